Background: an optimization exercise with open tools, aiming at small area. Do not read the settings as production practice.
RTL that was checked went through simulation tests only; none was proved equivalent to the original.
Order is by start time. A run may have started before the one above it ended, and the first run may already hold edits.
The series may have gaps, and a smaller design here may also do less where the tests do not look.
For run 9, only the layout was checked, not whether the RTL still works.
In runs 10 to 29 the design's own scripts or RTL, not TritonCTS, make the clock network.
The clock input has no modelled driver; a real chip could not lean on it and would need a root buffer or a full tree.
No activity file was given, so power comes from the tool's default toggle rates.

`flow/config.mk`:
```
export PLATFORM = sky130hd
export DESIGN_NAME = UART_FIFO_Top
export DESIGN_NICKNAME = UART_FIFO_Top
export VERILOG_FILES = /design/flow/design.v
export SDC_FILE = /design/flow/constraint.sdc
export NUM_CORES = 4
export LEC_CHECK = 0
export CAP_MARGIN = 20
export CORE_MARGIN = 2
export CORE_UTILIZATION = 40
export SLEW_MARGIN = 20
```
`flow/constraint.sdc`:
```
create_clock -name core_clock -period 5.0 [get_ports {clk}]
set_input_delay 1.0000 -clock core_clock [delete_from_list [all_inputs] [get_ports {clk}]]
set_output_delay 1.0000 -clock core_clock [all_outputs]
set_load 0.01 [all_outputs]
```
`flow/design.v`:
```
`timescale 1ns / 1ps
module UART_FIFO_Top #(
    parameter DATA_WIDTH = 8,    
    parameter FIFO_DEPTH = 16,   
    parameter ADDR_WIDTH = 4     
)(
    input clk,
    input rst,
    input en,               
    input push_in,          
    input pop_in,           
    input [DATA_WIDTH-1:0] din,        
    input [3:0] threshold,  
    output [DATA_WIDTH-1:0] dout,      
    output empty,           
    output full,            
    output overrun,         
    output underrun,        
    output thr_trigger      
);
reg [DATA_WIDTH-1:0] mem [0:FIFO_DEPTH-1];      
reg [ADDR_WIDTH:0] waddr;     
reg empty_t;     
reg full_t;      
reg underrun_t;
reg overrun_t;
reg thr_t;
logic push;  
logic pop;   
always @(posedge clk, posedge rst) begin
    if (rst) begin
        empty_t <= 1'b1;     
    end else begin
        case ({push, pop})  
            2'b01: empty_t <= ((waddr == 1) |~(en));    
            2'b10: empty_t <= 1'b0;  
            default: ;
        endcase
    end
end
always @(posedge clk, posedge rst) begin
    if (rst) begin
        full_t <= 1'b0;  
    end else begin
        case ({push, pop})  
            2'b10: full_t <= ((waddr == FIFO_DEPTH-1) |~(en));  
            2'b01: full_t <= 1'b0;
            default: ;
        endcase
    end    
end
assign push = push_in & ~full_t;     
assign pop = pop_in & ~empty_t;      
assign dout = mem[0];
always @(posedge clk, posedge rst) begin
    if (rst) begin
        waddr <= {(ADDR_WIDTH+1){1'b0}};
    end else begin
        case ({push, pop})
            2'b10: begin
                if (full_t == 1'b0)        
                    waddr <= waddr + 1;                 
                else
                    waddr <= waddr;
            end
            2'b01: begin
                if (waddr != 0 && empty_t == 1'b0)
                    waddr <= waddr - 1;
                else
                    waddr <= waddr;
            end
            default: ;
        endcase
    end
end
always @(posedge clk, posedge rst) begin
    if (rst) begin
        for (int i = 0; i < FIFO_DEPTH; i++)
            mem[i] <= {DATA_WIDTH{1'b0}};
    end else begin
        case ({push, pop})
            2'b00: ;
            2'b01: begin    
                for (int i = 0; i < FIFO_DEPTH-1; i++) begin
                    mem[i] <= mem[i+1];
                end
                mem[FIFO_DEPTH-1] <= {DATA_WIDTH{1'b0}};
            end
            2'b10: begin
                mem[waddr] <= din;
            end
            2'b11: begin
                for (int i = 0; i < FIFO_DEPTH-1; i++) begin
                    mem[i] <= mem[i+1];
                end
                mem[FIFO_DEPTH-1] <= {DATA_WIDTH{1'b0}};
                mem[waddr - 1] <= din;
            end
        endcase
    end
end
always @(posedge clk, posedge rst) begin
    if (rst)
        underrun_t <= 1'b0;
    else if (pop_in == 1'b1 && empty_t == 1'b1)
        underrun_t <= 1'b1;
    else
        underrun_t <= 1'b0;
end
always @(posedge clk, posedge rst) begin
    if (rst)
        overrun_t <= 1'b0;
    else if (push_in == 1'b1 && full_t == 1'b1)
        overrun_t <= 1'b1;
    else
        overrun_t <= 1'b0;
end
always @(posedge clk, posedge rst) begin
    if (rst) begin
        thr_t <= 1'b0;
    end else if (push ^ pop) begin   
        thr_t <= (waddr >= threshold) ? 1'b1 : 1'b0;     
    end            
end
assign empty = empty_t;
assign full = full_t;
assign overrun = overrun_t;
assign underrun = underrun_t;
assign thr_trigger = thr_t;
endmodule
```
`flow/run.sh`:
```
#!/bin/bash
# synth_recipe.tcl (not shown) runs the flow's synth.tcl, then flattens the netlist and writes it again
# the make line also repeats each setting of config.mk as NAME=value (left out here)
make -C /OpenROAD-flow-scripts/flow DESIGN_CONFIG=/design/flow/config.mk WORK_HOME=/design/flow/orfs CLKGATE_MAP_FILE= SYNTH_SCRIPT=/design/flow/synth_recipe.tcl finish
```
==> impl_metrics.tcl, run 1 <==
set metrics [dict create \
    cts_hold_buf 0 \
    cap_violations 0 \
    pwr-share-clk 0.198 \
    cts_made_buffers 17 \
    yosysUniqueCellTypes 43 \
    peakVddDrop_mv 0.300 \
    routed-via-count 7436 \
    synthesis.area_sq_um 7940 \
    fmax_mhz 257 \
    period_minus_slack_ns 3.89 \
    slowest_delay_ns 0.64 \
    finalHoldWorstSlack_ns 0.545 \
    core_sq_um 19500 \
    dp.cells 1236 \
    antenna_found_initial 0 \
    p_switching_mw 2.91 \
    grt_pass1_wl_mm 39.6 \
    final_hold_viol_count 0 \
    synth_top_area_frac 0.432 \
    overflow 0 \
    yosysMostFrequentCell "nor2_1" \
    yosysWarnings 2 \
    place_area_sq_um 8540 \
    setup_ws_ns 1.11 \
    io_pins 30 \
    p_leak_nw 3.79 \
    required_ns 5.26 \
    ant_nets 0 \
    pre_cts_ws_ns 0.658 \
    finalSetupTns_ns 0 \
    rows 51 \
    cp-end-kind "register" \
    syn_inst 980 \
    postCtsSetupRepairBufs 0 \
    start_kind "primary input" \
    crit_chain "clkdlybuf4s50_1 > nand2b_1 > ha_1 > nor2_1 > a21o_1 > a21boi_1 > a221oi_1" \
    clk_pin_slew_ns 0.06 \
    cp_slowest_cell "a21boi_1" \
    power_frac_comb 0.500 \
    drtIter0Drc 580 \
    p_sw_frac 0.453 \
    syn_area_per_cell_sq_um 8.11 \
    clock_latency_ns 0.43 \
    rsz0062_at_grt "no" \
    cts_sinks 138 \
    cts.path.max_buffers 2 \
    io_buffers 29 \
    fin_crit_sh 0.778 \
    area_delta_synth_final_pct 14.7 \
    utilization 0.468 \
    cts_resized 0 \
    grt_usage 0.238 \
    crit_type "primary input to register" \
    synthTopCellsByArea "dfrtp_1, nor2_1, a221oi_1, a21oi_1, o21ai_0" \
    wire_per_inst_um 19.2 \
    slew_headroom 0.339 \
    synth_common_cells "nor2_1, dfrtp_1, a221oi_1" \
    num_antenna_cells 0 \
    drc 0 \
    synth-seq-cells 138 \
    cts.htree.levels 4 \
    worst_pin_slew_ns 0.991 \
    async_flop_share 1.00 \
    gp_congestion 0.854 \
    hold_class "register to register" \
    wl_mm 24.3 \
    arrival_ns 4.15 \
    routed_via_density 5.87 \
    cts_root_buf "clkbuf_16" \
    start_util 0.408 \
    slew_violations 0 \
    status "no timing/DRC/antenna violations" \
    layout.cell_area.non_filler_sq_um 9110 \
    hold_path_depth 2 \
    r2r_cells 6 \
    drive_gt1_frac 0.0828 \
    ys.flop_type "dfrtp_1" \
    cellPowerDensity_nw_per_um2 704 \
    synth_area_leader_cell "dfrtp_1" \
    dieArea_sq_um 21000 \
    finalNonFillerCells 1267 \
    die_y_um 145 \
    nNetsFinal 1021 \
    power_mw 6.42 \
    die_w_um 145 \
    p_seq_frac 0.303 \
    skew_ns 0.0127 \
    ys_seq_area_frac 0.435 \
    setup-violations-final 0 \
    p_int_mw 3.51 \
    dp_hpwl_mm 15.6 \
    grt_pass1_vias 7125 \
    synth_edf_count 0 \
    cp_max_fo 18 \
    dr.pass1.iters 5 \
    cts_tree "yes" \
    syn-num-nets 1011 \
    grt_max_degree 99 \
]
==> sequential cells by signal, indices dropped and copies added (netlist names) <==
name / count
waddr: 5
underrun_t: 1
overrun_t: 1
thr_t: 1
full_t: 1
empty_t: 1
mem: 128
==> metal layers <==
layer,GRT usage,up-vias,wire length [um]
met5,0,-,0
met4,0.0693,0,459
met3,0.0591,39,1640
met2,0.372,214,11100
met1,0.327,3648,11100
li1,-,3535,-
==> kinds of logic after synthesis <==
kind of cell | Yosys count | share of synthesized area
DFF | 138 | 0.435
AOI/OAI and AO/OA | 327 | 0.281
xor gates and xnor gates | 4 | 0.00441
buffers and inverters | 88 | 0.0443
adders and majority gates | 14 | 0.0221
muxes | 3 | 0.00409
and+or+nand+nor | 406 | 0.209
==> path summary, 6_finish.rpt <==
kind / startpoint / to / slack (ns)
worst max register to register: full_t / mem[4][7] / 1.62
worst min-delay path: thr_t / thr_t / 0.54
worst max-delay path: push_in / mem[4][7] / 1.11
worst min register to register: thr_t / thr_t / 0.54
max in group asynchronous: rst / mem[4][5] / 2.95
min in group asynchronous: rst / mem[1][7] / 1.17
==> layout by cell type (no fill, tap or decap), types with 3 or more instances in the layout <==
cell	n
dfrtp_1	137
a22o_1	8
o21ai_0	53
nor2b_1	12
clkinv_2	5
or3b_1	4
nor2_1	310
inv_1	14
ha_1	14
a31oi_1	4
a221oi_1	120
nand2_1	48
a21oi_2	6
clkbuf_16	17
buf_4	34
nand2b_1	3
a21oi_1	110
clkdlybuf4s50_1	29
a21o_1	5
and2_1	11
xor2_1	3
or3_1	8
o21a_1	8
==> layout make-up <==
class | count | area (sq um)
Timing Repair Buffer | 63 | 546
Clock inverter | 11 | 121
Clock buffer | 20 | 457
Sequential cell | 138 | 3450
Tap cell | 265 | 332
Fill cell | 1919 | 10300
Inverter | 16 | 66.3
Multi-Input combinational cell | 754 | 4140
==> power groups by stage <==
stage                     Combinational [mW]  Sequential (mW)  Clock, mW
after global placement                  3.12             1.95          0
after global routing                    3.62             2.00       1.33
after detailed placement                3.17             1.95          0
after floorplan                         2.35             1.82          0
after CTS                               3.19             1.94       1.28
final                                   3.21             1.94       1.27
==> worst max-delay path, delay by kind of cell <==
| kind | cells | cell delay, ns |
|---|---|---|
| and+or+nand+nor | 2 | 0.90 |
| adders and majority gates | 1 | 0.47 |
| AOI/OAI and AO/OA | 3 | 1.30 |
| buffers and inverters | 1 | 0.47 |
==> run 2: changes to the inputs <==
==> flow/design.v (replaced) <==
`timescale 1ns / 1ps
module UART_FIFO_Top #(
    parameter DATA_WIDTH = 8,
    parameter FIFO_DEPTH = 16,
    parameter ADDR_WIDTH = 4
)(
    input clk,
    input rst,
    input en,
    input push_in,
    input pop_in,
    input [DATA_WIDTH-1:0] din,
    input [3:0] threshold,
    output [DATA_WIDTH-1:0] dout,
    output empty,
    output full,
    output overrun,
    output underrun,
    output thr_trigger
);
reg [DATA_WIDTH-1:0] mem [0:FIFO_DEPTH-1];    
reg [ADDR_WIDTH-1:0] rp;                      
reg empty_t, full_t, overrun_t, underrun_t, thr_t;
wire push = push_in & ~full_t;
wire pop  = pop_in & ~empty_t;
always @(posedge clk) begin
    if (push) begin
        mem[0] <= din;
        for (int i = 1; i < FIFO_DEPTH; i++)
            mem[i] <= mem[i-1];
    end
end
reg [DATA_WIDTH-1:0] rd;
always @* begin
    rd = 0;
    for (int i = 0; i < FIFO_DEPTH; i++)
        rd = rd | (mem[i] & {DATA_WIDTH{rp == i}});
end
assign dout = rd;
wire thr_ge = (&rp) ? (pop | (threshold == 0)) : ({1'b0, rp} + 5'd1 >= {1'b0, threshold});
always @(posedge clk, posedge rst) begin
    if (rst) begin
        rp <= {ADDR_WIDTH{1'b1}};
        empty_t <= 1'b1;
        full_t <= 1'b0;
        overrun_t <= 1'b0;
        underrun_t <= 1'b0;
        thr_t <= 1'b0;
    end else begin
        overrun_t <= push_in & full_t;
        underrun_t <= pop_in & empty_t;
        if (push & ~pop) begin
            rp <= rp + 1'b1;
            empty_t <= 1'b0;
            full_t <= (rp == FIFO_DEPTH-2) | ~en;
        end else if (pop & ~push) begin
            rp <= rp - 1'b1;
            full_t <= 1'b0;
            empty_t <= (rp == 0) | ~en;
        end
        if (push ^ pop)
            thr_t <= thr_ge;
    end
end
assign empty = empty_t;
assign full = full_t;
assign overrun = overrun_t;
assign underrun = underrun_t;
assign thr_trigger = thr_t;
endmodule
==> run 2 against run 1 <==
Compared with the run above: final cell count decreased by 56%; critical endpoint is now dout[1]; largest cell class is now registers; critical path depth unchanged; first-iteration DRC count shrank 44%; count of clock-buffer cells in the layout is the same; register-to-register slack gained 1.3 ns; via count fell by 58%; utilization is 1.8 points higher; die area down 31%; global-route usage decreased by 8.3 points.
==> impl_metrics.tcl, run 2 <==
set metrics [dict create \
    status "no timing/DRC/antenna violations" \
    cts_sinks 137 \
    cts_hold_buf 0 \
    start_util 0.411 \
    clk_pin_slew_ns 0.05 \
    setup_ws_ns 0.811 \
    syn_inst 340 \
    yosysMostFrequentCell "edfxtp_1" \
    drc 0 \
    syn_area_per_cell_sq_um 16.0 \
    rsz0062_at_grt "no" \
    routed_via_density 5.51 \
    cp_slowest_cell "ha_1" \
    crit_type "register to output pin" \
    hold_class "register to register" \
    dieArea_sq_um 14600 \
    wl_mm 10.4 \
    rows 42 \
    power_mw 4.33 \
    top_regs "mem: 128 flops, rp: 4 flops" \
    finalSetupTns_ns 0 \
    grt_pass1_vias 3069 \
    cellPowerDensity_nw_per_um2 672 \
    synth_edf_count 128 \
    num_antenna_cells 0 \
    core_sq_um 13200 \
    required_ns 4.00 \
    cts_root_buf "clkbuf_16" \
    slew_violations 0 \
    crit_chain "ha_1 > buf_4 > a22oi_1 > a22oi_1 > a22oi_1 > o211ai_1 > clkdlybuf4s50_1" \
    io_pins 30 \
    final_hold_viol_count 0 \
    slowest_delay_ns 0.61 \
    grt_pass1_wl_mm 16.9 \
    area_delta_synth_final_pct 18.4 \
    synth_area_leader_cell "edfxtp_1" \
    cts.path.max_buffers 2 \
    crit_path_frequent_cell "a22oi_1" \
    path_buf_inv 2 \
    worst_pin_slew_ns 0.898 \
    critPathTopFamily "buffers and inverters" \
    arrival_ns 3.19 \
    drtIter0Drc 323 \
    ys_seq_area_frac 0.748 \
    finalHoldWorstSlack_ns 0.444 \
    period_minus_slack_ns 4.19 \
    die_w_um 121 \
    io_buffers 29 \
    async_flop_share 0.0657 \
    gp_congestion 0.816 \
    cp_max_fo 16 \
    synthesis.area_sq_um 5450 \
    clock_latency_ns 0.41 \
    cap_violations 0 \
    cts_tree "yes" \
    cts_made_buffers 17 \
    wire_per_inst_um 18.6 \
    utilization 0.487 \
    grt_usage 0.155 \
    synth_common_cells "edfxtp_1, a22oi_1, nand2_1" \
    fin_crit_sh 0.838 \
    start_kind "register" \
    cts_resized 0 \
    ant_nets 0 \
    nNetsFinal 399 \
    antenna_found_initial 0 \
    p_leak_nw 2.21 \
    layout_common_cells "edfxtp_1, a22oi_1, clkdlybuf4s50_1" \
    overflow 0 \
    slew_headroom 0.401 \
    synth_top_area_frac 0.706 \
    largest_reg_flops 128 \
    routed-via-count 3087 \
    top_register "mem" \
    skew_ns 0.00437 \
    ys.flop_type "edfxtp_1" \
    drive_gt1_frac 0.107 \
    synthTopCellsByArea "edfxtp_1, a22oi_1, dfstp_2, ha_1, dfrtp_1" \
    postCtsSetupRepairBufs 0 \
    dp_hpwl_mm 6.06 \
    yosysUniqueCellTypes 42 \
    peakVddDrop_mv 0.276 \
    die_y_um 121 \
    cts.htree.levels 4 \
    cp-end-kind "output pin" \
    final_common_cell "edfxtp_1" \
    yosysWarnings 2 \
    syn-num-nets 367 \
    setup-violations-final 0 \
    grt_max_degree 108 \
    pre_cts_ws_ns 1.26 \
    dr.pass1.iters 5 \
    fmax_mhz 239 \
    synth-seq-cells 137 \
]
==> run 2: changes by cell type after synthesis, moves of 9 or more <==
cell,previous run,this run
inv_1,16,7
nor2b_1,12,1
nor2_1,310,4
a22oi_1,1,33
clkbuf_1,55,3
dfrtp_1,137,4
o21ai_0,53,14
nand3_1,1,15
a21oi_1,110,12
a221oi_1,120,7
nand2_1,48,20
edfxtp_1,0,128
==> run 2: cell type report <==
| class | count | area [sq um] |
|---|---|---|
| fillers | 1112 | 6800 |
| clock inverters | 11 | 106 |
| inverters | 7 | 26.3 |
| flip-flops and latches | 137 | 4080 |
| repair buffers | 36 | 355 |
| multi-input cells | 173 | 1230 |
| clock buffers | 20 | 437 |
| well taps | 176 | 220 |
==> run 2: path summary, 6_finish.rpt <==
check | startpoint | endpoint | slack [ns] | cells after the start
worst max-delay path | rp[1] | dout[1] | 0.81 | 7
worst min-delay path | mem[7][6] | mem[8][6] | 0.44 | 0
worst max register to register | rp[2] | thr_t | 2.90 | 3
worst min register to register | mem[7][6] | mem[8][6] | 0.44 | 0
max in group asynchronous | rst | empty_t | 3.84 | 2
min in group asynchronous | rst | underrun_t | 0.86 | 2
==> run 2: power by group <==
part           switching [mW]  total [mW]  internal (mW)
clock network           0.436        1.16          0.720
logic                   0.737        1.30          0.560
registers               0.216        1.88           1.66
==> run 2: layer usage <==
| metal | track usage | up-vias | routed length (um) |
|---|---|---|---|
| met5 | 0 | - | 0 |
| met4 | 0.0538 | 0 | 148 |
| met3 | 0.0557 | 15 | 520 |
| met2 | 0.222 | 92 | 4760 |
| met1 | 0.218 | 1550 | 5010 |
| li1 | - | 1430 | - |
==> run 2: cell families (layout without fill, tap and decap cells) <==
group | count (synthesis) | after routing | synth area share
compound gates | 99 | 99 | 0.132
xor+xnor | 6 | 6 | 0.00965
fa+ha+maj | 10 | 10 | 0.0230
buf+inv | 30 | 74 | 0.0278
flops | 137 | 137 | 0.748
mux | 7 | 7 | 0.0131
simple gates | 51 | 51 | 0.0457
==> run 2: stage by stage <==
step,cells,area [sq um]
floorplan,340,5450
global placement,529,5900
detailed placement,529,5900
CTS,560,6450
global route,560,6450
finish,560,6450
==> run 3: changes to the inputs <==
==> flow/design.v (replaced) <==
`timescale 1ns / 1ps
module UART_FIFO_Top #(
    parameter DATA_WIDTH = 8,
    parameter FIFO_DEPTH = 16,
    parameter ADDR_WIDTH = 4
)(
    input clk,
    input rst,
    input en,
    input push_in,
    input pop_in,
    input [DATA_WIDTH-1:0] din,
    input [3:0] threshold,
    output [DATA_WIDTH-1:0] dout,
    output empty,
    output full,
    output overrun,
    output underrun,
    output thr_trigger
);
reg [DATA_WIDTH-1:0] mem [0:FIFO_DEPTH-1];    
reg [ADDR_WIDTH-1:0] cnt;                     
reg empty_t, full_t, overrun_t, underrun_t, thr_t;
wire push = push_in & ~full_t;
wire pop  = pop_in & ~empty_t;
wire inc  = push & ~pop;
wire dec  = pop & ~push;
always @(posedge clk) begin
    if (push) begin
        mem[0] <= din;
        for (int i = 1; i < FIFO_DEPTH; i++)
            mem[i] <= mem[i-1];
    end
end
wire [FIFO_DEPTH-1:0] hit;
genvar g;
generate
    for (g = 0; g < FIFO_DEPTH; g = g + 1) begin : g_hit
        assign hit[g] = (cnt[3:2] == g / 4) & (cnt[1:0] == g % 4);
    end
endgenerate
wire [FIFO_DEPTH-1:0] sel = {hit[0], hit[FIFO_DEPTH-1:1]};
generate
    for (g = 0; g < DATA_WIDTH; g = g + 1) begin : g_rd
        wire [FIFO_DEPTH-1:0] col;
        for (genvar k = 0; k < FIFO_DEPTH; k = k + 1) begin : g_col
            assign col[k] = mem[k][g];
        end
        fifo_mux16 u_mux (.s(sel), .d(col), .y(dout[g]));
    end
endgenerate
wire [ADDR_WIDTH-1:0] tgl;
assign tgl[0] = inc | dec;
generate
    for (g = 1; g < ADDR_WIDTH; g = g + 1) begin : g_tgl
        assign tgl[g] = (inc & (&cnt[g-1:0])) | (dec & ~(|cnt[g-1:0]));
    end
endgenerate
wire [ADDR_WIDTH:0] cge;
assign cge[0] = 1'b1;
generate
    for (g = 0; g < ADDR_WIDTH; g = g + 1) begin : g_cge
        assign cge[g+1] = (cnt[g] & ~threshold[g]) | ((cnt[g] | ~threshold[g]) & cge[g]);
    end
endgenerate
wire thr_ge = cge[ADDR_WIDTH] | (hit[0] & full_t);
always @(posedge clk, posedge rst) begin
    if (rst) begin
        cnt <= {ADDR_WIDTH{1'b0}};
        empty_t <= 1'b1;
        full_t <= 1'b0;
        overrun_t <= 1'b0;
        underrun_t <= 1'b0;
        thr_t <= 1'b0;
    end else begin
        cnt <= cnt ^ tgl;
        overrun_t <= push_in & full_t;
        underrun_t <= pop_in & empty_t;
        if (inc) begin
            empty_t <= 1'b0;
            full_t <= hit[FIFO_DEPTH-1] | ~en;
        end else if (dec) begin
            full_t <= 1'b0;
            empty_t <= hit[1] | ~en;
        end
        if (inc | dec)
            thr_t <= thr_ge;
    end
end
assign empty = empty_t;
assign full = full_t;
assign overrun = overrun_t;
assign underrun = underrun_t;
assign thr_trigger = thr_t;
endmodule
module fifo_mux16 (
    input  [15:0] s,
    input  [15:0] d,
    output y
);
wire [5:0] t;
fifo_aoi222 u0 (.a0(s[0]),  .b0(d[0]),  .a1(s[1]),  .b1(d[1]),  .a2(s[2]),  .b2(d[2]),  .y(t[0]));
fifo_aoi222 u1 (.a0(s[3]),  .b0(d[3]),  .a1(s[4]),  .b1(d[4]),  .a2(s[5]),  .b2(d[5]),  .y(t[1]));
fifo_aoi222 u2 (.a0(s[6]),  .b0(d[6]),  .a1(s[7]),  .b1(d[7]),  .a2(s[8]),  .b2(d[8]),  .y(t[2]));
fifo_aoi222 u3 (.a0(s[9]),  .b0(d[9]),  .a1(s[10]), .b1(d[10]), .a2(s[11]), .b2(d[11]), .y(t[3]));
fifo_aoi222 u4 (.a0(s[12]), .b0(d[12]), .a1(s[13]), .b1(d[13]), .a2(s[14]), .b2(d[14]), .y(t[4]));
assign t[5] = ~(s[15] & d[15]);
assign y = ~&t;
endmodule
module fifo_aoi222 (
    input a0, b0, a1, b1, a2, b2,
    output y
);
assign y = ~((a0 & b0) | (a1 & b1) | (a2 & b2));
endmodule
--- a/flow/config.mk
+++ b/flow/config.mk
@@ -9,3 +9,4 @@
 export CORE_MARGIN = 2
 export CORE_UTILIZATION = 40
 export SLEW_MARGIN = 20
+export SYNTH_HIERARCHICAL = 1
==> run 3 against run 2 <==
Compared with the run above: fmax increased by 3.9%; critical path type unchanged; largest cell class unchanged; area after synthesis shrank 8.3%; global-route usage barely moved; highest routed layer unchanged; clock power shrank 11%; final cell count shrank 12%; die area is 8.1% lower; sequential cell count unchanged; total power is 13% lower; count of clock-buffer cells in the layout is the same.
==> impl_metrics.tcl, run 3 <==
set metrics [dict create \
    syn_inst 265 \
    p_leak_nw 1.99 \
    die_y_um 116 \
    start_kind "register" \
    critPathTopFamily "simple AND/OR/NAND/NOR gates" \
    synth_edf_count 128 \
    dieArea_sq_um 13400 \
    ys.flop_type "edfxtp_1" \
    slowest_delay_ns 0.68 \
    num_antenna_cells 0 \
    layout_common_cells "edfxtp_1, a222oi_1, clkdlybuf4s50_1" \
    yosysWarnings 8 \
    io_buffers 29 \
    grt_max_degree 65 \
    final_hold_viol_count 0 \
    wire_per_inst_um 19.7 \
    antenna_found_initial 0 \
    synth-seq-cells 137 \
    required_ns 4.00 \
    overflow 0 \
    final_common_cell "edfxtp_1" \
    cts_tree "yes" \
    grt_usage 0.155 \
    hold_class "register to register" \
    period_minus_slack_ns 4.03 \
    gp_congestion 0.770 \
    routed-via-count 2741 \
    clk_pin_slew_ns 0.05 \
    cellPowerDensity_nw_per_um2 632 \
    area_delta_synth_final_pct 19.9 \
    cts_sinks 137 \
    cts_made_buffers 17 \
    cp-end-kind "output pin" \
    drc 0 \
    skew_ns 0.0150 \
    arrival_ns 3.03 \
    cp_slowest_cell "nor2_1" \
    fmax_mhz 248 \
    drtIter0Drc 419 \
    cap_violations 0 \
    dr.pass1.iters 7 \
    slew_headroom 0.429 \
    cts_root_buf "clkbuf_16" \
    drive_gt1_frac 0.102 \
    peakVddDrop_mv 0.257 \
    finalSetupTns_ns 0 \
    grt_pass1_wl_mm 14.6 \
    setup-violations-final 0 \
    core_sq_um 12100 \
    crit_chain "nand2b_1 > nor2_1 > a222oi_1 > and3_1 > nand4_1 > clkdlybuf4s50_1" \
    io_pins 30 \
    synth_common_cells "edfxtp_1, a222oi_1, nand2_1" \
    routed_via_density 5.56 \
    postCtsSetupRepairBufs 0 \
    cts_resized 0 \
    largest_reg_flops 128 \
    rsz0062_at_grt "no" \
    dp_hpwl_mm 5.98 \
    synthTopCellsByArea "edfxtp_1, a222oi_1, dfrtp_1, nand2_1, and3_1" \
    cts_hold_buf 0 \
    crit_type "register to output pin" \
    async_flop_share 0.0657 \
    worst_pin_slew_ns 0.853 \
    synth_area_leader_cell "edfxtp_1" \
    grt_pass1_vias 2562 \
    slew_violations 0 \
    cts.htree.levels 4 \
    status "no timing/DRC/antenna violations" \
    power_mw 3.78 \
    fin_crit_sh 0.807 \
    wl_mm 9.71 \
    top_register "mem" \
    yosysMostFrequentCell "edfxtp_1" \
    synth_top_area_frac 0.770 \
    ys_seq_area_frac 0.815 \
    cp_max_fo 12 \
    rows 40 \
    nNetsFinal 335 \
    syn-num-nets 284 \
    cts.path.max_buffers 2 \
    path_buf_inv 1 \
    die_w_um 116 \
    synthesis.area_sq_um 4990 \
    syn_area_per_cell_sq_um 18.8 \
    clock_latency_ns 0.42 \
    yosysUniqueCellTypes 30 \
    ant_nets 0 \
    start_util 0.412 \
    top_regs "mem: 128 flops, cnt: 4 flops" \
]
[run 3: changes by cell type in the layout (fill, tap and decap cells not counted), sizes merged, moves of 7 or more]
cell and delta:
a21oi -12, a222oi +34, a22oi -33, and3 +8, ha -8, nand3 -14
nand4 +7, o21ai -12
[run 3: area by class of cell]
class | instances | area [sq um]
clock buffer | 20 | 437
sequential | 137 | 4070
inverter | 5 | 21.3
clock inverter | 8 | 35.0
multi-input combinational | 119 | 867
tap | 168 | 210
timing repair buffer | 36 | 343
fill | 1052 | 6130
[run 3: cell families (layout without fill, tap and decap cells)]
family | Yosys count | count (layout) | share of synthesized area
flops | 137 | 137 | 0.815
simple gates | 64 | 64 | 0.0689
compound gates | 48 | 48 | 0.0907
buf+inv | 9 | 69 | 0.0108
xor+xnor | 4 | 4 | 0.00702
fa+ha+maj | 2 | 2 | 0.00501
mux | 1 | 1 | 0.00201
[run 3: per-stage QoR]
stage          setup slack [ns]  hold slack, ns  utilization  std cells  instance area, sq um
5_1_grt                   0.789           0.452        0.494        493                  5980
3_3_place_gp               1.37           0.430        0.455        465                  5510
2_1_floorplan              1.68           0.425            -        265                  4990
3_5_place_dp               1.36           0.434        0.455        465                  5510
6_report                  0.967           0.444        0.494        493                  5980
4_1_cts                   0.921           0.447        0.494        493                  5980
[run 3: power by group]
group | switching [mW] | internal (mW)
clock network | 0.419 | 0.609
registers | 0.192 | 1.65
logic | 0.497 | 0.417
[run 3: worst paths after layout]
check | startpoint | depth (start not counted) | to | slack, ns
max in group asynchronous | rst | 2 | empty_t | 3.84
min | mem[10][3] | 0 | mem[11][3] | 0.44
min in group asynchronous | rst | 2 | underrun_t | 0.86
min reg2reg | mem[10][3] | 0 | mem[11][3] | 0.44
max reg2reg | full_t | 3 | mem[12][5] | 2.84
max | cnt[2] | 6 | dout[1] | 0.97
[run 3: Yosys stat by module (local to each module, per instance)]
module         flip-flops and latches  times used  cells  area (sq um)
UART_FIFO_Top                     137           1    201          4460
fifo_mux16                          0           8      3          16.3
fifo_aoi222                         0          40      1          10.0
[run 3: metal layers]
layer / track usage / share of wire / up-vias
li1: - / - / 1245
met1: 0.226 / 0.46 / 1357
met2: 0.205 / 0.44 / 129
met3: 0.0586 / 0.092 / 10
met4: 0.0738 / 0.015 / 0
met5: 0 / 0 / -
==> run 4: changes to the inputs <==
--- a/flow/config.mk
+++ b/flow/config.mk
@@ -8,5 +8,6 @@
 export CAP_MARGIN = 20
 export CORE_MARGIN = 2
 export CORE_UTILIZATION = 40
+export CTS_BUF_LIST = sky130_fd_sc_hd__clkbuf_4
 export SLEW_MARGIN = 20
 export SYNTH_HIERARCHICAL = 1
==> run 4 against run 3 <==
Compared with the run above: highest routed layer unchanged; count of clock-buffer cells in the layout did not move; critical path depth did not move; fmax is 2.6% lower; clock skew is 0.0064 ns lower; largest power group unchanged; non-clock buffer count unchanged; design area shrank 4.7%; largest cell class unchanged.
==> impl_metrics.tcl, run 4 <==
set metrics [dict create \
    core_sq_um 12100 \
    ys.flop_type "edfxtp_1" \
    arrival_ns 3.14 \
    finalHoldWorstSlack_ns 0.459 \
    required_ns 4.00 \
    top_regs "mem: 128 flops, cnt: 4 flops" \
    critPathLaunch "cnt[2]" \
    wire_per_inst_um 19.3 \
    peakVddDrop_mv 0.176 \
    cts_resized 0 \
    overflow 0 \
    cp_max_fo 12 \
    cts_tree "yes" \
    cp_slowest_cell "nor2_1" \
    drc 0 \
    p_seq_frac 0.559 \
    syn-num-nets 284 \
    cts_made_buffers 17 \
    die_w_um 116 \
    synthesis.area_sq_um 4990 \
    synth_area_leader_cell "edfxtp_1" \
    gp_congestion 0.770 \
    cts_hold_buf 0 \
    start_util 0.412 \
    p_sw_frac 0.314 \
    yosysMostFrequentCell "edfxtp_1" \
    die_y_um 116 \
    cap_violations 0 \
    p_switching_mw 1.03 \
    antenna_found_initial 1 \
    yosysUniqueCellTypes 30 \
    routed_via_density 5.45 \
    clock_latency_ns 0.51 \
    async_flop_share 0.0657 \
    setup-violations-final 0 \
    yosysWarnings 8 \
    dp_hpwl_mm 5.98 \
    slew_violations 0 \
    area_delta_synth_final_pct 14.2 \
    finalSetupTns_ns 0 \
    cts.path.max_buffers 2 \
    routed-via-count 2693 \
    drtIter0Drc 469 \
    dieArea_sq_um 13400 \
    nNetsFinal 335 \
    period_minus_slack_ns 4.14 \
    slew_headroom 0.433 \
    io_pins 30 \
    cts_sinks 137 \
    final_hold_viol_count 0 \
    top_register "mem" \
    drive_gt1_frac 0.111 \
    syn_area_per_cell_sq_um 18.8 \
    worst_pin_slew_ns 0.847 \
    start_kind "register" \
    grt_pass1_wl_mm 14.5 \
    synth_edf_count 128 \
    fmax_mhz 241 \
    io_buffers 29 \
    synth_common_cells "edfxtp_1, a222oi_1, nand2_1" \
    grt_usage 0.155 \
    largest_reg_flops 128 \
    hold_class "register to register" \
    layout_common_cells "edfxtp_1, a222oi_1, clkdlybuf4s50_1" \
    synth-seq-cells 137 \
    synthTopCellsByArea "edfxtp_1, a222oi_1, dfrtp_1, nand2_1, and3_1" \
    crit_type "register to output pin" \
    grt_max_degree 65 \
    cp-end-kind "output pin" \
    cts_root_buf "clkbuf_4" \
    pwr-share-clk 0.165 \
    hold_start "mem[2][2]" \
    p_int_mw 2.25 \
    rsz0062_at_grt "no" \
    syn_inst 265 \
    timing.rr.start "full_t" \
    skew_ns 0.00862 \
    final_common_cell "edfxtp_1" \
    synth_top_area_frac 0.770 \
    cellPowerDensity_nw_per_um2 576 \
    wl_mm 9.55 \
    rows 40 \
    dr.pass1.iters 6 \
    grt_pass1_vias 2559 \
    fin_crit_sh 0.828 \
    postCtsSetupRepairBufs 0 \
    power_frac_comb 0.276 \
    clk_pin_slew_ns 0.10 \
    ant_nets 0 \
    slowest_delay_ns 0.67 \
    p_leak_nw 1.87 \
    status "no timing/DRC/antenna violations" \
    crit_chain "nand2b_1 > nor2_1 > a222oi_1 > and3_1 > nand4_1 > clkdlybuf4s50_1" \
    ys_seq_area_frac 0.815 \
    cts.htree.levels 4 \
]
[run 4: cell types whose count changed in the layout (fill, tap and decap cells not counted)]
cell	previous run	this run
diode_2	0	1
clkbuf_4	0	20
clkbuf_1	3	0
clkbuf_16	17	0
[run 4: critical path: cells and delay by family, from the launching register on]
kind,cells,cell delay [ns]
and+or+nand+nor,4,1.27
DFF,1,0.55
buffers and inverters,1,0.54
AOI/OAI and AO/OA,1,0.27
[run 4: metrics by stage]
stage          std cells  utilization  power, mW  cell area, sq um  setup slack [ns]
2_1_floorplan        265            -       2.34              4990              1.68
3_3_place_gp         465        0.455       2.76              5510              1.37
3_5_place_dp         465        0.455       2.78              5510              1.36
4_1_cts              493        0.470       3.32              5700             0.766
5_1_grt              494        0.471       3.47              5700             0.615
6_report             494        0.471       3.29              5700             0.858
[run 4: routing by layer]
layer  GRT usage  vias up  part of all wire
met5           0        -                 0
met4      0.0762        0             0.015
met2       0.204      138              0.43
li1            -     1241                 -
met1       0.223     1304              0.45
met3      0.0617       10              0.10
[run 4: power by group through the flow]
stage,sequential (mW),combinational [mW],clock [mW]
6_report,1.84,0.908,0.542
5_1_grt,1.87,0.988,0.613
4_1_cts,1.84,0.921,0.566
3_5_place_dp,1.86,0.920,0
3_3_place_gp,1.84,0.914,0
2_1_floorplan,1.77,0.568,0
[run 4: final cells by class]
cell class,instances,area (sq um)
timing repair buffer,36,343
fill,1089,6410
tap,168,210
antenna,1,2.50
multi-input combinational,119,867
clock inverter,8,35.0
clock buffer,20,150
sequential,137,4070
inverter,5,21.3
[run 4: worst paths after layout]
check	endpoint	slack, ns	depth (start not counted)
max	dout[1]	0.86	6
min	mem[3][2]	0.46	0
max reg2reg	mem[3][5]	2.85	3
min reg2reg	mem[3][2]	0.46	0
max in group asynchronous	empty_t	3.95	2
min in group asynchronous	cnt[0]	0.74	2
[run 4: cells by family after synthesis]
| kind of cell | after synthesis | share of synthesized area |
|---|---|---|
| AO/OA/AOI/OAI | 48 | 0.0907 |
| XOR/XNOR | 4 | 0.00702 |
| adder cells (fa/ha/maj) | 2 | 0.00501 |
| buffers and inverters | 9 | 0.0108 |
| flip-flops | 137 | 0.815 |
| multiplexers | 1 | 0.00201 |
| AND/OR/NAND/NOR | 64 | 0.0689 |
[run 4: per-module statistics from Yosys (local to each module, per instance)]
module	cell area (sq um)	flip-flops and latches	cells	times used
fifo_mux16	16.3	0	3	8
fifo_aoi222	10.0	0	1	40
UART_FIFO_Top	4460	137	201	1
==> run 5: changes to the inputs <==
--- a/flow/config.mk
+++ b/flow/config.mk
@@ -9,5 +9,7 @@
 export CORE_MARGIN = 2
 export CORE_UTILIZATION = 40
 export CTS_BUF_LIST = sky130_fd_sc_hd__clkbuf_4
+export CTS_CLUSTER_DIAMETER = 100
+export CTS_CLUSTER_SIZE = 20
 export SLEW_MARGIN = 20
 export SYNTH_HIERARCHICAL = 1
==> run 5 against run 4 <==
Compared with the run above: clock skew unchanged; fmax unchanged; clock power about the same; sequential cell count unchanged; hold slack unchanged; highest routed layer unchanged.
==> impl_metrics.tcl, run 5 <==
set metrics [dict create \
    cts.path.max_buffers 2 \
    area_delta_synth_final_pct 14.2 \
    slew_headroom 0.433 \
    grt_pass1_wl_mm 14.5 \
    grt_pass1_vias 2559 \
    top_regs "mem: 128 flops, cnt: 4 flops" \
    syn-num-nets 284 \
    fmax_mhz 241 \
    synth_common_cells "edfxtp_1, a222oi_1, nand2_1" \
    grt_max_degree 65 \
    die_y_um 116 \
    drtIter0Drc 469 \
    synthesis.area_sq_um 4990 \
    crit_type "register to output pin" \
    met3_usage 0.0617 \
    cap_violations 0 \
    clk_pin_slew_ns 0.10 \
    cp-end-kind "output pin" \
    dr.pass1.iters 6 \
    overflow 0 \
    syn_inst 265 \
    drive_gt1_frac 0.111 \
    syn_area_per_cell_sq_um 18.8 \
    peakVddDrop_mv 0.176 \
    synth_top_area_frac 0.770 \
    skew_ns 0.00862 \
    antenna_found_initial 1 \
    r2r_cells 3 \
    worst_pin_slew_ns 0.847 \
    postCtsSetupRepairBufs 0 \
    cts.htree.levels 4 \
    synth-seq-cells 137 \
    r2r_slack_ns 2.85 \
    synth_area_leader_cell "edfxtp_1" \
    final_common_cell "edfxtp_1" \
    routed-via-count 2693 \
    dieArea_sq_um 13400 \
    synth_edf_count 128 \
    async_flop_share 0.0657 \
    cts_hold_buf 0 \
    nNetsFinal 335 \
    p_leak_nw 1.87 \
    slew_violations 0 \
    r2r-end "mem[3][5]" \
    start_util 0.412 \
    ant_nets 0 \
    layout_common_cells "edfxtp_1, a222oi_1, clkdlybuf4s50_1" \
    yosysWarnings 8 \
    dp_hpwl_mm 5.98 \
    grt_util_met1 0.223 \
    largest_reg_flops 128 \
    ys.flop_type "edfxtp_1" \
    cts_resized 0 \
    core_sq_um 12100 \
    timing.rr.start "full_t" \
    critPathLaunch "cnt[2]" \
    wl_mm 9.55 \
    gp_congestion 0.770 \
    routed_via_density 5.45 \
    start_kind "register" \
    cp_max_fo 12 \
    clock_latency_ns 0.51 \
    io_buffers 29 \
    cts_tree "yes" \
    grt_util_met2 0.204 \
    grt_usage 0.155 \
    cts_sinks 137 \
    period_minus_slack_ns 4.14 \
    hold_class "register to register" \
    rows 40 \
    status "no timing/DRC/antenna violations" \
    ys_seq_area_frac 0.815 \
    final_hold_viol_count 0 \
    finalSetupTns_ns 0 \
    required_ns 4.00 \
    fin_crit_sh 0.828 \
    io_pins 30 \
    yosysMostFrequentCell "edfxtp_1" \
    arrival_ns 3.14 \
    die_w_um 116 \
    drc 0 \
    wire_per_inst_um 19.3 \
    cellPowerDensity_nw_per_um2 576 \
    endpoint "dout[1]" \
    setup-violations-final 0 \
    cts_made_buffers 17 \
    cts_root_buf "clkbuf_4" \
    grt.busiest_layer "met1" \
    yosysUniqueCellTypes 30 \
    top_register "mem" \
    power_mw 3.29 \
    rsz0062_at_grt "no" \
    synthTopCellsByArea "edfxtp_1, a222oi_1, dfrtp_1, nand2_1, and3_1" \
    finalHoldWorstSlack_ns 0.459 \
]
-- run 5: cell counts after synthesis --
Identical to the previous run, type by type.
-- run 5: layout make-up --
cell class	instances	area [sq um]
sequential	137	4070
timing repair buffer	36	343
clock buffer	20	150
tap	168	210
antenna	1	2.50
inverter	5	21.3
multi-input combinational	119	867
fill	1089	6410
clock inverter	8	35.0
-- run 5: report_power, final --
part | total (mW) | internal (mW) | switching, mW | leakage [nW]
Sequential | 1.84 | 1.64 | 0.192 | 1.35
Clock | 0.542 | 0.192 | 0.350 | 0.114
Combinational | 0.908 | 0.417 | 0.491 | 0.413
Total | 3.29 | 2.25 | 1.03 | 1.87
-- run 5: kinds of logic (layout without fill, tap and decap cells) --
group                    after synthesis  count (layout)  share of synthesized area
adder cells (fa/ha/maj)                2               2                    0.00501
AND/OR/NAND/NOR                       64              64                     0.0689
flip-flops                           137             137                      0.815
XOR/XNOR                               4               4                    0.00702
AO/OA/AOI/OAI                         48              48                     0.0907
multiplexers                           1               1                    0.00201
buffers and inverters                  9              69                     0.0108
other                                  0               1                          0
-- run 5: worst min path at each step --
stage	startpoint	end	slack, ns	cells past startpoint
after global placement	mem[11][4]	mem[12][4]	0.43	0
after CTS	mem[11][2]	mem[12][2]	0.46	0
after global routing	mem[12][4]	mem[13][4]	0.47	0
after detailed placement	mem[1][6]	mem[2][6]	0.43	0
after floorplan	mem[9][0]	mem[10][0]	0.43	0
final	mem[2][2]	mem[3][2]	0.46	0
-- run 5: metal layers --
layer | vias up | wire, um
li1 | 1241 | -
met1 | 1304 | 4330
met2 | 138 | 4120
met3 | 10 | 956
met4 | 0 | 146
met5 | - | 0
-- run 5: worst max-delay path, cell delays in order (launching register included) --
cell and delay (ns):
dfrtp_1 0.55, nand2b_1 0.27, nor2_1 0.67, a222oi_1 0.27, and3_1 0.23, nand4_1 0.10, clkdlybuf4s50_1 0.54
-- run 5: per-module statistics from Yosys, one instance, submodules excluded --
module         area (sq um)  flops+latches
fifo_aoi222            10.0              0
UART_FIFO_Top          4460            137
fifo_mux16             16.3              0
-- run 5: per-stage QoR --
stage | setup WS (ns) | area, sq um | util | std cells
2_1_floorplan | 1.68 | 4990 | - | 265
3_3_place_gp | 1.37 | 5510 | 0.455 | 465
3_5_place_dp | 1.36 | 5510 | 0.455 | 465
4_1_cts | 0.766 | 5700 | 0.470 | 493
5_1_grt | 0.615 | 5700 | 0.471 | 494
6_report | 0.858 | 5700 | 0.471 | 494
==> run 6: changes to the inputs <==
--- a/flow/config.mk
+++ b/flow/config.mk
@@ -8,8 +8,8 @@
 export CAP_MARGIN = 20
 export CORE_MARGIN = 2
 export CORE_UTILIZATION = 40
-export CTS_BUF_LIST = sky130_fd_sc_hd__clkbuf_4
+export CTS_BUF_LIST = sky130_fd_sc_hd__clkbuf_8
 export CTS_CLUSTER_DIAMETER = 100
-export CTS_CLUSTER_SIZE = 20
+export CTS_CLUSTER_SIZE = 30
 export SLEW_MARGIN = 20
 export SYNTH_HIERARCHICAL = 1
==> run 6 against run 5 <==
Compared with the run above: sequential share of layout area fell by 1.1 points; utilization rose by 0.76 points; routed wire length rose by 0.57%; hold slack worse by 0.0069 ns; count of clock-buffer cells in the layout is 3 lower; highest routed layer unchanged; still clean; sequential power hardly changed; design area up 1.6%; synthesized cell count is the same; critical endpoint unchanged; total power up 4.5%; non-clock buffer count unchanged; largest cell class unchanged; clock skew fell by 0.0032 ns.
==> impl_metrics.tcl, run 6 <==
set metrics [dict create \
    status "no timing/DRC/antenna violations" \
    wl_mm 9.61 \
    top_regs "mem: 128 flops, cnt: 4 flops" \
    syn_area_per_cell_sq_um 18.8 \
    cts.htree.levels 4 \
    start_util 0.412 \
    syn_inst 265 \
    cts.path.max_buffers 2 \
    start_kind "register" \
    arrival_ns 3.05 \
    cellPowerDensity_nw_per_um2 593 \
    synth_area_leader_cell "edfxtp_1" \
    crit_type "register to output pin" \
    cap_violations 0 \
    area_delta_synth_final_pct 16.0 \
    antenna_found_initial 0 \
    multi_input_area_sq_um 867 \
    skew_ns 0.00542 \
    worst_pin_slew_ns 0.854 \
    largest_reg_flops 128 \
    cp-end-kind "output pin" \
    p_leak_nw 1.92 \
    layout_common_cells "edfxtp_1, a222oi_1, clkdlybuf4s50_1" \
    cts_hold_buf 0 \
    core_sq_um 12100 \
    synthTopCellsByArea "edfxtp_1, a222oi_1, dfrtp_1, nand2_1, and3_1" \
    final_common_cell "edfxtp_1" \
    syn-num-nets 284 \
    dr.pass1.iters 6 \
    final_hold_viol_count 0 \
    async_flop_share 0.0657 \
    layout.cell_area.non_filler_sq_um 5790 \
    peakVddDrop_mv 0.200 \
    cts_root_buf "clkbuf_8" \
    cts_made_buffers 17 \
    fmax_mhz 247 \
    dp_hpwl_mm 5.98 \
    wire_per_inst_um 19.5 \
    grt_pass1_wl_mm 14.6 \
    dieArea_sq_um 13400 \
    required_ns 4.00 \
    rsz0062_at_grt "no" \
    drc 0 \
    cts_tree "yes" \
    fillers 1086 \
    synth_common_cells "edfxtp_1, a222oi_1, nand2_1" \
    routed_via_density 5.46 \
    ys_seq_area_frac 0.815 \
    cp_max_fo 12 \
    num_antenna_cells 0 \
    synthesis.area_sq_um 4990 \
    yosysWarnings 8 \
    finalSetupTns_ns 0 \
    die_w_um 116 \
    cts_resized 0 \
    io_pins 30 \
    grt_pass1_vias 2592 \
    synth_edf_count 128 \
    drtIter0Drc 440 \
    period_minus_slack_ns 4.05 \
    grt_usage 0.155 \
    seqCellArea_sq_um 4070 \
    ys.flop_type "edfxtp_1" \
    yosysMostFrequentCell "edfxtp_1" \
    cts_sinks 137 \
    io_buffers 29 \
    ant_nets 0 \
    grt_max_degree 65 \
    top_register "mem" \
    yosysUniqueCellTypes 30 \
    clock_latency_ns 0.42 \
    place_area_sq_um 5510 \
    nNetsFinal 335 \
    rows 40 \
    hold_class "register to register" \
    clk_pin_slew_ns 0.06 \
    synth_top_area_frac 0.770 \
    drive_gt1_frac 0.102 \
    synth-seq-cells 137 \
    postCtsSetupRepairBufs 0 \
    overflow 0 \
    setup-violations-final 0 \
    slew_violations 0 \
    gp_congestion 0.770 \
    fin_crit_sh 0.810 \
    routed-via-count 2692 \
    die_y_um 116 \
    slew_headroom 0.429 \
]
-- run 6: cell counts after synthesis --
Identical to the previous run, type by type.
-- run 6: critical path: stages, from the launching register on --
cell             delay (ns)
dfrtp_1                0.53
nand2b_1               0.27
nor2_1                 0.67
a222oi_1               0.28
and3_1                 0.24
nand4_1                0.10
clkdlybuf4s50_1        0.54
-- run 6: logic make-up after synthesis --
kind of cell	count (synthesis)	synth area share
flip-flops	137	0.815
multiplexers	1	0.00201
AND/OR/NAND/NOR	64	0.0689
buffers and inverters	9	0.0108
XOR/XNOR	4	0.00702
AO/OA/AOI/OAI	48	0.0907
adder cells (fa/ha/maj)	2	0.00501
-- run 6: area by class of cell --
class,count,area share
clock buffers,17,0.0404
clock inverters,11,0.00799
inverters,5,0.00367
multi-input cells,119,0.150
flip-flops and latches,137,0.703
well taps,168,0.0363
repair buffers,36,0.0592
-- run 6: power breakdown --
part           switching, mW  leakage, nW  total (mW)  internal [mW]
Combinational          0.494        0.413       0.911          0.417
Sequential             0.192         1.35        1.84           1.65
Clock                  0.370        0.160       0.684          0.314
Total                   1.06         1.92        3.43           2.38
-- run 6: final timing paths --
| path | startpoint | to | slack, ns | cells after the start |
|---|---|---|---|---|
| max | cnt[2] | dout[1] | 0.95 | 6 |
| min | mem[1][5] | mem[2][5] | 0.45 | 0 |
| max reg2reg | full_t | mem[3][5] | 2.87 | 3 |
| min reg2reg | mem[1][5] | mem[2][5] | 0.45 | 0 |
| max in group asynchronous | rst | empty_t | 3.86 | 2 |
| min in group asynchronous | rst | cnt[0] | 0.84 | 2 |
-- run 6: through the flow --
| stage | hold slack [ns] | total power [mW] | worst slack, ns | utilization | instances |
|---|---|---|---|---|---|
| floorplan | 0.425 | 2.34 | 1.68 | - | 265 |
| global placement | 0.430 | 2.76 | 1.37 | 0.455 | 465 |
| detailed placement | 0.434 | 2.78 | 1.36 | 0.455 | 465 |
| CTS | 0.450 | 3.47 | 0.892 | 0.478 | 493 |
| global route | 0.456 | 3.62 | 0.748 | 0.478 | 493 |
| finish | 0.452 | 3.43 | 0.949 | 0.478 | 493 |
-- run 6: routing by layer --
layer / up-vias / GRT usage / wire length (um)
met4: 0 / 0.0667 / 123
met3: 9 / 0.0643 / 904
met5: - / 0 / 0
met1: 1330 / 0.221 / 4320
li1: 1236 / - / -
met2: 117 / 0.207 / 4260
-- run 6: per-module statistics from Yosys (local to each module, per instance) --
module         cells inside  flip-flops and latches  cell area [sq um]  copies in the design
UART_FIFO_Top           201                     137               4460                     1
fifo_mux16                3                       0               16.3                     8
fifo_aoi222               1                       0               10.0                    40
==> run 7: changes to the inputs <==
--- a/flow/design.v
+++ b/flow/design.v
@@ -33,12 +33,8 @@
     end
 end
 wire [FIFO_DEPTH-1:0] hit;
+fifo_dec4 u_dec (.a(cnt), .y(hit));
 genvar g;
-generate
-    for (g = 0; g < FIFO_DEPTH; g = g + 1) begin : g_hit
-        assign hit[g] = (cnt[3:2] == g / 4) & (cnt[1:0] == g % 4);
-    end
-endgenerate
 wire [FIFO_DEPTH-1:0] sel = {hit[0], hit[FIFO_DEPTH-1:1]};
 generate
     for (g = 0; g < DATA_WIDTH; g = g + 1) begin : g_rd
@@ -113,3 +109,37 @@
 );
 assign y = ~((a0 & b0) | (a1 & b1) | (a2 & b2));
 endmodule
+module fifo_dec4 (
+    input  [3:0] a,
+    output [15:0] y
+);
+wire [3:0] a_n;
+wire [3:0] lo_n, hi_n;
+fifo_inv   i0 (.a(a[0]), .y(a_n[0]));
+fifo_inv   i1 (.a(a[1]), .y(a_n[1]));
+fifo_inv   i2 (.a(a[2]), .y(a_n[2]));
+fifo_inv   i3 (.a(a[3]), .y(a_n[3]));
+fifo_nand2 l0 (.a(a_n[1]), .b(a_n[0]), .y(lo_n[0]));
+fifo_nand2 l1 (.a(a_n[1]), .b(a[0]),   .y(lo_n[1]));
+fifo_nand2 l2 (.a(a[1]),   .b(a_n[0]), .y(lo_n[2]));
+fifo_nand2 l3 (.a(a[1]),   .b(a[0]),   .y(lo_n[3]));
+fifo_nand2 h0 (.a(a_n[3]), .b(a_n[2]), .y(hi_n[0]));
+fifo_nand2 h1 (.a(a_n[3]), .b(a[2]),   .y(hi_n[1]));
+fifo_nand2 h2 (.a(a[3]),   .b(a_n[2]), .y(hi_n[2]));
+fifo_nand2 h3 (.a(a[3]),   .b(a[2]),   .y(hi_n[3]));
+genvar i;
+generate
+    for (i = 0; i < 16; i = i + 1) begin : g_y
+        fifo_nor2 u (.a(hi_n[i / 4]), .b(lo_n[i % 4]), .y(y[i]));
+    end
+endgenerate
+endmodule
+module fifo_inv (input a, output y);
+assign y = ~a;
+endmodule
+module fifo_nand2 (input a, input b, output y);
+assign y = ~(a & b);
+endmodule
+module fifo_nor2 (input a, input b, output y);
+assign y = ~(a | b);
+endmodule
--- a/flow/config.mk
+++ b/flow/config.mk
@@ -7,9 +7,7 @@
 export LEC_CHECK = 0
 export CAP_MARGIN = 20
 export CORE_MARGIN = 2
-export CORE_UTILIZATION = 40
-export CTS_BUF_LIST = sky130_fd_sc_hd__clkbuf_8
-export CTS_CLUSTER_DIAMETER = 100
-export CTS_CLUSTER_SIZE = 30
+export CORE_UTILIZATION = 70
+export CTS_BUF_LIST = sky130_fd_sc_hd__clkbuf_4
 export SLEW_MARGIN = 20
 export SYNTH_HIERARCHICAL = 1
==> run 7 against run 6 <==
Compared with the run above: still clean on timing, DRC and antenna; clock skew rose by 0.0097 ns; first-iteration DRC count rose by 29%; die area fell by 42%; final cell count down 14%; register-to-register slack improved by 0.08 ns; critical endpoint unchanged.
==> impl_metrics.tcl, run 7 <==
set metrics [dict create \
    status "no timing/DRC/antenna violations" \
    hold_start "mem[4][6]" \
    postCtsSetupRepairBufs 0 \
    required_ns 4.00 \
    start_kind "register" \
    async_flop_share 0.0657 \
    hold_path_depth 0 \
    syn_inst 266 \
    fmax_mhz 249 \
    dp_hpwl_mm 6.11 \
    grt_pass1_vias 2657 \
    die_w_um 88.1 \
    synth_compound_area_frac 0.0941 \
    syn-num-nets 285 \
    arrival_ns 3.02 \
    setup_ws_ns 0.979 \
    p_int_mw 2.36 \
    r2r-end "mem[4][4]" \
    area_delta_synth_final_pct 14.1 \
    synth_area_leader_cell "edfxtp_1" \
    cts_made_buffers 17 \
    wl_mm 9.62 \
    cp_max_fo 9 \
    synth_top_area_frac 0.777 \
    synth_common_cells "edfxtp_1, a222oi_1, nand2_1" \
    clock_latency_ns 0.52 \
    synthAdderAreaFrac 0.00734 \
    layout_common_cells "edfxtp_1, a222oi_1, clkdlybuf4s50_1" \
    routed-via-count 2863 \
    hold_class "register to register" \
    synth-seq-cells 137 \
    synthSimpleGateAreaFrac 0.0610 \
    grt_max_degree 48 \
    pre_cts_ws_ns 1.56 \
    synthesis.area_sq_um 4950 \
    cellPowerDensity_nw_per_um2 606 \
    top_register "mem" \
    drc 0 \
    io_pins 30 \
    worst_pin_slew_ns 0.906 \
    wire_per_inst_um 22.7 \
    r2r_cells 3 \
    cts_sinks 137 \
    fin_crit_sh 0.804 \
    synthMuxAreaShare 0 \
    gp_congestion 0.812 \
    r2r_slack_ns 2.95 \
    cts_resized 0 \
    rows 30 \
    finalSetupTns_ns 0 \
    p_leak_nw 1.90 \
    start_util 0.724 \
    holdPathEnd "mem[5][6]" \
    synth-xor-area-share 0.00708 \
    slew_headroom 0.394 \
    drtIter0Drc 566 \
    cts.htree.levels 4 \
    ant_nets 0 \
    setup-violations-final 0 \
    peakVddDrop_mv 0.376 \
    cts_tree "yes" \
    final_hold_viol_count 0 \
    largest_reg_flops 128 \
    ys_seq_area_frac 0.823 \
    p_seq_frac 0.534 \
    antenna_found_initial 0 \
    period_minus_slack_ns 4.02 \
    p_switching_mw 1.07 \
    yosysWarnings 8 \
    nNetsFinal 335 \
    drive_gt1_frac 0.113 \
    synth_top_family_by_area "compound AO/OA/AOI/OAI gates" \
    overflow 0 \
    cp-end-kind "output pin" \
    skew_ns 0.0151 \
    pwr-share-clk 0.201 \
    cts_root_buf "clkbuf_4" \
    synth_edf_count 128 \
    cts.path.max_buffers 2 \
    top_regs "mem: 128 flops, cnt: 4 flops" \
    ys.flop_type "edfxtp_1" \
    synthTopCellsByArea "edfxtp_1, a222oi_1, dfrtp_1, nand2_1, nor2_1" \
    p_sw_frac 0.312 \
    final_common_cell "edfxtp_1" \
    slew_violations 0 \
    yosysUniqueCellTypes 24 \
    grt_usage 0.265 \
    yosysMostFrequentCell "edfxtp_1" \
    io_buffers 29 \
    clk_pin_slew_ns 0.12 \
    dieArea_sq_um 7750 \
    num_antenna_cells 0 \
    syn_area_per_cell_sq_um 18.6 \
    timing.rr.start "full_t" \
    die_y_um 88.1 \
    crit_type "register to output pin" \
    routed_via_density 6.75 \
    core_sq_um 6830 \
    dr.pass1.iters 6 \
    cap_violations 0 \
    cts_hold_buf 0 \
    power_frac_comb 0.265 \
    rsz0062_at_grt "no" \
    grt_pass1_wl_mm 14.4 \
]
run 7: cell types whose count changed in the layout (fill, tap and decap cells not counted), moves of 4 or more:
cell	change
nor2_1	+6
clkbuf_4	+19
o21ai_0	+4
clkbuf_8	-17
nor3_1	-4
clkinv_1	-4
buf_4	-5
run 7: cell type report:
class                   instances  area (sq um)
clock buffers                  19           143
clock inverters                12           129
fillers                       364          1190
inverters                      10          40.0
multi-input cells             119           838
flip-flops and latches        137          4070
well taps                      96           120
repair buffers                 31           305
run 7: cell families (layout without fill, tap and decap cells):
| family | count (synthesis) | after routing |
|---|---|---|
| DFF | 137 | 137 |
| and+or+nand+nor | 63 | 63 |
| AOI/OAI and AO/OA | 49 | 49 |
| buffers and inverters | 10 | 72 |
| xor gates and xnor gates | 4 | 4 |
| adders and majority gates | 3 | 3 |
run 7: worst max-delay path by stage:
| stage | start | endpoint | depth (start not counted) |
|---|---|---|---|
| after floorplan | push_in | cnt[3] | 5 |
| after global placement | cnt[1] | dout[6] | 7 |
| after detailed placement | cnt[1] | dout[1] | 7 |
| after CTS | cnt[1] | dout[6] | 7 |
| after global routing | cnt[1] | dout[6] | 7 |
| final | cnt[1] | dout[1] | 7 |
run 7: worst max-delay path, stage by stage, from the launching register on:
cell	delay [ns]
dfrtp_1	0.49
inv_1	0.11
nand2_1	0.11
nor2_1	0.66
a222oi_1	0.28
and3_1	0.19
nand4_1	0.12
clkdlybuf4s50_1	0.56
run 7: Yosys stat by module (local to each module, per instance), excerpt:
| module | flip-flops and latches | cells inside | times used | cell area [sq um] |
|---|---|---|---|---|
| fifo_nand2 | 0 | 1 | 8 | 3.75 |
| fifo_nor2 | 0 | 1 | 16 | 3.75 |
| UART_FIFO_Top | 137 | 174 | 1 | 4310 |
| fifo_inv | 0 | 1 | 4 | 3.75 |
| fifo_mux16 | 0 | 3 | 8 | 16.3 |
| fifo_aoi222 | 0 | 1 | 40 | 10.0 |
run 7: per-stage QoR:
stage          power, mW   util  cell area, sq um  hold slack (ns)  std cells
6_report            3.42  0.826              5650            0.453        424
5_1_grt             3.56  0.826              5650            0.468        424
4_1_cts             3.42  0.826              5650            0.456        424
3_5_place_dp        2.74  0.787              5370            0.434        393
3_3_place_gp        2.71  0.787              5370            0.429        393
2_1_floorplan       2.31      -              4950            0.425        266
run 7: routing by layer:
metal  GRT usage  part of all wire  wire, um
met5           0                 0         0
met3      0.0650              0.11      1100
met1       0.385              0.39      3710
met2       0.394              0.47      4560
met4       0.113             0.026       250
run 7: power groups by stage:
stage / combinational, mW / clock, mW / sequential [mW]
global route: 0.972 / 0.732 / 1.86
detailed placement: 0.895 / 0 / 1.85
finish: 0.907 / 0.686 / 1.83
global placement: 0.881 / 0 / 1.83
floorplan: 0.506 / 0 / 1.81
CTS: 0.901 / 0.694 / 1.83
==> run 8: changes to the inputs <==
==> flow/flow/run.sh (new file) <==
#!/bin/bash
# The standard ORFS layout (standard.sh), with two changes:
#  - the smallest buffer (buf_1) on each input and output port instead of
#    buffer_ports' default choice;
#  - clock tree: clkbuf_4 leaves under a clkbuf_8 root, no dummy loads.
set -euo pipefail
bash standard.sh \
  "BUFFER_PORTS_ARGS=-buffer_cell sky130_fd_sc_hd__buf_1" \
  "CTS_ARGS=-sink_clustering_enable -repair_clock_nets -buf_list sky130_fd_sc_hd__clkbuf_4 -root_buf sky130_fd_sc_hd__clkbuf_8 -dont_use_dummy_load" \
  finish > standard.log 2>&1
==> flow/standard.sh (new file) <==
#!/bin/bash
# synth_recipe.tcl (not shown) runs the flow's synth.tcl, then flattens the netlist and writes it again
# the make line also repeats each setting of config.mk as NAME=value (left out here)
make -C /OpenROAD-flow-scripts/flow DESIGN_CONFIG=/design/flow/config.mk WORK_HOME=/design/flow/orfs CLKGATE_MAP_FILE= SYNTH_SCRIPT=/design/flow/synth_recipe.tcl "${@:-finish}"
--- a/flow/config.mk
+++ b/flow/config.mk
@@ -7,7 +7,7 @@
 export LEC_CHECK = 0
 export CAP_MARGIN = 20
 export CORE_MARGIN = 2
-export CORE_UTILIZATION = 70
+export CORE_UTILIZATION = 40
 export CTS_BUF_LIST = sky130_fd_sc_hd__clkbuf_4
 export SLEW_MARGIN = 20
 export SYNTH_HIERARCHICAL = 1
removed: flow/run.sh
==> run 8 against run 7 <==
Compared with the run above: still clean on timing, DRC and antenna; non-clock buffer count stayed put; worst setup slack better by 0.37 ns; routed wire length is 6.3% higher; area after synthesis stayed put; synthesized cell count stayed put; design area is 4.1% lower; hold slack worse by 0.014 ns; sequential cell count stayed put; clock skew is 0.0026 ns higher; clock power is 28% lower; die area is 71% higher; critical path depth stayed put; critical path type unchanged; critical endpoint is now dout[2]; largest power group unchanged.
==> impl_metrics.tcl, run 8 <==
set metrics [dict create \
    dieArea_sq_um 13300 \
    start_util 0.410 \
    routed_via_density 5.77 \
    cp_max_fo 9 \
    syn_area_per_cell_sq_um 18.6 \
    hold_start "mem[5][3]" \
    timing.rr.start "full_t" \
    status "no timing/DRC/antenna violations" \
    crit_chain "inv_1 > nand2_1 > nor2_1 > a222oi_1 > and3_1 > nand4_1 > buf_1" \
    layout.cell_area.non_filler_sq_um 5420 \
    routed-via-count 2782 \
    nNetsFinal 335 \
    syn_inst 266 \
    cts_sinks 137 \
    cts_tree "yes" \
    synth_area_leader_cell "edfxtp_1" \
    ant_nets 0 \
    clk_pin_slew_ns 0.10 \
    layout_common_cells "edfxtp_1, a222oi_1, buf_1" \
    cts_root_buf "clkbuf_8" \
    synth-seq-cells 137 \
    cellPowerDensity_nw_per_um2 573 \
    yosysWarnings 8 \
    cts.path.max_buffers 2 \
    async_flop_share 0.0657 \
    die_y_um 115 \
    antenna_found_initial 0 \
    synthesis.area_sq_um 4950 \
    cp_slowest_cell "nor2_1" \
    p_leak_nw 1.76 \
    top_regs "mem: 128 flops, cnt: 4 flops" \
    synth_edf_count 128 \
    utilization 0.449 \
    largest_reg_flops 128 \
    rows 40 \
    ys.flop_type "edfxtp_1" \
    die_w_um 115 \
    grt_usage 0.165 \
    slew_violations 0 \
    place_area_sq_um 5280 \
    critPathTopFamily "simple AND/OR/NAND/NOR gates" \
    io_buffers 29 \
    yosysMostFrequentCell "edfxtp_1" \
    cts.htree.levels 4 \
    path_buf_inv 2 \
    required_ns 4.00 \
    grt_pass1_vias 2714 \
    gp_congestion 0.748 \
    wl_mm 10.2 \
    io_pins 30 \
    cap_violations 0 \
    grt_pass1_wl_mm 15.6 \
    overflow 0 \
    cp-end-kind "output pin" \
    rsz0062_at_grt "no" \
    hold_class "register to register" \
    arrival_ns 2.65 \
    setup-violations-final 0 \
    final_hold_viol_count 0 \
    top_register "mem" \
    synthTopCellsByArea "edfxtp_1, a222oi_1, dfrtp_1, nand2_1, nor2_1" \
    peakVddDrop_mv 0.190 \
    dp.cells 465 \
    drive_gt1_frac 0.0732 \
    core_sq_um 12100 \
    finalSetupTns_ns 0 \
    period_minus_slack_ns 3.65 \
    area_delta_synth_final_pct 9.51 \
    wire_per_inst_um 21.2 \
    ys_seq_area_frac 0.823 \
    worst_pin_slew_ns 1.01 \
    syn-num-nets 285 \
    critPathLaunch "cnt[1]" \
    drc 0 \
    synth_top_area_frac 0.777 \
    fin_crit_sh 0.729 \
    crit_type "register to output pin" \
    cts_hold_buf 0 \
    cts_made_buffers 17 \
    dp_hpwl_mm 6.24 \
    fmax_mhz 274 \
    dr.pass1.iters 6 \
    postCtsSetupRepairBufs 0 \
    synth_common_cells "edfxtp_1, a222oi_1, nand2_1" \
    finalNonFillerCells 482 \
    start_kind "register" \
    drtIter0Drc 425 \
    yosysUniqueCellTypes 24 \
    slowest_delay_ns 0.69 \
    skew_ns 0.0177 \
    num_antenna_cells 0 \
    grt_max_degree 62 \
    final_common_cell "edfxtp_1" \
    slew_headroom 0.327 \
    clock_latency_ns 0.42 \
    cts_resized 0 \
]
==> run 8: cell type report <==
type / count / area [sq um]
timing repair buffer: 31 / 124
inverter: 10 / 40.0
tap: 168 / 210
fill: 1057 / 6650
clock buffer: 17 / 134
sequential: 137 / 4070
multi-input combinational: 119 / 838
==> run 8: cell families after synthesis <==
logic type | count (synthesis) | share of synthesized area
adders and majority gates | 3 | 0.00734
xor gates and xnor gates | 4 | 0.00708
buffers and inverters | 10 | 0.00759
and+or+nand+nor | 63 | 0.0610
AOI/OAI and AO/OA | 49 | 0.0941
DFF | 137 | 0.823
==> run 8: worst paths after layout <==
check                             to  slack [ns]  cells past startpoint
max in group asynchronous    empty_t        4.19                      2
hold / removal             mem[6][3]        0.44                      0
setup reg to reg           mem[0][7]        2.86                      3
min in group asynchronous  overrun_t        0.51                      2
setup / recovery             dout[2]        1.35                      7
hold reg to reg            mem[6][3]        0.44                      0
==> run 8: where the power goes <==
group          switching (mW)  internal [mW]
clock                   0.329          0.167
combinational           0.522          0.265
sequential              0.172           1.65
total                    1.02           2.08
==> run 8: per-module statistics from Yosys, one instance, submodules excluded, excerpt <==
| module | cells inside | times used | area, sq um |
|---|---|---|---|
| fifo_nand2 | 1 | 8 | 3.75 |
| fifo_aoi222 | 1 | 40 | 10.0 |
| fifo_inv | 1 | 4 | 3.75 |
| UART_FIFO_Top | 174 | 1 | 4310 |
| fifo_nor2 | 1 | 16 | 3.75 |
| fifo_mux16 | 3 | 8 | 16.3 |
==> run 8: metrics by stage <==
step | worst slack [ns] | hold WS (ns) | total power, mW
2_1_floorplan | 0.475 | 0.425 | 2.31
3_3_place_gp | 1.74 | 0.427 | 2.62
3_5_place_dp | 1.79 | 0.435 | 2.63
4_1_cts | 1.33 | 0.440 | 3.12
5_1_grt | 1.15 | 0.456 | 3.27
6_report | 1.35 | 0.439 | 3.10
==> run 8: routing by layer <==
metal  vias up  part of all wire  global-route usage
met3        10             0.097              0.0575
met1      1382              0.44               0.232
li1       1220                 -                   -
met4         0            0.0099              0.0618
met2       170              0.46               0.240
met5         -                 0                   0
==> run 9: changes to the inputs <==
--- a/flow/design.v
+++ b/flow/design.v
@@ -25,16 +25,24 @@
 wire pop  = pop_in & ~empty_t;
 wire inc  = push & ~pop;
 wire dec  = pop & ~push;
-always @(posedge clk) begin
-    if (push) begin
-        mem[0] <= din;
-        for (int i = 1; i < FIFO_DEPTH; i++)
-            mem[i] <= mem[i-1];
+wire [DATA_WIDTH-1:0] push_l;
+wire push_in_n;
+fifo_inv u_push_n (.a(push_in), .y(push_in_n));
+genvar g;
+generate
+    for (g = 0; g < DATA_WIDTH; g = g + 1) begin : g_lane
+        fifo_nor2 u_push (.a(push_in_n), .b(full_t), .y(push_l[g]));
+        always @(posedge clk) begin
+            if (push_l[g]) begin
+                mem[0][g] <= din[g];
+                for (int i = 1; i < FIFO_DEPTH; i++)
+                    mem[i][g] <= mem[i-1][g];
+            end
+        end
     end
-end
+endgenerate
 wire [FIFO_DEPTH-1:0] hit;
 fifo_dec4 u_dec (.a(cnt), .y(hit));
-genvar g;
 wire [FIFO_DEPTH-1:0] sel = {hit[0], hit[FIFO_DEPTH-1:1]};
 generate
     for (g = 0; g < DATA_WIDTH; g = g + 1) begin : g_rd
==> run 9 against run 8 <==
Compared with the run above: total power is 0.27% higher; sequential cell count did not move; combinational power up 0.8%; first-iteration DRC count rose by 4.2%.
==> impl_metrics.tcl, run 9 <==
set metrics [dict create \
    status "no timing/DRC/antenna violations" \
    power_frac_comb 0.255 \
    synth_area_leader_cell "edfxtp_1" \
    crit_cells 7 \
    routed_via_density 5.80 \
    final_common_cell "edfxtp_1" \
    syn-num-nets 292 \
    wire_per_inst_um 21.8 \
    crit_type "register to output pin" \
    syn_area_per_cell_sq_um 18.3 \
    ys.flop_type "edfxtp_1" \
    arrival_ns 2.63 \
    cellPowerDensity_nw_per_um2 569 \
    critPathLaunch "cnt[1]" \
    synth_common_cells "edfxtp_1, a222oi_1, nor2_1" \
    synth-seq-cells 137 \
    synthesis.area_sq_um 4980 \
    cp_slowest_cell "nor2_1" \
    clk_pin_slew_ns 0.09 \
    final_hold_viol_count 0 \
    r2r_cells 5 \
    place_area_sq_um 5330 \
    synth_top_area_frac 0.771 \
    pwr-share-clk 0.157 \
    finalSetupTns_ns 0 \
    path_buf_inv 2 \
    p_leak_nw 1.79 \
    dp_hpwl_mm 6.27 \
    slowest_delay_ns 0.81 \
    peakVddDrop_mv 0.258 \
    critPathTopFamily "simple AND/OR/NAND/NOR gates" \
    skew_ns 0.0220 \
    start_kind "register" \
    rows 40 \
    rsz0062_at_grt "no" \
    cts.htree.levels 4 \
    yosysWarnings 8 \
    cap_violations 0 \
    synthTopCellsByArea "edfxtp_1, a222oi_1, dfrtp_1, nor2_1, nand2_1" \
    wl_mm 10.6 \
    layout_common_cells "edfxtp_1, a222oi_1, buf_1" \
    io_buffers 29 \
    cts_sinks 137 \
    cts_resized 0 \
    postCtsSetupRepairBufs 0 \
    dieArea_sq_um 13400 \
    yosysMostFrequentCell "edfxtp_1" \
    cts.path.max_buffers 2 \
    crit_chain "inv_1 > nand2_1 > nor2_1 > a222oi_1 > and3_1 > nand4_1 > buf_1" \
    largest_reg_flops 128 \
    gp_congestion 0.775 \
    grt_pass1_wl_mm 15.7 \
    setup-violations-final 0 \
    die_y_um 116 \
    r2r_slack_ns 3.04 \
    ys_seq_area_frac 0.817 \
    routed-via-count 2834 \
    utilization 0.453 \
    p_switching_mw 1.02 \
    dr.pass1.iters 5 \
    nNetsFinal 342 \
    syn_inst 273 \
    p_int_mw 2.09 \
    cts_hold_buf 0 \
    fin_crit_sh 0.727 \
    timing.rr.start "cnt[1]" \
    slew_violations 0 \
    top_regs "mem: 128 flops, cnt: 4 flops" \
    clock_latency_ns 0.41 \
    grt_max_degree 17 \
    top_register "mem" \
    fmax_mhz 275 \
    start_util 0.413 \
    required_ns 4.00 \
    num_antenna_cells 0 \
    synth_edf_count 128 \
    drive_gt1_frac 0.0903 \
    grt_usage 0.166 \
    antenna_found_initial 0 \
    overflow 0 \
    setup_ws_ns 1.37 \
    drc 0 \
    endpoint "dout[4]" \
    r2r-end "empty_t" \
    hold_class "register to register" \
    die_w_um 116 \
    io_pins 30 \
    cp_max_fo 9 \
    drtIter0Drc 443 \
    p_sw_frac 0.328 \
    finalHoldWorstSlack_ns 0.445 \
    yosysUniqueCellTypes 24 \
    core_sq_um 12100 \
    ant_nets 0 \
    cts_made_buffers 17 \
    hold_path_depth 0 \
    cts_root_buf "clkbuf_8" \
    period_minus_slack_ns 3.63 \
    cts_tree "yes" \
    cp-end-kind "output pin" \
    area_delta_synth_final_pct 9.69 \
    pre_cts_ws_ns 1.83 \
    worst_pin_slew_ns 1.14 \
    p_seq_frac 0.588 \
    grt_pass1_vias 2753 \
    async_flop_share 0.0657 \
    slew_headroom 0.238 \
    layout.cell_area.non_filler_sq_um 5470 \
]
run 9: cell count changes in the layout (fill, tap and decap cells not counted), sizes merged, moves of 2 or more:
cell    previous run  this run
xnor2              2         4
mux2i              0         2
nand2b             5         3
xor2               2         0
nand2             20        18
nor2              16        25
run 9: logic make-up (layout without fill, tap and decap cells):
kind of cell,Yosys count,after routing,synth area share
compound gates,47,47,0.0907
fa+ha+maj,3,3,0.00728
xor+xnor,4,4,0.00703
mux,2,2,0.00402
simple gates,69,69,0.0658
buf+inv,11,59,0.00829
flops,137,137,0.817
run 9: worst min-delay path by stage:
stage / to / slack [ns] / from
finish: mem[7][0] / 0.44 / mem[6][0]
global route: mem[5][5] / 0.45 / mem[4][5]
CTS: mem[7][0] / 0.45 / mem[6][0]
detailed placement: mem[4][5] / 0.43 / mem[3][5]
global placement: mem[13][5] / 0.43 / mem[12][5]
floorplan: mem[10][0] / 0.43 / mem[9][0]
run 9: area by class of cell:
class                   instances  area (sq um)
fillers                      1060          6600
clock buffers                  17           134
repair buffers                 31           124
inverters                      11          41.3
well taps                     168           210
multi-input cells             125           886
flip-flops and latches        137          4070
run 9: Yosys stat by module, one instance, submodules excluded, excerpt:
module,times used,cell area [sq um],flip-flops and latches,cells
fifo_mux16,8,16.3,0,3
fifo_nand2,8,3.75,0,1
fifo_inv,5,3.75,0,1
UART_FIFO_Top,1,4310,137,172
fifo_nor2,24,3.75,0,1
fifo_aoi222,40,10.0,0,1
run 9: stage by stage:
stage / std cells / power [mW]
after detailed placement: 472 / 2.64
after global routing: 489 / 3.28
after floorplan: 273 / 2.30
after CTS: 489 / 3.13
final: 489 / 3.11
after global placement: 472 / 2.62
run 9: power by group through the flow:
stage / Clock [mW] / Sequential (mW) / Combinational [mW]
4_1_cts: 0.506 / 1.83 / 0.798
5_1_grt: 0.554 / 1.86 / 0.866
3_3_place_gp: 0 / 1.84 / 0.782
3_5_place_dp: 0 / 1.85 / 0.797
2_1_floorplan: 0 / 1.79 / 0.512
6_report: 0.488 / 1.83 / 0.794
run 9: routing by layer:
metal / vias up / global-route usage / part of all wire / routed length, um
li1: 1242 / - / - / -
met1: 1457 / 0.237 / 0.44 / 4660
met2: 127 / 0.244 / 0.47 / 4960
met3: 8 / 0.0513 / 0.088 / 933
met4: 0 / 0.0554 / 0.0080 / 85
met5: - / 0 / 0 / 0
run 9: worst register-to-register path, delay by kind of cell (launching register included):
family / cells / cell delay, ns
DFF: 1 / 0.46
AOI/OAI and AO/OA: 2 / 0.39
buffers and inverters: 1 / 0.10
and+or+nand+nor: 2 / 0.92
==> run 10: changes to the inputs <==
--- a/flow/design.v
+++ b/flow/design.v
@@ -25,24 +25,16 @@
 wire pop  = pop_in & ~empty_t;
 wire inc  = push & ~pop;
 wire dec  = pop & ~push;
-wire [DATA_WIDTH-1:0] push_l;
-wire push_in_n;
-fifo_inv u_push_n (.a(push_in), .y(push_in_n));
-genvar g;
-generate
-    for (g = 0; g < DATA_WIDTH; g = g + 1) begin : g_lane
-        fifo_nor2 u_push (.a(push_in_n), .b(full_t), .y(push_l[g]));
-        always @(posedge clk) begin
-            if (push_l[g]) begin
-                mem[0][g] <= din[g];
-                for (int i = 1; i < FIFO_DEPTH; i++)
-                    mem[i][g] <= mem[i-1][g];
-            end
-        end
+always @(posedge clk) begin
+    if (push) begin
+        mem[0] <= din;
+        for (int i = 1; i < FIFO_DEPTH; i++)
+            mem[i] <= mem[i-1];
     end
-endgenerate
+end
 wire [FIFO_DEPTH-1:0] hit;
 fifo_dec4 u_dec (.a(cnt), .y(hit));
+genvar g;
 wire [FIFO_DEPTH-1:0] sel = {hit[0], hit[FIFO_DEPTH-1:1]};
 generate
     for (g = 0; g < DATA_WIDTH; g = g + 1) begin : g_rd
==> flow/flow/run.sh (replaced) <==
#!/bin/bash
# The standard ORFS layout (standard.sh), with two changes:
#  - the smallest buffer (buf_1) on each input and output port instead of
#    buffer_ports' default choice;
#  - the clock tree is built by flow/cts_hook.tcl (a root clkbuf_8 feeding
#    CTS_NLEAF clkbuf_4 leaves over k-means clusters of the flip-flops)
#    instead of TritonCTS; the rest of ORFS's CTS step runs unchanged.
set -euo pipefail
export CTS_NLEAF=13
bash standard.sh \
  "BUFFER_PORTS_ARGS=-buffer_cell sky130_fd_sc_hd__buf_1" \
  "PRE_CTS_TCL=$(pwd)/flow/cts_hook.tcl" \
  finish > standard.log 2>&1
==> flow/flow/cts_hook.tcl (new file) <==
# Clock tree built here in place of TritonCTS: the flip-flops are split into
# CTS_NLEAF clusters of about equal size by k-means on their placed
# positions, each driven by one leaf buffer at its centre; a single root
# buffer, at the centre of the leaves and the only cell the clock port feeds,
# drives the leaves. ORFS's cts.tcl then legalizes and repairs timing as usual.
rename clock_tree_synthesis my_orig_clock_tree_synthesis
proc clock_tree_synthesis {args} {
  set nleaf [expr {[info exists ::env(CTS_NLEAF)] ? $::env(CTS_NLEAF) : 12}]
  set leaf_master_name [expr {[info exists ::env(CTS_LEAF_BUF)] ? $::env(CTS_LEAF_BUF) : "sky130_fd_sc_hd__clkbuf_4"}]
  set root_master_name [expr {[info exists ::env(CTS_ROOT_BUF)] ? $::env(CTS_ROOT_BUF) : "sky130_fd_sc_hd__clkbuf_8"}]
  set db [ord::get_db]
  set block [ord::get_db_block]
  set leaf_master [$db findMaster $leaf_master_name]
  set root_master [$db findMaster $root_master_name]
  set clk_net [$block findNet clk]
  # sinks: every instance pin on the clock net
  set sinks {}
  foreach it [$clk_net getITerms] {
    set inst [$it getInst]
    set bb [$inst getBBox]
    set x [expr {([$bb xMin] + [$bb xMax]) / 2.0}]
    set y [expr {([$bb yMin] + [$bb yMax]) / 2.0}]
    lappend sinks [list $it $x $y]
  }
  set n [llength $sinks]
  puts "custom CTS: $n sinks, $nleaf leaves"
  # k-means with a size cap: seed centres along a sorted order, then iterate
  set sorted [lsort -real -index 1 $sinks]
  set cx {}; set cy {}
  for {set k 0} {$k < $nleaf} {incr k} {
    set s [lindex $sorted [expr {int(($k + 0.5) * $n / $nleaf)}]]
    lappend cx [lindex $s 1]; lappend cy [lindex $s 2]
  }
  set cap [expr {int(ceil(double($n) / $nleaf))}]
  for {set iter 0} {$iter < 30} {incr iter} {
    # capacitated assignment: greedily by distance over all sink-centre pairs
    set pairs {}
    for {set i 0} {$i < $n} {incr i} {
      set s [lindex $sinks $i]
      for {set k 0} {$k < $nleaf} {incr k} {
        set d [expr {abs([lindex $s 1] - [lindex $cx $k]) + abs([lindex $s 2] - [lindex $cy $k])}]
        lappend pairs [list $d $i $k]
      }
    }
    set pairs [lsort -real -index 0 $pairs]
    set assign [lrepeat $n -1]
    set count [lrepeat $nleaf 0]
    set left $n
    foreach p $pairs {
      lassign $p d i k
      if {[lindex $assign $i] >= 0} continue
      if {[lindex $count $k] >= $cap} continue
      lset assign $i $k
      lset count $k [expr {[lindex $count $k] + 1}]
      incr left -1
      if {$left == 0} break
    }
    set sx [lrepeat $nleaf 0.0]; set sy [lrepeat $nleaf 0.0]
    for {set i 0} {$i < $n} {incr i} {
      set k [lindex $assign $i]
      set s [lindex $sinks $i]
      lset sx $k [expr {[lindex $sx $k] + [lindex $s 1]}]
      lset sy $k [expr {[lindex $sy $k] + [lindex $s 2]}]
    }
    for {set k 0} {$k < $nleaf} {incr k} {
      set c [lindex $count $k]
      if {$c > 0} {
        lset cx $k [expr {[lindex $sx $k] / $c}]
        lset cy $k [expr {[lindex $sy $k] / $c}]
      }
    }
  }
  puts "custom CTS: cluster sizes $count"
  # root buffer at the centre of the leaves
  set rx 0.0; set ry 0.0
  for {set k 0} {$k < $nleaf} {incr k} {
    set rx [expr {$rx + [lindex $cx $k]}]; set ry [expr {$ry + [lindex $cy $k]}]
  }
  set rx [expr {int($rx / $nleaf)}]; set ry [expr {int($ry / $nleaf)}]
  set root [odb::dbInst_create $block $root_master clkbuf_root]
  $root setLocation $rx $ry
  $root setPlacementStatus PLACED
  set root_net [odb::dbNet_create $block clknet_root]
  $root_net setSigType CLOCK
  [$root findITerm X] connect $root_net
  set leaf_nets {}
  for {set k 0} {$k < $nleaf} {incr k} {
    set b [odb::dbInst_create $block $leaf_master clkbuf_leaf_$k]
    $b setLocation [expr {int([lindex $cx $k])}] [expr {int([lindex $cy $k])}]
    $b setPlacementStatus PLACED
    set ln [odb::dbNet_create $block clknet_leaf_$k]
    $ln setSigType CLOCK
    [$b findITerm A] connect $root_net
    [$b findITerm X] connect $ln
    lappend leaf_nets $ln
  }
  for {set i 0} {$i < $n} {incr i} {
    set it [lindex [lindex $sinks $i] 0]
    $it disconnect
    $it connect [lindex $leaf_nets [lindex $assign $i]]
  }
  [$root findITerm A] connect $clk_net
  $clk_net setSigType CLOCK
  puts "custom CTS: done"
}
--- a/flow/config.mk
+++ b/flow/config.mk
@@ -8,6 +8,5 @@
 export CAP_MARGIN = 20
 export CORE_MARGIN = 2
 export CORE_UTILIZATION = 40
-export CTS_BUF_LIST = sky130_fd_sc_hd__clkbuf_4
 export SLEW_MARGIN = 20
 export SYNTH_HIERARCHICAL = 1
==> run 10 against run 9 <==
Compared with the run above: utilization shrank 0.59 points; critical path depth did not move; critical endpoint is now dout[2]; final cell count down 2.0%; clock power shrank 6.8%; clock skew fell by 0.0084 ns; sequential share of layout area rose by 0.98 points; via count decreased by 1.3%; sequential cell count stayed put; routed wire length fell by 4.9%; total power fell by 1.6%; sequential power about the same; register-to-register slack worse by 0.18 ns.
==> impl_metrics.tcl, run 10 <==
set metrics [dict create \
    rsz0062_at_grt "no" \
    num_antenna_cells 0 \
    status "no timing/DRC/antenna violations" \
    synth_edf_count 128 \
    yosysMostFrequentCell "edfxtp_1" \
    drtIter0Drc 537 \
    top_register "mem" \
    synthesis.area_sq_um 4950 \
    cellPowerDensity_nw_per_um2 568 \
    required_ns 4.00 \
    async_flop_share 0.0657 \
    finalSetupTns_ns 0 \
    drc 0 \
    drive_gt1_frac 0.0643 \
    grt_pass1_vias 2678 \
    dp_hpwl_mm 6.24 \
    peakVddDrop_mv 0.187 \
    ant_nets 0 \
    syn_inst 266 \
    grt_max_degree 62 \
    core_sq_um 12100 \
    final_hold_viol_count 0 \
    worst_pin_slew_ns 1.01 \
    grt_usage 0.152 \
    routed-via-count 2797 \
    syn_area_per_cell_sq_um 18.6 \
    p_leak_nw 1.75 \
    slew_violations 0 \
    synth_area_leader_cell "edfxtp_1" \
    wl_mm 10.1 \
    slew_headroom 0.324 \
    clk_pin_slew_ns 0.11 \
    layout_common_cells "edfxtp_1, a222oi_1, buf_1" \
    fmax_mhz 270 \
    cap_violations 0 \
    die_w_um 115 \
    die_y_um 115 \
    grt_util_met1 0.229 \
    rows 40 \
    utilization 0.447 \
    synthTopCellsByArea "edfxtp_1, a222oi_1, dfrtp_1, nand2_1, nor2_1" \
    clock_latency_ns 0.42 \
    yosysWarnings 8 \
    met3_usage 0.0211 \
    grt_pass1_wl_mm 15.4 \
    dr.pass1.iters 8 \
    r2r_slack_ns 2.86 \
    area_delta_synth_final_pct 9.06 \
    hold_class "register to register" \
    fin_crit_sh 0.741 \
    cts_resized 0 \
    io_pins 30 \
    ys.flop_type "edfxtp_1" \
    yosysUniqueCellTypes 24 \
    synth-seq-cells 137 \
    postCtsSetupRepairBufs 0 \
    largest_reg_flops 128 \
    cp-end-kind "output pin" \
    io_buffers 29 \
    antenna_found_initial 0 \
    start_util 0.410 \
    grt_util_met2 0.240 \
    cp_max_fo 9 \
    dieArea_sq_um 13300 \
    nNetsFinal 332 \
    period_minus_slack_ns 3.70 \
    syn-num-nets 285 \
    grt.busiest_layer "met2" \
    start_kind "register" \
    ys_seq_area_frac 0.823 \
    wire_per_inst_um 21.1 \
    setup-violations-final 0 \
    top_regs "mem: 128 flops, cnt: 4 flops" \
    gp_congestion 0.748 \
    final_common_cell "edfxtp_1" \
    cts_hold_buf 0 \
    routed_via_density 5.84 \
    crit_type "register to output pin" \
    overflow 0 \
    synth_common_cells "edfxtp_1, a222oi_1, nand2_1" \
    skew_ns 0.0136 \
    synth_top_area_frac 0.777 \
    arrival_ns 2.70 \
]
run 10: cell count changes in the layout (fill, tap and decap cells not counted), sizes merged, moves of 2 or more:
cell,before,now
nor2,25,16
nand2,18,20
xnor2,4,2
mux2i,2,0
xor2,0,2
nand2b,3,5
clkbuf,17,14
run 10: cells by family (layout without fill, tap and decap cells):
| family | Yosys count | count (layout) | synth area share |
|---|---|---|---|
| AO/OA/AOI/OAI | 49 | 49 | 0.0941 |
| AND/OR/NAND/NOR | 63 | 63 | 0.0610 |
| XOR/XNOR | 4 | 4 | 0.00708 |
| buffers and inverters | 10 | 55 | 0.00759 |
| adder cells (fa/ha/maj) | 3 | 3 | 0.00734 |
| flip-flops | 137 | 137 | 0.823 |
run 10: path summary, 6_finish.rpt:
check                       endpoint      start  cells after the start
setup reg to reg           mem[0][7]     full_t                      3
hold reg to reg            mem[8][0]  mem[7][0]                      0
min in group asynchronous  overrun_t        rst                      2
hold / removal             mem[8][0]  mem[7][0]                      0
setup / recovery             dout[2]     cnt[1]                      7
max in group asynchronous    empty_t        rst                      2
run 10: per-stage QoR:
| step | cells | power, mW | cell area [sq um] | hold WS (ns) | setup WS, ns |
|---|---|---|---|---|---|
| floorplan | 266 | 2.31 | 4950 | 0.425 | 0.475 |
| detailed placement | 465 | 2.63 | 5280 | 0.435 | 1.79 |
| CTS | 479 | 2.96 | 5390 | 0.435 | 1.79 |
| global placement | 465 | 2.62 | 5280 | 0.427 | 1.74 |
| global route | 479 | 3.23 | 5390 | 0.469 | 1.15 |
| finish | 479 | 3.06 | 5390 | 0.453 | 1.30 |
run 10: layout make-up:
type / count / area (sq um)
Fill cell: 1053 / 6670
Sequential cell: 137 / 4070
Multi-Input combinational cell: 119 / 838
Buffer: 14 / 111
Tap cell: 168 / 210
Inverter: 10 / 40.0
Timing Repair Buffer: 31 / 124
run 10: modules after synthesis, one instance, submodules excluded, a selection:
module | cell area, sq um | copies in the design | cells | flops+latches
UART_FIFO_Top | 4310 | 1 | 174 | 137
fifo_aoi222 | 10.0 | 40 | 1 | 0
fifo_inv | 3.75 | 4 | 1 | 0
fifo_mux16 | 16.3 | 8 | 3 | 0
fifo_nand2 | 3.75 | 8 | 1 | 0
fifo_nor2 | 3.75 | 16 | 1 | 0
run 10: where the power goes:
group | internal, mW | switching, mW
Combinational | 0.265 | 0.523
Clock | 0.139 | 0.316
Sequential | 1.65 | 0.172
Total | 2.05 | 1.01
run 10: per-layer routing:
layer  vias to the layer above  part of all wire
li1                       1219                 -
met1                      1394              0.42
met2                       169              0.46
met3                        15             0.097
met4                         0             0.021
met5                         -                 0
run 10: critical path: stages (launching register included):
cell	delay [ns]
dfrtp_1	0.50
inv_1	0.11
nand2_1	0.11
nor2_1	0.72
a222oi_1	0.34
and3_1	0.22
nand4_1	0.11
buf_1	0.17
==> run 11: changes to the inputs <==
--- a/flow/flow/run.sh
+++ b/flow/flow/run.sh
@@ -6,7 +6,7 @@
 #    CTS_NLEAF clkbuf_4 leaves over k-means clusters of the flip-flops)
 #    instead of TritonCTS; the rest of ORFS's CTS step runs unchanged.
 set -euo pipefail
-export CTS_NLEAF=13
+export CTS_NLEAF=12
 bash standard.sh \
   "BUFFER_PORTS_ARGS=-buffer_cell sky130_fd_sc_hd__buf_1" \
   "PRE_CTS_TCL=$(pwd)/flow/cts_hook.tcl" \
--- a/flow/config.mk
+++ b/flow/config.mk
@@ -7,6 +7,6 @@
 export LEC_CHECK = 0
 export CAP_MARGIN = 20
 export CORE_MARGIN = 2
-export CORE_UTILIZATION = 40
+export CORE_UTILIZATION = 65
 export SLEW_MARGIN = 20
 export SYNTH_HIERARCHICAL = 1
==> run 11 against run 10 <==
Compared with the run above: critical endpoint is now dout[1]; still clean; global-route usage increased by 7.8 points; clock power decreased by 5.5%; sequential cell count stayed put; first-iteration DRC count shrank 26%.
==> impl_metrics.tcl, run 11 <==
set metrics [dict create \
    overflow 0 \
    clock_latency_ns 0.41 \
    syn-num-nets 285 \
    grt_pass1_vias 2625 \
    clk_pin_slew_ns 0.11 \
    timing.rr.start "full_t" \
    routed-via-count 2750 \
    synthTopCellsByArea "edfxtp_1, a222oi_1, dfrtp_1, nand2_1, nor2_1" \
    synth_edf_count 128 \
    ys_seq_area_frac 0.823 \
    final_common_cell "edfxtp_1" \
    wl_met3_um 841 \
    holdPathEnd "mem[6][5]" \
    hold_path_depth 0 \
    skew_ns 0.0330 \
    slew_headroom 0.373 \
    grt_max_degree 51 \
    slew_violations 0 \
    top_register "mem" \
    crit_type "register to output pin" \
    r2r_slack_ns 2.89 \
    slowest_delay_ns 0.64 \
    r2r-end "mem[2][7]" \
    async_flop_share 0.0657 \
    postCtsSetupRepairBufs 0 \
    layout_common_cells "edfxtp_1, a222oi_1, buf_1" \
    syn_area_per_cell_sq_um 18.6 \
    yosysMostFrequentCell "edfxtp_1" \
    synth_common_cells "edfxtp_1, a222oi_1, nand2_1" \
    status "no timing/DRC/antenna violations" \
    grt_pass1_wl_mm 14.6 \
    hold_start "mem[5][5]" \
    cp_slowest_cell "nor2_1" \
    io_buffers 29 \
    ys.flop_type "edfxtp_1" \
    drive_gt1_frac 0.0613 \
    wire_per_inst_um 22.8 \
    wl_mm 9.33 \
    rsz0062_at_grt "no" \
    dp_hpwl_mm 5.92 \
    critPathTopFamily "simple AND/OR/NAND/NOR gates" \
    largest_reg_flops 128 \
    finalSetupTns_ns 0 \
    setup-violations-final 0 \
    crit_chain "inv_1 > nand2_1 > nor2_1 > a222oi_1 > and3_1 > nand4_1 > buf_1" \
    synth_area_leader_cell "edfxtp_1" \
    arrival_ns 2.55 \
    cts_hold_buf 0 \
    top_regs "mem: 128 flops, cnt: 4 flops" \
    required_ns 4.00 \
    nNetsFinal 331 \
    yosysUniqueCellTypes 24 \
    r2r_cells 3 \
    cp-end-kind "output pin" \
    start_util 0.678 \
    dp.cells 396 \
    cellPowerDensity_nw_per_um2 569 \
    grt_usage 0.229 \
    wl_met1_mm 3.88 \
    synth_top_area_frac 0.777 \
    power_mw 3.02 \
    path_buf_inv 2 \
    synth-seq-cells 137 \
    highest_layer "met4" \
    fillers 478 \
    ant_nets 0 \
    die_w_um 91.2 \
    cap_violations 0 \
    hold_class "register to register" \
    yosysWarnings 8 \
    setup_ws_ns 1.45 \
    cp_max_fo 9 \
    peakVddDrop_mv 0.268 \
    gp_congestion 0.767 \
    rows 31 \
    io_pins 30 \
    route.met2.wl_mm 4.37 \
    start_kind "register" \
    num_antenna_cells 0 \
    dr.pass1.iters 8 \
    area_delta_synth_final_pct 7.16 \
    drc 0 \
    routed_via_density 6.72 \
    p_leak_nw 1.74 \
    period_minus_slack_ns 3.55 \
    final_hold_viol_count 0 \
    fin_crit_sh 0.710 \
    finalNonFillerCells 409 \
    core_sq_um 7290 \
    dieArea_sq_um 8320 \
    cts_resized 0 \
    drtIter0Drc 400 \
    antenna_found_initial 0 \
    fmax_mhz 282 \
    syn_inst 266 \
    die_y_um 91.2 \
    worst_pin_slew_ns 0.937 \
    synthesis.area_sq_um 4950 \
    pre_cts_ws_ns 1.89 \
]
run 11: cell counts after synthesis:
No cell type changed its count.
run 11: worst max-delay path by stage:
stage	from	endpoint	slack [ns]	cells past startpoint
finish	cnt[1]	dout[1]	1.45	7
global route	cnt[1]	dout[1]	1.22	7
CTS	cnt[1]	dout[7]	1.90	7
detailed placement	cnt[1]	dout[1]	1.89	7
global placement	cnt[1]	dout[3]	1.94	7
floorplan	push_in	cnt[3]	0.47	5
run 11: Yosys stat by module, one instance, submodules excluded, excerpt:
module / copies in the design / cell area, sq um / cells inside / flip-flops and latches
fifo_nor2: 16 / 3.75 / 1 / 0
UART_FIFO_Top: 1 / 4310 / 174 / 137
fifo_inv: 4 / 3.75 / 1 / 0
fifo_aoi222: 40 / 10.0 / 1 / 0
fifo_mux16: 8 / 16.3 / 3 / 0
fifo_nand2: 8 / 3.75 / 1 / 0
run 11: cells by family (layout without fill, tap and decap cells):
logic type / after synthesis / in the layout / share of synthesized area
compound gates: 49 / 49 / 0.0941
xor+xnor: 4 / 4 / 0.00708
fa+ha+maj: 3 / 3 / 0.00734
buf+inv: 10 / 54 / 0.00759
flops: 137 / 137 / 0.823
simple gates: 63 / 63 / 0.0610
run 11: cell type report:
cell class	instances	area, sq um	area share
multi-input combinational	119	838	0.158
inverter	10	40.0	0.00755
buffer	13	104	0.0196
timing repair buffer	31	124	0.0234
sequential	137	4070	0.768
tap	99	124	0.0234
run 11: where the power goes:
part / leakage, nW / switching, mW / internal (mW)
clock: 0.0624 / 0.299 / 0.131
combinational: 0.334 / 0.509 / 0.265
sequential: 1.35 / 0.168 / 1.65
total: 1.74 / 0.976 / 2.04
run 11: per-layer routing:
metal	up-vias	track usage
li1	1215	-
met5	-	0
met1	1353	0.355
met4	0	0.0644
met2	160	0.351
met3	22	0.0315
run 11: per-stage QoR:
| stage | hold slack (ns) | area [sq um] | utilization |
|---|---|---|---|
| CTS | 0.433 | 5300 | 0.727 |
| global route | 0.437 | 5300 | 0.727 |
| global placement | 0.427 | 5200 | 0.713 |
| floorplan | 0.425 | 4950 | - |
| finish | 0.433 | 5300 | 0.727 |
| detailed placement | 0.434 | 5200 | 0.713 |
==> run 12: changes to the inputs <==
--- a/flow/flow/run.sh
+++ b/flow/flow/run.sh
@@ -6,8 +6,9 @@
 #    CTS_NLEAF clkbuf_4 leaves over k-means clusters of the flip-flops)
 #    instead of TritonCTS; the rest of ORFS's CTS step runs unchanged.
 set -euo pipefail
-export CTS_NLEAF=12
+export CTS_NLEAF=13
 bash standard.sh \
   "BUFFER_PORTS_ARGS=-buffer_cell sky130_fd_sc_hd__buf_1" \
   "PRE_CTS_TCL=$(pwd)/flow/cts_hook.tcl" \
+  "RECOVER_POWER=100" \
   finish > standard.log 2>&1
--- a/flow/config.mk
+++ b/flow/config.mk
@@ -7,6 +7,6 @@
 export LEC_CHECK = 0
 export CAP_MARGIN = 20
 export CORE_MARGIN = 2
-export CORE_UTILIZATION = 65
+export CORE_UTILIZATION = 40
 export SLEW_MARGIN = 20
 export SYNTH_HIERARCHICAL = 1
==> run 12 against run 11 <==
Compared with the run above: die area up 59%; sequential share of layout area shrank 1.2 points; the layout now fails its checks (max-capacitance violations, max-slew violations); clock power increased by 5.3%.
==> impl_metrics.tcl, run 12 <==
set metrics [dict create \
    cp_max_fo 9 \
    antenna_found_initial 0 \
    io_buffers 29 \
    syn_inst 266 \
    multi_input_area_sq_um 838 \
    grt_util_met2 0.240 \
    synthTopCellsByArea "edfxtp_1, a222oi_1, dfrtp_1, nand2_1, nor2_1" \
    ys_seq_area_frac 0.823 \
    syn-num-nets 285 \
    top_regs "mem: 128 flops, cnt: 4 flops" \
    grt.busiest_layer "met2" \
    dr.pass1.iters 5 \
    grt_usage 0.152 \
    synth_area_leader_cell "edfxtp_1" \
    cellPowerDensity_nw_per_um2 568 \
    core_sq_um 12100 \
    start_kind "register" \
    met3_usage 0.0211 \
    final_hold_viol_count 0 \
    synth_common_cells "edfxtp_1, a222oi_1, nand2_1" \
    setup-violations-final 0 \
    ys.flop_type "edfxtp_1" \
    required_ns 4.00 \
    timing.rr.start "full_t" \
    drtIter0Drc 496 \
    skew_ns 0.0122 \
    clock_latency_ns 0.42 \
    nNetsFinal 332 \
    num_antenna_cells 0 \
    hold_path_depth 0 \
    rows 40 \
    dp.cells 465 \
    clk_pin_slew_ns 0.11 \
    top_register "mem" \
    wire_per_inst_um 21.0 \
    syn_area_per_cell_sq_um 18.6 \
    r2r-end "mem[1][2]" \
    start_util 0.410 \
    worst_pin_slew_ns 1.87 \
    seqCellArea_sq_um 4070 \
    dp_hpwl_mm 6.24 \
    hold_class "register to register" \
    synth_top_area_frac 0.777 \
    largest_reg_flops 128 \
    yosysWarnings 8 \
    dieArea_sq_um 13300 \
    synth_edf_count 128 \
    grt_pass1_wl_mm 15.4 \
    yosysMostFrequentCell "edfxtp_1" \
    grt_pass1_vias 2678 \
    period_minus_slack_ns 3.66 \
    drc 0 \
    routed-via-count 2775 \
    synth-seq-cells 137 \
    gp_congestion 0.748 \
    slew_headroom -0.247 \
    grt_max_degree 62 \
    final_common_cell "edfxtp_1" \
    overflow 0 \
    fillers 1057 \
    crit_type "register to output pin" \
    cts_hold_buf 0 \
    cap_violations 2 \
    rsz0062_at_grt "no" \
    cp-end-kind "output pin" \
    finalSetupTns_ns 0 \
    holdPathEnd "mem[8][0]" \
    grt_util_met1 0.229 \
    p_leak_nw 1.74 \
    peakVddDrop_mv 0.187 \
    finalNonFillerCells 479 \
    ant_nets 0 \
    status "failed layout checks" \
    wl_mm 10.1 \
    r2r_slack_ns 1.93 \
    synthesis.area_sq_um 4950 \
    slew_violations 72 \
    postCtsSetupRepairBufs 0 \
    arrival_ns 2.66 \
    area_delta_synth_final_pct 8.90 \
    cts_resized 0 \
    fmax_mhz 274 \
    io_pins 30 \
    die_w_um 115 \
    yosysUniqueCellTypes 24 \
    async_flop_share 0.0657 \
    fin_crit_sh 0.731 \
    utilization 0.447 \
    r2r_cells 3 \
    check.faults "max-capacitance violations, max-slew violations" \
    layout_common_cells "edfxtp_1, a222oi_1, buf_1" \
    die_y_um 115 \
    routed_via_density 5.79 \
    drive_gt1_frac 0.0547 \
    hold_start "mem[7][0]" \
]
run 12: metal layers:
layer  share of wire  up-vias
met4           0.020        0
li1                -     1220
met1            0.43     1393
met5               0        -
met3           0.084       18
met2            0.46      144
run 12: per-module statistics from Yosys (local to each module, per instance), excerpt:
module / area (sq um) / copies in the design / cells inside / flops+latches
UART_FIFO_Top: 4310 / 1 / 174 / 137
fifo_aoi222: 10.0 / 40 / 1 / 0
fifo_inv: 3.75 / 4 / 1 / 0
fifo_mux16: 16.3 / 8 / 3 / 0
fifo_nand2: 3.75 / 8 / 1 / 0
fifo_nor2: 3.75 / 16 / 1 / 0
run 12: metrics by stage:
step,hold slack (ns),area (sq um),total power [mW],worst slack [ns]
floorplan,0.425,4950,2.31,0.475
global placement,0.427,5280,2.62,1.74
detailed placement,0.435,5280,2.63,1.79
CTS,0.435,5390,2.96,1.79
global route,0.469,5390,3.23,1.15
finish,0.452,5390,3.06,1.34
run 12: critical path: stages (launching register included):
cell,delay [ns]
dfrtp_1,0.49
inv_1,0.11
nand2_1,0.11
nor2_1,0.70
a222oi_1,0.33
and3_1,0.21
nand4_1,0.11
buf_1,0.17
run 12: worst max path at each step:
stage,from,end,cells past startpoint
finish,cnt[1],dout[2],7
global route,cnt[1],dout[4],7
CTS,cnt[1],dout[2],7
detailed placement,cnt[1],dout[2],7
global placement,cnt[1],dout[2],7
floorplan,push_in,cnt[3],5
run 12: area by class of cell:
| type | count | share of cell area |
|---|---|---|
| Buffer | 14 | 0.0207 |
| Multi-Input combinational cell | 119 | 0.156 |
| Tap cell | 168 | 0.0390 |
| Timing Repair Buffer | 31 | 0.0216 |
| Inverter | 10 | 0.00743 |
| Sequential cell | 137 | 0.756 |
run 12: report_power, final:
part           switching [mW]  internal [mW]  total (mW)
registers               0.172           1.65        1.82
clock network           0.313          0.139       0.453
logic                   0.522          0.262       0.783
total                    1.01           2.05        3.06
run 12: logic make-up after synthesis:
group / synth area share
flip-flops: 0.823
AND/OR/NAND/NOR: 0.0610
AO/OA/AOI/OAI: 0.0941
buffers and inverters: 0.00759
XOR/XNOR: 0.00708
adder cells (fa/ha/maj): 0.00734
==> run 13: changes to the inputs <==
--- a/flow/design.v
+++ b/flow/design.v
@@ -21,10 +21,11 @@
 reg [DATA_WIDTH-1:0] mem [0:FIFO_DEPTH-1];    
 reg [ADDR_WIDTH-1:0] cnt;                     
 reg empty_t, full_t, overrun_t, underrun_t, thr_t;
-wire push = push_in & ~full_t;
-wire pop  = pop_in & ~empty_t;
-wire inc  = push & ~pop;
-wire dec  = pop & ~push;
+wire push_in_n, pop_in_n, push, pop;
+fifo_inv  u_pshn (.a(push_in), .y(push_in_n));
+fifo_inv  u_popn (.a(pop_in),  .y(pop_in_n));
+fifo_nor2 u_push (.a(push_in_n), .b(full_t),  .y(push));
+fifo_nor2 u_pop  (.a(pop_in_n),  .b(empty_t), .y(pop));
 always @(posedge clk) begin
     if (push) begin
         mem[0] <= din;
@@ -32,9 +33,15 @@
             mem[i] <= mem[i-1];
     end
 end
+wire [ADDR_WIDTH-1:0] cnt_n;
 wire [FIFO_DEPTH-1:0] hit;
-fifo_dec4 u_dec (.a(cnt), .y(hit));
 genvar g;
+generate
+    for (g = 0; g < ADDR_WIDTH; g = g + 1) begin : g_cnt_n
+        fifo_inv u (.a(cnt[g]), .y(cnt_n[g]));
+    end
+endgenerate
+fifo_dec4 u_dec (.a(cnt), .a_n(cnt_n), .y(hit));
 wire [FIFO_DEPTH-1:0] sel = {hit[0], hit[FIFO_DEPTH-1:1]};
 generate
     for (g = 0; g < DATA_WIDTH; g = g + 1) begin : g_rd
@@ -45,21 +52,40 @@
         fifo_mux16 u_mux (.s(sel), .d(col), .y(dout[g]));
     end
 endgenerate
-wire [ADDR_WIDTH-1:0] tgl;
-assign tgl[0] = inc | dec;
+wire mv;
+fifo_xor2 u_mv (.a(push), .b(pop), .y(mv));
+wire e0, e1_n, e2, t1_n, t2, t3_n;
+wire [ADDR_WIDTH-1:0] cnt_d;
+fifo_xnor2 u_e0  (.a(cnt[0]), .b(push), .y(e0));
+fifo_xor2  u_e1  (.a(cnt[1]), .b(push), .y(e1_n));
+fifo_xnor2 u_e2  (.a(cnt[2]), .b(push), .y(e2));
+fifo_nand2 u_t1  (.a(mv), .b(e0), .y(t1_n));
+fifo_nor2  u_t2  (.a(t1_n), .b(e1_n), .y(t2));
+fifo_nand2 u_t3  (.a(t2), .b(e2), .y(t3_n));
+fifo_xor2  u_d0  (.a(cnt[0]), .b(mv),   .y(cnt_d[0]));
+fifo_xnor2 u_d1  (.a(cnt[1]), .b(t1_n), .y(cnt_d[1]));
+fifo_xor2  u_d2  (.a(cnt[2]), .b(t2),   .y(cnt_d[2]));
+fifo_xnor2 u_d3  (.a(cnt[3]), .b(t3_n), .y(cnt_d[3]));
+wire [ADDR_WIDTH:1] lt;
+wire n16_n, thr_ge, thr_d;
+fifo_and2 u_lt1 (.a(cnt_n[0]), .b(threshold[0]), .y(lt[1]));
 generate
-    for (g = 1; g < ADDR_WIDTH; g = g + 1) begin : g_tgl
-        assign tgl[g] = (inc & (&cnt[g-1:0])) | (dec & ~(|cnt[g-1:0]));
+    for (g = 1; g < ADDR_WIDTH; g = g + 1) begin : g_lt
+        fifo_maj3 u (.a(cnt_n[g]), .b(threshold[g]), .c(lt[g]), .y(lt[g+1]));
     end
 endgenerate
-wire [ADDR_WIDTH:0] cge;
-assign cge[0] = 1'b1;
-generate
-    for (g = 0; g < ADDR_WIDTH; g = g + 1) begin : g_cge
-        assign cge[g+1] = (cnt[g] & ~threshold[g]) | ((cnt[g] | ~threshold[g]) & cge[g]);
-    end
-endgenerate
-wire thr_ge = cge[ADDR_WIDTH] | (hit[0] & full_t);
+fifo_nand2 u_n16 (.a(hit[0]), .b(full_t), .y(n16_n));
+fifo_nand2 u_ge  (.a(lt[ADDR_WIDTH]), .b(n16_n), .y(thr_ge));
+fifo_mux2  u_thr (.a0(thr_t), .a1(thr_ge), .s(mv), .y(thr_d));
+wire fe, fs, full_d, ee, es, empty_d, ovr_d, und_d;
+fifo_orn  u_fe  (.a(hit[FIFO_DEPTH-1]), .b(en), .y(fe));
+fifo_and2 u_fs  (.a(push), .b(fe), .y(fs));
+fifo_mux2 u_fd  (.a0(full_t), .a1(fs), .s(mv), .y(full_d));
+fifo_orn  u_ee  (.a(hit[1]), .b(en), .y(ee));
+fifo_and2 u_es  (.a(pop), .b(ee), .y(es));
+fifo_mux2 u_ed  (.a0(empty_t), .a1(es), .s(mv), .y(empty_d));
+fifo_and2 u_ovr (.a(push_in), .b(full_t),  .y(ovr_d));
+fifo_and2 u_und (.a(pop_in),  .b(empty_t), .y(und_d));
 always @(posedge clk, posedge rst) begin
     if (rst) begin
         cnt <= {ADDR_WIDTH{1'b0}};
@@ -69,18 +95,12 @@
         underrun_t <= 1'b0;
         thr_t <= 1'b0;
     end else begin
-        cnt <= cnt ^ tgl;
-        overrun_t <= push_in & full_t;
-        underrun_t <= pop_in & empty_t;
-        if (inc) begin
-            empty_t <= 1'b0;
-            full_t <= hit[FIFO_DEPTH-1] | ~en;
-        end else if (dec) begin
-            full_t <= 1'b0;
-            empty_t <= hit[1] | ~en;
-        end
-        if (inc | dec)
-            thr_t <= thr_ge;
+        cnt <= cnt_d;
+        full_t <= full_d;
+        empty_t <= empty_d;
+        overrun_t <= ovr_d;
+        underrun_t <= und_d;
+        thr_t <= thr_d;
     end
 end
 assign empty = empty_t;
@@ -103,22 +123,12 @@
 assign t[5] = ~(s[15] & d[15]);
 assign y = ~&t;
 endmodule
-module fifo_aoi222 (
-    input a0, b0, a1, b1, a2, b2,
-    output y
-);
-assign y = ~((a0 & b0) | (a1 & b1) | (a2 & b2));
-endmodule
 module fifo_dec4 (
     input  [3:0] a,
+    input  [3:0] a_n,
     output [15:0] y
 );
-wire [3:0] a_n;
 wire [3:0] lo_n, hi_n;
-fifo_inv   i0 (.a(a[0]), .y(a_n[0]));
-fifo_inv   i1 (.a(a[1]), .y(a_n[1]));
-fifo_inv   i2 (.a(a[2]), .y(a_n[2]));
-fifo_inv   i3 (.a(a[3]), .y(a_n[3]));
 fifo_nand2 l0 (.a(a_n[1]), .b(a_n[0]), .y(lo_n[0]));
 fifo_nand2 l1 (.a(a_n[1]), .b(a[0]),   .y(lo_n[1]));
 fifo_nand2 l2 (.a(a[1]),   .b(a_n[0]), .y(lo_n[2]));
@@ -134,6 +144,12 @@
     end
 endgenerate
 endmodule
+module fifo_aoi222 (
+    input a0, b0, a1, b1, a2, b2,
+    output y
+);
+assign y = ~((a0 & b0) | (a1 & b1) | (a2 & b2));
+endmodule
 module fifo_inv (input a, output y);
 assign y = ~a;
 endmodule
@@ -143,3 +159,21 @@
 module fifo_nor2 (input a, input b, output y);
 assign y = ~(a | b);
 endmodule
+module fifo_and2 (input a, input b, output y);
+assign y = a & b;
+endmodule
+module fifo_orn (input a, input b, output y);
+assign y = a | ~b;
+endmodule
+module fifo_xor2 (input a, input b, output y);
+assign y = a ^ b;
+endmodule
+module fifo_xnor2 (input a, input b, output y);
+assign y = ~(a ^ b);
+endmodule
+module fifo_maj3 (input a, input b, input c, output y);
+assign y = (a & b) | (a & c) | (b & c);
+endmodule
+module fifo_mux2 (input a0, input a1, input s, output y);
+assign y = s ? a1 : a0;
+endmodule
--- a/flow/flow/run.sh
+++ b/flow/flow/run.sh
@@ -10,5 +10,4 @@
 bash standard.sh \
   "BUFFER_PORTS_ARGS=-buffer_cell sky130_fd_sc_hd__buf_1" \
   "PRE_CTS_TCL=$(pwd)/flow/cts_hook.tcl" \
-  "RECOVER_POWER=100" \
   finish > standard.log 2>&1
==> run 13 against run 12 <==
Compared with the run above: register-to-register slack better by 0.79 ns; total power is 0.77% lower; final cell count is 5.6% lower; critical endpoint is now dout[3]; via count is 3.5% lower; design area is 0.44% lower; highest routed layer unchanged; sequential cell count stayed put; utilization hardly changed; die area is 0.19% lower; now clean on timing, DRC and antenna; hold slack better by 0.0074 ns.
==> impl_metrics.tcl, run 13 <==
set metrics [dict create \
    yosysUniqueCellTypes 15 \
    cellPowerDensity_nw_per_um2 566 \
    yosysMostFrequentCell "edfxtp_1" \
    grt_max_degree 83 \
    clock_latency_ns 0.41 \
    grt_usage 0.153 \
    syn_inst 260 \
    layout_common_cells "edfxtp_1, a222oi_1, buf_1" \
    drc 0 \
    wire_per_inst_um 22.4 \
    drtIter0Drc 438 \
    synth-seq-cells 137 \
    arrival_ns 2.63 \
    num_antenna_cells 0 \
    rsz0062_at_grt "no" \
    synth_common_cells "edfxtp_1, a222oi_1, nand2_1" \
    fin_crit_sh 0.726 \
    antenna_found_initial 0 \
    multi_input_area_sq_um 847 \
    syn_area_per_cell_sq_um 19.0 \
    dr.pass1.iters 5 \
    dp_hpwl_mm 6.07 \
    rows 40 \
    io_buffers 29 \
    fillers 1065 \
    dieArea_sq_um 13200 \
    synth_area_leader_cell "edfxtp_1" \
    final_common_cell "edfxtp_1" \
    start_util 0.411 \
    worst_pin_slew_ns 1.07 \
    slew_headroom 0.283 \
    drive_gt1_frac 0.0787 \
    synth_top_area_frac 0.779 \
    postCtsSetupRepairBufs 0 \
    core_sq_um 12000 \
    start_kind "register" \
    yosysWarnings 8 \
    synthTopCellsByArea "edfxtp_1, a222oi_1, dfrtp_1, nand2_1, nor2_1" \
    top_register "mem" \
    ys_seq_area_frac 0.825 \
    gp_congestion 0.747 \
    cp_max_fo 9 \
    skew_ns 0.0133 \
    synth_edf_count 128 \
    cp-end-kind "output pin" \
    peakVddDrop_mv 0.193 \
    cts_hold_buf 0 \
    overflow 0 \
    largest_reg_flops 128 \
    p_leak_nw 1.74 \
    grt_pass1_wl_mm 15.3 \
    final_hold_viol_count 0 \
    required_ns 4.00 \
    wl_mm 10.1 \
    nNetsFinal 324 \
    fmax_mhz 276 \
    syn-num-nets 277 \
    period_minus_slack_ns 3.63 \
    finalHoldWorstSlack_ns 0.460 \
    cap_violations 0 \
    r2r_slack_ns 2.72 \
    area_delta_synth_final_pct 8.64 \
    routed-via-count 2679 \
    io_pins 30 \
    grt_pass1_vias 2639 \
    top_regs "mem: 128 flops, cnt: 4 flops" \
    hold_class "register to register" \
    slew_violations 0 \
    setup-violations-final 0 \
    finalSetupTns_ns 0 \
    ant_nets 0 \
    die_y_um 115 \
    crit_type "register to output pin" \
    die_w_um 115 \
    synthesis.area_sq_um 4940 \
    seqCellArea_sq_um 4070 \
    clk_pin_slew_ns 0.11 \
    ys.flop_type "edfxtp_1" \
    cts_resized 0 \
    async_flop_share 0.0657 \
    status "no timing/DRC/antenna violations" \
    routed_via_density 5.93 \
]
==> run 13: cell types whose count changed in the layout (fill, tap and decap cells not counted), moves of 3 or more <==
cell,delta
o21ai_0,-4
and2_1,+5
mux2_4,+3
nand2b_1,-3
==> run 13: kinds of logic after synthesis <==
| kind of cell | Yosys count | synth area share |
|---|---|---|
| flip-flops | 137 | 0.825 |
| adder cells (fa/ha/maj) | 3 | 0.00684 |
| multiplexers | 3 | 0.00912 |
| AND/OR/NAND/NOR | 62 | 0.0588 |
| AO/OA/AOI/OAI | 40 | 0.0811 |
| buffers and inverters | 7 | 0.00532 |
| XOR/XNOR | 8 | 0.0142 |
==> run 13: per-module statistics from Yosys, one instance, submodules excluded, a selection <==
module	flops+latches	cells
UART_FIFO_Top	137	138
fifo_mux16	0	3
fifo_mux2	0	1
fifo_maj3	0	1
fifo_aoi222	0	1
fifo_xnor2	0	1
fifo_xor2	0	1
fifo_and2	0	1
fifo_orn	0	1
fifo_inv	0	1
fifo_nand2	0	1
fifo_nor2	0	1
==> run 13: where the power goes <==
| part | internal [mW] | total [mW] | switching, mW |
|---|---|---|---|
| Combinational | 0.283 | 0.796 | 0.514 |
| Clock | 0.140 | 0.454 | 0.314 |
| Sequential | 1.63 | 1.79 | 0.154 |
| Total | 2.05 | 3.04 | 0.982 |
==> run 13: final timing paths <==
path                              endpoint        from  depth (start not counted)
worst max-delay path               dout[3]      cnt[1]                          7
worst min-delay path            mem[13][5]  mem[12][5]                          0
worst max register to register      cnt[3]      full_t                          6
worst min register to register  mem[13][5]  mem[12][5]                          0
max in group asynchronous          empty_t         rst                          2
min in group asynchronous           cnt[1]         rst                          2
==> run 13: per-layer routing <==
metal / GRT usage / vias up / wire, um / share of wire
met2: 0.225 / 142 / 4390 / 0.43
met5: 0 / - / 0 / 0
met1: 0.234 / 1328 / 4440 / 0.44
met3: 0.0221 / 17 / 1040 / 0.10
li1: - / 1192 / - / -
met4: 0.0554 / 0 / 260 / 0.026
==> run 13: area by class of cell <==
type | instances | share of cell area
flip-flops and latches | 137 | 0.759
multi-input cells | 116 | 0.158
well taps | 147 | 0.0343
repair buffers | 31 | 0.0231
plain buffers | 14 | 0.0208
inverters | 7 | 0.00490
==> run 13: critical path: stages (launching register included) <==
cell	delay (ns)
dfrtp_1	0.46
inv_1	0.12
nand2_1	0.13
nor2_1	0.73
a222oi_1	0.29
and3_1	0.21
nand4_1	0.10
buf_1	0.17
==> run 13: per-stage QoR <==
stage / instance area [sq um] / std cells / total power, mW / setup WS [ns] / util
finish: 5360 / 452 / 3.04 / 1.37 / 0.446
global route: 5360 / 452 / 3.21 / 1.22 / 0.446
CTS: 5360 / 452 / 2.95 / 1.83 / 0.446
detailed placement: 5250 / 438 / 2.61 / 1.81 / 0.437
global placement: 5250 / 438 / 2.59 / 1.93 / 0.437
floorplan: 4940 / 260 / 2.29 / 0.831 / -
==> run 14: changes to the inputs <==
==> flow/design.v: back to that of run 7 <==
==> flow/flow/run.sh (replaced) <==
#!/bin/bash
# The standard ORFS layout (standard.sh), with three changes:
#  - the smallest buffer (buf_1) on each input and output port instead of
#    buffer_ports' default choice;
#  - after the floorplan, flow/downsize.tcl sets every combinational cell to
#    the smallest drive strength of its kind (placement's repair_design then
#    fixes any slew or capacitance this breaks);
#  - the clock tree is built by flow/cts_hook.tcl (a root clkbuf_8 feeding
#    CTS_NLEAF clkbuf_4 leaves over k-means clusters of the flip-flops)
#    instead of TritonCTS; the rest of ORFS's CTS step runs unchanged.
set -euo pipefail
export CTS_NLEAF=13
bash standard.sh \
  "BUFFER_PORTS_ARGS=-buffer_cell sky130_fd_sc_hd__buf_1" \
  "POST_FLOORPLAN_TCL=$(pwd)/flow/downsize.tcl" \
  "PRE_CTS_TCL=$(pwd)/flow/cts_hook.tcl" \
  finish > standard.log 2>&1
==> flow/flow/downsize.tcl (new file) <==
# Each combinational cell that synthesis gave more than the smallest drive
# strength is set back to the smallest one of its kind; placement's
# repair_design then sizes up or buffers whatever that leaves too weak.
set my_lib [lindex [get_libs *] 0]
set my_n 0
foreach inst [get_cells *] {
  set ref [get_property $inst ref_name]
  if {![regexp {^(sky130_fd_sc_hd__([a-z0-9]+))_([0-9]+)$} $ref -> base kind drive]} continue
  if {[regexp {^(df|edf|sdf|sedf|dl|tap|fill|decap|conb)} $kind]} continue
  set best $ref
  set best_area [get_property [get_lib_cells */$ref] area]
  foreach lc [get_lib_cells */${base}_*] {
    set name [get_property $lc name]
    if {![regexp "^${base}_\[0-9\]+\$" $name]} continue
    if {[get_property $lc dont_use]} continue
    set a [get_property $lc area]
    if {$a < $best_area} { set best $name; set best_area $a }
  }
  if {$best ne $ref} {
    replace_cell $inst [get_lib_cells */$best]
    incr my_n
  }
}
puts "downsize: $my_n cells set to their smallest drive strength"
==> run 14 against run 13 <==
Compared with the run above: via count increased by 0.97%; design area rose by 0.44%; worst setup slack improved by 0.046 ns; clock skew up 0.010 ns; total power is 0.44% higher; sequential cell count unchanged; global-route usage shrank 0.70 points; first-iteration DRC count is 27% higher; utilization about the same; register-to-register slack better by 0.07 ns; die area grew 0.19%; combinational power decreased by 3.3%; largest power group unchanged; highest routed layer unchanged.
==> impl_metrics.tcl, run 14 <==
set metrics [dict create \
    p_leak_nw 1.75 \
    cts_hold_buf 0 \
    io_pins 30 \
    yosysUniqueCellTypes 24 \
    wire_per_inst_um 20.4 \
    cap_violations 0 \
    utilization 0.447 \
    ant_nets 0 \
    p_int_mw 2.05 \
    grt_util_met1 0.219 \
    synthesis.area_sq_um 4950 \
    cp-end-kind "output pin" \
    p_seq_frac 0.598 \
    crit_chain "inv_1 > nand2_1 > nor2_1 > a222oi_1 > and3_1 > nand4_1 > buf_1" \
    p_sw_frac 0.328 \
    slew_violations 0 \
    yosysMostFrequentCell "edfxtp_1" \
    top_register "mem" \
    dieArea_sq_um 13300 \
    ys.flop_type "edfxtp_1" \
    synth_area_leader_cell "edfxtp_1" \
    syn-num-nets 285 \
    finalNonFillerCells 479 \
    grt_pass1_wl_mm 15.2 \
    cts_resized 0 \
    pre_cts_ws_ns 1.90 \
    fmax_mhz 279 \
    required_ns 4.00 \
    rows 40 \
    grt_util_met2 0.232 \
    slowest_delay_ns 0.63 \
    yosysWarnings 8 \
    layout_common_cells "edfxtp_1, a222oi_1, buf_1" \
    grt_pass1_vias 2697 \
    overflow 0 \
    setup_ws_ns 1.42 \
    nNetsFinal 332 \
    synthTopCellsByArea "edfxtp_1, a222oi_1, dfrtp_1, nand2_1, nor2_1" \
    final_hold_viol_count 0 \
    core_sq_um 12100 \
    grt_max_degree 65 \
    drc 0 \
    status "no timing/DRC/antenna violations" \
    area_delta_synth_final_pct 8.90 \
    power_frac_comb 0.253 \
    fillers 1061 \
    clock_latency_ns 0.41 \
    finalHoldWorstSlack_ns 0.441 \
    top_regs "mem: 128 flops, cnt: 4 flops" \
    drtIter0Drc 556 \
    crit_type "register to output pin" \
    routed-via-count 2705 \
    cp_slowest_cell "nor2_1" \
    wl_mm 9.78 \
    cellPowerDensity_nw_per_um2 566 \
    rsz0062_at_grt "no" \
    die_w_um 115 \
    ys_seq_area_frac 0.823 \
    io_buffers 29 \
    syn_inst 266 \
    dr.pass1.iters 6 \
    clk_pin_slew_ns 0.12 \
    final_common_cell "edfxtp_1" \
    synth-seq-cells 137 \
    start_util 0.410 \
    pwr-share-clk 0.149 \
    r2r_cells 3 \
    hold_path_depth 0 \
    async_flop_share 0.0657 \
    gp_congestion 0.823 \
    peakVddDrop_mv 0.187 \
    hold_class "register to register" \
    worst_pin_slew_ns 0.875 \
    synth_edf_count 128 \
    start_kind "register" \
    setup-violations-final 0 \
    routed_via_density 5.65 \
    p_switching_mw 0.999 \
    skew_ns 0.0233 \
    largest_reg_flops 128 \
    arrival_ns 2.58 \
    postCtsSetupRepairBufs 0 \
    num_antenna_cells 0 \
    die_y_um 115 \
    met3_usage 0.0190 \
    synth_top_area_frac 0.777 \
    fin_crit_sh 0.717 \
    syn_area_per_cell_sq_um 18.6 \
    slew_headroom 0.415 \
    dp.cells 465 \
    antenna_found_initial 0 \
    dp_hpwl_mm 6.42 \
    period_minus_slack_ns 3.58 \
    grt.busiest_layer "met2" \
    drive_gt1_frac 0.0579 \
    synth_common_cells "edfxtp_1, a222oi_1, nand2_1" \
    finalSetupTns_ns 0 \
    cp_max_fo 9 \
    grt_usage 0.146 \
]
## run 14: Yosys stat by module, one instance, submodules excluded, a selection
module / cell area, sq um / flip-flops and latches / cells inside / times used
fifo_nor2: 3.75 / 0 / 1 / 16
fifo_mux16: 16.3 / 0 / 3 / 8
UART_FIFO_Top: 4310 / 137 / 174 / 1
fifo_inv: 3.75 / 0 / 1 / 4
fifo_nand2: 3.75 / 0 / 1 / 8
fifo_aoi222: 10.0 / 0 / 1 / 40
## run 14: metal layers
metal / up-vias / part of all wire
met5: - / 0
met4: 0 / 0.021
met3: 21 / 0.064
met2: 116 / 0.46
met1: 1349 / 0.46
li1: 1219 / -
## run 14: stage by stage
| stage | total power, mW | cell area (sq um) |
|---|---|---|
| 2_1_floorplan | 2.31 | 4950 |
| 5_1_grt | 3.22 | 5390 |
| 3_5_place_dp | 2.62 | 5280 |
| 6_report | 3.05 | 5390 |
| 3_3_place_gp | 2.60 | 5280 |
| 4_1_cts | 2.95 | 5390 |
## run 14: power by group through the flow
stage	logic, mW	registers, mW	clock network (mW)
2_1_floorplan	0.506	1.81	0
3_3_place_gp	0.758	1.84	0
3_5_place_dp	0.770	1.85	0
4_1_cts	0.773	1.85	0.324
5_1_grt	0.842	1.86	0.514
6_report	0.770	1.82	0.455
## run 14: cell type report
type,count,area (sq um),share of cell area
buffer,14,111,0.0207
multi-input combinational,119,831,0.154
inverter,10,40.0,0.00743
timing repair buffer,31,124,0.0230
sequential,137,4070,0.756
tap,168,210,0.0390
## run 14: worst paths after layout
kind,from,end,slack [ns]
worst max-delay path,cnt[1],dout[4],1.42
worst min-delay path,mem[7][1],mem[8][1],0.44
worst max register to register,full_t,mem[12][4],2.79
min in group asynchronous,rst,underrun_t,0.50
max in group asynchronous,rst,empty_t,4.19
worst min register to register,mem[7][1],mem[8][1],0.44
## run 14: critical path: cells and delay by family (launching register included)
| kind | cells | cell delay, ns |
|---|---|---|
| AO/OA/AOI/OAI | 1 | 0.33 |
| buffers and inverters | 2 | 0.28 |
| flip-flops | 1 | 0.49 |
| AND/OR/NAND/NOR | 4 | 1.05 |
## run 14: kinds of logic after synthesis
family	synth area share
DFF	0.823
and+or+nand+nor	0.0610
AOI/OAI and AO/OA	0.0941
buffers and inverters	0.00759
xor gates and xnor gates	0.00708
adders and majority gates	0.00734
==> run 15: changes to the inputs <==
==> flow/design.v: back to that of run 13 <==
==> run 15 against run 14 <==
Compared with the run above: first-iteration DRC count shrank 32%; final cell count shrank 5.8%; total power shrank 2.2%; critical endpoint is now dout[2].
==> impl_metrics.tcl, run 15 <==
set metrics [dict create \
    die_w_um 115 \
    arrival_ns 2.49 \
    yosysMostFrequentCell "edfxtp_1" \
    slowest_delay_ns 0.62 \
    syn_inst 260 \
    wl_mm 8.86 \
    setup-violations-final 0 \
    layout_common_cells "edfxtp_1, a222oi_1, buf_1" \
    critPathLaunch "cnt[1]" \
    async_flop_share 0.0657 \
    nNetsFinal 323 \
    ys_seq_area_frac 0.825 \
    hold_class "register to register" \
    r2r_cells 7 \
    required_ns 4.00 \
    grt_usage 0.133 \
    dp_hpwl_mm 5.90 \
    start_util 0.411 \
    setup_ws_ns 1.51 \
    drive_gt1_frac 0.0559 \
    path_buf_inv 2 \
    synth_edf_count 128 \
    p_int_mw 2.04 \
    grt_pass1_vias 2549 \
    worst_pin_slew_ns 0.750 \
    synth-seq-cells 137 \
    skew_ns 0.0217 \
    fmax_mhz 286 \
    crit_type "register to output pin" \
    dr.pass1.iters 6 \
    crit_cells 7 \
    routed-via-count 2624 \
    top_regs "mem: 128 flops, cnt: 4 flops" \
    cp-end-kind "output pin" \
    status "no timing/DRC/antenna violations" \
    drc 0 \
    timing.rr.start "cnt[0]" \
    rows 40 \
    crit_chain "inv_1 > nand2_1 > nor2_1 > a222oi_1 > and3_1 > nand4_1 > buf_1" \
    p_switching_mw 0.943 \
    grt_pass1_wl_mm 14.0 \
    clk_pin_slew_ns 0.11 \
    ant_nets 0 \
    final_hold_viol_count 0 \
    rsz0062_at_grt "no" \
    yosysUniqueCellTypes 15 \
    top_register "mem" \
    hold_start "mem[8][0]" \
    start_kind "register" \
    critPathTopFamily "simple AND/OR/NAND/NOR gates" \
    cts_resized 0 \
    fin_crit_sh 0.698 \
    synthTopCellsByArea "edfxtp_1, a222oi_1, dfrtp_1, nand2_1, nor2_1" \
    syn_area_per_cell_sq_um 19.0 \
    peakVddDrop_mv 0.150 \
    synth_area_leader_cell "edfxtp_1" \
    hold_path_depth 0 \
    clock_latency_ns 0.40 \
    finalSetupTns_ns 0 \
    slew_headroom 0.498 \
    cp_max_fo 9 \
    largest_reg_flops 128 \
    wire_per_inst_um 19.6 \
    p_seq_frac 0.597 \
    postCtsSetupRepairBufs 0 \
    gp_congestion 0.759 \
    area_delta_synth_final_pct 8.44 \
    yosysWarnings 8 \
    p_sw_frac 0.316 \
    cts_hold_buf 0 \
    cp_slowest_cell "nor2_1" \
    dieArea_sq_um 13200 \
    p_leak_nw 1.73 \
    syn-num-nets 277 \
    io_pins 30 \
    core_sq_um 12000 \
    num_antenna_cells 0 \
    slew_violations 0 \
    synthesis.area_sq_um 4940 \
    ys.flop_type "edfxtp_1" \
    power_frac_comb 0.253 \
    overflow 0 \
    grt_max_degree 133 \
    die_y_um 115 \
    cellPowerDensity_nw_per_um2 558 \
    antenna_found_initial 0 \
    synth_top_area_frac 0.779 \
    routed_via_density 5.82 \
    pre_cts_ws_ns 1.93 \
    final_common_cell "edfxtp_1" \
    synth_common_cells "edfxtp_1, a222oi_1, nand2_1" \
    io_buffers 29 \
    period_minus_slack_ns 3.49 \
    drtIter0Drc 380 \
    cap_violations 0 \
    pwr-share-clk 0.150 \
    utilization 0.446 \
]
## run 15: cell count changes after synthesis, sizes merged, moves of 3 or more
cell | previous run | this run
o21ai | 4 | 0
and2 | 2 | 5
inv | 10 | 7
mux2 | 0 | 3
nand2b | 5 | 2
nor2 | 16 | 19
## run 15: path summary, 6_finish.rpt
kind / endpoint / slack [ns]
max in group asynchronous: empty_t / 4.17
min in group asynchronous: thr_t / 0.52
setup reg to reg: thr_t / 2.91
hold reg to reg: mem[9][0] / 0.45
setup / recovery: dout[2] / 1.51
hold / removal: mem[9][0] / 0.45
## run 15: power groups by stage
stage / Combinational (mW) / Sequential [mW] / Clock [mW]
2_1_floorplan: 0.521 / 1.77 / 0
3_3_place_gp: 0.759 / 1.79 / 0
3_5_place_dp: 0.763 / 1.81 / 0
4_1_cts: 0.765 / 1.81 / 0.324
5_1_grt: 0.825 / 1.82 / 0.515
6_report: 0.756 / 1.78 / 0.447
## run 15: kinds of logic (layout without fill, tap and decap cells)
| logic type | after synthesis | in the layout | share of synthesized area |
|---|---|---|---|
| simple gates | 62 | 62 | 0.0588 |
| xor+xnor | 8 | 8 | 0.0142 |
| mux | 3 | 3 | 0.00912 |
| fa+ha+maj | 3 | 3 | 0.00684 |
| buf+inv | 7 | 51 | 0.00532 |
| flops | 137 | 137 | 0.825 |
| compound gates | 40 | 40 | 0.0811 |
## run 15: metrics by stage
stage               hold slack, ns  instance area (sq um)  std cells  total power, mW
floorplan                    0.425                   4940        260             2.29
finish                       0.452                   5350        451             2.98
global route                 0.458                   5350        451             3.16
CTS                          0.434                   5350        451             2.90
detailed placement           0.434                   5240        437             2.57
global placement             0.427                   5240        437             2.55
## run 15: per-module statistics from Yosys (local to each module, per instance), excerpt
| module | times used | area (sq um) |
|---|---|---|
| UART_FIFO_Top | 1 | 4070 |
| fifo_mux16 | 8 | 16.3 |
| fifo_mux2 | 3 | 15.0 |
| fifo_maj3 | 3 | 11.3 |
| fifo_aoi222 | 40 | 10.0 |
| fifo_xnor2 | 4 | 8.76 |
| fifo_xor2 | 4 | 8.76 |
| fifo_and2 | 5 | 6.26 |
| fifo_orn | 2 | 6.26 |
| fifo_inv | 6 | 3.75 |
| fifo_nand2 | 12 | 3.75 |
| fifo_nor2 | 19 | 3.75 |
## run 15: per-layer routing
metal / global-route usage / wire, um / up-vias
met2: 0.208 / 4090 / 105
met3: 0.0158 / 588 / 10
met5: 0 / 0 / -
met4: 0.0273 / 128 / 0
li1: - / - / 1187
met1: 0.204 / 4050 / 1322
## run 15: area by class of cell
| cell class | instances | area (sq um) |
|---|---|---|
| Tap cell | 147 | 184 |
| Timing Repair Buffer | 30 | 129 |
| Fill cell | 1051 | 6660 |
| Buffer | 14 | 111 |
| Sequential cell | 137 | 4070 |
| Inverter | 7 | 26.3 |
| Multi-Input combinational cell | 116 | 832 |
==> run 16: changes to the inputs <==
--- a/flow/config.mk
+++ b/flow/config.mk
@@ -5,8 +5,8 @@
 export SDC_FILE = /design/flow/constraint.sdc
 export NUM_CORES = 4
 export LEC_CHECK = 0
-export CAP_MARGIN = 20
+export CAP_MARGIN = 0
 export CORE_MARGIN = 2
-export CORE_UTILIZATION = 40
-export SLEW_MARGIN = 20
+export CORE_UTILIZATION = 50
+export SLEW_MARGIN = 0
 export SYNTH_HIERARCHICAL = 1
==> run 16 against run 15 <==
Compared with the run above: routed wire length decreased by 0.80%; still clean; clock power increased by 1%; via count increased by 0.95%; highest routed layer unchanged; total power about the same; critical path depth unchanged; clock skew about the same; fmax decreased by 1.5%; register-to-register slack got worse by 0.37 ns; utilization increased by 10 points; design area decreased by 0.42%; sequential share of layout area increased by 0.32 points; worst setup slack got worse by 0.053 ns.
==> impl_metrics.tcl, run 16 <==
set metrics [dict create \
    drc 0 \
    top_regs "mem: 128 flops, cnt: 4 flops" \
    slew_violations 0 \
    drive_gt1_frac 0.0590 \
    synth_area_leader_cell "edfxtp_1" \
    fmax_mhz 282 \
    dp.cells 424 \
    synth_common_cells "edfxtp_1, a222oi_1, nand2_1" \
    top_register "mem" \
    required_ns 4.00 \
    synthesis.area_sq_um 4940 \
    overflow 0 \
    worst_pin_slew_ns 0.977 \
    clk_pin_slew_ns 0.13 \
    path_buf_inv 2 \
    fin_crit_sh 0.709 \
    grt_max_degree 81 \
    synthSimpleGateAreaFrac 0.0588 \
    fillers 803 \
    grt_pass1_wl_mm 13.7 \
    drtIter0Drc 440 \
    grt_pass1_vias 2503 \
    grt_util_met2 0.255 \
    layout_common_cells "edfxtp_1, a222oi_1, buf_1" \
    synth-seq-cells 137 \
    slowest_delay_ns 0.64 \
    die_w_um 103 \
    nNetsFinal 324 \
    io_buffers 29 \
    slew_headroom 0.349 \
    grt_usage 0.166 \
    synthTopCellsByArea "edfxtp_1, a222oi_1, dfrtp_1, nand2_1, nor2_1" \
    ys.flop_type "edfxtp_1" \
    postCtsSetupRepairBufs 0 \
    seqCellArea_sq_um 4070 \
    gp_congestion 0.792 \
    cp_max_fo 9 \
    cts_hold_buf 0 \
    syn_area_per_cell_sq_um 19.0 \
    cp-end-kind "output pin" \
    yosysWarnings 8 \
    status "no timing/DRC/antenna violations" \
    arrival_ns 2.54 \
    antenna_found_initial 0 \
    grt.busiest_layer "met1" \
    start_kind "register" \
    clock_latency_ns 0.43 \
    core_sq_um 9680 \
    crit_chain "inv_1 > nand2_1 > nor2_1 > a222oi_1 > and3_1 > nand4_1 > buf_1" \
    synthMuxAreaShare 0.00913 \
    dr.pass1.iters 5 \
    ant_nets 0 \
    grt_util_met1 0.266 \
    final_hold_viol_count 0 \
    cts_resized 0 \
    finalSetupTns_ns 0 \
    synth_top_area_frac 0.779 \
    cp_slowest_cell "nor2_1" \
    rows 36 \
    crit_type "register to output pin" \
    critPathTopFamily "simple AND/OR/NAND/NOR gates" \
    area_delta_synth_final_pct 7.98 \
    yosysMostFrequentCell "edfxtp_1" \
    routed_via_density 6.05 \
    hold_class "register to register" \
    routed-via-count 2649 \
    start_util 0.510 \
    p_leak_nw 1.73 \
    dieArea_sq_um 10700 \
    skew_ns 0.0219 \
    synth-xor-area-share 0.0142 \
    num_antenna_cells 0 \
    wl_mm 8.78 \
    ys_seq_area_frac 0.825 \
    dp_hpwl_mm 5.83 \
    period_minus_slack_ns 3.54 \
    peakVddDrop_mv 0.207 \
    async_flop_share 0.0657 \
    setup-violations-final 0 \
    cellPowerDensity_nw_per_um2 560 \
    synthAdderAreaFrac 0.00684 \
    rsz0062_at_grt "no" \
    largest_reg_flops 128 \
    syn_inst 260 \
    final_common_cell "edfxtp_1" \
    finalNonFillerCells 438 \
    wire_per_inst_um 20.1 \
    cap_violations 0 \
    io_pins 30 \
    synth_edf_count 128 \
    syn-num-nets 277 \
    yosysUniqueCellTypes 15 \
    met3_usage 0.0215 \
    synth_top_family_by_area "compound AO/OA/AOI/OAI gates" \
    synth_compound_area_frac 0.0811 \
    die_y_um 103 \
    multi_input_area_sq_um 832 \
]
[run 16: cells by family after synthesis]
group,count (synthesis)
DFF,137
AOI/OAI and AO/OA,40
buffers and inverters,7
muxes,3
and+or+nand+nor,62
adders and majority gates,3
xor gates and xnor gates,8
[run 16: report_power, final]
part | internal, mW | switching, mW
Clock | 0.140 | 0.313
Combinational | 0.268 | 0.481
Sequential | 1.63 | 0.153
Total | 2.04 | 0.946
[run 16: per-module statistics from Yosys (local to each module, per instance), a selection]
module         area (sq um)  cells
fifo_xnor2             8.76      1
fifo_aoi222            10.0      1
fifo_orn               6.26      1
fifo_nor2              3.75      1
fifo_mux2              15.0      1
fifo_inv               3.75      1
fifo_and2              6.26      1
fifo_xor2              8.76      1
fifo_maj3              11.3      1
fifo_mux16             16.3      3
fifo_nand2             3.75      1
UART_FIFO_Top          4070    138
[run 16: area by class of cell]
type | count | share of cell area
Sequential cell | 137 | 0.764
Inverter | 7 | 0.00493
Buffer | 14 | 0.0209
Multi-Input combinational cell | 116 | 0.156
Timing Repair Buffer | 31 | 0.0232
Tap cell | 133 | 0.0312
[run 16: per-stage QoR]
stage                     power (mW)  hold WS (ns)  cell area [sq um]  worst slack [ns]   util
after floorplan                 2.29         0.425               4940             0.831      -
after global placement          2.54         0.427               5220              1.93  0.539
after detailed placement        2.56         0.432               5220              1.88  0.539
after CTS                       2.89         0.432               5330              1.89  0.550
after global routing            3.17         0.461               5330              1.26  0.550
final                           2.99         0.436               5330              1.46  0.550
[run 16: worst paths after layout]
kind / cells after the start / to / slack (ns) / startpoint
min in group asynchronous: 2 / cnt[2] / 0.48 / rst
worst min register to register: 0 / mem[5][3] / 0.44 / mem[4][3]
worst max-delay path: 7 / dout[4] / 1.46 / cnt[1]
worst min-delay path: 0 / mem[5][3] / 0.44 / mem[4][3]
worst max register to register: 3 / mem[3][7] / 2.54 / full_t
max in group asynchronous: 2 / empty_t / 4.19 / rst
[run 16: worst register-to-register path, cell delays in order (launching register included)]
cell     delay, ns
dfrtp_1       0.46
nor2_4        0.14
buf_4         0.55
buf_4         0.86
[run 16: metal layers]
| metal | wire, um | vias to the layer above |
|---|---|---|
| met1 | 4120 | 1336 |
| met4 | 136 | 0 |
| li1 | - | 1197 |
| met3 | 575 | 11 |
| met2 | 3960 | 105 |
| met5 | 0 | - |
==> run 17: changes to the inputs <==
--- a/flow/flow/run.sh
+++ b/flow/flow/run.sh
@@ -9,7 +9,9 @@
 #    CTS_NLEAF clkbuf_4 leaves over k-means clusters of the flip-flops)
 #    instead of TritonCTS; the rest of ORFS's CTS step runs unchanged.
 set -euo pipefail
-export CTS_NLEAF=13
+export CTS_NLEAF=16
+export CTS_LEAF_BUF=sky130_fd_sc_hd__clkinv_2
+export CTS_ROOT_BUF=sky130_fd_sc_hd__clkinv_8
 bash standard.sh \
   "BUFFER_PORTS_ARGS=-buffer_cell sky130_fd_sc_hd__buf_1" \
   "POST_FLOORPLAN_TCL=$(pwd)/flow/downsize.tcl" \
--- a/flow/flow/cts_hook.tcl
+++ b/flow/flow/cts_hook.tcl
@@ -77,12 +77,19 @@
     set rx [expr {$rx + [lindex $cx $k]}]; set ry [expr {$ry + [lindex $cy $k]}]
   }
   set rx [expr {int($rx / $nleaf)}]; set ry [expr {int($ry / $nleaf)}]
+  proc my_pin {inst dir} {
+    foreach it [$inst getITerms] {
+      if {$dir eq "INPUT" && [$it isInputSignal]} { return $it }
+      if {$dir eq "OUTPUT" && [$it isOutputSignal]} { return $it }
+    }
+    error "no $dir pin on [$inst getName]"
+  }
   set root [odb::dbInst_create $block $root_master clkbuf_root]
   $root setLocation $rx $ry
   $root setPlacementStatus PLACED
   set root_net [odb::dbNet_create $block clknet_root]
   $root_net setSigType CLOCK
-  [$root findITerm X] connect $root_net
+  [my_pin $root OUTPUT] connect $root_net
   set leaf_nets {}
   for {set k 0} {$k < $nleaf} {incr k} {
     set b [odb::dbInst_create $block $leaf_master clkbuf_leaf_$k]
@@ -90,8 +97,8 @@
     $b setPlacementStatus PLACED
     set ln [odb::dbNet_create $block clknet_leaf_$k]
     $ln setSigType CLOCK
-    [$b findITerm A] connect $root_net
-    [$b findITerm X] connect $ln
+    [my_pin $b INPUT] connect $root_net
+    [my_pin $b OUTPUT] connect $ln
     lappend leaf_nets $ln
   }
   for {set i 0} {$i < $n} {incr i} {
@@ -99,7 +106,7 @@
     $it disconnect
     $it connect [lindex $leaf_nets [lindex $assign $i]]
   }
-  [$root findITerm A] connect $clk_net
+  [my_pin $root INPUT] connect $clk_net
   $clk_net setSigType CLOCK
   puts "custom CTS: done"
 }
--- a/flow/config.mk
+++ b/flow/config.mk
@@ -5,8 +5,8 @@
 export SDC_FILE = /design/flow/constraint.sdc
 export NUM_CORES = 4
 export LEC_CHECK = 0
-export CAP_MARGIN = 0
+export CAP_MARGIN = 20
 export CORE_MARGIN = 2
-export CORE_UTILIZATION = 50
-export SLEW_MARGIN = 0
+export CORE_UTILIZATION = 40
+export SLEW_MARGIN = 20
 export SYNTH_HIERARCHICAL = 1
==> run 17 against run 16 <==
Compared with the run above: hold slack better by 0.018 ns; highest routed layer unchanged; largest cell class unchanged; critical path type unchanged; largest power group unchanged; final cell count is 3.7% higher; global-route usage is 3.3 points lower.
==> impl_metrics.tcl, run 17 <==
set metrics [dict create \
    die_w_um 115 \
    power_mw 2.94 \
    skew_ns 0.0203 \
    yosysWarnings 8 \
    rsz0062_at_grt "no" \
    required_ns 4.00 \
    clk_pin_slew_ns 0.12 \
    fmax_mhz 299 \
    die_y_um 115 \
    wire_per_inst_um 19.7 \
    syn_inst 260 \
    grt_max_degree 133 \
    wl_mm 8.96 \
    top_regs "mem: 128 flops, cnt: 4 flops" \
    power_frac_comb 0.258 \
    cts_hold_buf 0 \
    io_pins 30 \
    routed-via-count 2649 \
    drive_gt1_frac 0.0651 \
    worst_pin_slew_ns 0.731 \
    rows 40 \
    cts_resized 0 \
    ys.flop_type "edfxtp_1" \
    pwr-share-clk 0.135 \
    synth_area_leader_cell "edfxtp_1" \
    crit_type "register to output pin" \
    ant_nets 0 \
    p_seq_frac 0.606 \
    num_antenna_cells 0 \
    antenna_found_initial 0 \
    yosysUniqueCellTypes 15 \
    finalSetupTns_ns 0 \
    synth_top_area_frac 0.779 \
    pre_cts_ws_ns 1.93 \
    p_switching_mw 0.996 \
    dieArea_sq_um 13200 \
    clock_latency_ns 0.27 \
    setup-violations-final 0 \
    layout_common_cells "edfxtp_1, a222oi_1, buf_1" \
    hold_class "register to register" \
    grt_pass1_vias 2553 \
    fin_crit_sh 0.670 \
    cap_violations 0 \
    synth_edf_count 128 \
    start_util 0.411 \
    period_minus_slack_ns 3.35 \
    cp_max_fo 9 \
    final_hold_viol_count 0 \
    synth-seq-cells 137 \
    peakVddDrop_mv 0.157 \
    top_register "mem" \
    setup_ws_ns 1.65 \
    yosysMostFrequentCell "edfxtp_1" \
    dr.pass1.iters 5 \
    arrival_ns 2.35 \
    cellPowerDensity_nw_per_um2 551 \
    largest_reg_flops 128 \
    p_leak_nw 1.73 \
    slew_headroom 0.511 \
    p_sw_frac 0.339 \
    routed_via_density 5.83 \
    drtIter0Drc 374 \
    start_kind "register" \
    gp_congestion 0.759 \
    nNetsFinal 326 \
    grt_pass1_wl_mm 13.9 \
    core_sq_um 12000 \
    area_delta_synth_final_pct 8.14 \
    status "no timing/DRC/antenna violations" \
    syn_area_per_cell_sq_um 19.0 \
    postCtsSetupRepairBufs 0 \
    drc 0 \
    synth_common_cells "edfxtp_1, a222oi_1, nand2_1" \
    dp_hpwl_mm 5.90 \
    async_flop_share 0.0657 \
    ys_seq_area_frac 0.825 \
    overflow 0 \
    cp-end-kind "output pin" \
    synthesis.area_sq_um 4940 \
    grt_usage 0.133 \
    p_int_mw 1.94 \
    io_buffers 29 \
    syn-num-nets 277 \
    synthTopCellsByArea "edfxtp_1, a222oi_1, dfrtp_1, nand2_1, nor2_1" \
    final_common_cell "edfxtp_1" \
    slew_violations 0 \
    finalHoldWorstSlack_ns 0.454 \
]
run 17: power by group through the flow:
stage,logic [mW],registers (mW),clock network (mW)
final,0.759,1.78,0.398
after global routing,0.825,1.82,0.463
after CTS,0.765,1.81,0.275
after detailed placement,0.763,1.81,0
after global placement,0.759,1.79,0
after floorplan,0.521,1.77,0
run 17: metal layers:
metal | track usage | routed length (um)
met5 | 0 | 0
met4 | 0.0233 | 145
met2 | 0.204 | 4010
met1 | 0.205 | 4170
met3 | 0.0221 | 644
run 17: area by class of cell:
class	count	area, sq um
repair buffers	30	129
flip-flops and latches	137	4070
well taps	147	184
inverters	24	123
fillers	1059	6670
multi-input cells	116	832
run 17: cells by family after synthesis:
logic type               after synthesis  share of synthesized area
adder cells (fa/ha/maj)                3                    0.00684
multiplexers                           3                    0.00912
AO/OA/AOI/OAI                         40                     0.0811
XOR/XNOR                               8                     0.0142
AND/OR/NAND/NOR                       62                     0.0588
flip-flops                           137                      0.825
buffers and inverters                  7                    0.00532
run 17: stage by stage:
step / cell area (sq um) / util / cells
CTS: 5340 / 0.444 / 454
floorplan: 4940 / - / 260
detailed placement: 5240 / 0.436 / 437
global route: 5340 / 0.444 / 454
global placement: 5240 / 0.436 / 437
finish: 5340 / 0.444 / 454
run 17: Yosys stat by module (local to each module, per instance), a selection:
module | times used | area (sq um) | cells inside | flip-flops and latches
fifo_nand2 | 12 | 3.75 | 1 | 0
fifo_maj3 | 3 | 11.3 | 1 | 0
fifo_orn | 2 | 6.26 | 1 | 0
fifo_aoi222 | 40 | 10.0 | 1 | 0
fifo_inv | 6 | 3.75 | 1 | 0
fifo_mux16 | 8 | 16.3 | 3 | 0
fifo_and2 | 5 | 6.26 | 1 | 0
fifo_nor2 | 19 | 3.75 | 1 | 0
fifo_xnor2 | 4 | 8.76 | 1 | 0
fifo_mux2 | 3 | 15.0 | 1 | 0
fifo_xor2 | 4 | 8.76 | 1 | 0
run 17: worst max-delay path: stages, from the launching register on:
cell	delay (ns)
dfrtp_1	0.46
inv_1	0.12
nand2_1	0.13
nor2_1	0.60
a222oi_1	0.28
and3_1	0.20
nand4_1	0.11
buf_1	0.17
run 17: final timing paths:
| path | end | from | slack [ns] | cells past startpoint |
|---|---|---|---|---|
| max reg2reg | thr_t | cnt[0] | 2.91 | 7 |
| min in group asynchronous | cnt[3] | rst | 0.66 | 2 |
| max in group asynchronous | empty_t | rst | 4.01 | 2 |
| min | mem[6][3] | mem[5][3] | 0.45 | 0 |
| max | dout[2] | cnt[1] | 1.65 | 7 |
| min reg2reg | mem[6][3] | mem[5][3] | 0.45 | 0 |
==> run 18: changes to the inputs <==
--- a/flow/flow/run.sh
+++ b/flow/flow/run.sh
@@ -11,7 +11,8 @@
 set -euo pipefail
 export CTS_NLEAF=16
 export CTS_LEAF_BUF=sky130_fd_sc_hd__clkinv_2
-export CTS_ROOT_BUF=sky130_fd_sc_hd__clkinv_8
+export CTS_ROOT_BUF=sky130_fd_sc_hd__clkinv_4
+export CTS_NROOT=2
 bash standard.sh \
   "BUFFER_PORTS_ARGS=-buffer_cell sky130_fd_sc_hd__buf_1" \
   "POST_FLOORPLAN_TCL=$(pwd)/flow/downsize.tcl" \
--- a/flow/flow/cts_hook.tcl
+++ b/flow/flow/cts_hook.tcl
@@ -1,8 +1,11 @@
-# Clock tree built here in place of TritonCTS: the flip-flops are split into
+# Clock tree built here in place of TritonCTS. The flip-flops are split into
 # CTS_NLEAF clusters of about equal size by k-means on their placed
-# positions, each driven by one leaf buffer at its centre; a single root
-# buffer, at the centre of the leaves and the only cell the clock port feeds,
-# drives the leaves. ORFS's cts.tcl then legalizes and repairs timing as usual.
+# positions, each driven by one leaf cell (CTS_LEAF_BUF) at its centre. The
+# leaves are split by x into CTS_NROOT groups, each driven by one root cell
+# (CTS_ROOT_BUF) at the centre of its leaves; the root cells are the only
+# cells the clock port feeds. With inverters for both, every flip-flop sees
+# the clock through exactly two inversions. ORFS's cts.tcl then legalizes
+# and repairs timing as usual.
 rename clock_tree_synthesis my_orig_clock_tree_synthesis
 proc clock_tree_synthesis {args} {
   set nleaf [expr {[info exists ::env(CTS_NLEAF)] ? $::env(CTS_NLEAF) : 12}]
@@ -71,12 +74,6 @@
     }
   }
   puts "custom CTS: cluster sizes $count"
-  # root buffer at the centre of the leaves
-  set rx 0.0; set ry 0.0
-  for {set k 0} {$k < $nleaf} {incr k} {
-    set rx [expr {$rx + [lindex $cx $k]}]; set ry [expr {$ry + [lindex $cy $k]}]
-  }
-  set rx [expr {int($rx / $nleaf)}]; set ry [expr {int($ry / $nleaf)}]
   proc my_pin {inst dir} {
     foreach it [$inst getITerms] {
       if {$dir eq "INPUT" && [$it isInputSignal]} { return $it }
@@ -84,29 +81,49 @@
     }
     error "no $dir pin on [$inst getName]"
   }
-  set root [odb::dbInst_create $block $root_master clkbuf_root]
-  $root setLocation $rx $ry
-  $root setPlacementStatus PLACED
-  set root_net [odb::dbNet_create $block clknet_root]
-  $root_net setSigType CLOCK
-  [my_pin $root OUTPUT] connect $root_net
+  # leaves, split into nroot groups of about equal size by x; each group has
+  # its own root buffer at the centre of its leaves, fed by the clock port
+  set nroot [expr {[info exists ::env(CTS_NROOT)] ? $::env(CTS_NROOT) : 1}]
+  set order {}
+  for {set k 0} {$k < $nleaf} {incr k} { lappend order [list $k [lindex $cx $k]] }
+  set order [lsort -real -index 1 $order]
   set leaf_nets {}
-  for {set k 0} {$k < $nleaf} {incr k} {
-    set b [odb::dbInst_create $block $leaf_master clkbuf_leaf_$k]
-    $b setLocation [expr {int([lindex $cx $k])}] [expr {int([lindex $cy $k])}]
-    $b setPlacementStatus PLACED
-    set ln [odb::dbNet_create $block clknet_leaf_$k]
-    $ln setSigType CLOCK
-    [my_pin $b INPUT] connect $root_net
-    [my_pin $b OUTPUT] connect $ln
-    lappend leaf_nets $ln
+  for {set k 0} {$k < $nleaf} {incr k} { lappend leaf_nets {} }
+  set roots {}
+  for {set r 0} {$r < $nroot} {incr r} {
+    set lo [expr {$r * $nleaf / $nroot}]
+    set hi [expr {($r + 1) * $nleaf / $nroot}]
+    set rx 0.0; set ry 0.0
+    for {set j $lo} {$j < $hi} {incr j} {
+      set k [lindex [lindex $order $j] 0]
+      set rx [expr {$rx + [lindex $cx $k]}]; set ry [expr {$ry + [lindex $cy $k]}]
+    }
+    set rx [expr {int($rx / ($hi - $lo))}]; set ry [expr {int($ry / ($hi - $lo))}]
+    set root [odb::dbInst_create $block $root_master clkbuf_root_$r]
+    $root setLocation $rx $ry
+    $root setPlacementStatus PLACED
+    set root_net [odb::dbNet_create $block clknet_root_$r]
+    $root_net setSigType CLOCK
+    [my_pin $root OUTPUT] connect $root_net
+    lappend roots $root
+    for {set j $lo} {$j < $hi} {incr j} {
+      set k [lindex [lindex $order $j] 0]
+      set b [odb::dbInst_create $block $leaf_master clkbuf_leaf_$k]
+      $b setLocation [expr {int([lindex $cx $k])}] [expr {int([lindex $cy $k])}]
+      $b setPlacementStatus PLACED
+      set ln [odb::dbNet_create $block clknet_leaf_$k]
+      $ln setSigType CLOCK
+      [my_pin $b INPUT] connect $root_net
+      [my_pin $b OUTPUT] connect $ln
+      lset leaf_nets $k $ln
+    }
   }
   for {set i 0} {$i < $n} {incr i} {
     set it [lindex [lindex $sinks $i] 0]
     $it disconnect
     $it connect [lindex $leaf_nets [lindex $assign $i]]
   }
-  [my_pin $root INPUT] connect $clk_net
+  foreach root $roots { [my_pin $root INPUT] connect $clk_net }
   $clk_net setSigType CLOCK
   puts "custom CTS: done"
 }
==> run 18 against run 17 <==
Compared with the run above: still clean; clock skew grew 0.019 ns; synthesized cell count is the same; sequential share of layout area is essentially flat; routed wire length grew 0.10%; design area is essentially flat; hold slack lost 0.022 ns; fmax shrank 0.15%; final cell count grew 0.22%; critical path depth is the same; clock power is essentially flat; critical endpoint unchanged.
==> impl_metrics.tcl, run 18 <==
set metrics [dict create \
    grt_pass1_wl_mm 14.0 \
    top_regs "mem: 128 flops, cnt: 4 flops" \
    async_flop_share 0.0657 \
    hold_class "register to register" \
    synth_top_area_frac 0.779 \
    dp_hpwl_mm 5.90 \
    drive_gt1_frac 0.0682 \
    p_int_mw 1.95 \
    top_register "mem" \
    synth_area_leader_cell "edfxtp_1" \
    final_common_cell "edfxtp_1" \
    p_seq_frac 0.606 \
    area_delta_synth_final_pct 8.16 \
    die_w_um 115 \
    ant_nets 0 \
    period_minus_slack_ns 3.35 \
    io_buffers 29 \
    syn_inst 260 \
    io_pins 30 \
    finalHoldWorstSlack_ns 0.431 \
    rsz0062_at_grt "no" \
    yosysUniqueCellTypes 15 \
    p_sw_frac 0.338 \
    drtIter0Drc 413 \
    dieArea_sq_um 13200 \
    wire_per_inst_um 19.7 \
    cap_violations 0 \
    cp-end-kind "output pin" \
    synthesis.area_sq_um 4940 \
    antenna_found_initial 0 \
    synth-seq-cells 137 \
    setup-violations-final 0 \
    grt_util_met2 0.204 \
    grt.busiest_layer "met1" \
    synthTopCellsByArea "edfxtp_1, a222oi_1, dfrtp_1, nand2_1, nor2_1" \
    slew_headroom 0.499 \
    syn_area_per_cell_sq_um 19.0 \
    cts_resized 0 \
    routed-via-count 2673 \
    grt_pass1_vias 2560 \
    synth_common_cells "edfxtp_1, a222oi_1, nand2_1" \
    finalSetupTns_ns 0 \
    clock_latency_ns 0.26 \
    clk_pin_slew_ns 0.12 \
    power_frac_comb 0.258 \
    cellPowerDensity_nw_per_um2 551 \
    ys_seq_area_frac 0.825 \
    yosysMostFrequentCell "edfxtp_1" \
    fillers 1057 \
    cts_hold_buf 0 \
    required_ns 4.00 \
    routed_via_density 5.87 \
    largest_reg_flops 128 \
    worst_pin_slew_ns 0.748 \
    dr.pass1.iters 6 \
    grt_usage 0.133 \
    rows 40 \
    slew_violations 0 \
    pwr-share-clk 0.136 \
    peakVddDrop_mv 0.157 \
    grt_max_degree 133 \
    overflow 0 \
    drc 0 \
    final_hold_viol_count 0 \
    die_y_um 115 \
    arrival_ns 2.35 \
    grt_util_met1 0.205 \
    met3_usage 0.0206 \
    layout_common_cells "edfxtp_1, a222oi_1, buf_1" \
    start_util 0.411 \
    skew_ns 0.0388 \
    crit_type "register to output pin" \
    cp_max_fo 9 \
    p_leak_nw 1.73 \
    fin_crit_sh 0.671 \
    ys.flop_type "edfxtp_1" \
    postCtsSetupRepairBufs 0 \
    syn-num-nets 277 \
    fmax_mhz 298 \
    status "no timing/DRC/antenna violations" \
    gp_congestion 0.759 \
    start_kind "register" \
    synth_edf_count 128 \
    wl_mm 8.97 \
    yosysWarnings 8 \
    core_sq_um 12000 \
    num_antenna_cells 0 \
    p_switching_mw 0.995 \
    nNetsFinal 327 \
]
[run 18: power by group through the flow]
stage	Clock [mW]	Combinational, mW	Sequential (mW)
after global routing	0.460	0.825	1.82
after floorplan	0	0.521	1.77
after CTS	0.275	0.765	1.81
after global placement	0	0.759	1.79
final	0.399	0.758	1.78
after detailed placement	0	0.763	1.81
[run 18: path summary, 6_finish.rpt]
kind                                start         to  slack [ns]  cells past startpoint
max in group asynchronous             rst    empty_t        4.01                      2
min in group asynchronous             rst     cnt[3]        0.66                      2
worst max register to register     cnt[0]      thr_t        2.91                      7
worst min-delay path            mem[7][5]  mem[8][5]        0.43                      0
worst min register to register  mem[7][5]  mem[8][5]        0.43                      0
worst max-delay path               cnt[1]    dout[2]        1.65                      7
[run 18: cell type report]
type                    count  area, sq um  area share
flip-flops and latches    137         4070       0.762
multi-input cells         116          832       0.156
well taps                 147          184      0.0345
repair buffers             30          129      0.0241
inverters                  25          124      0.0232
[run 18: layer usage]
layer / share of wire / up-vias
met5: 0 / -
met4: 0.019 / 0
met3: 0.076 / 17
met2: 0.44 / 124
met1: 0.46 / 1331
li1: - / 1201
[run 18: cell families after synthesis]
family                   synth area share
buffers and inverters             0.00532
flip-flops                          0.825
adder cells (fa/ha/maj)           0.00684
AND/OR/NAND/NOR                    0.0588
XOR/XNOR                           0.0142
multiplexers                      0.00912
AO/OA/AOI/OAI                      0.0811
[run 18: worst max-delay path, cell delays in order, from the launching register on]
cell and delay, ns:
dfrtp_1 0.46, inv_1 0.12, nand2_1 0.12, nor2_1 0.62, a222oi_1 0.28, and3_1 0.20
nand4_1 0.11, buf_1 0.17
[run 18: per-module statistics from Yosys, one instance, submodules excluded, a selection]
| module | cells inside | area [sq um] | flip-flops and latches | times used |
|---|---|---|---|---|
| fifo_aoi222 | 1 | 10.0 | 0 | 40 |
| UART_FIFO_Top | 138 | 4070 | 137 | 1 |
| fifo_mux16 | 3 | 16.3 | 0 | 8 |
| fifo_orn | 1 | 6.26 | 0 | 2 |
| fifo_nor2 | 1 | 3.75 | 0 | 19 |
| fifo_nand2 | 1 | 3.75 | 0 | 12 |
| fifo_maj3 | 1 | 11.3 | 0 | 3 |
[run 18: per-stage QoR]
stage                     utilization  setup slack (ns)  instances  area (sq um)  power, mW
after floorplan                     -             0.831        260          4940       2.29
after global placement          0.436              1.90        437          5240       2.55
after detailed placement        0.436              1.93        437          5240       2.57
after CTS                       0.444              1.94        455          5340       2.85
after global routing            0.444              1.48        455          5340       3.10
final                           0.444              1.65        455          5340       2.94
==> run 19: changes to the inputs <==
--- a/flow/flow/run.sh
+++ b/flow/flow/run.sh
@@ -11,8 +11,8 @@
 set -euo pipefail
 export CTS_NLEAF=16
 export CTS_LEAF_BUF=sky130_fd_sc_hd__clkinv_2
-export CTS_ROOT_BUF=sky130_fd_sc_hd__clkinv_4
-export CTS_NROOT=2
+export CTS_ROOT_BUF=sky130_fd_sc_hd__clkinv_2
+export CTS_NROOT=4
 bash standard.sh \
   "BUFFER_PORTS_ARGS=-buffer_cell sky130_fd_sc_hd__buf_1" \
   "POST_FLOORPLAN_TCL=$(pwd)/flow/downsize.tcl" \
==> run 19 against run 18 <==
Compared with the run above: register-to-register slack is essentially flat; hold slack lost 0.0094 ns; fmax grew 0.70%; area after synthesis is the same; worst setup slack gained 0.023 ns; utilization is essentially flat; still clean on timing, DRC and antenna; highest routed layer unchanged.
==> impl_metrics.tcl, run 19 <==
set metrics [dict create \
    status "no timing/DRC/antenna violations" \
    dr.pass1.iters 5 \
    dp_hpwl_mm 5.90 \
    cts_hold_buf 0 \
    syn-num-nets 277 \
    drtIter0Drc 388 \
    rsz0062_at_grt "no" \
    multi_input_area_sq_um 832 \
    yosysMostFrequentCell "edfxtp_1" \
    yosysWarnings 8 \
    dp.cells 437 \
    antenna_found_initial 0 \
    yosysUniqueCellTypes 15 \
    setup_ws_ns 1.67 \
    slew_violations 0 \
    die_w_um 115 \
    overflow 0 \
    slew_headroom 0.515 \
    period_minus_slack_ns 3.33 \
    hold_class "register to register" \
    grt_pass1_wl_mm 14.1 \
    area_delta_synth_final_pct 8.21 \
    clk_pin_slew_ns 0.11 \
    ys_seq_area_frac 0.825 \
    finalSetupTns_ns 0 \
    cap_violations 0 \
    synth_common_cells "edfxtp_1, a222oi_1, nand2_1" \
    grt_pass1_vias 2586 \
    setup-violations-final 0 \
    layout.cell_area.non_filler_sq_um 5340 \
    nNetsFinal 329 \
    gp_congestion 0.759 \
    peakVddDrop_mv 0.157 \
    crit_type "register to output pin" \
    synth_top_area_frac 0.779 \
    cp-end-kind "output pin" \
    cp_max_fo 9 \
    required_ns 4.00 \
    pre_cts_ws_ns 1.93 \
    skew_ns 0.0467 \
    synthTopCellsByArea "edfxtp_1, a222oi_1, dfrtp_1, nand2_1, nor2_1" \
    seqCellArea_sq_um 4070 \
    routed-via-count 2648 \
    synth_edf_count 128 \
    fmax_mhz 300 \
    fillers 1059 \
    place_area_sq_um 5240 \
    drive_gt1_frac 0.0742 \
    synth_area_leader_cell "edfxtp_1" \
    syn_inst 260 \
    core_sq_um 12000 \
    routed_via_density 5.79 \
    wire_per_inst_um 19.7 \
    syn_area_per_cell_sq_um 19.0 \
    cellPowerDensity_nw_per_um2 551 \
    arrival_ns 2.33 \
    finalHoldWorstSlack_ns 0.422 \
    num_antenna_cells 0 \
    rows 40 \
    start_kind "register" \
    layout_common_cells "edfxtp_1, a222oi_1, buf_1" \
    cts_resized 0 \
    synth-seq-cells 137 \
    p_leak_nw 1.74 \
    wl_mm 9.02 \
    dieArea_sq_um 13200 \
    top_register "mem" \
    synthesis.area_sq_um 4940 \
    start_util 0.411 \
    clock_latency_ns 0.26 \
    worst_pin_slew_ns 0.725 \
    fin_crit_sh 0.666 \
    grt_max_degree 133 \
    die_y_um 115 \
    ant_nets 0 \
    io_buffers 29 \
    io_pins 30 \
    final_hold_viol_count 0 \
    grt_usage 0.134 \
    final_common_cell "edfxtp_1" \
    finalNonFillerCells 457 \
    drc 0 \
    async_flop_share 0.0657 \
    postCtsSetupRepairBufs 0 \
    top_regs "mem: 128 flops, cnt: 4 flops" \
    ys.flop_type "edfxtp_1" \
    largest_reg_flops 128 \
]
==> run 19: cell count changes in the layout (fill, tap and decap cells not counted) <==
| cell | delta |
|---|---|
| clkinv_4 | -2 |
| clkinv_2 | +4 |
==> run 19: power breakdown <==
group          leakage (nW)  internal [mW]  total, mW  switching, mW
clock                0.0782         0.0442      0.404          0.359
sequential             1.34           1.63       1.78          0.151
combinational         0.322          0.271      0.757          0.487
==> run 19: path summary, 6_finish.rpt <==
kind	start	cells past startpoint	slack, ns	endpoint
max	cnt[1]	7	1.67	dout[2]
min	mem[9][3]	0	0.42	mem[10][3]
max reg2reg	cnt[0]	7	2.91	thr_t
min reg2reg	mem[9][3]	0	0.42	mem[10][3]
max in group asynchronous	rst	2	4.00	empty_t
min in group asynchronous	rst	2	0.65	cnt[3]
==> run 19: final cells by class <==
cell class | count | share of cell area
multi-input cells | 116 | 0.156
inverters | 27 | 0.0237
repair buffers | 30 | 0.0241
well taps | 147 | 0.0344
flip-flops and latches | 137 | 0.762
==> run 19: routing by layer <==
layer / part of all wire / GRT usage
met1: 0.46 / 0.206
met2: 0.45 / 0.204
met3: 0.074 / 0.0169
met4: 0.024 / 0.0378
met5: 0 / 0
==> run 19: kinds of logic (layout without fill, tap and decap cells) <==
logic type | count (synthesis) | count (layout) | share of synthesized area
buffers and inverters | 7 | 57 | 0.00532
DFF | 137 | 137 | 0.825
adders and majority gates | 3 | 3 | 0.00684
AOI/OAI and AO/OA | 40 | 40 | 0.0811
xor gates and xnor gates | 8 | 8 | 0.0142
and+or+nand+nor | 62 | 62 | 0.0588
muxes | 3 | 3 | 0.00912
==> run 19: modules after synthesis, one instance, submodules excluded, excerpt <==
module,area [sq um],cells inside
fifo_xor2,8.76,1
fifo_mux16,16.3,3
fifo_and2,6.26,1
fifo_maj3,11.3,1
fifo_xnor2,8.76,1
fifo_mux2,15.0,1
fifo_orn,6.26,1
fifo_nand2,3.75,1
fifo_inv,3.75,1
fifo_aoi222,10.0,1
fifo_nor2,3.75,1
==> run 19: critical path, cell delays in order (launching register included) <==
cell and delay [ns]:
dfrtp_1 0.46, inv_1 0.12, nand2_1 0.12, nor2_1 0.60, a222oi_1 0.28, and3_1 0.20
nand4_1 0.11, buf_1 0.17
==> run 19: stage by stage <==
| stage | total power, mW | util |
|---|---|---|
| 6_report | 2.94 | 0.445 |
| 5_1_grt | 3.11 | 0.445 |
| 4_1_cts | 2.85 | 0.445 |
| 3_5_place_dp | 2.57 | 0.436 |
| 3_3_place_gp | 2.55 | 0.436 |
| 2_1_floorplan | 2.29 | - |
==> run 20: changes to the inputs <==
--- a/flow/flow/run.sh
+++ b/flow/flow/run.sh
@@ -9,10 +9,10 @@
 #    CTS_NLEAF clkbuf_4 leaves over k-means clusters of the flip-flops)
 #    instead of TritonCTS; the rest of ORFS's CTS step runs unchanged.
 set -euo pipefail
-export CTS_NLEAF=16
+export CTS_NLEAF=17
 export CTS_LEAF_BUF=sky130_fd_sc_hd__clkinv_2
-export CTS_ROOT_BUF=sky130_fd_sc_hd__clkinv_2
-export CTS_NROOT=4
+export CTS_ROOT_BUF=sky130_fd_sc_hd__clkinv_4
+export CTS_NROOT=2
 bash standard.sh \
   "BUFFER_PORTS_ARGS=-buffer_cell sky130_fd_sc_hd__buf_1" \
   "POST_FLOORPLAN_TCL=$(pwd)/flow/downsize.tcl" \
--- a/flow/flow/cts_hook.tcl
+++ b/flow/flow/cts_hook.tcl
@@ -34,7 +34,8 @@
     set s [lindex $sorted [expr {int(($k + 0.5) * $n / $nleaf)}]]
     lappend cx [lindex $s 1]; lappend cy [lindex $s 2]
   }
-  set cap [expr {int(ceil(double($n) / $nleaf))}]
+  set capx [expr {[info exists ::env(CTS_CAP_SLACK)] ? $::env(CTS_CAP_SLACK) : 0}]
+  set cap [expr {int(ceil(double($n) / $nleaf)) + $capx}]
   for {set iter 0} {$iter < 30} {incr iter} {
     # capacitated assignment: greedily by distance over all sink-centre pairs
     set pairs {}
==> run 20 against run 19 <==
Compared with the run above: clock power fell by 3%; highest routed layer unchanged; area after synthesis did not move; largest power group unchanged; design area barely moved.
==> impl_metrics.tcl, run 20 <==
set metrics [dict create \
    finalHoldWorstSlack_ns 0.415 \
    drive_gt1_frac 0.0712 \
    rsz0062_at_grt "no" \
    ant_nets 0 \
    rows 40 \
    syn_inst 260 \
    clock_latency_ns 0.25 \
    syn_area_per_cell_sq_um 19.0 \
    start_kind "register" \
    synthSimpleGateAreaFrac 0.0588 \
    num_antenna_cells 0 \
    drc 0 \
    synth-seq-cells 137 \
    dieArea_sq_um 13200 \
    layout_common_cells "edfxtp_1, a222oi_1, buf_1" \
    io_buffers 29 \
    critPathLaunch "cnt[2]" \
    routed-via-count 2640 \
    ys_seq_area_frac 0.825 \
    overflow 0 \
    routed_via_density 5.79 \
    wire_per_inst_um 19.4 \
    dr.pass1.iters 6 \
    synthMuxAreaShare 0.00913 \
    cp_max_fo 9 \
    wl_mm 8.85 \
    synthesis.area_sq_um 4940 \
    timing.rr.start "cnt[0]" \
    synthTopCellsByArea "edfxtp_1, a222oi_1, dfrtp_1, nand2_1, nor2_1" \
    power_mw 2.93 \
    cts_hold_buf 0 \
    cts_resized 0 \
    p_leak_nw 1.74 \
    io_pins 30 \
    finalSetupTns_ns 0 \
    grt_pass1_vias 2560 \
    grt_max_degree 133 \
    arrival_ns 2.33 \
    setup-violations-final 0 \
    final_common_cell "edfxtp_1" \
    top_register "mem" \
    period_minus_slack_ns 3.33 \
    r2r_slack_ns 2.91 \
    synth_area_leader_cell "edfxtp_1" \
    final_hold_viol_count 0 \
    dp_hpwl_mm 5.90 \
    worst_pin_slew_ns 0.735 \
    synth_compound_area_frac 0.0811 \
    fmax_mhz 300 \
    yosysMostFrequentCell "edfxtp_1" \
    peakVddDrop_mv 0.161 \
    r2r_cells 7 \
    synthAdderAreaFrac 0.00684 \
    endpoint "dout[6]" \
    crit_chain "inv_1 > nand2_1 > nor2_1 > a222oi_1 > and3_1 > nand4_1 > buf_1" \
    required_ns 4.00 \
    synth_top_family_by_area "compound AO/OA/AOI/OAI gates" \
    synth_top_area_frac 0.779 \
    status "no timing/DRC/antenna violations" \
    area_delta_synth_final_pct 8.26 \
    slowest_delay_ns 0.59 \
    yosysWarnings 8 \
    cellPowerDensity_nw_per_um2 549 \
    top_regs "mem: 128 flops, cnt: 4 flops" \
    synth_common_cells "edfxtp_1, a222oi_1, nand2_1" \
    slew_headroom 0.508 \
    start_util 0.411 \
    ys.flop_type "edfxtp_1" \
    gp_congestion 0.759 \
    syn-num-nets 277 \
    antenna_found_initial 0 \
    dp.cells 437 \
    r2r-end "thr_t" \
    cap_violations 0 \
    yosysUniqueCellTypes 15 \
    synth_edf_count 128 \
    crit_type "register to output pin" \
    utilization 0.445 \
    async_flop_share 0.0657 \
    cp_slowest_cell "nor2_1" \
    die_w_um 115 \
    clk_pin_slew_ns 0.11 \
    largest_reg_flops 128 \
    fin_crit_sh 0.667 \
    drtIter0Drc 365 \
    grt_usage 0.132 \
    nNetsFinal 328 \
    slew_violations 0 \
    core_sq_um 12000 \
    hold_class "register to register" \
    hold_start "mem[5][0]" \
    grt_pass1_wl_mm 13.9 \
    die_y_um 115 \
    skew_ns 0.0370 \
    synth-xor-area-share 0.0142 \
    postCtsSetupRepairBufs 0 \
    finalNonFillerCells 456 \
    cp-end-kind "output pin" \
]
==> run 20: worst min-delay path by stage <==
| stage | to | slack [ns] | cells after the start |
|---|---|---|---|
| after floorplan | mem[10][0] | 0.43 | 0 |
| after global placement | mem[13][6] | 0.43 | 0 |
| after detailed placement | mem[2][2] | 0.43 | 0 |
| after CTS | mem[2][2] | 0.43 | 0 |
| after global routing | mem[6][0] | 0.44 | 0 |
| final | mem[6][0] | 0.42 | 0 |
==> run 20: logic make-up (layout without fill, tap and decap cells) <==
logic type,count (synthesis),after routing
AO/OA/AOI/OAI,40,40
XOR/XNOR,8,8
adder cells (fa/ha/maj),3,3
buffers and inverters,7,56
flip-flops,137,137
multiplexers,3,3
AND/OR/NAND/NOR,62,62
==> run 20: final cells by class <==
type / instances / area (sq um)
multi-input cells: 116 / 832
inverters: 26 / 129
well taps: 147 / 184
flip-flops and latches: 137 / 4070
repair buffers: 30 / 129
fillers: 1052 / 6670
==> run 20: modules after synthesis, one instance, submodules excluded, excerpt <==
module,cells,times used,area [sq um]
UART_FIFO_Top,138,1,4070
fifo_mux16,3,8,16.3
fifo_mux2,1,3,15.0
fifo_maj3,1,3,11.3
fifo_aoi222,1,40,10.0
fifo_xnor2,1,4,8.76
fifo_xor2,1,4,8.76
fifo_and2,1,5,6.26
fifo_orn,1,2,6.26
fifo_inv,1,6,3.75
fifo_nand2,1,12,3.75
fifo_nor2,1,19,3.75
==> run 20: layer usage <==
layer	GRT usage	wire length, um
met3	0.0185	670
met4	0.0321	164
met2	0.202	4020
met1	0.203	4000
met5	0	0
==> run 20: stage by stage <==
stage	area, sq um	setup slack, ns
2_1_floorplan	4940	0.831
3_3_place_gp	5240	1.90
3_5_place_dp	5240	1.93
4_1_cts	5340	1.95
5_1_grt	5340	1.49
6_report	5340	1.67
==> run 20: worst max-delay path, delay by kind of cell (launching register included) <==
kind	cells	cell delay, ns
AOI/OAI and AO/OA	1	0.30
DFF	1	0.46
and+or+nand+nor	4	1.02
buffers and inverters	2	0.28
==> run 20: power by group <==
group	internal [mW]	leakage, nW	total, mW	switching (mW)
clock	0.0456	0.0747	0.393	0.347
combinational	0.271	0.322	0.756	0.486
sequential	1.63	1.34	1.78	0.152
total	1.95	1.74	2.93	0.985
==> run 21: changes to the inputs <==
--- a/flow/flow/run.sh
+++ b/flow/flow/run.sh
@@ -9,10 +9,11 @@
 #    CTS_NLEAF clkbuf_4 leaves over k-means clusters of the flip-flops)
 #    instead of TritonCTS; the rest of ORFS's CTS step runs unchanged.
 set -euo pipefail
-export CTS_NLEAF=17
+export CTS_NLEAF=16
 export CTS_LEAF_BUF=sky130_fd_sc_hd__clkinv_2
 export CTS_ROOT_BUF=sky130_fd_sc_hd__clkinv_4
 export CTS_NROOT=2
+export CTS_CAP_SLACK=1
 bash standard.sh \
   "BUFFER_PORTS_ARGS=-buffer_cell sky130_fd_sc_hd__buf_1" \
   "POST_FLOORPLAN_TCL=$(pwd)/flow/downsize.tcl" \
==> run 21 against run 20 <==
Compared with the run above: worst setup slack lost 0.024 ns; area after synthesis stayed put; still clean on timing, DRC and antenna; global-route usage barely moved; clock skew shrank 0.0062 ns; clock power barely moved; combinational power is essentially flat; largest power group unchanged; total power is essentially flat; first-iteration DRC count increased by 14%; sequential cell count unchanged; critical path type unchanged; die area unchanged.
==> impl_metrics.tcl, run 21 <==
set metrics [dict create \
    status "no timing/DRC/antenna violations" \
    crit_chain "inv_1 > nand2_1 > nor2_1 > a222oi_1 > and3_1 > nand4_1 > buf_1" \
    wire_per_inst_um 19.6 \
    overflow 0 \
    yosysMostFrequentCell "edfxtp_1" \
    start_kind "register" \
    seqCellArea_sq_um 4070 \
    path_buf_inv 2 \
    synth_common_cells "edfxtp_1, a222oi_1, nand2_1" \
    clk_pin_slew_ns 0.11 \
    start_util 0.411 \
    cp-end-kind "output pin" \
    top_regs "mem: 128 flops, cnt: 4 flops" \
    slew_violations 0 \
    timing.rr.start "cnt[0]" \
    skew_ns 0.0308 \
    async_flop_share 0.0657 \
    syn_area_per_cell_sq_um 19.0 \
    die_y_um 115 \
    cts_hold_buf 0 \
    core_sq_um 12000 \
    slew_headroom 0.488 \
    cp_slowest_cell "nor2_1" \
    slowest_delay_ns 0.63 \
    dp_hpwl_mm 5.90 \
    syn_inst 260 \
    rows 40 \
    layout.cell_area.non_filler_sq_um 5340 \
    wl_met1_mm 4.11 \
    final_common_cell "edfxtp_1" \
    grt_pass1_vias 2576 \
    synth-seq-cells 137 \
    fillers 1047 \
    route.met2.wl_mm 4.02 \
    highest_layer "met4" \
    crit_type "register to output pin" \
    drive_gt1_frac 0.0682 \
    num_antenna_cells 0 \
    peakVddDrop_mv 0.140 \
    p_leak_nw 1.73 \
    finalSetupTns_ns 0 \
    clock_latency_ns 0.24 \
    largest_reg_flops 128 \
    cap_violations 0 \
    io_pins 30 \
    antenna_found_initial 0 \
    r2r-end "thr_t" \
    hold_class "register to register" \
    required_ns 4.00 \
    setup-violations-final 0 \
    pre_cts_ws_ns 1.93 \
    nNetsFinal 327 \
    wl_mm 8.93 \
    hold_start "mem[1][2]" \
    cellPowerDensity_nw_per_um2 549 \
    layout_common_cells "edfxtp_1, a222oi_1, buf_1" \
    grt_max_degree 133 \
    ys_seq_area_frac 0.825 \
    dr.pass1.iters 5 \
    multi_input_area_sq_um 832 \
    io_buffers 29 \
    synthesis.area_sq_um 4940 \
    grt_pass1_wl_mm 14.0 \
    fmax_mhz 298 \
    critPathTopFamily "simple AND/OR/NAND/NOR gates" \
    rsz0062_at_grt "no" \
    ant_nets 0 \
    final_hold_viol_count 0 \
    ys.flop_type "edfxtp_1" \
    synth_top_area_frac 0.779 \
    fin_crit_sh 0.672 \
    cp_max_fo 9 \
    setup_ws_ns 1.64 \
    r2r_slack_ns 2.91 \
    yosysUniqueCellTypes 15 \
    cts_resized 0 \
    period_minus_slack_ns 3.36 \
    r2r_cells 7 \
    wl_met3_um 659 \
    routed-via-count 2631 \
    area_delta_synth_final_pct 8.16 \
    worst_pin_slew_ns 0.766 \
    hold_path_depth 0 \
    die_w_um 115 \
    utilization 0.444 \
    synth_edf_count 128 \
    gp_congestion 0.759 \
    synthTopCellsByArea "edfxtp_1, a222oi_1, dfrtp_1, nand2_1, nor2_1" \
    holdPathEnd "mem[2][2]" \
    syn-num-nets 277 \
    drtIter0Drc 416 \
    synth_area_leader_cell "edfxtp_1" \
    grt_usage 0.133 \
    drc 0 \
    routed_via_density 5.78 \
    arrival_ns 2.36 \
    top_register "mem" \
    yosysWarnings 8 \
    postCtsSetupRepairBufs 0 \
    place_area_sq_um 5240 \
    dieArea_sq_um 13200 \
]
run 21: cell count changes in the layout (fill, tap and decap cells not counted):
cell	change
clkinv_2	-1
run 21: how the worst max path moves through the flow:
stage | startpoint | endpoint | slack (ns) | cells past startpoint
3_5_place_dp | cnt[1] | dout[2] | 1.93 | 7
5_1_grt | cnt[1] | dout[0] | 1.48 | 7
2_1_floorplan | push_in | cnt[2] | 0.83 | 6
3_3_place_gp | cnt[2] | dout[6] | 1.90 | 7
6_report | cnt[1] | dout[6] | 1.64 | 7
4_1_cts | cnt[1] | dout[2] | 1.95 | 7
run 21: cell families after synthesis:
family / count (synthesis) / share of synthesized area
AO/OA/AOI/OAI: 40 / 0.0811
flip-flops: 137 / 0.825
XOR/XNOR: 8 / 0.0142
buffers and inverters: 7 / 0.00532
AND/OR/NAND/NOR: 62 / 0.0588
multiplexers: 3 / 0.00912
adder cells (fa/ha/maj): 3 / 0.00684
run 21: area by class of cell:
type | instances | area share
sequential | 137 | 0.762
multi-input combinational | 116 | 0.156
tap | 147 | 0.0345
timing repair buffer | 30 | 0.0241
inverter | 25 | 0.0232
run 21: Yosys stat by module (local to each module, per instance), excerpt:
module         flops+latches  cell area, sq um
fifo_nand2                 0              3.75
fifo_mux2                  0              15.0
fifo_orn                   0              6.26
fifo_maj3                  0              11.3
fifo_mux16                 0              16.3
fifo_aoi222                0              10.0
fifo_and2                  0              6.26
fifo_nor2                  0              3.75
fifo_inv                   0              3.75
fifo_xnor2                 0              8.76
UART_FIFO_Top            137              4070
fifo_xor2                  0              8.76
run 21: stage by stage:
stage	instances	power, mW	hold WS (ns)
finish	455	2.93	0.432
global route	455	3.10	0.434
CTS	455	2.85	0.434
detailed placement	437	2.57	0.434
global placement	437	2.55	0.427
floorplan	260	2.29	0.425
run 21: metal layers:
metal  track usage  vias to the layer above
li1              -                     1198
met1         0.205                     1312
met2         0.203                      104
met3        0.0179                       17
met4        0.0281                        0
met5             0                        -
run 21: report_power, final:
| group | switching (mW) | internal [mW] |
|---|---|---|
| Sequential | 0.151 | 1.63 |
| Combinational | 0.489 | 0.271 |
| Clock | 0.347 | 0.0438 |
| Total | 0.987 | 1.95 |
==> run 22: changes to the inputs <==
--- a/flow/flow/run.sh
+++ b/flow/flow/run.sh
@@ -5,9 +5,10 @@
 #  - after the floorplan, flow/downsize.tcl sets every combinational cell to
 #    the smallest drive strength of its kind (placement's repair_design then
 #    fixes any slew or capacitance this breaks);
-#  - the clock tree is built by flow/cts_hook.tcl (a root clkbuf_8 feeding
-#    CTS_NLEAF clkbuf_4 leaves over k-means clusters of the flip-flops)
-#    instead of TritonCTS; the rest of ORFS's CTS step runs unchanged.
+#  - the clock tree is built by flow/cts_hook.tcl instead of TritonCTS: the
+#    clock port feeds two clkinv_4 roots, each feeding eight clkinv_2 leaves
+#    over k-means clusters of the flip-flops (two inversions to every
+#    flip-flop); the rest of ORFS's CTS step runs unchanged.
 set -euo pipefail
 export CTS_NLEAF=16
 export CTS_LEAF_BUF=sky130_fd_sc_hd__clkinv_2
==> run 22 against run 21 <==
Compared with the run above: critical path depth stayed put; clock skew did not move; clock power barely moved; combinational power about the same; register-to-register slack hardly changed; largest cell class unchanged; largest power group unchanged.
==> impl_metrics.tcl, run 22 <==
set metrics [dict create \
    fin_crit_sh 0.672 \
    routed_via_density 5.78 \
    finalHoldWorstSlack_ns 0.432 \
    timing.rr.start "cnt[0]" \
    finalSetupTns_ns 0 \
    p_leak_nw 1.73 \
    p_sw_frac 0.337 \
    slew_violations 0 \
    p_seq_frac 0.608 \
    final_hold_viol_count 0 \
    power_frac_comb 0.259 \
    synth_common_cells "edfxtp_1, a222oi_1, nand2_1" \
    cap_violations 0 \
    holdPathEnd "mem[2][2]" \
    dp_hpwl_mm 5.90 \
    num_antenna_cells 0 \
    yosysWarnings 8 \
    r2r-end "thr_t" \
    area_delta_synth_final_pct 8.16 \
    synth_area_leader_cell "edfxtp_1" \
    io_buffers 29 \
    synth-xor-area-share 0.0142 \
    die_w_um 115 \
    crit_cells 7 \
    syn_inst 260 \
    skew_ns 0.0308 \
    peakVddDrop_mv 0.140 \
    synthTopCellsByArea "edfxtp_1, a222oi_1, dfrtp_1, nand2_1, nor2_1" \
    synth_compound_area_frac 0.0811 \
    ant_nets 0 \
    path_buf_inv 2 \
    cellPowerDensity_nw_per_um2 549 \
    drive_gt1_frac 0.0682 \
    slowest_delay_ns 0.63 \
    ys_seq_area_frac 0.825 \
    grt_usage 0.133 \
    synthMuxAreaShare 0.00913 \
    rows 40 \
    cts_hold_buf 0 \
    drc 0 \
    fillers 1047 \
    gp_congestion 0.759 \
    cp_max_fo 9 \
    syn_area_per_cell_sq_um 19.0 \
    syn-num-nets 277 \
    slew_headroom 0.488 \
    synth-seq-cells 137 \
    hold_path_depth 0 \
    clk_pin_slew_ns 0.11 \
    async_flop_share 0.0657 \
    grt_pass1_vias 2576 \
    setup-violations-final 0 \
    grt_max_degree 133 \
    start_util 0.411 \
    overflow 0 \
    top_regs "mem: 128 flops, cnt: 4 flops" \
    dr.pass1.iters 5 \
    clock_latency_ns 0.24 \
    synthSimpleGateAreaFrac 0.0588 \
    yosysUniqueCellTypes 15 \
    antenna_found_initial 0 \
    rsz0062_at_grt "no" \
    nNetsFinal 327 \
    top_register "mem" \
    crit_chain "inv_1 > nand2_1 > nor2_1 > a222oi_1 > and3_1 > nand4_1 > buf_1" \
    dieArea_sq_um 13200 \
    drtIter0Drc 416 \
    wire_per_inst_um 19.6 \
    ys.flop_type "edfxtp_1" \
    layout_common_cells "edfxtp_1, a222oi_1, buf_1" \
    synth_top_area_frac 0.779 \
    p_switching_mw 0.987 \
    synthesis.area_sq_um 4940 \
    largest_reg_flops 128 \
    critPathTopFamily "simple AND/OR/NAND/NOR gates" \
    synth_top_family_by_area "compound AO/OA/AOI/OAI gates" \
    routed-via-count 2631 \
    hold_start "mem[1][2]" \
    start_kind "register" \
    synthAdderAreaFrac 0.00684 \
    io_pins 30 \
    core_sq_um 12000 \
    r2r_slack_ns 2.91 \
    die_y_um 115 \
    final_common_cell "edfxtp_1" \
    arrival_ns 2.36 \
    cp_slowest_cell "nor2_1" \
    synth_edf_count 128 \
    worst_pin_slew_ns 0.766 \
    cp-end-kind "output pin" \
    hold_class "register to register" \
    status "no timing/DRC/antenna violations" \
    period_minus_slack_ns 3.36 \
    cts_resized 0 \
    fmax_mhz 298 \
    yosysMostFrequentCell "edfxtp_1" \
    postCtsSetupRepairBufs 0 \
    pwr-share-clk 0.133 \
    crit_type "register to output pin" \
    r2r_cells 7 \
    required_ns 4.00 \
    wl_mm 8.93 \
    p_int_mw 1.95 \
    grt_pass1_wl_mm 14.0 \
]
run 22: cell counts after synthesis:
No cell type changed its count.
run 22: area by class of cell:
class | count | area (sq um) | share of cell area
sequential | 137 | 4070 | 0.762
timing repair buffer | 30 | 129 | 0.0241
tap | 147 | 184 | 0.0345
multi-input combinational | 116 | 832 | 0.156
inverter | 25 | 124 | 0.0232
run 22: metrics by stage:
step | util | power, mW | instance area (sq um) | setup WS, ns | std cells
6_report | 0.444 | 2.93 | 5340 | 1.64 | 455
5_1_grt | 0.444 | 3.10 | 5340 | 1.48 | 455
4_1_cts | 0.444 | 2.85 | 5340 | 1.95 | 455
3_5_place_dp | 0.436 | 2.57 | 5240 | 1.93 | 437
3_3_place_gp | 0.436 | 2.55 | 5240 | 1.90 | 437
2_1_floorplan | - | 2.29 | 4940 | 0.831 | 260
run 22: worst max-delay path by stage:
stage               startpoint      end  slack (ns)
floorplan              push_in   cnt[2]        0.83
CTS                     cnt[1]  dout[2]        1.95
detailed placement      cnt[1]  dout[2]        1.93
finish                  cnt[1]  dout[6]        1.64
global route            cnt[1]  dout[0]        1.48
global placement        cnt[2]  dout[6]        1.90
run 22: logic make-up after synthesis:
| logic type | after synthesis |
|---|---|
| AO/OA/AOI/OAI | 40 |
| XOR/XNOR | 8 |
| adder cells (fa/ha/maj) | 3 |
| buffers and inverters | 7 |
| flip-flops | 137 |
| multiplexers | 3 |
| AND/OR/NAND/NOR | 62 |
run 22: layer usage:
layer	wire, um	GRT usage	vias up
met3	659	0.0179	17
met1	4110	0.205	1312
met4	145	0.0281	0
met2	4020	0.203	104
met5	0	0	-
li1	-	-	1198
run 22: per-module statistics from Yosys, one instance, submodules excluded, excerpt:
module	copies in the design	cells inside	flops+latches
fifo_maj3	3	1	0
fifo_xor2	4	1	0
fifo_and2	5	1	0
fifo_mux2	3	1	0
fifo_mux16	8	3	0
fifo_nand2	12	1	0
fifo_nor2	19	1	0
fifo_xnor2	4	1	0
fifo_orn	2	1	0
fifo_aoi222	40	1	0
UART_FIFO_Top	1	138	137
fifo_inv	6	1	0
run 22: worst reg2reg max path: stages, from the launching register on:
cell	delay (ns)
dfrtp_1	0.45
inv_1	0.11
and2_1	0.17
maj3_1	0.35
maj3_1	0.36
maj3_1	0.39
nand2_1	0.09
mux2_1	0.12
run 22: power groups by stage:
stage / Clock [mW] / Sequential (mW) / Combinational [mW]
floorplan: 0 / 1.77 / 0.521
global placement: 0 / 1.79 / 0.759
detailed placement: 0 / 1.81 / 0.763
CTS: 0.275 / 1.81 / 0.765
global route: 0.461 / 1.82 / 0.824
finish: 0.390 / 1.78 / 0.759
==> run 23: changes to the inputs <==
--- a/flow/config.mk
+++ b/flow/config.mk
@@ -5,8 +5,8 @@
 export SDC_FILE = /design/flow/constraint.sdc
 export NUM_CORES = 4
 export LEC_CHECK = 0
-export CAP_MARGIN = 20
+export CAP_MARGIN = 0
 export CORE_MARGIN = 2
 export CORE_UTILIZATION = 40
-export SLEW_MARGIN = 20
+export SLEW_MARGIN = 0
 export SYNTH_HIERARCHICAL = 1
==> run 23 against run 22 <==
Compared with the run above: routed wire length is the same; register-to-register slack is essentially flat; still clean; sequential power is essentially flat; critical path type unchanged; hold slack is the same; global-route usage is the same; first-iteration DRC count is the same; highest routed layer unchanged; utilization is the same; largest cell class unchanged.
==> impl_metrics.tcl, run 23 <==
set metrics [dict create \
    r2r-end "thr_t" \
    grt_usage 0.133 \
    grt_util_met2 0.203 \
    drtIter0Drc 416 \
    power_frac_comb 0.259 \
    peakVddDrop_mv 0.140 \
    overflow 0 \
    dr.pass1.iters 5 \
    layout_common_cells "edfxtp_1, a222oi_1, buf_1" \
    ys.flop_type "edfxtp_1" \
    postCtsSetupRepairBufs 0 \
    ant_nets 0 \
    antenna_found_initial 0 \
    r2r_slack_ns 2.91 \
    synth_area_leader_cell "edfxtp_1" \
    met3_usage 0.0179 \
    cts_hold_buf 0 \
    finalSetupTns_ns 0 \
    wire_per_inst_um 19.6 \
    fmax_mhz 298 \
    skew_ns 0.0308 \
    p_leak_nw 1.73 \
    gp_congestion 0.759 \
    die_y_um 115 \
    p_sw_frac 0.337 \
    area_delta_synth_final_pct 8.16 \
    synthTopCellsByArea "edfxtp_1, a222oi_1, dfrtp_1, nand2_1, nor2_1" \
    clk_pin_slew_ns 0.11 \
    core_sq_um 12000 \
    start_kind "register" \
    pwr-share-clk 0.133 \
    p_int_mw 1.95 \
    final_hold_viol_count 0 \
    grt_pass1_vias 2576 \
    start_util 0.411 \
    drive_gt1_frac 0.0682 \
    cap_violations 0 \
    yosysWarnings 8 \
    synth_top_area_frac 0.779 \
    routed_via_density 5.78 \
    dieArea_sq_um 13200 \
    place_area_sq_um 5240 \
    wl_mm 8.93 \
    slew_violations 0 \
    required_ns 4.00 \
    cts_resized 0 \
    cellPowerDensity_nw_per_um2 549 \
    grt_pass1_wl_mm 14.0 \
    setup_ws_ns 1.64 \
    largest_reg_flops 128 \
    yosysUniqueCellTypes 15 \
    period_minus_slack_ns 3.36 \
    synth-seq-cells 137 \
    synth_common_cells "edfxtp_1, a222oi_1, nand2_1" \
    clock_latency_ns 0.24 \
    nNetsFinal 327 \
    layout.cell_area.non_filler_sq_um 5340 \
    grt.busiest_layer "met1" \
    cp_max_fo 9 \
    top_register "mem" \
    drc 0 \
    routed-via-count 2631 \
    arrival_ns 2.36 \
    rows 40 \
    slew_headroom 0.488 \
    grt_max_degree 133 \
    rsz0062_at_grt "no" \
    top_regs "mem: 128 flops, cnt: 4 flops" \
    io_buffers 29 \
    num_antenna_cells 0 \
    fin_crit_sh 0.672 \
    hold_path_depth 0 \
    synth_edf_count 128 \
    timing.rr.start "cnt[0]" \
    r2r_cells 7 \
    holdPathEnd "mem[2][2]" \
    syn-num-nets 277 \
    io_pins 30 \
    grt_util_met1 0.205 \
    pre_cts_ws_ns 1.93 \
    hold_start "mem[1][2]" \
    syn_inst 260 \
    yosysMostFrequentCell "edfxtp_1" \
    async_flop_share 0.0657 \
    ys_seq_area_frac 0.825 \
    p_switching_mw 0.987 \
    crit_type "register to output pin" \
    die_w_um 115 \
    final_common_cell "edfxtp_1" \
    setup-violations-final 0 \
    p_seq_frac 0.608 \
    status "no timing/DRC/antenna violations" \
    syn_area_per_cell_sq_um 19.0 \
    hold_class "register to register" \
    dp_hpwl_mm 5.90 \
    synthesis.area_sq_um 4940 \
    cp-end-kind "output pin" \
    worst_pin_slew_ns 0.766 \
]
run 23: cell counts in the layout (fill, tap and decap cells not counted):
No cell type changed its count.
run 23: Yosys stat by module (local to each module, per instance), a selection:
module         cells  cell area [sq um]  times used  flops+latches
fifo_mux16         3               16.3           8              0
fifo_maj3          1               11.3           3              0
fifo_orn           1               6.26           2              0
fifo_nand2         1               3.75          12              0
fifo_xor2          1               8.76           4              0
UART_FIFO_Top    138               4070           1            137
fifo_nor2          1               3.75          19              0
fifo_xnor2         1               8.76           4              0
fifo_and2          1               6.26           5              0
run 23: how the worst max path moves through the flow:
stage | from | to
after floorplan | push_in | cnt[2]
after global placement | cnt[2] | dout[6]
after detailed placement | cnt[1] | dout[2]
after CTS | cnt[1] | dout[2]
after global routing | cnt[1] | dout[0]
final | cnt[1] | dout[6]
run 23: layout make-up:
class                   instances  area [sq um]
fillers                      1047          6670
well taps                     147           184
inverters                      25           124
flip-flops and latches        137          4070
repair buffers                 30           129
multi-input cells             116           832
run 23: power by group through the flow:
| stage | Clock, mW | Sequential, mW | Combinational (mW) |
|---|---|---|---|
| after floorplan | 0 | 1.77 | 0.521 |
| after global placement | 0 | 1.79 | 0.759 |
| after detailed placement | 0 | 1.81 | 0.763 |
| after CTS | 0.275 | 1.81 | 0.765 |
| after global routing | 0.461 | 1.82 | 0.824 |
| final | 0.390 | 1.78 | 0.759 |
run 23: kinds of logic after synthesis:
logic type / Yosys count / share of synthesized area
and+or+nand+nor: 62 / 0.0588
muxes: 3 / 0.00912
xor gates and xnor gates: 8 / 0.0142
buffers and inverters: 7 / 0.00532
adders and majority gates: 3 / 0.00684
DFF: 137 / 0.825
AOI/OAI and AO/OA: 40 / 0.0811
run 23: metrics by stage:
stage | std cells | power (mW) | hold WS, ns | util
floorplan | 260 | 2.29 | 0.425 | -
global placement | 437 | 2.55 | 0.427 | 0.436
detailed placement | 437 | 2.57 | 0.434 | 0.436
CTS | 455 | 2.85 | 0.434 | 0.444
global route | 455 | 3.10 | 0.434 | 0.444
finish | 455 | 2.93 | 0.432 | 0.444
run 23: critical path: stages (launching register included):
cell      delay, ns
dfrtp_1        0.46
inv_1          0.12
nand2_1        0.12
nor2_1         0.63
a222oi_1       0.31
and3_1         0.21
nand4_1        0.10
buf_1          0.16
run 23: per-layer routing:
metal | routed length, um | part of all wire
met5 | 0 | 0
met4 | 145 | 0.016
met3 | 659 | 0.074
met2 | 4020 | 0.45
met1 | 4110 | 0.46
==> run 24: changes to the inputs <==
==> flow/flow/run.sh (replaced) <==
#!/bin/bash
# The standard ORFS layout (standard.sh), with four changes:
#  - the smallest buffer (buf_1) on each input and output port instead of
#    buffer_ports' default choice;
#  - after the floorplan, flow/downsize.tcl sets every combinational cell to
#    the smallest drive strength of its kind (placement's repair_design then
#    fixes any slew or capacitance this breaks);
#  - the clock tree is built by flow/cts_hook.tcl instead of TritonCTS: the
#    clock port feeds two clkinv_4 roots, each feeding eight clkinv_2 leaves
#    over k-means clusters of the flip-flops (two inversions to every
#    flip-flop); the rest of ORFS's CTS step runs unchanged;
#  - in global route, flow/grt_downsize.tcl takes the place of the power
#    recovery step: it sets each combinational cell to its smallest drive
#    strength that keeps slews and slack within bounds.
set -euo pipefail
export CTS_NLEAF=16
export CTS_LEAF_BUF=sky130_fd_sc_hd__clkinv_2
export CTS_ROOT_BUF=sky130_fd_sc_hd__clkinv_4
export CTS_NROOT=2
export CTS_CAP_SLACK=1
bash standard.sh \
  "BUFFER_PORTS_ARGS=-buffer_cell sky130_fd_sc_hd__buf_1" \
  "POST_FLOORPLAN_TCL=$(pwd)/flow/downsize.tcl" \
  "PRE_CTS_TCL=$(pwd)/flow/cts_hook.tcl" \
  "PRE_GLOBAL_ROUTE_TCL=$(pwd)/flow/grt_downsize.tcl" \
  finish > standard.log 2>&1
==> flow/flow/grt_downsize.tcl (new file) <==
# Sourced before ORFS's global route step. It replaces recover_power_helper,
# which global_route.tcl calls after its repair_design and repair_timing
# (between global_route -start_incremental and -end_incremental), with a
# greedy downsizer: each combinational cell is set to the smallest drive
# strength of its kind that keeps its output slew under 1.0 ns (the
# library's limit is 1.5 ns), no max-slew or max-capacitance violation, the
# setup slack at least 0.5 ns and the hold slack at least 0.05 ns, all on
# global-route parasitics.
proc recover_power_helper { } {
  set n 0
  foreach inst [get_cells *] {
    set ref [get_property $inst ref_name]
    if {![regexp {^(sky130_fd_sc_hd__([a-z0-9]+))_([0-9]+)$} $ref -> base kind drive]} continue
    if {[regexp {^(df|edf|sdf|sedf|dl|tap|fill|decap|conb|clk)} $kind]} continue
    set cur_area [get_property [get_lib_cells */$ref] area]
    set cands {}
    foreach lc [get_lib_cells */${base}_*] {
      set name [get_property $lc name]
      if {![regexp "^${base}_\[0-9\]+\$" $name]} continue
      if {[get_property $lc dont_use]} continue
      set a [get_property $lc area]
      if {$a < $cur_area} { lappend cands [list $name $a] }
    }
    if {![llength $cands]} continue
    set cands [lsort -real -index 1 $cands]
    set out [get_pins -of_objects $inst -filter "direction==output"]
    set done 0
    foreach c $cands {
      set name [lindex $c 0]
      replace_cell $inst [get_lib_cells */$name]
      set ok 1
      foreach p $out {
        foreach e {rise fall} {
          set s [get_property $p slew_max_$e]
          if {$s > 1.0} { set ok 0 }
        }
      }
      if {$ok} {
        if {[sta::max_slew_violation_count] > 0 || [sta::max_capacitance_violation_count] > 0} { set ok 0 }
      }
      if {$ok} {
        if {[worst_slack -max] < 0.5 || [worst_slack -min] < 0.05} { set ok 0 }
      }
      if {$ok} { set done 1; break }
    }
    if {$done} {
      incr n
      puts "grt_downsize: [get_full_name $inst] $ref -> [get_property $inst ref_name]"
    } else {
      replace_cell $inst [get_lib_cells */$ref]
    }
  }
  puts "grt_downsize: $n cells downsized"
}
--- a/flow/config.mk
+++ b/flow/config.mk
@@ -5,8 +5,8 @@
 export SDC_FILE = /design/flow/constraint.sdc
 export NUM_CORES = 4
 export LEC_CHECK = 0
-export CAP_MARGIN = 0
+export CAP_MARGIN = 20
 export CORE_MARGIN = 2
 export CORE_UTILIZATION = 40
-export SLEW_MARGIN = 0
+export SLEW_MARGIN = 20
 export SYNTH_HIERARCHICAL = 1
==> run 24 against run 23 <==
Compared with the run above: utilization fell by 0.062 points; critical path type unchanged; largest power group unchanged; area after synthesis is the same; routed wire length up 0.20%; global-route usage unchanged; fmax is 0.31% lower; register-to-register slack lost 0.08 ns; clock skew about the same; combinational power about the same; sequential cell count unchanged.
==> impl_metrics.tcl, run 24 <==
set metrics [dict create \
    status "no timing/DRC/antenna violations" \
    hold_class "register to register" \
    area_delta_synth_final_pct 8.01 \
    num_antenna_cells 0 \
    p_int_mw 1.94 \
    critPathLaunch "cnt[1]" \
    nNetsFinal 327 \
    clk_pin_slew_ns 0.11 \
    top_regs "mem: 128 flops, cnt: 4 flops" \
    drtIter0Drc 416 \
    syn_area_per_cell_sq_um 19.0 \
    required_ns 4.00 \
    routed_via_density 5.82 \
    routed-via-count 2647 \
    rows 40 \
    worst_pin_slew_ns 0.765 \
    r2r-end "cnt[3]" \
    overflow 0 \
    final_common_cell "edfxtp_1" \
    hold_start "mem[1][2]" \
    cts_resized 0 \
    wire_per_inst_um 19.7 \
    io_pins 30 \
    synth_common_cells "edfxtp_1, a222oi_1, nand2_1" \
    fin_crit_sh 0.674 \
    pwr-share-clk 0.133 \
    die_y_um 115 \
    arrival_ns 2.37 \
    yosysMostFrequentCell "edfxtp_1" \
    crit_chain "inv_1 > nand2_1 > nor2_1 > a222oi_1 > and3_1 > nand4_1 > buf_1" \
    finalSetupTns_ns 0 \
    slew_headroom 0.488 \
    layout_common_cells "edfxtp_1, a222oi_1, buf_1" \
    synth_edf_count 128 \
    slew_violations 0 \
    timing.rr.start "full_t" \
    drc 0 \
    io_buffers 29 \
    ys_seq_area_frac 0.825 \
    final_hold_viol_count 0 \
    cp_max_fo 9 \
    dieArea_sq_um 13200 \
    syn_inst 260 \
    ys.flop_type "edfxtp_1" \
    utilization 0.444 \
    synthTopCellsByArea "edfxtp_1, a222oi_1, dfrtp_1, nand2_1, nor2_1" \
    fmax_mhz 297 \
    period_minus_slack_ns 3.37 \
    peakVddDrop_mv 0.140 \
    rsz0062_at_grt "no" \
    ant_nets 0 \
    yosysWarnings 8 \
    top_register "mem" \
    slowest_delay_ns 0.63 \
    crit_type "register to output pin" \
    async_flop_share 0.0657 \
    p_seq_frac 0.608 \
    endpoint "dout[6]" \
    wl_mm 8.95 \
    largest_reg_flops 128 \
    cap_violations 0 \
    cp_slowest_cell "nor2_1" \
    p_switching_mw 0.986 \
    cp-end-kind "output pin" \
    syn-num-nets 277 \
    die_w_um 115 \
    synth_area_leader_cell "edfxtp_1" \
    gp_congestion 0.759 \
    cts_hold_buf 0 \
    layout.cell_area.non_filler_sq_um 5330 \
    r2r_cells 7 \
    r2r_slack_ns 2.83 \
    synth-seq-cells 137 \
    drive_gt1_frac 0.0649 \
    grt_pass1_wl_mm 14.0 \
    place_area_sq_um 5240 \
    dr.pass1.iters 6 \
    p_leak_nw 1.73 \
    synth_top_area_frac 0.779 \
    grt_pass1_vias 2576 \
    postCtsSetupRepairBufs 0 \
    skew_ns 0.0308 \
    start_kind "register" \
    yosysUniqueCellTypes 15 \
    power_frac_comb 0.259 \
    clock_latency_ns 0.24 \
    synthesis.area_sq_um 4940 \
    core_sq_um 12000 \
    antenna_found_initial 0 \
    p_sw_frac 0.337 \
    fillers 1047 \
    grt_max_degree 133 \
    dp_hpwl_mm 5.90 \
    start_util 0.411 \
    grt_usage 0.133 \
    power_mw 2.93 \
    cellPowerDensity_nw_per_um2 550 \
    setup-violations-final 0 \
]
-- run 24: changes by cell type in the layout (fill, tap and decap cells not counted) --
cell | before | now
nor2_1 | 18 | 19
nor2_4 | 1 | 0
-- run 24: kinds of logic (layout without fill, tap and decap cells) --
group	count (synthesis)	after routing	synth area share
AOI/OAI and AO/OA	40	40	0.0811
xor gates and xnor gates	8	8	0.0142
adders and majority gates	3	3	0.00684
buffers and inverters	7	55	0.00532
DFF	137	137	0.825
muxes	3	3	0.00912
and+or+nand+nor	62	62	0.0588
-- run 24: worst min-delay path by stage --
stage	end	slack (ns)	cells after the start
after global routing	mem[2][2]	0.43	0
after global placement	mem[13][6]	0.43	0
after CTS	mem[2][2]	0.43	0
after detailed placement	mem[2][2]	0.43	0
final	mem[2][2]	0.43	0
after floorplan	mem[10][0]	0.43	0
-- run 24: power groups by stage --
stage	clock [mW]	combinational, mW	sequential [mW]
floorplan	0	0.521	1.77
global placement	0	0.759	1.79
detailed placement	0	0.763	1.81
CTS	0.275	0.765	1.81
global route	0.461	0.823	1.82
finish	0.391	0.758	1.78
-- run 24: critical path, delay by kind of cell, from the launching register on --
family | cells | cell delay, ns
AO/OA/AOI/OAI | 1 | 0.31
buffers and inverters | 2 | 0.28
flip-flops | 1 | 0.46
AND/OR/NAND/NOR | 4 | 1.06
-- run 24: layout make-up --
| cell class | count | area [sq um] | area share |
|---|---|---|---|
| Multi-Input combinational cell | 116 | 825 | 0.155 |
| Inverter | 25 | 124 | 0.0232 |
| Sequential cell | 137 | 4070 | 0.763 |
| Timing Repair Buffer | 30 | 129 | 0.0242 |
| Tap cell | 147 | 184 | 0.0345 |
-- run 24: per-module statistics from Yosys, one instance, submodules excluded, excerpt --
module         flops+latches  copies in the design  cells inside  area [sq um]
fifo_aoi222                0                    40             1          10.0
fifo_mux16                 0                     8             3          16.3
fifo_mux2                  0                     3             1          15.0
fifo_inv                   0                     6             1          3.75
fifo_nand2                 0                    12             1          3.75
fifo_nor2                  0                    19             1          3.75
UART_FIFO_Top            137                     1           138          4070
fifo_and2                  0                     5             1          6.26
fifo_xor2                  0                     4             1          8.76
fifo_orn                   0                     2             1          6.26
fifo_maj3                  0                     3             1          11.3
fifo_xnor2                 0                     4             1          8.76
-- run 24: routing by layer --
layer	GRT usage	vias up	wire [um]
met5	0	-	0
met4	0.0281	0	142
met3	0.0179	17	642
met2	0.203	106	4030
met1	0.205	1326	4130
li1	-	1198	-
-- run 24: per-stage QoR --
step                      setup slack, ns  hold WS (ns)  instances
final                                1.63         0.432        455
after global routing                 1.48         0.434        455
after CTS                            1.95         0.434        455
after detailed placement             1.93         0.434        437
after global placement               1.90         0.427        437
after floorplan                     0.831         0.425        260
==> run 25: changes to the inputs <==
--- a/flow/flow/run.sh
+++ b/flow/flow/run.sh
@@ -13,7 +13,7 @@
 #    recovery step: it sets each combinational cell to its smallest drive
 #    strength that keeps slews and slack within bounds.
 set -euo pipefail
-export CTS_NLEAF=16
+export CTS_NLEAF=15
 export CTS_LEAF_BUF=sky130_fd_sc_hd__clkinv_2
 export CTS_ROOT_BUF=sky130_fd_sc_hd__clkinv_4
 export CTS_NROOT=2
==> run 25 against run 24 <==
Compared with the run above: clock power about the same; global-route usage about the same; fmax up 0.87%; routed wire length down 0.38%; combinational power about the same; first-iteration DRC count fell by 8.9%; register-to-register slack improved by 0.04 ns; sequential cell count is the same; total power decreased by 0.17%; hold slack worse by 0.014 ns; critical path depth stayed put; largest cell class unchanged; largest power group unchanged.
==> impl_metrics.tcl, run 25 <==
set metrics [dict create \
    period_minus_slack_ns 3.34 \
    cap_violations 0 \
    status "no timing/DRC/antenna violations" \
    fmax_mhz 299 \
    final_hold_viol_count 0 \
    start_util 0.411 \
    io_pins 30 \
    timing.rr.start "full_t" \
    top_regs "mem: 128 flops, cnt: 4 flops" \
    finalSetupTns_ns 0 \
    peakVddDrop_mv 0.165 \
    die_w_um 115 \
    drtIter0Drc 379 \
    r2r_cells 7 \
    largest_reg_flops 128 \
    required_ns 4.00 \
    async_flop_share 0.0657 \
    synthTopCellsByArea "edfxtp_1, a222oi_1, dfrtp_1, nand2_1, nor2_1" \
    dp.cells 437 \
    yosysUniqueCellTypes 15 \
    io_buffers 29 \
    syn_area_per_cell_sq_um 19.0 \
    final_common_cell "edfxtp_1" \
    grt_usage 0.132 \
    routed_via_density 5.78 \
    arrival_ns 2.34 \
    cellPowerDensity_nw_per_um2 549 \
    hold_start "mem[5][6]" \
    nNetsFinal 326 \
    slew_violations 0 \
    area_delta_synth_final_pct 7.91 \
    routed-via-count 2626 \
    hold_path_depth 0 \
    cp_max_fo 9 \
    rsz0062_at_grt "no" \
    synth_edf_count 128 \
    grt_pass1_vias 2551 \
    postCtsSetupRepairBufs 0 \
    cts_resized 0 \
    slew_headroom 0.505 \
    syn_inst 260 \
    synth-seq-cells 137 \
    wl_mm 8.91 \
    layout.cell_area.non_filler_sq_um 5330 \
    synth_top_area_frac 0.779 \
    start_kind "register" \
    r2r_slack_ns 2.87 \
    clock_latency_ns 0.26 \
    synth_area_leader_cell "edfxtp_1" \
    ys.flop_type "edfxtp_1" \
    grt_pass1_wl_mm 13.9 \
    p_leak_nw 1.73 \
    wire_per_inst_um 19.6 \
    layout_common_cells "edfxtp_1, a222oi_1, buf_1" \
    drive_gt1_frac 0.0619 \
    finalNonFillerCells 454 \
    finalHoldWorstSlack_ns 0.418 \
    rows 40 \
    cts_hold_buf 0 \
    drc 0 \
    syn-num-nets 277 \
    cp-end-kind "output pin" \
    ant_nets 0 \
    top_register "mem" \
    dieArea_sq_um 13200 \
    worst_pin_slew_ns 0.740 \
    crit_type "register to output pin" \
    clk_pin_slew_ns 0.12 \
    synthesis.area_sq_um 4940 \
    core_sq_um 12000 \
    overflow 0 \
    grt_max_degree 133 \
    r2r-end "cnt[3]" \
    dp_hpwl_mm 5.90 \
    skew_ns 0.0526 \
    yosysWarnings 8 \
    fin_crit_sh 0.668 \
    gp_congestion 0.759 \
    synth_common_cells "edfxtp_1, a222oi_1, nand2_1" \
    ys_seq_area_frac 0.825 \
    antenna_found_initial 0 \
    setup-violations-final 0 \
    die_y_um 115 \
    yosysMostFrequentCell "edfxtp_1" \
    num_antenna_cells 0 \
    place_area_sq_um 5240 \
    dr.pass1.iters 5 \
    holdPathEnd "mem[6][6]" \
    hold_class "register to register" \
]
==> run 25: changes by cell type in the layout (fill, tap and decap cells not counted), sizes merged <==
| cell | delta |
|---|---|
| clkinv | -1 |
==> run 25: cell type report <==
class | count | area [sq um]
multi-input cells | 116 | 825
flip-flops and latches | 137 | 4070
well taps | 147 | 184
inverters | 24 | 119
repair buffers | 30 | 129
fillers | 1052 | 6690
==> run 25: stage by stage <==
stage / total power [mW] / util / setup slack (ns)
finish: 2.93 / 0.443 / 1.66
detailed placement: 2.57 / 0.436 / 1.93
global route: 3.09 / 0.443 / 1.48
global placement: 2.55 / 0.436 / 1.90
floorplan: 2.29 / - / 0.831
CTS: 2.85 / 0.444 / 1.95
==> run 25: worst max-delay path by stage <==
stage	start	endpoint	cells after the start
global placement	cnt[2]	dout[6]	7
finish	cnt[1]	dout[6]	7
floorplan	push_in	cnt[2]	6
global route	cnt[1]	dout[0]	7
CTS	cnt[1]	dout[2]	7
detailed placement	cnt[1]	dout[2]	7
==> run 25: kinds of logic (layout without fill, tap and decap cells) <==
logic type | after synthesis | in the layout | share of synthesized area
flip-flops | 137 | 137 | 0.825
AND/OR/NAND/NOR | 62 | 62 | 0.0588
AO/OA/AOI/OAI | 40 | 40 | 0.0811
XOR/XNOR | 8 | 8 | 0.0142
buffers and inverters | 7 | 54 | 0.00532
adder cells (fa/ha/maj) | 3 | 3 | 0.00684
multiplexers | 3 | 3 | 0.00912
==> run 25: per-module statistics from Yosys (local to each module, per instance), excerpt <==
module      copies in the design  flops+latches  area [sq um]  cells
fifo_maj3                      3              0          11.3      1
fifo_mux16                     8              0          16.3      3
fifo_xor2                      4              0          8.76      1
fifo_and2                      5              0          6.26      1
fifo_orn                       2              0          6.26      1
fifo_nand2                    12              0          3.75      1
==> run 25: worst max-delay path: stages, from the launching register on <==
cell	delay, ns
dfrtp_1	0.46
inv_1	0.12
nand2_1	0.12
nor2_1	0.61
a222oi_1	0.30
and3_1	0.20
nand4_1	0.10
buf_1	0.16
==> run 25: report_power, final <==
group | switching (mW) | total [mW] | internal (mW)
Sequential | 0.151 | 1.78 | 1.63
Combinational | 0.486 | 0.755 | 0.269
Clock | 0.347 | 0.389 | 0.0421
Total | 0.983 | 2.93 | 1.94
==> run 25: per-layer routing <==
metal	GRT usage	part of all wire
met5	0	0
met4	0.0265	0.021
met3	0.0169	0.069
met2	0.203	0.45
met1	0.205	0.46
==> run 26: changes to the inputs <==
--- a/flow/flow/run.sh
+++ b/flow/flow/run.sh
@@ -17,7 +17,7 @@
 export CTS_LEAF_BUF=sky130_fd_sc_hd__clkinv_2
 export CTS_ROOT_BUF=sky130_fd_sc_hd__clkinv_4
 export CTS_NROOT=2
-export CTS_CAP_SLACK=1
+export CTS_CAP_SLACK=0
 bash standard.sh \
   "BUFFER_PORTS_ARGS=-buffer_cell sky130_fd_sc_hd__buf_1" \
   "POST_FLOORPLAN_TCL=$(pwd)/flow/downsize.tcl" \
--- a/flow/flow/cts_hook.tcl
+++ b/flow/flow/cts_hook.tcl
@@ -74,6 +74,59 @@
       }
     }
   }
+  # compact the clusters: swap pairs of sinks between clusters while that
+  # shortens their total distance to the cluster centres, then re-centre
+  for {set pass 0} {$pass < 20} {incr pass} {
+    set swaps 0
+    for {set i 0} {$i < $n} {incr i} {
+      set si [lindex $sinks $i]
+      for {set j [expr {$i + 1}]} {$j < $n} {incr j} {
+        set ki [lindex $assign $i]
+        set kj [lindex $assign $j]
+        if {$ki == $kj} continue
+        set sj [lindex $sinks $j]
+        set xi [lindex $si 1]; set yi [lindex $si 2]
+        set xj [lindex $sj 1]; set yj [lindex $sj 2]
+        set cxi [lindex $cx $ki]; set cyi [lindex $cy $ki]
+        set cxj [lindex $cx $kj]; set cyj [lindex $cy $kj]
+        set before [expr {abs($xi - $cxi) + abs($yi - $cyi) + abs($xj - $cxj) + abs($yj - $cyj)}]
+        set after [expr {abs($xi - $cxj) + abs($yi - $cyj) + abs($xj - $cxi) + abs($yj - $cyi)}]
+        if {$after < $before - 1} {
+          lset assign $i $kj
+          lset assign $j $ki
+          incr swaps
+        }
+      }
+    }
+    set sx [lrepeat $nleaf 0.0]; set sy [lrepeat $nleaf 0.0]
+    for {set i 0} {$i < $n} {incr i} {
+      set k [lindex $assign $i]
+      set s [lindex $sinks $i]
+      lset sx $k [expr {[lindex $sx $k] + [lindex $s 1]}]
+      lset sy $k [expr {[lindex $sy $k] + [lindex $s 2]}]
+    }
+    for {set k 0} {$k < $nleaf} {incr k} {
+      set c [lindex $count $k]
+      if {$c > 0} {
+        lset cx $k [expr {[lindex $sx $k] / $c}]
+        lset cy $k [expr {[lindex $sy $k] / $c}]
+      }
+    }
+    if {$swaps == 0} break
+  }
+  # report each cluster's half-perimeter
+  set hp {}
+  for {set k 0} {$k < $nleaf} {incr k} {
+    set x0 1e12; set x1 -1e12; set y0 1e12; set y1 -1e12
+    for {set i 0} {$i < $n} {incr i} {
+      if {[lindex $assign $i] != $k} continue
+      set s [lindex $sinks $i]
+      set x0 [expr {min($x0, [lindex $s 1])}]; set x1 [expr {max($x1, [lindex $s 1])}]
+      set y0 [expr {min($y0, [lindex $s 2])}]; set y1 [expr {max($y1, [lindex $s 2])}]
+    }
+    lappend hp [expr {int(($x1 - $x0 + $y1 - $y0) / 1000)}]
+  }
+  puts "custom CTS: cluster half-perimeters (um) $hp"
   puts "custom CTS: cluster sizes $count"
   proc my_pin {inst dir} {
     foreach it [$inst getITerms] {
--- a/flow/flow/grt_downsize.tcl
+++ b/flow/flow/grt_downsize.tcl
@@ -32,7 +32,7 @@
       foreach p $out {
         foreach e {rise fall} {
           set s [get_property $p slew_max_$e]
-          if {$s > 1.0} { set ok 0 }
+          if {$s > 1.2} { set ok 0 }
         }
       }
       if {$ok} {
==> run 26 against run 25 <==
Compared with the run above: sequential power about the same; global-route usage up 0.080 points; final cell count unchanged; hold slack better by 0.012 ns; largest cell class unchanged; critical path type unchanged; design area about the same; clock power about the same; fmax up 1.0%; critical path depth unchanged; area after synthesis unchanged; first-iteration DRC count up 13%; total power down 0.17%; die area unchanged.
==> impl_metrics.tcl, run 26 <==
set metrics [dict create \
    cts_resized 0 \
    power_frac_comb 0.257 \
    top_regs "mem: 128 flops, cnt: 4 flops" \
    synthSimpleGateAreaFrac 0.0588 \
    peakVddDrop_mv 0.161 \
    path_buf_inv 2 \
    dp_hpwl_mm 5.90 \
    cp_max_fo 9 \
    slew_headroom 0.357 \
    crit_type "register to output pin" \
    worst_pin_slew_ns 0.965 \
    fmax_mhz 303 \
    grt_usage 0.133 \
    synth_edf_count 128 \
    yosysWarnings 8 \
    overflow 0 \
    cp_slowest_cell "nor2_1" \
    synth_top_family_by_area "compound AO/OA/AOI/OAI gates" \
    nNetsFinal 326 \
    required_ns 4.00 \
    p_seq_frac 0.611 \
    cap_violations 0 \
    ys_seq_area_frac 0.825 \
    p_switching_mw 0.979 \
    critPathLaunch "cnt[1]" \
    holdPathEnd "mem[7][3]" \
    power_mw 2.92 \
    skew_ns 0.0341 \
    p_sw_frac 0.335 \
    r2r_cells 7 \
    finalSetupTns_ns 0 \
    gp_congestion 0.759 \
    grt_pass1_vias 2545 \
    syn_area_per_cell_sq_um 19.0 \
    r2r_slack_ns 2.79 \
    setup-violations-final 0 \
    die_w_um 115 \
    cp-end-kind "output pin" \
    synthAdderAreaFrac 0.00684 \
    synthesis.area_sq_um 4940 \
    final_hold_viol_count 0 \
    status "no timing/DRC/antenna violations" \
    synthMuxAreaShare 0.00913 \
    io_pins 30 \
    io_buffers 29 \
    synth_area_leader_cell "edfxtp_1" \
    rsz0062_at_grt "no" \
    antenna_found_initial 0 \
    slew_violations 0 \
    p_int_mw 1.94 \
    slowest_delay_ns 0.60 \
    grt_max_degree 133 \
    synth_common_cells "edfxtp_1, a222oi_1, nand2_1" \
    hold_start "mem[6][3]" \
    rows 40 \
    layout_common_cells "edfxtp_1, a222oi_1, buf_1" \
    start_util 0.411 \
    synthTopCellsByArea "edfxtp_1, a222oi_1, dfrtp_1, nand2_1, nor2_1" \
    routed_via_density 5.81 \
    area_delta_synth_final_pct 7.81 \
    top_register "mem" \
    period_minus_slack_ns 3.31 \
    drive_gt1_frac 0.0619 \
    num_antenna_cells 0 \
    r2r-end "cnt[3]" \
    arrival_ns 2.31 \
    yosysMostFrequentCell "edfxtp_1" \
    final_common_cell "edfxtp_1" \
    clock_latency_ns 0.25 \
    largest_reg_flops 128 \
    die_y_um 115 \
    dieArea_sq_um 13200 \
    synth_top_area_frac 0.779 \
    start_kind "register" \
    syn_inst 260 \
    ys.flop_type "edfxtp_1" \
    fin_crit_sh 0.661 \
    pwr-share-clk 0.132 \
    cellPowerDensity_nw_per_um2 549 \
    drtIter0Drc 429 \
    ant_nets 0 \
    wl_mm 8.88 \
    synth-seq-cells 137 \
    critPathTopFamily "simple AND/OR/NAND/NOR gates" \
    core_sq_um 12000 \
    yosysUniqueCellTypes 15 \
    crit_chain "inv_1 > nand2_1 > nor2_1 > a222oi_1 > and3_1 > nand4_1 > buf_1" \
    cts_hold_buf 0 \
    postCtsSetupRepairBufs 0 \
    clk_pin_slew_ns 0.11 \
    grt_pass1_wl_mm 14.0 \
    timing.rr.start "full_t" \
    hold_class "register to register" \
    wire_per_inst_um 19.6 \
    synth_compound_area_frac 0.0811 \
    dr.pass1.iters 5 \
    drc 0 \
    async_flop_share 0.0657 \
    syn-num-nets 277 \
    p_leak_nw 1.73 \
    hold_path_depth 0 \
    routed-via-count 2638 \
    synth-xor-area-share 0.0142 \
]
-- run 26: cell types whose count changed in the layout (fill, tap and decap cells not counted) --
cell and delta:
buf_12 -1, buf_8 +1
-- run 26: worst register-to-register path: cells and delay by family (launching register included) --
family,cells,cell delay [ns]
buffers and inverters,1,0.70
and+or+nand+nor,4,0.64
DFF,1,0.42
xor gates and xnor gates,2,0.37
-- run 26: logic make-up (layout without fill, tap and decap cells) --
kind of cell,Yosys count,after routing
xor+xnor,8,8
flops,137,137
buf+inv,7,54
compound gates,40,40
fa+ha+maj,3,3
mux,3,3
simple gates,62,62
-- run 26: power by group through the flow --
| stage | clock [mW] | sequential, mW | combinational, mW |
|---|---|---|---|
| final | 0.386 | 1.78 | 0.751 |
| after global routing | 0.455 | 1.82 | 0.820 |
| after CTS | 0.269 | 1.81 | 0.765 |
| after detailed placement | 0 | 1.81 | 0.763 |
| after global placement | 0 | 1.79 | 0.759 |
| after floorplan | 0 | 1.77 | 0.521 |
-- run 26: per-layer routing --
layer	part of all wire	track usage	routed length, um	up-vias
met2	0.45	0.203	4010	94
met5	0	0	0	-
met1	0.47	0.206	4130	1325
li1	-	-	-	1202
met3	0.063	0.0190	561	17
met4	0.019	0.0265	170	0
-- run 26: through the flow --
stage	hold WS (ns)	std cells	worst slack, ns	utilization	cell area (sq um)
3_3_place_gp	0.427	437	1.90	0.436	5240
2_1_floorplan	0.425	260	0.831	-	4940
3_5_place_dp	0.434	437	1.93	0.436	5240
6_report	0.430	454	1.69	0.443	5320
4_1_cts	0.434	454	1.95	0.444	5330
5_1_grt	0.452	454	1.50	0.443	5320
-- run 26: cell type report --
cell class	instances	area (sq um)
Sequential cell	137	4070
Multi-Input combinational cell	116	825
Fill cell	1063	6690
Timing Repair Buffer	30	124
Inverter	24	119
Tap cell	147	184
-- run 26: how the worst max path moves through the flow --
| stage | endpoint | slack, ns | cells after the start |
|---|---|---|---|
| final | dout[6] | 1.69 | 7 |
| after global routing | dout[0] | 1.50 | 7 |
| after CTS | dout[2] | 1.95 | 7 |
| after detailed placement | dout[2] | 1.93 | 7 |
| after global placement | dout[6] | 1.90 | 7 |
| after floorplan | cnt[2] | 0.83 | 6 |
-- run 26: Yosys stat by module, one instance, submodules excluded, a selection --
module / times used / cell area (sq um) / cells
fifo_inv: 6 / 3.75 / 1
UART_FIFO_Top: 1 / 4070 / 138
fifo_orn: 2 / 6.26 / 1
fifo_xnor2: 4 / 8.76 / 1
fifo_nand2: 12 / 3.75 / 1
fifo_xor2: 4 / 8.76 / 1
fifo_nor2: 19 / 3.75 / 1
fifo_mux16: 8 / 16.3 / 3
fifo_maj3: 3 / 11.3 / 1
fifo_and2: 5 / 6.26 / 1
fifo_mux2: 3 / 15.0 / 1
fifo_aoi222: 40 / 10.0 / 1
==> run 27: changes to the inputs <==
--- a/flow/flow/run.sh
+++ b/flow/flow/run.sh
@@ -17,7 +17,7 @@
 export CTS_LEAF_BUF=sky130_fd_sc_hd__clkinv_2
 export CTS_ROOT_BUF=sky130_fd_sc_hd__clkinv_4
 export CTS_NROOT=2
-export CTS_CAP_SLACK=0
+export CTS_CAP_SLACK=1
 bash standard.sh \
   "BUFFER_PORTS_ARGS=-buffer_cell sky130_fd_sc_hd__buf_1" \
   "POST_FLOORPLAN_TCL=$(pwd)/flow/downsize.tcl" \
==> run 27 against run 26 <==
Compared with the run above: hold slack worse by 0.011 ns; final cell count unchanged; clock power about the same; worst setup slack worse by 0.043 ns; area after synthesis unchanged; combinational power about the same; sequential cell count unchanged; synthesized cell count unchanged; critical path depth unchanged; sequential power about the same; routed wire length down 0.27%; die area unchanged; critical path type unchanged; largest cell class unchanged.
==> impl_metrics.tcl, run 27 <==
set metrics [dict create \
    status "no timing/DRC/antenna violations" \
    timing.rr.start "full_t" \
    hold_class "register to register" \
    synth_edf_count 128 \
    arrival_ns 2.35 \
    p_leak_nw 1.73 \
    r2r-end "cnt[3]" \
    grt_max_degree 133 \
    die_w_um 115 \
    layout.cell_area.non_filler_sq_um 5320 \
    cp_max_fo 9 \
    yosysUniqueCellTypes 15 \
    grt_pass1_vias 2554 \
    pre_cts_ws_ns 1.93 \
    syn-num-nets 277 \
    overflow 0 \
    io_buffers 29 \
    finalSetupTns_ns 0 \
    skew_ns 0.0536 \
    multi_input_area_sq_um 825 \
    area_delta_synth_final_pct 7.81 \
    final_hold_viol_count 0 \
    syn_inst 260 \
    cp-end-kind "output pin" \
    syn_area_per_cell_sq_um 19.0 \
    start_util 0.411 \
    cts_resized 0 \
    crit_type "register to output pin" \
    wire_per_inst_um 19.5 \
    synthesis.area_sq_um 4940 \
    place_area_sq_um 5240 \
    die_y_um 115 \
    grt_usage 0.132 \
    yosysWarnings 8 \
    rsz0062_at_grt "no" \
    fillers 1055 \
    final_common_cell "edfxtp_1" \
    period_minus_slack_ns 3.35 \
    ant_nets 0 \
    fin_crit_sh 0.670 \
    io_pins 30 \
    async_flop_share 0.0657 \
    cap_violations 0 \
    setup_ws_ns 1.65 \
    fmax_mhz 299 \
    routed_via_density 5.81 \
    peakVddDrop_mv 0.169 \
    cts_hold_buf 0 \
    cellPowerDensity_nw_per_um2 548 \
    synth_top_area_frac 0.779 \
    nNetsFinal 326 \
    drtIter0Drc 341 \
    ys_seq_area_frac 0.825 \
    postCtsSetupRepairBufs 0 \
    slew_headroom 0.357 \
    largest_reg_flops 128 \
    drc 0 \
    ys.flop_type "edfxtp_1" \
    r2r_cells 7 \
    rows 40 \
    top_register "mem" \
    top_regs "mem: 128 flops, cnt: 4 flops" \
    dp_hpwl_mm 5.90 \
    wl_mm 8.85 \
    clock_latency_ns 0.26 \
    utilization 0.443 \
    grt_pass1_wl_mm 13.9 \
    synth_area_leader_cell "edfxtp_1" \
    layout_common_cells "edfxtp_1, a222oi_1, buf_1" \
    gp_congestion 0.759 \
    required_ns 4.00 \
    critPathLaunch "cnt[1]" \
    dp.cells 437 \
    core_sq_um 12000 \
    dr.pass1.iters 8 \
    start_kind "register" \
    yosysMostFrequentCell "edfxtp_1" \
    dieArea_sq_um 13200 \
    drive_gt1_frac 0.0619 \
    synth_common_cells "edfxtp_1, a222oi_1, nand2_1" \
    endpoint "dout[6]" \
    clk_pin_slew_ns 0.12 \
    synth-seq-cells 137 \
    finalNonFillerCells 454 \
    worst_pin_slew_ns 0.965 \
    synthTopCellsByArea "edfxtp_1, a222oi_1, dfrtp_1, nand2_1, nor2_1" \
    antenna_found_initial 0 \
    seqCellArea_sq_um 4070 \
    setup-violations-final 0 \
    slew_violations 0 \
    r2r_slack_ns 2.71 \
    routed-via-count 2636 \
    num_antenna_cells 0 \
]
## run 27: metrics by stage
| step | hold WS [ns] | power [mW] |
|---|---|---|
| finish | 0.418 | 2.91 |
| global placement | 0.427 | 2.55 |
| detailed placement | 0.434 | 2.57 |
| CTS | 0.434 | 2.85 |
| floorplan | 0.425 | 2.29 |
| global route | 0.432 | 3.09 |
## run 27: layout make-up
cell class / count / area share
tap: 147 / 0.0346
sequential: 137 / 0.765
inverter: 24 / 0.0223
multi-input combinational: 116 / 0.155
timing repair buffer: 30 / 0.0233
## run 27: cells by family (layout without fill, tap and decap cells)
| kind of cell | after synthesis | count (layout) | share of synthesized area |
|---|---|---|---|
| AOI/OAI and AO/OA | 40 | 40 | 0.0811 |
| xor gates and xnor gates | 8 | 8 | 0.0142 |
| adders and majority gates | 3 | 3 | 0.00684 |
| muxes | 3 | 3 | 0.00912 |
| buffers and inverters | 7 | 54 | 0.00532 |
| DFF | 137 | 137 | 0.825 |
| and+or+nand+nor | 62 | 62 | 0.0588 |
## run 27: per-module statistics from Yosys, one instance, submodules excluded, a selection
module	area, sq um	flops+latches
fifo_xor2	8.76	0
fifo_nor2	3.75	0
fifo_nand2	3.75	0
fifo_mux2	15.0	0
fifo_orn	6.26	0
fifo_inv	3.75	0
fifo_and2	6.26	0
fifo_maj3	11.3	0
fifo_aoi222	10.0	0
## run 27: worst max-delay path, cell delays in order, from the launching register on
cell	delay [ns]
dfrtp_1	0.46
inv_1	0.12
nand2_1	0.12
nor2_1	0.62
a222oi_1	0.29
and3_1	0.20
nand4_1	0.10
buf_1	0.16
## run 27: power breakdown
part	internal (mW)	switching [mW]
clock	0.0421	0.341
sequential	1.63	0.150
combinational	0.267	0.483
## run 27: layer usage
| metal | up-vias | track usage | share of wire | wire [um] |
|---|---|---|---|---|
| met5 | - | 0 | 0 | 0 |
| met4 | 0 | 0.0265 | 0.021 | 190 |
| met3 | 17 | 0.0169 | 0.067 | 592 |
| met2 | 94 | 0.204 | 0.46 | 4090 |
| met1 | 1325 | 0.205 | 0.45 | 3980 |
| li1 | 1200 | - | - | - |
## run 27: worst min path at each step
stage,from,end,slack [ns],cells after the start
floorplan,mem[9][0],mem[10][0],0.43,0
global placement,mem[12][6],mem[13][6],0.43,0
detailed placement,mem[1][2],mem[2][2],0.43,0
CTS,mem[1][2],mem[2][2],0.43,0
global route,mem[14][7],mem[15][7],0.43,0
finish,mem[5][6],mem[6][6],0.42,0
==> run 28: changes to the inputs <==
--- a/flow/flow/run.sh
+++ b/flow/flow/run.sh
@@ -13,7 +13,7 @@
 #    recovery step: it sets each combinational cell to its smallest drive
 #    strength that keeps slews and slack within bounds.
 set -euo pipefail
-export CTS_NLEAF=15
+export CTS_NLEAF=16
 export CTS_LEAF_BUF=sky130_fd_sc_hd__clkinv_2
 export CTS_ROOT_BUF=sky130_fd_sc_hd__clkinv_4
 export CTS_NROOT=2
--- a/flow/flow/cts_hook.tcl
+++ b/flow/flow/cts_hook.tcl
@@ -1,6 +1,7 @@
 # Clock tree built here in place of TritonCTS. The flip-flops are split into
 # CTS_NLEAF clusters of about equal size by k-means on their placed
-# positions, each driven by one leaf cell (CTS_LEAF_BUF) at its centre. The
+# positions (then compacted by pairwise swaps), each driven by one leaf cell
+# (CTS_LEAF_BUF) at its centre. The
 # leaves are split by x into CTS_NROOT groups, each driven by one root cell
 # (CTS_ROOT_BUF) at the centre of its leaves; the root cells are the only
 # cells the clock port feeds. With inverters for both, every flip-flop sees
--- a/flow/flow/grt_downsize.tcl
+++ b/flow/flow/grt_downsize.tcl
@@ -2,7 +2,7 @@
 # which global_route.tcl calls after its repair_design and repair_timing
 # (between global_route -start_incremental and -end_incremental), with a
 # greedy downsizer: each combinational cell is set to the smallest drive
-# strength of its kind that keeps its output slew under 1.0 ns (the
+# strength of its kind that keeps its output slew under 1.2 ns (the
 # library's limit is 1.5 ns), no max-slew or max-capacitance violation, the
 # setup slack at least 0.5 ns and the hold slack at least 0.05 ns, all on
 # global-route parasitics.
==> run 28 against run 27 <==
Compared with the run above: synthesized cell count stayed put; sequential power hardly changed; critical path depth stayed put; clock skew is 0.023 ns lower; global-route usage is 0.067 points higher; fmax is 0.55% higher; hold slack better by 0.013 ns; clock power is 3% higher; critical endpoint unchanged; largest cell class unchanged; largest power group unchanged.
==> impl_metrics.tcl, run 28 <==
set metrics [dict create \
    largest_reg_flops 128 \
    top_regs "mem: 128 flops, cnt: 4 flops" \
    die_y_um 115 \
    antenna_found_initial 0 \
    slew_violations 0 \
    die_w_um 115 \
    cp-end-kind "output pin" \
    clock_latency_ns 0.25 \
    routed-via-count 2658 \
    core_sq_um 12000 \
    ys.flop_type "edfxtp_1" \
    arrival_ns 2.33 \
    synth_edf_count 128 \
    dp_hpwl_mm 5.90 \
    nNetsFinal 327 \
    syn_inst 260 \
    drive_gt1_frac 0.0649 \
    ant_nets 0 \
    area_delta_synth_final_pct 7.91 \
    slew_headroom 0.365 \
    synthesis.area_sq_um 4940 \
    yosysUniqueCellTypes 15 \
    ys_seq_area_frac 0.825 \
    io_pins 30 \
    grt_usage 0.133 \
    clk_pin_slew_ns 0.11 \
    postCtsSetupRepairBufs 0 \
    start_util 0.411 \
    rows 40 \
    top_register "mem" \
    dr.pass1.iters 6 \
    drtIter0Drc 411 \
    cp_max_fo 9 \
    overflow 0 \
    crit_type "register to output pin" \
    fmax_mhz 300 \
    num_antenna_cells 0 \
    gp_congestion 0.759 \
    status "no timing/DRC/antenna violations" \
    dieArea_sq_um 13200 \
    cts_resized 0 \
    p_leak_nw 1.73 \
    grt_pass1_vias 2584 \
    syn-num-nets 277 \
    synth_common_cells "edfxtp_1, a222oi_1, nand2_1" \
    start_kind "register" \
    synth_top_area_frac 0.779 \
    final_common_cell "edfxtp_1" \
    synthTopCellsByArea "edfxtp_1, a222oi_1, dfrtp_1, nand2_1, nor2_1" \
    routed_via_density 5.84 \
    skew_ns 0.0308 \
    grt_pass1_wl_mm 14.0 \
    r2r_slack_ns 2.73 \
    wire_per_inst_um 19.7 \
    cellPowerDensity_nw_per_um2 550 \
    drc 0 \
    cts_hold_buf 0 \
    async_flop_share 0.0657 \
    yosysWarnings 8 \
    finalSetupTns_ns 0 \
    peakVddDrop_mv 0.142 \
    synth_area_leader_cell "edfxtp_1" \
    finalNonFillerCells 455 \
    hold_class "register to register" \
    synth-seq-cells 137 \
    place_area_sq_um 5240 \
    io_buffers 29 \
    layout.cell_area.non_filler_sq_um 5330 \
    rsz0062_at_grt "no" \
    fin_crit_sh 0.666 \
    wl_mm 8.96 \
    yosysMostFrequentCell "edfxtp_1" \
    required_ns 4.00 \
    worst_pin_slew_ns 0.952 \
    cap_violations 0 \
    dp.cells 437 \
    layout_common_cells "edfxtp_1, a222oi_1, buf_1" \
    period_minus_slack_ns 3.33 \
    setup-violations-final 0 \
    grt_max_degree 133 \
    syn_area_per_cell_sq_um 19.0 \
    final_hold_viol_count 0 \
]
[run 28: area by class of cell]
cell class / instances / area (sq um)
fill: 1051 / 6690
inverter: 25 / 124
multi-input combinational: 116 / 825
sequential: 137 / 4070
tap: 147 / 184
timing repair buffer: 30 / 124
[run 28: metrics by stage]
stage	power (mW)	util	hold slack, ns	setup slack (ns)
after global routing	3.10	0.443	0.434	1.48
after floorplan	2.29	-	0.425	0.831
after detailed placement	2.57	0.436	0.434	1.93
final	2.93	0.443	0.431	1.67
after global placement	2.55	0.436	0.427	1.90
after CTS	2.85	0.444	0.434	1.95
[run 28: layer usage]
layer / global-route usage / share of wire / vias to the layer above
met3: 0.0179 / 0.073 / 19
li1: - / - / 1198
met4: 0.0297 / 0.020 / 0
met1: 0.204 / 0.46 / 1325
met5: 0 / 0 / -
met2: 0.204 / 0.45 / 116
[run 28: logic make-up (layout without fill, tap and decap cells)]
group           Yosys count  count (layout)  synth area share
flops                   137             137             0.825
xor+xnor                  8               8            0.0142
simple gates             62              62            0.0588
buf+inv                   7              55           0.00532
mux                       3               3           0.00912
compound gates           40              40            0.0811
fa+ha+maj                 3               3           0.00684
[run 28: worst paths after layout]
| path | depth (start not counted) | to | from |
|---|---|---|---|
| worst max-delay path | 7 | dout[6] | cnt[1] |
| worst min-delay path | 0 | mem[15][0] | mem[14][0] |
| worst max register to register | 7 | cnt[3] | full_t |
| worst min register to register | 0 | mem[15][0] | mem[14][0] |
| max in group asynchronous | 2 | empty_t | rst |
| min in group asynchronous | 2 | cnt[2] | rst |
[run 28: worst max-delay path, stage by stage, from the launching register on]
cell	delay, ns
dfrtp_1	0.46
inv_1	0.13
nand2_1	0.13
nor2_1	0.60
a222oi_1	0.30
and3_1	0.20
nand4_1	0.10
buf_1	0.16
[run 28: power breakdown]
part | internal (mW) | switching (mW)
registers | 1.63 | 0.151
clock network | 0.0438 | 0.351
logic | 0.267 | 0.486
[run 28: per-module statistics from Yosys (local to each module, per instance), a selection]
module / cell area (sq um) / flops+latches / cells / copies in the design
fifo_maj3: 11.3 / 0 / 1 / 3
UART_FIFO_Top: 4070 / 137 / 138 / 1
fifo_xor2: 8.76 / 0 / 1 / 4
fifo_mux16: 16.3 / 0 / 3 / 8
fifo_nor2: 3.75 / 0 / 1 / 19
fifo_orn: 6.26 / 0 / 1 / 2
==> run 29: changes to the inputs <==
--- a/flow/design.v
+++ b/flow/design.v
@@ -84,8 +84,8 @@
 fifo_orn  u_ee  (.a(hit[1]), .b(en), .y(ee));
 fifo_and2 u_es  (.a(pop), .b(ee), .y(es));
 fifo_mux2 u_ed  (.a0(empty_t), .a1(es), .s(mv), .y(empty_d));
-fifo_and2 u_ovr (.a(push_in), .b(full_t),  .y(ovr_d));
-fifo_and2 u_und (.a(pop_in),  .b(empty_t), .y(und_d));
+fifo_nor2 u_ovr (.a(push_in_n), .b(push), .y(ovr_d));
+fifo_nor2 u_und (.a(pop_in_n),  .b(pop),  .y(und_d));
 always @(posedge clk, posedge rst) begin
     if (rst) begin
         cnt <= {ADDR_WIDTH{1'b0}};
==> run 29 against run 28 <==
Compared with the run above: routed wire length fell by 2.9%; combinational power fell by 0.5%; total power fell by 0.31%; hold slack improved by 0.0057 ns; first-iteration DRC count fell by 1.9%; sequential share of layout area rose by 0.072 points; fmax rose by 1.2%; utilization barely moved; critical path depth did not move; design area barely moved; die area barely moved; via count fell by 2.0%; critical path type unchanged; highest routed layer unchanged.
==> impl_metrics.tcl, run 29 <==
set metrics [dict create \
    dp_hpwl_mm 5.69 \
    gp_congestion 0.808 \
    grt_pass1_vias 2517 \
    ant_nets 0 \
    syn_area_per_cell_sq_um 19.0 \
    routed_via_density 5.73 \
    die_y_um 115 \
    fmax_mhz 304 \
    syn_inst 260 \
    status "no timing/DRC/antenna violations" \
    routed-via-count 2605 \
    grt_pass1_wl_mm 13.5 \
    cts_hold_buf 0 \
    drive_gt1_frac 0.0649 \
    synth_area_leader_cell "edfxtp_1" \
    drc 0 \
    hold_class "register to register" \
    wl_mm 8.69 \
    grt_usage 0.128 \
    area_delta_synth_final_pct 7.92 \
    critPathLaunch "cnt[1]" \
    start_kind "register" \
    ys.flop_type "edfxtp_1" \
    dieArea_sq_um 13200 \
    slowest_delay_ns 0.60 \
    r2r_cells 7 \
    cellPowerDensity_nw_per_um2 549 \
    skew_ns 0.0216 \
    clk_pin_slew_ns 0.11 \
    rows 40 \
    grt_max_degree 134 \
    crit_cells 7 \
    required_ns 4.00 \
    final_hold_viol_count 0 \
    postCtsSetupRepairBufs 0 \
    finalNonFillerCells 455 \
    arrival_ns 2.29 \
    crit_type "register to output pin" \
    synthTopCellsByArea "edfxtp_1, a222oi_1, dfrtp_1, nor2_1, nand2_1" \
    cts_resized 0 \
    synth_edf_count 128 \
    endpoint "dout[2]" \
    critPathTopFamily "simple AND/OR/NAND/NOR gates" \
    clock_latency_ns 0.25 \
    layout_common_cells "edfxtp_1, a222oi_1, buf_1" \
    wire_per_inst_um 19.1 \
    dr.pass1.iters 6 \
    core_sq_um 12000 \
    top_regs "mem: 128 flops, cnt: 4 flops" \
    die_w_um 115 \
    num_antenna_cells 0 \
    top_register "mem" \
    r2r_slack_ns 2.81 \
    antenna_found_initial 0 \
    cp_max_fo 8 \
    cp-end-kind "output pin" \
    worst_pin_slew_ns 0.963 \
    crit_chain "inv_1 > nand2_1 > nor2_1 > a222oi_1 > and3_1 > nand4_1 > buf_1" \
    p_leak_nw 1.73 \
    slew_headroom 0.358 \
    cap_violations 0 \
    final_common_cell "edfxtp_1" \
    seqCellArea_sq_um 4070 \
    setup-violations-final 0 \
    synth-seq-cells 137 \
    yosysMostFrequentCell "edfxtp_1" \
    path_buf_inv 2 \
    fillers 1057 \
    dp.cells 437 \
    r2r-end "cnt[3]" \
    ys_seq_area_frac 0.825 \
    drtIter0Drc 403 \
    peakVddDrop_mv 0.196 \
    slew_violations 0 \
    period_minus_slack_ns 3.29 \
    nNetsFinal 327 \
    multi_input_area_sq_um 820 \
    finalHoldWorstSlack_ns 0.437 \
    overflow 0 \
    io_buffers 29 \
    timing.rr.start "full_t" \
    finalSetupTns_ns 0 \
    synth_common_cells "edfxtp_1, a222oi_1, nor2_1" \
    synth_top_area_frac 0.779 \
    async_flop_share 0.0657 \
    yosysUniqueCellTypes 15 \
    syn-num-nets 277 \
    largest_reg_flops 128 \
    yosysWarnings 8 \
    io_pins 30 \
    start_util 0.411 \
    rsz0062_at_grt "no" \
    synthesis.area_sq_um 4930 \
    cp_slowest_cell "nor2_1" \
    fin_crit_sh 0.658 \
]
## run 29: changes by cell type after synthesis, sizes merged
cell  previous run  this run
and2             5         3
nor2            19        21
## run 29: worst min-delay path by stage
stage	cells after the start	to	from
3_3_place_gp	0	mem[10][7]	mem[9][7]
2_1_floorplan	0	mem[10][0]	mem[9][0]
5_1_grt	0	mem[11][6]	mem[10][6]
4_1_cts	0	mem[8][2]	mem[7][2]
3_5_place_dp	0	mem[8][2]	mem[7][2]
6_report	0	mem[11][6]	mem[10][6]
## run 29: stage by stage
step,utilization,worst slack (ns),cell area [sq um],power [mW]
after global routing,0.443,1.52,5320,3.09
final,0.443,1.71,5320,2.92
after global placement,0.436,1.95,5240,2.55
after floorplan,-,0.808,4940,2.29
after CTS,0.444,2.00,5330,2.85
after detailed placement,0.436,2.01,5240,2.56
## run 29: cell type report
| type | count | share of cell area |
|---|---|---|
| multi-input combinational | 116 | 0.154 |
| inverter | 25 | 0.0233 |
| tap | 147 | 0.0346 |
| timing repair buffer | 30 | 0.0233 |
| sequential | 137 | 0.765 |
## run 29: cell families (layout without fill, tap and decap cells)
kind of cell / after synthesis / in the layout / share of synthesized area
xor+xnor: 8 / 8 / 0.0142
fa+ha+maj: 3 / 3 / 0.00685
buf+inv: 7 / 55 / 0.00533
compound gates: 40 / 40 / 0.0812
simple gates: 62 / 62 / 0.0579
flops: 137 / 137 / 0.825
mux: 3 / 3 / 0.00913
## run 29: per-layer routing
| metal | GRT usage | wire [um] | vias up |
|---|---|---|---|
| met5 | 0 | 0 | - |
| met4 | 0.0345 | 235 | 0 |
| met3 | 0.0169 | 475 | 19 |
| met2 | 0.196 | 3970 | 86 |
| met1 | 0.195 | 4010 | 1299 |
| li1 | - | - | 1201 |
## run 29: power breakdown
| group | switching [mW] | leakage (nW) | internal [mW] |
|---|---|---|---|
| clock | 0.346 | 0.0708 | 0.0437 |
| sequential | 0.151 | 1.34 | 1.63 |
| combinational | 0.483 | 0.317 | 0.266 |
## run 29: Yosys stat by module (local to each module, per instance), a selection
module,flops+latches,copies in the design
UART_FIFO_Top,137,1
fifo_aoi222,0,40
fifo_inv,0,6
fifo_maj3,0,3
fifo_mux16,0,8
fifo_mux2,0,3
fifo_nand2,0,12
fifo_nor2,0,21
fifo_orn,0,2
fifo_xnor2,0,4
fifo_xor2,0,4

==> static timing again, ports no longer ideal <==
Ports are ideal in the flow. The routed layouts listed here were re-timed in OpenROAD.
Step 1, drivers: a clkbuf_16 drives clk and a buf_2 each remaining input, both assumed.
Step 2, shift: input delay + t, output delay - t, t = (earliest + latest rising clock arrival at the registers) / 2. This alone moves slack from input paths to output paths.
Slacks: no drivers / after step 1 / after step 2; pairs: no drivers / after step 1.
| run | shift t [ns] | slack for setup (ns) | hold slack, ns | cell pins on the clock port's net |
|---|---|---|---|---|
| run 1 | 0.475 | 1.111 / 1.133 / 0.658 | 0.545 / 0.545 / 0.545 | 1 |
| run 2 | 0.449 | 0.811 / 0.773 / 1.222 | 0.444 / 0.444 / 0.444 | 1 |
| run 3 | 0.444 | 0.967 / 0.932 / 1.375 | 0.444 / 0.444 / 0.444 | 1 |
| run 4 | 0.540 | 0.858 / 0.823 / 1.364 | 0.459 / 0.459 / 0.459 | 1 |
| run 5 | 0.540 | 0.858 / 0.823 / 1.364 | 0.459 / 0.459 / 0.459 | 1 |
| run 6 | 0.454 | 0.949 / 0.916 / 1.370 | 0.452 / 0.452 / 0.452 | 1 |
| run 7 | 0.537 | 0.979 / 0.953 / 1.490 | 0.453 / 0.453 / 0.453 | 1 |
| run 8 | 0.439 | 1.353 / 1.321 / 1.760 | 0.439 / 0.439 / 0.439 | 1 |
| run 9 | 0.423 | 1.365 / 1.333 / 1.756 | 0.445 / 0.445 / 0.445 | 1 |
| run 10 | 0.453 | 1.295 / 1.259 / 1.712 | 0.453 / 0.453 / 0.453 | 1 |
| run 11 | 0.428 | 1.452 / 1.421 / 1.849 | 0.433 / 0.433 / 0.433 | 1 |
| run 12 | 0.450 | 1.344 / 1.308 / 1.344 | 0.452 / 0.452 / 0.452 | 1 |
| run 13 | 0.440 | 1.371 / 1.338 / 1.778 | 0.460 / 0.460 / 0.460 | 1 |
| run 14 | 0.437 | 1.417 / 1.385 / 1.822 | 0.441 / 0.441 / 0.441 | 1 |
| run 15 | 0.426 | 1.509 / 1.476 / 1.902 | 0.452 / 0.452 / 0.452 | 1 |
| run 16 | 0.444 | 1.456 / 1.424 / 1.868 | 0.436 / 0.436 / 0.436 | 1 |
| run 17 | 0.314 | 1.651 / 1.597 / 1.911 | 0.454 / 0.454 / 0.454 | 1 |
| run 18 | 0.298 | 1.646 / 1.590 / 1.888 | 0.431 / 0.431 / 0.431 | 2 |
| run 19 | 0.307 | 1.669 / 1.604 / 1.912 | 0.422 / 0.421 / 0.421 | 4 |
| run 20 | 0.297 | 1.666 / 1.608 / 1.905 | 0.415 / 0.415 / 0.415 | 2 |
| run 21 | 0.290 | 1.641 / 1.583 / 1.873 | 0.432 / 0.432 / 0.432 | 2 |
| run 22 | 0.290 | 1.641 / 1.583 / 1.873 | 0.432 / 0.432 / 0.432 | 2 |
| run 23 | 0.290 | 1.641 / 1.583 / 1.873 | 0.432 / 0.432 / 0.432 | 2 |
| run 24 | 0.289 | 1.631 / 1.572 / 1.862 | 0.432 / 0.432 / 0.432 | 2 |
| run 25 | 0.290 | 1.660 / 1.601 / 1.891 | 0.418 / 0.418 / 0.418 | 2 |
| run 26 | 0.295 | 1.694 / 1.635 / 1.930 | 0.430 / 0.430 / 0.430 | 2 |
| run 27 | 0.289 | 1.651 / 1.593 / 1.882 | 0.418 / 0.418 / 0.418 | 2 |
| run 28 | 0.292 | 1.669 / 1.610 / 1.903 | 0.431 / 0.431 / 0.431 | 2 |
| run 29 | 0.294 | 1.708 / 1.651 / 1.945 | 0.437 / 0.437 / 0.437 | 2 |
The setup slack of run 1, which loses most, moves by +0.022 ns with the drivers and by -0.453 ns with both steps.
